This design comes from an exercise in tuning for small area, a short achievable clock period and few clock cycles per item on the open sky130 flow, not from production work. In this exercise RTL edits were held to simulation tests only and were not proved equivalent to the original. The runs stand in the order in which they began. Some may have run side by side, so a run need not build on the results above it, and the first need not be the original design. Some runs may be left out. An edit can pass the tests and still lose a function that they never use. Power figures rest on the tool's default switching activity, not on a simulated workload.

==> design.v <==
module pow5_pipelined_valid
#(
  parameter DATA_WIDTH = 8
)
(
  input  logic                      clk_i,
  input  logic                      rst_i,
  input  logic [DATA_WIDTH-1:0]     pow_data_i,
  input  logic                      data_valid_i,
  output logic [(5*DATA_WIDTH)-1:0] pow_data_o,
  output logic                      data_valid_o
);
  logic [DATA_WIDTH-1:0] pow_input_ff;
  logic [(2*DATA_WIDTH)-1:0] pow_mul_stage_1;
  logic [(3*DATA_WIDTH)-1:0] pow_mul_stage_2;
  logic [(4*DATA_WIDTH)-1:0] pow_mul_stage_3;
  logic [(5*DATA_WIDTH)-1:0] pow_mul_stage_4;
  logic [(2*DATA_WIDTH)-1:0] pow_data_stage_1_ff;
  logic [(3*DATA_WIDTH)-1:0] pow_data_stage_2_ff;
  logic [(4*DATA_WIDTH)-1:0] pow_data_stage_3_ff;
  logic [DATA_WIDTH-1:0] pow_input_stage_1_ff;
  logic [DATA_WIDTH-1:0] pow_input_stage_2_ff;
  logic [DATA_WIDTH-1:0] pow_input_stage_3_ff;
  logic [(5*DATA_WIDTH)-1:0] pow_output_ff;
  logic input_valid_ff;
  logic data_valid_stage_1_ff;
  logic data_valid_stage_2_ff;
  logic data_valid_stage_3_ff;
  logic output_valid_ff;
  always_ff @ (posedge clk_i or posedge rst_i)
    if (rst_i)
      input_valid_ff <= '0;
    else
      input_valid_ff <= data_valid_i;
  always_ff @ (posedge clk_i or posedge rst_i)
    if (rst_i) begin
      data_valid_stage_1_ff <= '0;
      data_valid_stage_2_ff <= '0;
      data_valid_stage_3_ff <= '0;
    end
    else begin
      data_valid_stage_1_ff <= input_valid_ff;
      data_valid_stage_2_ff <= data_valid_stage_1_ff;
      data_valid_stage_3_ff <= data_valid_stage_2_ff;
    end
  always_ff @ (posedge clk_i or posedge rst_i)
    if (rst_i)
      output_valid_ff <= '0;
    else
      output_valid_ff <= data_valid_stage_3_ff;
  always_ff @ (posedge clk_i or posedge rst_i)
    if (rst_i)
      pow_input_ff <= '0;
    else
      pow_input_ff <= pow_data_i;
  always_ff @ (posedge clk_i or posedge rst_i)
    if (rst_i)
      pow_input_stage_1_ff <= '0;
    else
      pow_input_stage_1_ff <= pow_input_ff;
  always_ff @ (posedge clk_i or posedge rst_i)
    if (rst_i)
      pow_input_stage_2_ff <= '0;
    else
      pow_input_stage_2_ff <= pow_input_stage_1_ff;
  always_ff @ (posedge clk_i or posedge rst_i)
    if (rst_i)
      pow_input_stage_3_ff <= '0;
    else
      pow_input_stage_3_ff <= pow_input_stage_2_ff;
    assign pow_mul_stage_1 = pow_input_ff        * pow_input_ff;
    assign pow_mul_stage_2 = pow_data_stage_1_ff * pow_input_stage_1_ff;
    assign pow_mul_stage_3 = pow_data_stage_2_ff * pow_input_stage_2_ff;
    assign pow_mul_stage_4 = pow_data_stage_3_ff * pow_input_stage_3_ff;
  always_ff @ (posedge clk_i or posedge rst_i)
    if (rst_i)
      pow_data_stage_1_ff <= '0;
    else
      pow_data_stage_1_ff <= pow_mul_stage_1;
  always_ff @ (posedge clk_i or posedge rst_i)
    if (rst_i)
      pow_data_stage_2_ff <= '0;
    else
      pow_data_stage_2_ff <= pow_mul_stage_2;
  always_ff @ (posedge clk_i or posedge rst_i)
    if (rst_i)
      pow_data_stage_3_ff <= '0;
    else
      pow_data_stage_3_ff <= pow_mul_stage_3;
  always_ff @ (posedge clk_i or posedge rst_i)
    if (rst_i)
      pow_output_ff <= '0;
    else
      pow_output_ff <= pow_mul_stage_4;
  assign pow_data_o   = pow_output_ff;
  assign data_valid_o = output_valid_ff;
endmodule
==> run.sh <==
#!/bin/bash
# synth_recipe.tcl (not shown) runs the flow's synth.tcl, then flattens the netlist and writes it again
# the make line also repeats each setting of config.mk as NAME=value (left out here)
make -C /OpenROAD-flow-scripts/flow DESIGN_CONFIG=/design/flow/config.mk WORK_HOME=/design/flow/orfs CLKGATE_MAP_FILE= SYNTH_SCRIPT=/design/flow/synth_recipe.tcl finish
==> config.mk <==
export PLATFORM = sky130hd
export DESIGN_NAME = pow5_pipelined_valid
export DESIGN_NICKNAME = pow5_pipelined_valid
export VERILOG_FILES = /design/flow/design.v
export SDC_FILE = /design/flow/constraint.sdc
export NUM_CORES = 4
export LEC_CHECK = 0
export CAP_MARGIN = 20
export CORE_MARGIN = 2
export CORE_UTILIZATION = 40
export SLEW_MARGIN = 20
==> constraint.sdc <==
create_clock -name core_clock -period 5.5 [get_ports {clk_i}]
set_input_delay 1.1000 -clock core_clock [delete_from_list [all_inputs] [get_ports {clk_i}]]
set_output_delay 1.1000 -clock core_clock [all_outputs]
set_load 0.01 [all_outputs]
==> results of run 1 <==
[Yosys cell counts (2+ instances only)]
| cell type | number |
|---|---|
| a31oi_1 | 9 |
| a311oi_1 | 3 |
| xnor2_1 | 66 |
| fa_1 | 416 |
| a21o_2 | 3 |
| o21a_1 | 13 |
| clkbuf_1 | 60 |
| a41oi_1 | 3 |
| or3_1 | 3 |
| o41ai_1 | 2 |
| a211o_1 | 3 |
| and3_1 | 8 |
| o22ai_1 | 2 |
| and2_1 | 416 |
| conb_1 | 2 |
| a21o_1 | 38 |
| mux2i_1 | 3 |
| a211oi_1 | 6 |
| nand2_1 | 227 |
| o211ai_1 | 8 |
| ha_1 | 186 |
| xor2_1 | 25 |
| o31ai_1 | 9 |
| a2111oi_0 | 2 |
| nand2b_1 | 8 |
| nor2b_1 | 13 |
| o31a_1 | 2 |
| nor3_1 | 15 |
| inv_1 | 383 |
| dfrtp_1 | 145 |
| o21ai_0 | 31 |
| nand4_1 | 12 |
| clkbuf_8 | 2 |
| nor2_1 | 60 |
| nand3_1 | 13 |
| and2_2 | 2 |
| or2_2 | 5 |
| o21bai_1 | 8 |
| a21oi_1 | 75 |
| o221ai_1 | 3 |
[placed cells by master, fill, tap and decap left out, types with 13 or more instances in the layout]
cell	synthesis	routed
clkbuf_16	0	17
nand2_1	227	227
fa_1	416	416
o21ai_0	31	31
nand3_1	13	13
xor2_1	25	25
clkdlybuf4s50_1	0	51
nor2_1	60	60
a21o_1	38	38
inv_1	383	382
ha_1	186	186
o21a_1	13	13
buf_4	1	31
nor2b_1	13	13
dfrtp_1	145	143
and2_1	416	416
a21oi_1	75	75
xnor2_1	66	66
nor3_1	15	15
[final cells by class]
cell class / count / area, um2 / share of cell area
flip-flops and latches: 145 / 3630 / 0.146
clock buffers: 18 / 439 / 0.0177
clock inverters: 14 / 169 / 0.00681
inverters: 383 / 1440 / 0.0582
multi-input cells: 1733 / 17400 / 0.702
repair buffers: 83 / 763 / 0.0308
well taps: 756 / 946 / 0.0381
[worst max-delay path, cell delays in order (launching register included)]
cell	delay [ns]
dfrtp_1	0.57
and2_1	0.26
fa_1	0.53
inv_1	0.06
fa_1	0.53
inv_1	0.05
fa_1	0.49
fa_1	0.41
ha_1	0.33
o21ai_0	0.15
a211oi_1	0.26
o31ai_1	0.15
a21oi_1	0.41
a21oi_1	0.19
a221oi_1	0.34
buf_4	0.18
a311oi_1	0.10
xnor2_1	0.14
[flip-flops by register name (all words and copies together), names as in the netlist]
name	flops
output_valid_ff	1
pow_data_stage_1_ff	14
pow_input_ff	8
pow_data_stage_3_ff	32
data_valid_stage_1_ff	1
data_valid_stage_3_ff	1
pow_input_stage_1_ff	8
data_valid_stage_2_ff	1
input_valid_ff	1
pow_input_stage_3_ff	7
pow_data_stage_2_ff	24
pow_output_ff	40
pow_input_stage_2_ff	7
[layer usage]
metal / track usage / wire length, um / vias up / share of wire
li1: - / - / 7249 / -
met1: 0.230 / 21900 / 7929 / 0.44
met2: 0.310 / 24700 / 248 / 0.50
met3: 0.0256 / 1360 / 77 / 0.028
met4: 0.0652 / 1370 / 0 / 0.028
met5: 0 / 0 / - / 0
[cell families (layout without fill, tap and decap cells)]
group	Yosys count	count (layout)
AND/OR/NAND/NOR	791	791
adder cells (fa/ha/maj)	602	602
buffers and inverters	447	498
AO/OA/AOI/OAI	242	242
flip-flops	145	145
XOR/XNOR	91	91
multiplexers	4	4
other	2	3
[worst paths after layout]
| check | start | endpoint | slack [ns] | depth (start not counted) |
|---|---|---|---|---|
| setup / recovery | pow_input_stage_2_ff[2] | pow_data_stage_3_ff[30] | 0.25 | 17 |
| hold / removal | data_valid_stage_1_ff | data_valid_stage_2_ff | 0.35 | 0 |
| setup reg to reg | pow_input_stage_2_ff[2] | pow_data_stage_3_ff[30] | 0.25 | 17 |
| hold reg to reg | data_valid_stage_1_ff | data_valid_stage_2_ff | 0.35 | 0 |
| max in group asynchronous | rst_i | pow_output_ff[34] | 3.46 | 3 |
| min in group asynchronous | rst_i | pow_output_ff[3] | 1.11 | 2 |
[through the flow]
step | instances | worst slack, ns | cell area (um2) | utilization
final | 3132 | 0.254 | 24800 | 0.441
after detailed placement | 3100 | 0.163 | 24200 | 0.429
after CTS | 3132 | 0.146 | 24800 | 0.440
after floorplan | 2325 | 0.505 | 22700 | -
after global placement | 3100 | 0.255 | 24200 | 0.429
after global routing | 3132 | 0.00853 | 24800 | 0.441
==> flow_summary.json, run 1 <==
{
  "outcome": "no timing/DRC/antenna violations",
  "postSynthCellCount": 2324,
  "startpoint_type": "flip-flop",
  "syn-cell-area_um2": 22700,
  "maxSlewViolCount": 0,
  "seq_area_frac_synth": 0.160,
  "row_count": 87,
  "synth-simple-area-share": 0.186,
  "ant_nets": 0,
  "clockBufferDepth": 2,
  "yosys.area.top_type_share": 0.367,
  "synth-seq-cells": 145,
  "netlist-cell-type-count": 74,
  "fillers": 5329,
  "drtIter0Drc": 606,
  "syn_to_final_growth_pct": 9.17,
  "drv_cap": 0,
  "worstMarginPinSlew_ns": 0.951,
  "wl_per_cell_um": 15.8,
  "first_global_vias": 17106,
  "port_buffers": 51,
  "cts_buffers": 17,
  "track_usage": 0.180,
  "start_util": 0.404,
  "finalSetupViolations": 0,
  "end_kind": "flip-flop",
  "die_w_um": 242,
  "fin_skew_ns": 0.0222,
  "hold_buffers": 0,
  "gp_congestion": 0.828,
  "io_pins": 52,
  "drtPass1Iterations": 5,
  "cp_max_fo": 15,
  "cts_sinks": 145,
  "die-area_um2": 58700,
  "vias": 15503,
  "nNetsFinal": 2976,
  "ys_top_cells_by_area": "fa_1 37%, dfrtp_1 16%, and2_1 11%",
  "crit_type": "flip-flop to flip-flop",
  "relSlewSlack": 0.366,
  "fp.coreArea_um2": 56300,
  "synth_xor_area_frac": 0.0351,
  "synth_compound_area_frac": 0.0731,
  "htreeDepth": 4,
  "fin_crit_ns": 5.25,
  "antenna_found_initial": 0,
  "dp_hpwl_mm": 40.2,
  "grt_pass1_wl_mm": 85.5,
  "clk_pin_slew_worst_paths_ns": 0.07,
  "synth_fa_ha_area_frac": 0.469,
  "synth_edf_count": 0,
  "wl_mm": 49.4,
  "hold_path_class": "flip-flop to flip-flop",
  "antennaDiodeCount": 0,
  "drc": 0,
  "rsz0062_at_grt": "false",
  "ys_dominant_reg_cell": "dfrtp_1",
  "drive_gt1_frac": 0.0391,
  "synth.area.mux_share": 0.00182,
  "ys_warn_count": 1,
  "holdWs_ns": 0.348,
  "routed_via_density": 4.95,
  "postCtsSetupRepairBufs": 0,
  "cts-resized-gates": 0,
  "ctsRootBufferMaster": "clkbuf_16",
  "clock.fmax_mhz": 191,
  "grt_start_max_net_pins": 80,
  "arrival_ns": 5.62,
  "fin_setup_tns_ns": 0,
  "clk_latency_ns": 0.49,
  "hold_viol_final": 0,
  "die_height_um": 242,
  "post-route-period-util": 0.954,
  "postSynthAreaPerCell_um2": 9.77,
  "synth_top_family_by_area": "adder cells",
  "async_reset_ff_frac": 1.00,
  "synth_area_leader_cell": "fa_1",
  "cts_tree": "done",
  "grt-ovfl-total": 0,
  "cp_data_required_time_ns": 5.87
}
Testbench counts, summed over its fixed seeds: cycles 16,032, items 16,000.
Power of run 1 is not shown: default switching activity piles up to over one toggle a cycle in this logic, so the estimate is an artifact.
## Run 2: large edit since run 1, in outline
design.v: 97 -> 2095 lines; modules unchanged: 0
  pow5_pipelined_valid: edited, 97 -> 24 lines
  pow5_logic: new, 2071 lines, shown in part
==> module pow5_pipelined_valid as of run 2 <==
module pow5_pipelined_valid
#(
  parameter DATA_WIDTH = 8
)
(
  input  logic                      clk_i,
  input  logic                      rst_i,
  input  logic [DATA_WIDTH-1:0]     pow_data_i,
  input  logic                      data_valid_i,
  output logic [(5*DATA_WIDTH)-1:0] pow_data_o,
  output logic                      data_valid_o
);
  logic                  valid_ff;
  logic [DATA_WIDTH-1:0] data_ff;
  always_ff @ (posedge clk_i or posedge rst_i)
    if (rst_i)
      valid_ff <= 1'b0;
    else
      valid_ff <= data_valid_i;
  always_ff @ (posedge clk_i)
    data_ff <= pow_data_i;
  pow5_logic u_pow5 (.x(data_ff), .y(pow_data_o));
  assign data_valid_o = valid_ff;
endmodule
==> module pow5_logic as of run 2, first 112 of 2071 lines <==
module pow5_logic (
  input logic [7:0] x,
  output logic [39:0] y
);
  logic _0000_;
  logic _0001_;
  logic _0002_;
  logic _0003_;
  logic _0004_;
  logic _0005_;
  logic _0006_;
  logic _0007_;
  logic _0008_;
  logic _0009_;
  logic _0010_;
  logic _0011_;
  logic _0012_;
  logic _0013_;
  logic _0014_;
  logic _0015_;
  logic _0016_;
  logic _0017_;
  logic _0018_;
  logic _0019_;
  logic _0020_;
  logic _0021_;
  logic _0022_;
  logic _0023_;
  logic _0024_;
  logic _0025_;
  logic _0026_;
  logic _0027_;
  logic _0028_;
  logic _0029_;
  logic _0030_;
  logic _0031_;
  logic _0032_;
  logic _0033_;
  logic _0034_;
  logic _0035_;
  logic _0036_;
  logic _0037_;
  logic _0038_;
  logic _0039_;
  logic _0040_;
  logic _0041_;
  logic _0042_;
  logic _0043_;
  logic _0044_;
  logic _0045_;
  logic _0046_;
  logic _0047_;
  logic _0048_;
  logic _0049_;
  logic _0050_;
  logic _0051_;
  logic _0052_;
  logic _0053_;
  logic _0054_;
  logic _0055_;
  logic _0056_;
  logic _0057_;
  logic _0058_;
  logic _0059_;
  logic _0060_;
  logic _0061_;
  logic _0062_;
  logic _0063_;
  logic _0064_;
  logic _0065_;
  logic _0066_;
  logic _0067_;
  logic _0068_;
  logic _0069_;
  logic _0070_;
  logic _0071_;
  logic _0072_;
  logic _0073_;
  logic _0074_;
  logic _0075_;
  logic _0076_;
  logic _0077_;
  logic _0078_;
  logic _0079_;
  logic _0080_;
  logic _0081_;
  logic _0082_;
  logic _0083_;
  logic _0084_;
  logic _0085_;
  logic _0086_;
  logic _0087_;
  logic _0088_;
  logic _0089_;
  logic _0090_;
  logic _0091_;
  logic _0092_;
  logic _0093_;
  logic _0094_;
  logic _0095_;
  logic _0096_;
  logic _0097_;
  logic _0098_;
  logic _0099_;
  logic _0100_;
  logic _0101_;
  logic _0102_;
  logic _0103_;
  logic _0104_;
  logic _0105_;
  logic _0106_;
  logic _0107_;
--- a/config.mk
+++ b/config.mk
@@ -6,6 +6,7 @@
 export NUM_CORES = 4
 export LEC_CHECK = 0
+export ABC_AREA = 1
 export CAP_MARGIN = 20
 export CORE_MARGIN = 2
-export CORE_UTILIZATION = 40
+export CORE_UTILIZATION = 25
 export SLEW_MARGIN = 20
==> flow_summary.json, run 2 <==
{
  "post_layout_nonfiller_instances": 1813,
  "synth_area_leader_cell": "nand2_1",
  "drive_gt1_frac": 0.0983,
  "grt_start_max_net_pins": 45,
  "cp_data_required_time_ns": 4.40,
  "htreeDepth": 1,
  "wl_mm": 75.1,
  "post-route-period-util": 1.02,
  "postCtsSetupRepairBufs": 0,
  "fin_setup_tns_ns": -0.0838,
  "end_kind": "output port",
  "drv_cap": 0,
  "hold_path_class": "input port to asynchronous set/reset pin",
  "grt_pass1_wl_mm": 100,
  "ctsRootBufferMaster": "clkbuf_16",
  "cts_sinks": 9,
  "syn_to_final_growth_pct": 25.1,
  "rsz0062_at_grt": "false",
  "syn-cell-area_um2": 6400,
  "outcome": "finished with violations",
  "dp_slack_ns": 0.803,
  "postSynthAreaPerCell_um2": 4.67,
  "ys_dominant_reg_cell": "dfxtp_1",
  "yosys.area.top_type_share": 0.286,
  "top_register": "data_ff",
  "clock.fmax_mhz": 179,
  "cts-resized-gates": 0,
  "antenna_found_initial": 9,
  "fp.coreArea_um2": 25200,
  "cp_max_fo": 24,
  "row_count": 58,
  "grt-ovfl-total": 0,
  "drtPass1Iterations": 11,
  "holdWs_ns": 0.981,
  "synth_edf_count": 0,
  "setup_ws_ns": -0.0838,
  "nNetsFinal": 1502,
  "ys_top_cells_by_area": "nand2_1 29%, nand3_1 20%, nor2_1 8.0%",
  "arrival_ns": 4.48,
  "async_reset_ff_frac": 0.111,
  "hold_buffers": 0,
  "postSynthCellCount": 1371,
  "drtIter0Drc": 2925,
  "startpoint_type": "flip-flop",
  "dp_cells": 1801,
  "hold_viol_final": 0,
  "die_height_um": 164,
  "cts_buffers": 3,
  "clk_pin_slew_worst_paths_ns": 0.05,
  "fillers": 3019,
  "ys_warn_count": 1,
  "largest_reg_flops": 8,
  "seq_area_frac_synth": 0.0289,
  "cpPeakStageDelay_ns": 0.88,
  "fin_crit_ns": 5.58,
  "finalSetupViolations": 1,
  "first_global_vias": 11972,
  "routed_via_density": 7.16,
  "track_usage": 0.549,
  "crit_type": "flip-flop to output port",
  "relSlewSlack": 0.224,
  "maxSlewViolCount": 0,
  "cts_tree": "done",
  "vias": 12976,
  "gp_congestion": 1.31,
  "irDropWorstVdd_v": 0.000153,
  "dp_hpwl_mm": 55.6,
  "p_leak_nw": 4.11,
  "layout_common_cells": "488 x nand2_1, 256 x nand3_1, 136 x nor2_1",
  "synth_commonest_cells": "488 x nand2_1, 256 x nand3_1, 137 x nor2_1",
  "p_per_area_nw_per_um2": 171,
  "die-area_um2": 26900,
  "worstMarginPinSlew_ns": 1.16,
  "synth-seq-cells": 9,
  "die_w_um": 164,
  "layout_commonest_cell": "nand2_1",
  "start_util": 0.254,
  "cp_common_cell": "nand2_1",
  "crit_chain": "buf_4 -> nor2_2 -> inv_1 -> nand2_1 -> nand2_1 -> nand2_1 -> nand2_1 -> nand3_1 -> nand3_1 -> nand2_1 -> nand2_1 -> nand2_1 -> clkdlybuf4s50_1",
  "yosysMostFrequentCell": "nand2_1",
  "clockBufferDepth": 2,
  "netlist-cell-type-count": 36,
  "wl_per_cell_um": 41.4,
  "reg_top3": "data_ff: 8 flops, valid_ff: 1 flops",
  "port_buffers": 51,
  "io_pins": 52,
  "so_faults": "negative setup slack",
  "slowest_stage": "dfxtp_2",
  "ant_nets": 0,
  "drc": 0
}
==> run 2: cell count changes after synthesis, sizes merged, moves of 23 or more <==
cell | previous run | this run
a21o | 41 | 0
and2 | 418 | 1
buf | 1 | 43
clkbuf | 63 | 26
dfrtp | 145 | 1
fa | 416 | 0
ha | 186 | 15
inv | 383 | 103
nand2 | 227 | 495
nand3 | 13 | 256
nor2 | 60 | 145
o21ai | 33 | 79
xnor2 | 66 | 0
xor2 | 25 | 2
==> run 2: logic make-up (layout without fill, tap and decap cells) <==
group | count (synthesis) | after routing | synth area share
and+or+nand+nor | 948 | 948 | 0.634
AOI/OAI and AO/OA | 219 | 219 | 0.191
buffers and inverters | 178 | 282 | 0.114
adders and majority gates | 15 | 15 | 0.0293
DFF | 9 | 9 | 0.0289
xor gates and xnor gates | 2 | 2 | 0.00274
other | 0 | 8 | 0
==> run 2: where the power goes <==
part | switching [mW] | internal [mW] | leakage [nW]
registers | 0.0105 | 0.0694 | 0.0792
logic | 0.851 | 0.299 | 3.99
clock network | 0.0422 | 0.0979 | 0.0382
total | 0.904 | 0.467 | 4.11
==> run 2: critical path, delay by kind of cell (launching register included) <==
kind                   cells  cell delay, ns
and+or+nand+nor           10            1.80
buffers and inverters      3            1.52
DFF                        1            0.88
==> run 2: worst paths after layout <==
check,from,end
min in group core_clock,data_valid_i,valid_ff
worst max-delay path,data_ff[3],pow_data_o[29]
max in group asynchronous,rst_i,valid_ff
worst min-delay path,rst_i,valid_ff
==> run 2: cell type report <==
class,instances,area (um2),share of cell area
multi-input combinational,1184,5490,0.686
timing repair buffer,169,1410,0.176
antenna,8,20.0,0.00250
clock buffer,4,78.8,0.00984
sequential,9,189,0.0236
tap,330,413,0.0516
inverter,109,409,0.0511
==> run 2: metal layers <==
| layer | track usage | vias up | wire length (um) | part of all wire |
|---|---|---|---|---|
| met4 | 0.473 | 4 | 9080 | 0.12 |
| met1 | 0.606 | 5844 | 24500 | 0.33 |
| met2 | 0.725 | 1697 | 27200 | 0.36 |
| met5 | 0 | - | 60 | 0.00080 |
| li1 | - | 4824 | - | - |
| met3 | 0.342 | 607 | 14200 | 0.19 |
==> run 2: metrics by stage <==
step	total power, mW	utilization	instance area (um2)
finish	1.37	0.318	8010
global placement	1.14	0.314	7910
CTS	1.24	0.317	7990
global route	1.36	0.317	7990
floorplan	0.560	-	6400
detailed placement	1.10	0.314	7910
Testbench counts for the RTL of run 2, summed over its fixed seeds: cycles 16,000, items 16,000.
--- run 3: outline of the changes from run 2 ---
design.v: 2095 -> 2248 lines; modules unchanged: 0
  pow5_pipelined_valid: edited, 24 -> 31 lines
  pow5_logic: edited, 2071 -> 2217 lines, shown in part
==> module pow5_pipelined_valid as of run 3 <==
module pow5_pipelined_valid
#(
  parameter DATA_WIDTH = 8
)
(
  input  logic                      clk_i,
  input  logic                      rst_i,
  input  logic [DATA_WIDTH-1:0]     pow_data_i,
  input  logic                      data_valid_i,
  output logic [(5*DATA_WIDTH)-1:0] pow_data_o,
  output logic                      data_valid_o
);
  logic                      valid_1_ff;
  logic                      valid_2_ff;
  logic [(5*DATA_WIDTH)-1:0] pow5;
  logic [(5*DATA_WIDTH)-1:0] pow_ff;
  always_ff @ (posedge clk_i or posedge rst_i)
    if (rst_i) begin
      valid_1_ff <= 1'b0;
      valid_2_ff <= 1'b0;
    end
    else begin
      valid_1_ff <= data_valid_i;
      valid_2_ff <= valid_1_ff;
    end
  always_ff @ (posedge clk_i)
    pow_ff <= pow5;
  pow5_logic u_pow5 (.clk(clk_i), .x(pow_data_i), .y(pow5));
  assign pow_data_o   = pow_ff;
  assign data_valid_o = valid_2_ff;
endmodule
==> module pow5_logic, changes in run 3, first 104 of 2931 lines <==
@@ -1,128 +1,71 @@
 module pow5_logic (
-  input logic [7:0] x,
+  input  logic clk,
+  input  logic [7:0] x,
   output logic [39:0] y
 );
+  logic _0478_;
+  logic _0489_;
+  logic _0500_;
+  logic _0511_;
+  logic _0521_;
+  logic _0531_;
+  logic _0541_;
+  logic _0552_;
+  logic _0563_;
+  logic _0574_;
+  logic _0584_;
+  logic _0595_;
+  logic _0606_;
+  logic _0617_;
+  logic _0628_;
+  logic _0638_;
+  logic _0649_;
+  logic _0660_;
+  logic _0670_;
+  logic _0681_;
+  logic _0692_;
+  logic _0703_;
+  logic _0713_;
+  logic _0724_;
+  logic _0735_;
+  logic _0746_;
+  logic _0756_;
+  logic _0767_;
+  logic _0777_;
+  logic _0788_;
+  logic _0799_;
+  logic _0809_;
+  logic _0820_;
+  logic _0831_;
+  logic _0842_;
+  logic _0852_;
+  logic _0863_;
+  logic _0873_;
+  logic _0884_;
+  logic _0894_;
+  logic _0905_;
+  logic _0916_;
+  logic _0926_;
+  logic _0937_;
+  logic _0947_;
+  logic _0958_;
+  logic _0968_;
+  logic _0979_;
+  logic _0989_;
+  logic _1000_;
+  logic _1010_;
+  logic _1021_;
   logic _0000_;
-  logic _0001_;
-  logic _0002_;
-  logic _0003_;
-  logic _0004_;
-  logic _0005_;
-  logic _0006_;
-  logic _0007_;
-  logic _0008_;
-  logic _0009_;
-  logic _0010_;
   logic _0011_;
-  logic _0012_;
-  logic _0013_;
-  logic _0014_;
-  logic _0015_;
-  logic _0016_;
-  logic _0017_;
-  logic _0018_;
-  logic _0019_;
-  logic _0020_;
   logic _0021_;
-  logic _0022_;
-  logic _0023_;
-  logic _0024_;
-  logic _0025_;
-  logic _0026_;
-  logic _0027_;
-  logic _0028_;
-  logic _0029_;
-  logic _0030_;
-  logic _0031_;
   logic _0032_;
-  logic _0033_;
-  logic _0034_;
-  logic _0035_;
-  logic _0036_;
-  logic _0037_;
-  logic _0038_;
-  logic _0039_;
-  logic _0040_;
-  logic _0041_;
   logic _0042_;
-  logic _0043_;
-  logic _0044_;
--- a/config.mk
+++ b/config.mk
@@ -6,7 +6,7 @@
 export NUM_CORES = 4
 export LEC_CHECK = 0
-export ABC_AREA = 1
 export CAP_MARGIN = 20
 export CORE_MARGIN = 2
-export CORE_UTILIZATION = 25
+export CORE_UTILIZATION = 30
+export PLACE_DENSITY = 0.45
 export SLEW_MARGIN = 20
==> flow_summary.json, run 3 <==
{
  "ctsRootBufferMaster": "clkbuf_16",
  "first_global_vias": 11814,
  "fin_setup_tns_ns": 0,
  "vias": 12719,
  "critPathTopFamily": "simple AND/OR/NAND/NOR gates",
  "crit_type": "flip-flop to flip-flop",
  "ant_nets": 0,
  "p_leak_nw": 3.24,
  "largest_reg_flops": 40,
  "postCtsSetupRepairBufs": 0,
  "antenna_found_initial": 10,
  "path_depth": 5,
  "clockBufferDepth": 2,
  "ys_warn_count": 2,
  "setup_ws_ns": 1.68,
  "rsz0062_at_grt": "false",
  "cts_sinks": 70,
  "finalSetupViolations": 0,
  "slowest_stage": "nor2_1",
  "drtPass1Iterations": 22,
  "cp_max_fo": 34,
  "nNetsFinal": 1209,
  "post-route-util": 0.347,
  "startpoint_type": "flip-flop",
  "hold_path_class": "flip-flop to flip-flop",
  "critPathBufInv": 0,
  "drive_gt1_frac": 0.114,
  "clk_pin_slew_worst_paths_ns": 0.08,
  "top_register": "pow_ff",
  "syn-cell-area_um2": 8010,
  "r2r_cells": 5,
  "cp_data_required_time_ns": 5.73,
  "grt_start_max_net_pins": 84,
  "crit_chain": "nand2_1 -> nor2_1 -> o21ai_0 -> a311oi_1 -> o21ai_1",
  "post-route-period-util": 0.695,
  "cts_buffers": 9,
  "die_height_um": 167,
  "syn_to_final_growth_pct": 13.3,
  "htreeDepth": 3,
  "wl_mm": 73.8,
  "seq_area_frac_synth": 0.176,
  "cpPeakStageDelay_ns": 1.07,
  "io_pins": 52,
  "cts_tree": "done",
  "fin_crit_ns": 3.82,
  "postSynthCellCount": 1206,
  "die-area_um2": 28000,
  "yosys.area.top_type_share": 0.170,
  "dp_hpwl_mm": 50.0,
  "p_per_area_nw_per_um2": 259,
  "wl_per_cell_um": 47.9,
  "synth_edf_count": 0,
  "busiest_layer": "met2",
  "ys_dominant_reg_cell": "dfxtp_1",
  "fp.coreArea_um2": 26100,
  "hold_buffers": 0,
  "grtUsageMet3": 0.328,
  "track_usage": 0.510,
  "grt-ovfl-total": 0,
  "cts-resized-gates": 0,
  "multi_input_area_um2": 5840,
  "hold_viol_final": 0,
  "synth-seq-cells": 70,
  "post_layout_nonfiller_instances": 1539,
  "async_reset_ff_frac": 0.0286,
  "yosysMostFrequentCell": "nor2_1",
  "irDropWorstVdd_v": 0.000154,
  "worstMarginPinSlew_ns": 1.29,
  "die_w_um": 167,
  "layout_common_cells": "120 x nor2_1, 120 x nand2_1, 107 x o21ai_0",
  "synth_commonest_cells": "125 x nor2_1, 120 x nand2_1, 108 x o21ai_0",
  "postSynthAreaPerCell_um2": 6.64,
  "ff_latch_area_um2": 1420,
  "dp_slack_ns": 2.26,
  "gp_congestion": 1.19,
  "drv_cap": 0,
  "row_count": 59,
  "use_met1": 0.578,
  "maxSlewViolCount": 0,
  "grt_use_met2": 0.658,
  "reg_top3": "pow_ff: 40 flops, u_pow5.rq: 28 flops",
  "netlist-cell-type-count": 97,
  "start_util": 0.307,
  "routed_via_density": 8.26,
  "drtIter0Drc": 3176,
  "grt_pass1_wl_mm": 99.3,
  "port_buffers": 51,
  "min_path_cells": 0,
  "ys_top_cells_by_area": "dfxtp_1 17%, o21ai_0 6.7%, a21oi_1 6.1%",
  "arrival_ns": 4.05,
  "synth_area_leader_cell": "dfxtp_1",
  "outcome": "no timing/DRC/antenna violations",
  "holdWs_ns": 0.354,
  "fin_skew_ns": 0.0166,
  "dp_cells": 1516,
  "fillers": 2972,
  "end_kind": "flip-flop",
  "clock.fmax_mhz": 262,
  "relSlewSlack": 0.136,
  "drc": 0,
  "clk_latency_ns": 0.38
}
[run 3: power by group]
part	switching (mW)	total (mW)	internal, mW
Sequential	0.0688	0.626	0.557
Clock	0.325	0.685	0.360
Combinational	0.750	1.04	0.291
Total	1.14	2.35	1.21
[run 3: worst paths after layout]
path | startpoint | endpoint | slack [ns]
min | valid_1_ff | valid_2_ff | 0.35
min reg2reg | valid_1_ff | valid_2_ff | 0.35
max reg2reg | u_pow5.rq[19] | pow_ff[32] | 1.68
max | u_pow5.rq[19] | pow_ff[32] | 1.68
min in group asynchronous | rst_i | valid_2_ff | 0.86
max in group asynchronous | rst_i | valid_1_ff | 4.52
[run 3: kinds of logic (layout without fill, tap and decap cells)]
logic type / after synthesis / count (layout) / synth area share
xor+xnor: 3 / 3 / 0.00328
mux: 3 / 3 / 0.00375
other cells: 0 / 6 / 0
simple gates: 461 / 461 / 0.280
flops: 70 / 70 / 0.176
fa+ha+maj: 6 / 6 / 0.00906
buf+inv: 163 / 155 / 0.0973
compound gates: 500 / 500 / 0.430
[run 3: metal layers]
layer,vias to the layer above,share of wire
met5,-,0.00098
met4,8,0.12
met3,617,0.19
met2,1611,0.36
met1,5930,0.34
li1,4553,-
[run 3: layout make-up]
type                            count  share of cell area
Antenna cell                        6             0.00165
Clock buffer                        9              0.0248
Clock inverter                      7             0.00882
Inverter                           29              0.0120
Multi-Input combinational cell    973               0.644
Sequential cell                    70               0.157
Tap cell                          335              0.0462
Timing Repair Buffer              110               0.106
[run 3: worst register-to-register path: cells and delay by family, from the launching register on]
family	cells	cell delay [ns]
AOI/OAI and AO/OA	3	0.96
DFF	1	0.98
and+or+nand+nor	2	1.75
[run 3: stage by stage]
step                      power [mW]  instance area [um2]
after detailed placement        1.55                 8740
after global placement          1.59                 8740
after CTS                       2.23                 9040
after global routing            2.34                 9060
after floorplan                 1.09                 8010
final                           2.35                 9080
Testbench counts for the RTL of run 3, summed over its fixed seeds: cycles 16,008, items 16,000.
==> run 4: changes to the inputs <==
--- a/config.mk
+++ b/config.mk
@@ -8,5 +8,6 @@
 export CAP_MARGIN = 20
 export CORE_MARGIN = 2
-export CORE_UTILIZATION = 30
-export PLACE_DENSITY = 0.45
+export CORE_UTILIZATION = 20
+export PLACE_DENSITY = 0.3
+export SETUP_SLACK_MARGIN = 3.0
 export SLEW_MARGIN = 20
==> flow_summary.json, run 4 <==
{
  "outcome": "no timing/DRC/antenna violations",
  "ff_latch_area_um2": 1450,
  "clock_power_share": 0.268,
  "start_util": 0.202,
  "grt_use_met2": 0.535,
  "cts_sinks": 70,
  "busiest_layer": "met2",
  "reg_top3": "pow_ff: 40 flops, u_pow5.rq: 28 flops",
  "p_leak_nw": 3.64,
  "fin_area_um2": 10400,
  "drtPass1Iterations": 6,
  "postSynthAreaPerCell_um2": 6.64,
  "post-route-period-util": 0.476,
  "ys_dominant_reg_cell": "dfxtp_1",
  "fillers": 4520,
  "cts_tree": "done",
  "grt_pass1_wl_mm": 109,
  "die-area_um2": 41700,
  "drv_cap": 0,
  "grt-ovfl-total": 0,
  "ctsRootBufferMaster": "clkbuf_16",
  "use_met1": 0.470,
  "htreeDepth": 3,
  "rrSetupSlack_ns": 2.88,
  "cellInternalPower_mw": 1.27,
  "row_count": 73,
  "ys_warn_count": 2,
  "p_sw_frac": 0.484,
  "nNetsFinal": 1260,
  "seq_area_frac_synth": 0.176,
  "layout_commonest_cell": "nand2_1",
  "p_comb_frac": 0.488,
  "post_layout_nonfiller_instances": 1778,
  "worstMarginPinSlew_ns": 1.22,
  "postSynthCellCount": 1206,
  "rsz0062_at_grt": "true",
  "grt_start_max_net_pins": 54,
  "arrival_ns": 2.90,
  "gp_congestion": 1.10,
  "r2r_start": "u_pow5.rq[3]",
  "maxSlewViolCount": 0,
  "cts_buffers": 9,
  "track_usage": 0.387,
  "ys_top_cells_by_area": "dfxtp_1 17%, o21ai_0 6.7%, a21oi_1 6.1%",
  "yosys.area.top_type_share": 0.170,
  "dp_cells": 1724,
  "io_pins": 52,
  "syn_to_final_growth_pct": 29.5,
  "relSlewSlack": 0.186,
  "crit_type": "flip-flop to flip-flop",
  "synth_commonest_cells": "125 x nor2_1, 120 x nand2_1, 108 x o21ai_0",
  "multi_input_area_um2": 6320,
  "p_per_area_nw_per_um2": 237,
  "grtUsageMet3": 0.171,
  "yosysMostFrequentCell": "nor2_1",
  "clk_latency_ns": 0.39,
  "hold_viol_final": 0,
  "wl_mm": 82.2,
  "die_height_um": 204,
  "p_switching_mw": 1.19,
  "fp.coreArea_um2": 39600,
  "finalSetupViolations": 0,
  "clockBufferDepth": 2,
  "synth_area_leader_cell": "dfxtp_1",
  "die_w_um": 204,
  "drtIter0Drc": 2322,
  "ant_nets": 0,
  "top_register": "pow_ff",
  "irDropWorstVdd_v": 0.000150,
  "layout_common_cells": "115 x nand2_1, 106 x nor2_1, 97 x o21ai_0",
  "netlist-cell-type-count": 97,
  "placedInstanceArea_um2": 9100,
  "largest_reg_flops": 40,
  "fin_crit_ns": 2.62,
  "min_to": "valid_2_ff",
  "fin_skew_ns": 0.0120,
  "startpoint_type": "flip-flop",
  "drive_gt1_frac": 0.224,
  "cp_data_required_time_ns": 5.78,
  "r2r-end": "pow_ff[22]",
  "async_reset_ff_frac": 0.0286,
  "dp_hpwl_mm": 56.2,
  "end_kind": "flip-flop",
  "clk_pin_slew_worst_paths_ns": 0.08,
  "routed_via_density": 7.19,
  "synth_edf_count": 0,
  "hold_path_class": "flip-flop to flip-flop",
  "cp_max_fo": 30,
  "min_path_cells": 0,
  "syn-cell-area_um2": 8010,
  "r2r_cells": 5,
  "holdWs_ns": 0.352,
  "clock.fmax_mhz": 382,
  "antenna_found_initial": 6,
  "vias": 12775,
  "pwr-share-seq": 0.244,
  "drc": 0,
  "crit_path_start": "u_pow5.rq[3]",
  "port_buffers": 51,
  "synth-seq-cells": 70,
  "first_global_vias": 11878,
  "fin_setup_tns_ns": 0,
  "holdCritStartpoint": "valid_1_ff",
  "wl_per_cell_um": 46.2
}
run 4: cell counts after synthesis:
No cell type changed its count.
run 4: final cells by class:
cell class | count | share of cell area
diodes | 4 | 0.000964
clock buffers | 10 | 0.0221
clock inverters | 6 | 0.00675
inverters | 29 | 0.0117
multi-input cells | 973 | 0.609
flip-flops and latches | 70 | 0.140
well taps | 525 | 0.0633
repair buffers | 161 | 0.147
run 4: how the worst max path moves through the flow:
stage,depth (start not counted),endpoint,slack (ns)
finish,5,pow_ff[22],2.88
global route,13,pow_ff[21],2.91
CTS,8,pow_ff[26],2.95
detailed placement,6,pow_ff[25],1.96
global placement,5,pow_ff[25],1.77
floorplan,11,pow_ff[9],3.11
run 4: kinds of logic (layout without fill, tap and decap cells):
kind of cell | count (synthesis) | in the layout | share of synthesized area
AO/OA/AOI/OAI | 500 | 500 | 0.430
AND/OR/NAND/NOR | 461 | 461 | 0.280
buffers and inverters | 163 | 206 | 0.0973
flip-flops | 70 | 70 | 0.176
adder cells (fa/ha/maj) | 6 | 6 | 0.00906
XOR/XNOR | 3 | 3 | 0.00328
multiplexers | 3 | 3 | 0.00375
other | 0 | 4 | 0
run 4: worst max-delay path: stages (launching register included):
cell and delay (ns):
dfxtp_2 0.34, buf_6 0.37, a2bb2oi_2 0.23, nor4_1 0.70
o221ai_1 0.42, a311oi_2 0.43
run 4: routing by layer:
| layer | wire length, um | share of wire | vias up |
|---|---|---|---|
| met3 | 12200 | 0.15 | 477 |
| li1 | - | - | 4662 |
| met4 | 8370 | 0.10 | 6 |
| met1 | 30200 | 0.37 | 6190 |
| met2 | 31300 | 0.38 | 1440 |
| met5 | 92 | 0.0011 | - |
run 4: stage by stage:
step	util	setup WS (ns)	power [mW]
floorplan	-	3.11	1.09
global placement	0.230	1.77	1.65
detailed placement	0.230	1.96	1.61
CTS	0.253	2.95	2.34
global route	0.262	2.91	2.47
finish	0.262	2.88	2.46
run 4: what timing repair did:
action | 4_1_cts | 5_1_grt
gates cloned | 1 | 0
hold buffers | 0 | 0
endpoints found under the hold margin | 0 | 0
resized for setup | 114 | 63
pin swaps | 6 | 7
setup endpoints to repair | 34 | 28
setup buffers | 26 | 6
run 4: power by group through the flow:
stage	combinational (mW)	clock, mW	sequential (mW)
3_3_place_gp	1.04	0	0.612
2_1_floorplan	0.480	0	0.606
3_5_place_dp	1.00	0	0.612
4_1_cts	1.07	0.675	0.598
5_1_grt	1.18	0.692	0.600
6_report	1.20	0.659	0.599
==> run 5: changes to the inputs <==
--- a/config.mk
+++ b/config.mk
@@ -10,4 +10,4 @@
 export CORE_UTILIZATION = 20
 export PLACE_DENSITY = 0.3
-export SETUP_SLACK_MARGIN = 3.0
+export SETUP_SLACK_MARGIN = 3.4
 export SLEW_MARGIN = 20
==> flow_summary.json, run 5 <==
{
  "outcome": "no timing/DRC/antenna violations",
  "arrival_ns": 2.74,
  "nNetsFinal": 1397,
  "irDropWorstVdd_v": 0.000189,
  "netlist-cell-type-count": 97,
  "postSynthAreaPerCell_um2": 6.64,
  "relSlewSlack": 0.390,
  "p_leak_nw": 4.91,
  "first_global_vias": 12513,
  "cp_data_required_time_ns": 5.79,
  "track_usage": 0.425,
  "start_util": 0.202,
  "hold_buffers": 0,
  "hold_viol_final": 0,
  "postSynthCellCount": 1206,
  "vias": 13535,
  "end_kind": "flip-flop",
  "layout_commonest_cell": "buf_4",
  "ys_dominant_reg_cell": "dfxtp_1",
  "clock.fmax_mhz": 408,
  "ys_top_cells_by_area": "dfxtp_1 17%, o21ai_0 6.7%, a21oi_1 6.1%",
  "cts_tree": "done",
  "rsz0062_at_grt": "true",
  "post-route-util": 0.337,
  "grt-ovfl-total": 0,
  "fillers": 4406,
  "hold_path_class": "flip-flop to flip-flop",
  "drtIter0Drc": 2393,
  "crit_type": "flip-flop to flip-flop",
  "startpoint_type": "flip-flop",
  "setup_ws_ns": 3.05,
  "port_buffers": 51,
  "row_count": 73,
  "cts_sinks": 70,
  "reg_top3": "pow_ff: 40 flops, u_pow5.rq: 28 flops",
  "routed_via_density": 7.08,
  "clk_latency_ns": 0.41,
  "fin_skew_ns": 0.0205,
  "drive_gt1_frac": 0.430,
  "fp.coreArea_um2": 39600,
  "synth_commonest_cells": "125 x nor2_1, 120 x nand2_1, 108 x o21ai_0",
  "cts_buffers": 9,
  "syn_to_final_growth_pct": 66.7,
  "die_w_um": 204,
  "dp_slack_ns": 2.04,
  "die-area_um2": 41700,
  "yosysMostFrequentCell": "nor2_1",
  "synth-seq-cells": 70,
  "gp_congestion": 1.09,
  "die_height_um": 204,
  "dp_hpwl_mm": 60.1,
  "finalSetupViolations": 0,
  "seq_area_frac_synth": 0.176,
  "worstMarginPinSlew_ns": 0.914,
  "clk_pin_slew_worst_paths_ns": 0.07,
  "post-route-period-util": 0.446,
  "clockBufferDepth": 2,
  "synth_area_leader_cell": "dfxtp_1",
  "yosys.area.top_type_share": 0.170,
  "layout_common_cells": "163 x buf_4, 97 x nand2_1, 87 x nor2_1",
  "ctsRootBufferMaster": "clkbuf_16",
  "p_per_area_nw_per_um2": 214,
  "holdWs_ns": 0.351,
  "cp_max_fo": 7,
  "antenna_found_initial": 0,
  "grt_pass1_wl_mm": 118,
  "grt_start_max_net_pins": 51,
  "drc": 0,
  "fin_crit_ns": 2.45,
  "synth_edf_count": 0,
  "async_reset_ff_frac": 0.0286,
  "wl_per_cell_um": 47.1,
  "htreeDepth": 3,
  "ant_nets": 0,
  "largest_reg_flops": 40,
  "maxSlewViolCount": 0,
  "syn-cell-area_um2": 8010,
  "wl_mm": 90.1,
  "io_pins": 52,
  "drv_cap": 0,
  "ys_warn_count": 2,
  "top_register": "pow_ff",
  "drtPass1Iterations": 8,
  "fin_setup_tns_ns": 0
}
-- run 5: cell counts after synthesis --
Identical to the previous run, type by type.
-- run 5: logic make-up after synthesis --
group,count (synthesis),share of synthesized area
flops,70,0.176
fa+ha+maj,6,0.00906
mux,3,0.00375
buf+inv,163,0.0973
simple gates,461,0.280
xor+xnor,3,0.00328
compound gates,500,0.430
-- run 5: worst paths after layout --
path	slack [ns]	start	to	depth (start not counted)
worst max-delay path	3.05	u_pow5.rq[13]	pow_ff[13]	9
worst min-delay path	0.35	valid_1_ff	valid_2_ff	0
worst max register to register	3.05	u_pow5.rq[13]	pow_ff[13]	9
worst min register to register	0.35	valid_1_ff	valid_2_ff	0
max in group asynchronous	4.55	rst_i	valid_1_ff	2
min in group asynchronous	0.84	rst_i	valid_2_ff	2
-- run 5: power by group --
group	internal, mW	total [mW]	switching (mW)
Sequential	0.555	0.597	0.0419
Combinational	0.515	1.50	0.986
Clock	0.454	0.759	0.304
Total	1.52	2.86	1.33
-- run 5: stage by stage --
stage	area, um2	instances	power, mW
after global routing	13400	1910	2.87
final	13400	1911	2.86
after floorplan	8030	1206	1.09
after global placement	9170	1733	1.69
after CTS	11900	1840	2.62
after detailed placement	9170	1733	1.65
-- run 5: repair_timing --
item	4_1_cts	5_1_grt
pin swaps	45	86
endpoints found under the setup margin	77	38
setup buffers	88	67
gates resized for setup	433	191
cloned	4	3
endpoints found under the hold margin	0	0
-- run 5: area by class of cell --
class	count	area (um2)	share of cell area
inverter	29	154	0.0115
antenna	1	2.50	0.000187
clock buffer	10	239	0.0179
timing repair buffer	298	3150	0.236
clock inverter	5	106	0.00796
tap	525	657	0.0492
multi-input combinational	973	7570	0.567
sequential	70	1480	0.110
-- run 5: metal layers --
metal / GRT usage / vias up / part of all wire
met2: 0.596 / 1433 / 0.39
met5: 0.00119 / - / 0
met3: 0.188 / 519 / 0.15
li1: - / 4938 / -
met4: 0.325 / 0 / 0.10
met1: 0.504 / 6645 / 0.36
-- run 5: worst max-delay path, cell delays in order, from the launching register on --
cell and delay (ns):
dfxtp_4 0.37, buf_8 0.15, buf_4 0.18, o22a_4 0.30
nor2_4 0.10, buf_6 0.17, a311oi_1 0.07, a31oi_1 0.42
o211ai_1 0.16, a2111oi_2 0.42
==> run 6: changes to the inputs <==
==> flow/run.sh (new file) <==
#!/bin/bash
# Own flow: the standard synthesis, then the combinational logic re-mapped by abc
# with an area-recovering script (flip-flops untouched), then the standard layout.
set -euo pipefail
R=orfs/results/${FLOW_PLATFORM}/pow5_pipelined_valid/base
bash standard.sh synth > log_synth_standard.log 2>&1
cp $R/1_2_yosys.v standard_1_2_yosys.v
ABC_SCRIPT=$(cat flow/abc_script.txt)
bash flow/remap.sh standard_1_2_yosys.v remapped.v "$ABC_SCRIPT" > log_remap_yosys.log 2>&1
cp remapped.v $R/1_2_yosys.v
rm -f $R/1_synth.odb $R/1_synth.sdc
bash standard.sh > log_layout.log 2>&1
==> flow/abc_script.txt (new file) <==
strash;dch;map -a;mfs2;strash;dch;map -a
==> flow/cellmodels.py (new file) <==
#!/usr/bin/env python3
"""Write Verilog models (one assign per output) of the combinational cells of a Liberty
file. usage: cellmodels.py LIB > models.v"""
import re, sys
txt = open(sys.argv[1]).read()
# split into cells
out = []
for m in re.finditer(r'\n\s*cell\s*\(\s*"?(\w+)"?\s*\)\s*\{', txt):
    name = m.group(1)
    start = m.end(); depth = 1; i = start
    while depth:
        c = txt[i]
        if c == '{': depth += 1
        elif c == '}': depth -= 1
        i += 1
    body = txt[start:i]
    if re.search(r'\b(ff|latch|statetable)\s*\(', body):
        continue
    pins = {}
    for pm in re.finditer(r'\bpin\s*\(\s*"?(\w+)"?\s*\)\s*\{', body):
        s = pm.end(); d = 1; j = s
        while d:
            if body[j] == '{': d += 1
            elif body[j] == '}': d -= 1
            j += 1
        pb = body[s:j]
        dm = re.search(r'direction\s*:\s*"?(\w+)"?', pb)
        fm = re.search(r'\bfunction\s*:\s*"([^"]*)"', pb)
        pins[pm.group(1)] = (dm.group(1) if dm else None, fm.group(1) if fm else None)
    outs = [p for p, (d, f) in pins.items() if d == 'output' and f]
    ins = [p for p, (d, f) in pins.items() if d == 'input']
    if not outs or any(d == 'output' and not f for p, (d, f) in pins.items()):
        continue
    def conv(f):
        f = f.replace('!', '~')
        toks = re.findall(r'\w+|[~&|^()*+]', f)
        r, prev = [], False
        for t in toks:
            if t == '*': t = '&'
            if t == '+': t = '|'
            opn = t in '(~' or re.match(r'\w', t)
            if prev and opn: r.append('&')
            r.append(t)
            prev = bool(re.match(r'\w', t)) or t == ')'
        return ' '.join(r)
    out.append(f"module {name} ({', '.join(ins + outs)});")
    for p in ins: out.append(f"  input {p};")
    for p in outs: out.append(f"  output {p};")
    for p in outs: out.append(f"  assign {p} = {conv(pins[p][1])};")
    out.append("endmodule")
print("\n".join(out))
==> flow/remap.sh (new file) <==
#!/bin/bash
# remap.sh IN.v OUT.v ABC_SCRIPT : re-map the combinational logic of the standard synthesis
# netlist with another abc script; every flip-flop instance (name, cell, connections) is kept.
set -euo pipefail
IN=$1; OUT=$2; SCR=$3
D=$(cd "$(dirname "$0")" && pwd)
YOSYS=$(command -v yosys || echo /OpenROAD-flow-scripts/tools/install/yosys/bin/yosys)
PLAT=${FLOW_HOME:-/OpenROAD-flow-scripts/flow}/platforms/sky130hd
LIB=$PLAT/lib/sky130_fd_sc_hd__tt_025C_1v80.lib
echo "$SCR" | tr ';' '\n' > remap_abc.script
DU=""
for c in $(grep -o "sky130_fd_sc_hd__lpflow\w*\|sky130_fd_sc_hd__probe\w*" $PLAT/config.mk | sort -u); do DU="$DU -dont_use $c"; done
python3 $D/cellmodels.py $LIB > remap_models.v
$YOSYS -p "read_verilog remap_models.v; read_liberty -lib -ignore_redef $LIB; read_verilog $IN; hierarchy -top $FLOW_TOP; flatten; techmap; opt -fast; opt_clean -purge; stat; abc -script remap_abc.script -liberty $LIB $DU; opt_clean -purge; splitnets; opt_clean -purge; hilomap -singleton -hicell sky130_fd_sc_hd__conb_1 HI -locell sky130_fd_sc_hd__conb_1 LO; insbuf -buf sky130_fd_sc_hd__buf_4 A X; stat -liberty $LIB; write_verilog -noattr -nohex -nodec $OUT"
==> standard.sh (new file) <==
#!/bin/bash
# synth_recipe.tcl (not shown) runs the flow's synth.tcl, then flattens the netlist and writes it again
# the make line also repeats each setting of config.mk as NAME=value (left out here)
make -C /OpenROAD-flow-scripts/flow DESIGN_CONFIG=/design/flow/config.mk WORK_HOME=/design/flow/orfs CLKGATE_MAP_FILE= SYNTH_SCRIPT=/design/flow/synth_recipe.tcl "${@:-finish}"
--- a/config.mk
+++ b/config.mk
@@ -10,4 +10,4 @@
 export CORE_UTILIZATION = 20
 export PLACE_DENSITY = 0.3
-export SETUP_SLACK_MARGIN = 3.4
+export SETUP_SLACK_MARGIN = 3.0
 export SLEW_MARGIN = 20
removed: run.sh
==> flow_summary.json, run 6 <==
{
  "track_usage": 0.490,
  "p_switching_mw": 1.25,
  "pwr-share-seq": 0.234,
  "crit_chain": "nor2_2 -> clkinv_1 -> buf_4 -> nor2_2 -> nor2_1 -> a22oi_1 -> nor2_1 -> nor3_1 -> o221a_2",
  "postSynthCellCount": 1158,
  "htreeDepth": 3,
  "cts_sinks": 70,
  "gp_congestion": 1.18,
  "layout_common_cells": "166 x nor2_1, 136 x buf_4, 120 x clkinv_1",
  "top_register": "pow_ff",
  "outcome": "no timing/DRC/antenna violations",
  "fin_skew_ns": 0.0165,
  "fin_crit_ns": 2.59,
  "row_count": 67,
  "cpPeakStageDelay_ns": 0.41,
  "cp_max_fo": 6,
  "drc": 0,
  "fp.coreArea_um2": 33400,
  "wl_per_cell_um": 47.5,
  "drtIter0Drc": 2264,
  "post-route-period-util": 0.472,
  "first_global_vias": 11956,
  "die_height_um": 188,
  "grt_pass1_wl_mm": 114,
  "startpoint_type": "flip-flop",
  "p_sw_frac": 0.495,
  "cts_buffers": 9,
  "drv_cap": 0,
  "dp_hpwl_mm": 64.8,
  "holdWs_ns": 0.374,
  "p_per_area_nw_per_um2": 241,
  "p_comb_frac": 0.500,
  "clock_power_share": 0.266,
  "worstMarginPinSlew_ns": 1.01,
  "clock.fmax_mhz": 385,
  "hold_viol_final": 0,
  "maxSlewViolCount": 0,
  "clockBufferDepth": 2,
  "ant_nets": 0,
  "largest_reg_flops": 40,
  "finalSetupViolations": 0,
  "critPathTopFamily": "simple AND/OR/NAND/NOR gates",
  "reg_top3": "pow_ff: 40 flops, u_pow5.rq: 28 flops",
  "start_util": 0.202,
  "antenna_found_initial": 8,
  "postSynthAreaPerCell_um2": 5.83,
  "hold_path_class": "flip-flop to flip-flop",
  "wl_mm": 87.3,
  "die-area_um2": 35200,
  "grt-ovfl-total": 0,
  "relSlewSlack": 0.328,
  "end_kind": "flip-flop",
  "syn-cell-area_um2": 6750,
  "arrival_ns": 2.93,
  "die_w_um": 188,
  "io_pins": 52,
  "port_buffers": 51,
  "fillers": 3881,
  "clk_latency_ns": 0.39,
  "critPathBufInv": 2,
  "cp_data_required_time_ns": 5.83,
  "dp_slack_ns": 1.34,
  "hold_buffers": 0,
  "grt_start_max_net_pins": 36,
  "fin_setup_tns_ns": 0,
  "clk_pin_slew_worst_paths_ns": 0.08,
  "slowest_stage": "dfxtp_4",
  "layout_commonest_cell": "nor2_1",
  "rsz0062_at_grt": "true",
  "irDropWorstVdd_v": 0.000174,
  "cts_tree": "done",
  "nNetsFinal": 1389,
  "crit_type": "flip-flop to flip-flop",
  "syn_to_final_growth_pct": 55.9,
  "path_depth": 9,
  "p_leak_nw": 3.72,
  "r2r_cells": 9,
  "setup_ws_ns": 2.91,
  "ys_warn_count": 2,
  "drtPass1Iterations": 8,
  "cellInternalPower_mw": 1.28,
  "min_path_cells": 0,
  "drive_gt1_frac": 0.278,
  "routed_via_density": 6.91,
  "ctsRootBufferMaster": "clkbuf_16",
  "vias": 12709
}
run 6: cell type report:
| cell class | instances | area, um2 | area share |
|---|---|---|---|
| sequential | 70 | 1450 | 0.138 |
| antenna | 7 | 17.5 | 0.00167 |
| inverter | 164 | 744 | 0.0708 |
| clock inverter | 6 | 70.1 | 0.00666 |
| multi-input combinational | 925 | 5610 | 0.533 |
| clock buffer | 10 | 239 | 0.0227 |
| tap | 448 | 561 | 0.0533 |
| timing repair buffer | 208 | 1830 | 0.174 |
run 6: metal layers:
| metal | GRT usage | vias to the layer above | wire (um) |
|---|---|---|---|
| met1 | 0.565 | 6060 | 31100 |
| met4 | 0.383 | 6 | 9600 |
| li1 | - | 4675 | - |
| met2 | 0.670 | 1452 | 32700 |
| met3 | 0.257 | 516 | 13800 |
| met5 | 0.0234 | - | 149 |
run 6: repair_timing:
item | in CTS | in global routing
pin swaps | 18 | 24
endpoints found under the setup margin | 33 | 30
setup buffers | 25 | 23
endpoints found under the hold margin | 0 | 0
cloned | 1 | 0
resized for setup | 215 | 110
run 6: per-stage QoR:
stage | util | instances | total power, mW | area, um2
2_1_floorplan | - | 1158 | 0.995 | 6760
3_3_place_gp | 0.260 | 1766 | 1.66 | 8670
3_5_place_dp | 0.260 | 1766 | 1.61 | 8670
4_1_cts | 0.296 | 1808 | 2.37 | 9890
5_1_grt | 0.315 | 1831 | 2.54 | 10500
6_report | 0.315 | 1838 | 2.53 | 10500
run 6: worst paths after layout:
check,from,slack [ns],endpoint
min in group asynchronous,rst_i,0.86,valid_1_ff
hold / removal,valid_1_ff,0.37,valid_2_ff
setup / recovery,u_pow5.rq[12],2.91,pow_ff[14]
setup reg to reg,u_pow5.rq[12],2.91,pow_ff[14]
max in group asynchronous,rst_i,4.55,valid_2_ff
hold reg to reg,valid_1_ff,0.37,valid_2_ff
run 6: power by group through the flow:
stage          Sequential, mW  Combinational (mW)  Clock (mW)
3_3_place_gp            0.604                1.05           0
3_5_place_dp            0.603                1.01           0
6_report                0.593                1.27       0.672
5_1_grt                 0.595                1.24       0.701
4_1_cts                 0.593                1.10       0.680
2_1_floorplan           0.629               0.366           0
==> run 7: changes to the inputs <==
--- a/flow/run.sh
+++ b/flow/run.sh
@@ -1,5 +1,6 @@
 #!/bin/bash
 # Own flow: the standard synthesis, then the combinational logic re-mapped by abc
-# with an area-recovering script (flip-flops untouched), then the standard layout.
+# with an area-recovering script (flip-flops untouched), then the standard layout
+# with plain buf_1 cells as the port buffers.
 set -euo pipefail
 R=orfs/results/${FLOW_PLATFORM}/pow5_pipelined_valid/base
@@ -10,3 +11,3 @@
 cp remapped.v $R/1_2_yosys.v
 rm -f $R/1_synth.odb $R/1_synth.sdc
-bash standard.sh > log_layout.log 2>&1
+bash standard.sh "BUFFER_PORTS_ARGS=-buffer_cell sky130_fd_sc_hd__buf_1" finish > log_layout.log 2>&1
==> flow/abc_script.txt (replaced) <==
strash;dch;map -a;mfs2;strash;dch;map -a;topo;buffer -c;upsize -D 1500;dnsize -D 1500
==> flow_summary.json, run 7 <==
{
  "crit_path_start": "u_pow5.rq[14]",
  "finalSetupViolations": 0,
  "gp_congestion": 1.18,
  "drc": 0,
  "r2r_start": "u_pow5.rq[14]",
  "nNetsFinal": 1417,
  "outcome": "no timing/DRC/antenna violations",
  "maxSlewViolCount": 0,
  "postSynthAreaPerCell_um2": 5.79,
  "worstMarginPinSlew_ns": 0.957,
  "first_global_vias": 12055,
  "io_pins": 52,
  "port_buffers": 51,
  "grt_pass1_wl_mm": 112,
  "cts_tree": "done",
  "layout_common_cells": "163 x nor2_1, 157 x buf_4, 114 x inv_1",
  "post-route-util": 0.312,
  "clk_latency_ns": 0.40,
  "wl_mm": 86.9,
  "post-route-period-util": 0.487,
  "irDropWorstVdd_v": 0.000180,
  "rsz0062_at_grt": "true",
  "hold_path_class": "flip-flop to flip-flop",
  "relSlewSlack": 0.359,
  "drive_gt1_frac": 0.305,
  "htreeDepth": 3,
  "r2r_cells": 8,
  "p_leak_nw": 3.97,
  "row_count": 67,
  "dp_slack_ns": 0.900,
  "fp.coreArea_um2": 33700,
  "fin_crit_ns": 2.68,
  "totalPowerFinal_mw": 2.50,
  "cts_buffers": 9,
  "reg_top3": "pow_ff: 40 flops, u_pow5.rq: 28 flops",
  "routed_via_density": 6.96,
  "vias": 12971,
  "grt-ovfl-total": 0,
  "p_per_area_nw_per_um2": 238,
  "crit_type": "flip-flop to flip-flop",
  "ys_warn_count": 2,
  "antenna_found_initial": 10,
  "r2r-end": "pow_ff[26]",
  "cp_max_fo": 12,
  "fin_skew_ns": 0.0190,
  "end_kind": "flip-flop",
  "hold_viol_final": 0,
  "start_util": 0.204,
  "holdWs_ns": 0.352,
  "cp-endpoint": "pow_ff[26]",
  "ant_nets": 0,
  "fillers": 3953,
  "drtPass1Iterations": 8,
  "cp_data_required_time_ns": 5.76,
  "clk_pin_slew_worst_paths_ns": 0.08,
  "clockBufferDepth": 2,
  "syn-cell-area_um2": 6860,
  "die_w_um": 189,
  "grt_start_max_net_pins": 46,
  "wl_per_cell_um": 46.6,
  "clock.fmax_mhz": 373,
  "layout_commonest_cell": "nor2_1",
  "startpoint_type": "flip-flop",
  "arrival_ns": 2.94,
  "ctsRootBufferMaster": "clkbuf_16",
  "syn_to_final_growth_pct": 53.3,
  "fin_setup_tns_ns": 0,
  "largest_reg_flops": 40,
  "die-area_um2": 35800,
  "postSynthCellCount": 1185,
  "drv_cap": 0,
  "die_height_um": 189,
  "rrSetupSlack_ns": 2.82,
  "setup_ws_ns": 2.82,
  "track_usage": 0.475,
  "drtIter0Drc": 2420,
  "top_register": "pow_ff",
  "hold_buffers": 0,
  "dp_hpwl_mm": 62.1,
  "cts_sinks": 70
}
==> run 7: layout make-up <==
type                    count  area, um2  area share
multi-input cells         924       5640       0.537
repair buffers            237       1840       0.175
flip-flops and latches     70       1450       0.138
inverters                 164        717      0.0682
well taps                 448        561      0.0533
clock buffers               9        225      0.0214
clock inverters             7       70.1     0.00666
diodes                      5       12.5     0.00119
==> run 7: critical path, cell delays in order, from the launching register on <==
cell and delay (ns):
dfxtp_1 0.47, buf_4 0.41, clkinvlp_4 0.34, nand2_2 0.28
nand2_1 0.16, o21ai_0 0.27, a31oi_1 0.11, nor3_2 0.38
o22ai_1 0.13
==> run 7: per-layer routing <==
layer	GRT usage	routed length [um]	vias up	share of wire
met5	0.0179	231	-	0.0027
met1	0.532	30100	6152	0.35
met3	0.272	14300	589	0.16
met4	0.400	9730	18	0.11
li1	-	-	4721	-
met2	0.642	32600	1491	0.37
==> run 7: how the worst min path moves through the flow <==
stage / start / end / cells past startpoint / slack, ns
after detailed placement: valid_1_ff / valid_2_ff / 0 / 0.34
after floorplan: valid_1_ff / valid_2_ff / 0 / 0.33
after global routing: valid_1_ff / valid_2_ff / 0 / 0.37
after CTS: valid_1_ff / valid_2_ff / 0 / 0.36
after global placement: valid_1_ff / valid_2_ff / 0 / 0.34
final: valid_1_ff / valid_2_ff / 0 / 0.35
==> run 7: per-stage QoR <==
| stage | cell area [um2] | instances |
|---|---|---|
| floorplan | 6860 | 1185 |
| global placement | 8180 | 1743 |
| detailed placement | 8180 | 1743 |
| CTS | 9610 | 1814 |
| global route | 10500 | 1859 |
| finish | 10500 | 1864 |
==> run 7: power breakdown <==
| part | total (mW) | internal [mW] | switching (mW) |
|---|---|---|---|
| sequential | 0.593 | 0.555 | 0.0378 |
| clock | 0.664 | 0.323 | 0.342 |
| combinational | 1.24 | 0.327 | 0.916 |
| total | 2.50 | 1.21 | 1.30 |
==> run 7: timing repair <==
item | 4_1_cts | 5_1_grt
cloned | 1 | 1
endpoints found under the setup margin | 33 | 30
gates resized for setup | 204 | 139
pin swaps | 24 | 33
buffers inserted | 54 | 44
==> run 8: changes to the inputs <==
--- a/config.mk
+++ b/config.mk
@@ -10,4 +10,4 @@
 export CORE_UTILIZATION = 20
 export PLACE_DENSITY = 0.3
-export SETUP_SLACK_MARGIN = 3.0
+export SETUP_SLACK_MARGIN = 2.8
 export SLEW_MARGIN = 20
==> flow_summary.json, run 8 <==
{
  "hold_buffers": 0,
  "drc": 0,
  "row_count": 67,
  "clockBufferDepth": 2,
  "cts_tree": "done",
  "port_buffers": 51,
  "dp_hpwl_mm": 62.1,
  "wl_per_cell_um": 46.8,
  "drv_cap": 0,
  "drtPass1Iterations": 14,
  "grt_start_max_net_pins": 46,
  "finalSetupViolations": 0,
  "antenna_found_initial": 10,
  "end_kind": "flip-flop",
  "fp.coreArea_um2": 33700,
  "reg_top3": "pow_ff: 40 flops, u_pow5.rq: 28 flops",
  "clock_power_share": 0.276,
  "layout_common_cells": "176 x nor2_1, 129 x inv_1, 127 x buf_4",
  "irDropWorstVdd_v": 0.000174,
  "critPathTopFamily": "buffers and inverters",
  "outcome": "no timing/DRC/antenna violations",
  "grt-ovfl-total": 0,
  "syn_to_final_growth_pct": 41.5,
  "busiest_layer": "met2",
  "die_height_um": 189,
  "layout_commonest_cell": "nor2_1",
  "wl_mm": 85.4,
  "largest_reg_flops": 40,
  "holdWs_ns": 0.355,
  "clock.fmax_mhz": 350,
  "postSynthAreaPerCell_um2": 5.79,
  "cellInternalPower_mw": 1.16,
  "drive_gt1_frac": 0.235,
  "top_register": "pow_ff",
  "relSlewSlack": 0.224,
  "p_switching_mw": 1.25,
  "p_leak_nw": 3.69,
  "fin_setup_tns_ns": 0,
  "maxSlewViolCount": 0,
  "multi_input_area_um2": 5310,
  "ff_latch_area_um2": 1430,
  "p_per_area_nw_per_um2": 249,
  "ant_nets": 0,
  "cpPeakStageDelay_ns": 0.39,
  "nNetsFinal": 1375,
  "die_w_um": 189,
  "grtUsageMet3": 0.256,
  "postSynthCellCount": 1185,
  "startpoint_type": "flip-flop",
  "grt_use_met2": 0.648,
  "cp_data_required_time_ns": 5.78,
  "pwr-share-seq": 0.248,
  "gp_congestion": 1.18,
  "setup_ws_ns": 2.64,
  "arrival_ns": 3.14,
  "dp_slack_ns": 0.900,
  "ctsRootBufferMaster": "clkbuf_16",
  "die-area_um2": 35800,
  "first_global_vias": 11827,
  "use_met1": 0.529,
  "slowest_stage": "dfxtp_4",
  "drtIter0Drc": 2452,
  "p_comb_frac": 0.476,
  "hold_viol_final": 0,
  "placedInstanceArea_um2": 8180,
  "start_util": 0.204,
  "post-route-period-util": 0.519,
  "grt_pass1_wl_mm": 111,
  "cts_sinks": 70,
  "clk_pin_slew_worst_paths_ns": 0.09,
  "crit_chain": "buf_12 -> nor2_2 -> buf_4 -> nor2_1 -> inv_2 -> nor2_4 -> nand2_1 -> buf_4 -> o311ai_0 -> o2111ai_1 -> nand2_1 -> a31oi_1",
  "p_sw_frac": 0.519,
  "hold_path_class": "flip-flop to flip-flop",
  "critPathBufInv": 4,
  "rrSetupSlack_ns": 2.64,
  "ys_warn_count": 2,
  "syn-cell-area_um2": 6860,
  "htreeDepth": 3,
  "vias": 12664,
  "fin_skew_ns": 0.0159,
  "cp_max_fo": 10,
  "routed_via_density": 6.94,
  "fillers": 4018,
  "worstMarginPinSlew_ns": 1.16,
  "io_pins": 52,
  "track_usage": 0.469,
  "cts_buffers": 9,
  "fin_crit_ns": 2.86,
  "fin_area_um2": 9710,
  "clk_latency_ns": 0.40,
  "crit_type": "flip-flop to flip-flop",
  "rsz0062_at_grt": "true"
}
run 8: path summary, 6_finish.rpt:
path / start / to / depth (start not counted)
min reg2reg: valid_1_ff / valid_2_ff / 0
max reg2reg: u_pow5.rq[19] / pow_ff[25] / 12
min in group asynchronous: rst_i / valid_2_ff / 2
max in group asynchronous: rst_i / valid_1_ff / 2
max: u_pow5.rq[19] / pow_ff[25] / 12
min: valid_1_ff / valid_2_ff / 0
run 8: repair_timing:
item                       4_1_cts  5_1_grt
setup endpoints to repair       33       27
setup buffers                   22       34
pin swaps                       10       22
resized for setup              112      110
cloned                           0        2
run 8: worst register-to-register path, stage by stage (launching register included):
cell and delay [ns]:
dfxtp_4 0.39, buf_12 0.18, nor2_2 0.27, buf_4 0.30
nor2_1 0.10, inv_2 0.24, nor2_4 0.15, nand2_1 0.09
buf_4 0.10, o311ai_0 0.27, o2111ai_1 0.22, nand2_1 0.12
a31oi_1 0.31
run 8: cell type report:
class / count / area share
tap: 448 / 0.0577
inverter: 164 / 0.0701
timing repair buffer: 194 / 0.145
antenna: 8 / 0.00206
clock inverter: 7 / 0.00721
timing repair inverter: 1 / 0.000515
clock buffer: 9 / 0.0232
sequential: 70 / 0.148
multi-input combinational: 924 / 0.547
run 8: through the flow:
stage | utilization | total power, mW | std cells
detailed placement | 0.243 | 1.52 | 1743
finish | 0.288 | 2.41 | 1825
global route | 0.288 | 2.41 | 1817
global placement | 0.243 | 1.56 | 1743
CTS | 0.268 | 2.24 | 1781
floorplan | - | 0.996 | 1185
run 8: power by group through the flow:
stage | clock (mW) | combinational, mW | sequential [mW]
after floorplan | 0 | 0.368 | 0.628
after global placement | 0 | 0.959 | 0.605
after detailed placement | 0 | 0.914 | 0.605
after CTS | 0.677 | 0.971 | 0.595
after global routing | 0.691 | 1.12 | 0.602
final | 0.665 | 1.15 | 0.599
run 8: per-layer routing:
layer	vias to the layer above	routed length [um]
met2	1469	32000
met1	5959	29700
met3	594	14000
met4	4	9630
met5	-	56
li1	4638	-
==> run 9: changes to the inputs <==
--- a/config.mk
+++ b/config.mk
@@ -10,4 +10,4 @@
 export CORE_UTILIZATION = 20
 export PLACE_DENSITY = 0.3
-export SETUP_SLACK_MARGIN = 2.8
+export SETUP_SLACK_MARGIN = 2.5
 export SLEW_MARGIN = 20
==> flow_summary.json, run 9 <==
{
  "outcome": "no timing/DRC/antenna violations",
  "wl_mm": 83.8,
  "cp_max_fo": 10,
  "fin_skew_ns": 0.0178,
  "wl_per_cell_um": 46.8,
  "die_w_um": 189,
  "syn_to_final_growth_pct": 30.8,
  "antenna_found_initial": 6,
  "port_buffers": 51,
  "first_global_vias": 11723,
  "end_kind": "flip-flop",
  "row_count": 67,
  "clockBufferDepth": 2,
  "cp_data_required_time_ns": 5.83,
  "grt_start_max_net_pins": 46,
  "routed_via_density": 6.86,
  "critPathBufInv": 1,
  "critPathTopFamily": "simple AND/OR/NAND/NOR gates",
  "clk_pin_slew_worst_paths_ns": 0.07,
  "finalSetupViolations": 0,
  "hold_path_class": "flip-flop to flip-flop",
  "cts_tree": "done",
  "gp_congestion": 1.18,
  "irDropWorstVdd_v": 0.000179,
  "drtPass1Iterations": 10,
  "p_leak_nw": 3.48,
  "vias": 12278,
  "min_path_cells": 0,
  "cpPeakStageDelay_ns": 0.76,
  "fp.coreArea_um2": 33700,
  "clock_power_share": 0.285,
  "drive_gt1_frac": 0.153,
  "cts_buffers": 9,
  "clock.fmax_mhz": 308,
  "hold_viol_final": 0,
  "dp_hpwl_mm": 62.1,
  "worstMarginPinSlew_ns": 1.11,
  "crit_type": "flip-flop to flip-flop",
  "ctsRootBufferMaster": "clkbuf_16",
  "r2r_start": "u_pow5.rq[11]",
  "grt-ovfl-total": 0,
  "p_sw_frac": 0.520,
  "postSynthCellCount": 1185,
  "r2r-end": "pow_ff[28]",
  "placedInstanceArea_um2": 8180,
  "fillers": 4068,
  "nNetsFinal": 1341,
  "startpoint_type": "flip-flop",
  "ys_warn_count": 2,
  "drtIter0Drc": 2252,
  "relSlewSlack": 0.257,
  "reg_top3": "pow_ff: 40 flops, u_pow5.rq: 28 flops",
  "drc": 0,
  "holdCritStartpoint": "valid_1_ff",
  "r2r_cells": 9,
  "cts_sinks": 70,
  "post_layout_nonfiller_instances": 1790,
  "postSynthAreaPerCell_um2": 5.79,
  "min_to": "valid_2_ff",
  "ant_nets": 0,
  "cellInternalPower_mw": 1.12,
  "die-area_um2": 35800,
  "slowest_stage": "o21ai_0",
  "top_register": "pow_ff",
  "p_switching_mw": 1.21,
  "die_height_um": 189,
  "crit_chain": "nor2_2 -> nor2_1 -> inv_1 -> nor2_2 -> o21ai_0 -> nand3_1 -> nand3_1 -> o21ai_0 -> a21oi_1",
  "layout_commonest_cell": "nor2_1",
  "rsz0062_at_grt": "true",
  "htreeDepth": 3,
  "track_usage": 0.463,
  "start_util": 0.204,
  "p_comb_frac": 0.459,
  "maxSlewViolCount": 0,
  "drv_cap": 0,
  "fin_area_um2": 8970,
  "fin_crit_ns": 3.25,
  "hold_buffers": 0,
  "largest_reg_flops": 40,
  "rrSetupSlack_ns": 2.25,
  "io_pins": 52,
  "layout_common_cells": "218 x nor2_1, 148 x inv_1, 109 x nand2_1",
  "post-route-period-util": 0.591,
  "fin_setup_tns_ns": 0,
  "arrival_ns": 3.58,
  "syn-cell-area_um2": 6860,
  "grt_pass1_wl_mm": 110,
  "pwr-share-seq": 0.256,
  "dp_cells": 1743,
  "p_per_area_nw_per_um2": 259,
  "holdWs_ns": 0.353,
  "clk_latency_ns": 0.41
}
-- run 9: worst max path at each step --
stage | from | end | cells after the start
after floorplan | u_pow5.rq[4] | pow_ff[31] | 6
after global placement | u_pow5.rq[3] | pow_ff[14] | 8
after detailed placement | u_pow5.rq[3] | pow_ff[14] | 8
after CTS | u_pow5.rq[13] | pow_ff[21] | 13
after global routing | u_pow5.rq[11] | pow_ff[28] | 9
final | u_pow5.rq[11] | pow_ff[28] | 9
-- run 9: layout make-up --
class / instances / area (um2) / area share
Tap cell: 448 / 561 / 0.0625
Antenna cell: 7 / 17.5 / 0.00195
Multi-Input combinational cell: 924 / 4990 / 0.556
Sequential cell: 70 / 1420 / 0.158
Inverter: 164 / 648 / 0.0722
Clock buffer: 9 / 225 / 0.0251
Clock inverter: 7 / 70.1 / 0.00781
Timing Repair Buffer: 161 / 1040 / 0.116
-- run 9: power groups by stage --
stage,registers (mW),clock network [mW],logic (mW)
floorplan,0.628,0,0.368
detailed placement,0.605,0,0.914
global route,0.599,0.695,1.04
finish,0.596,0.664,1.07
global placement,0.605,0,0.959
CTS,0.595,0.677,0.940
-- run 9: repair_timing --
action | in CTS | in global routing
buffers inserted | 12 | 11
setup endpoints to repair | 28 | 26
resized for setup | 48 | 43
endpoints found under the hold margin | 0 | 0
pin swaps | 4 | 6
-- run 9: through the flow --
stage          power (mW)  setup WS [ns]  utilization
2_1_floorplan       0.996           3.08            -
3_3_place_gp         1.56          0.561        0.243
3_5_place_dp         1.52          0.900        0.243
4_1_cts              2.21           2.51        0.259
5_1_grt              2.34           2.32        0.266
6_report             2.33           2.25        0.266
-- run 9: layer usage --
metal | global-route usage | vias up | share of wire
li1 | - | 4566 | -
met1 | 0.531 | 5901 | 0.36
met2 | 0.643 | 1299 | 0.38
met5 | 0.00687 | - | 0.00069
met3 | 0.239 | 506 | 0.15
met4 | 0.361 | 6 | 0.11
## Run 10: large edit since run 9, in outline
design.v: 2248 -> 2263 lines; modules unchanged: 1
  pow5_logic: edited, 2217 -> 2232 lines, shown in part
==> module pow5_logic, changes in run 10, first 72 of 1385 lines <==
@@ -1074,224 +1074,212 @@
   logic _0121_;
   logic o_y_7;
-  logic [27:0] rq;
-  assign _0478_ = ( ~ x[5] & ~ x[4] );
-  assign _0511_ = ( ~ x[3] & ~ x[1] );
+  logic p0;
+  logic p1;
+  logic p2;
+  logic p3;
+  logic p4;
+  logic p5;
+  logic p6;
+  logic p7;
+  logic p8;
+  logic p9;
+  logic p10;
+  logic p11;
+  logic p12;
+  logic p13;
+  logic p14;
+  logic p15;
+  logic p16;
+  logic p17;
+  logic p18;
+  logic p19;
+  logic p20;
+  logic p21;
   assign _0521_ = ( ~ x[2] );
   assign _0531_ = ( ~ x[1] );
   assign _0552_ = ( ~ x[2] & ~ x[1] );
   assign _0595_ = ( ~ x[0] );
+  assign _0681_ = ( _0531_ );
   assign _0777_ = ( ~ x[1] & ~ x[0] );
+  assign _0788_ = ( ~ _0777_ );
   assign _0799_ = ( ~ x[1] ) | ( ~ x[0] );
-  assign _0842_ = ( ~ x[4] );
-  assign _0937_ = ( ~ x[3] ) | ( ~ x[1] );
-  assign _0968_ = ( ~ x[5] );
+  assign _0809_ = ( ~ _0788_ ) | ( ~ _0799_ );
   assign _1010_ = ( ~ x[3] );
-  assign _0128_ = ( ~ x[2] & ~ x[0] );
+  assign _0011_ = ( ~ x[2] & ~ _0595_ );
+  assign _0021_ = ( _0011_ );
   assign _0133_ = ( ~ x[2] ) | ( ~ x[0] );
-  assign _0163_ = ( ~ x[3] & ~ x[2] );
-  assign _0202_ = ( ~ x[6] );
-  assign _0206_ = ( ~ x[3] ) | ( ~ x[2] );
-  assign _0246_ = ( ~ x[4] & ~ x[3] );
-  assign _0316_ = ( ~ x[5] & ~ x[6] );
-  assign _0445_ = ( ~ x[4] & ~ _0511_ );
-  always_ff @ (posedge clk) begin
-    rq[0] <= x[0];
-    rq[1] <= x[1];
-    rq[2] <= x[2];
-    rq[3] <= x[3];
-    rq[4] <= x[4];
-    rq[5] <= x[5];
-    rq[6] <= x[6];
-    rq[7] <= x[7];
-    rq[8] <= _0478_;
-    rq[9] <= _0511_;
-    rq[10] <= _0521_;
-    rq[11] <= _0531_;
-    rq[12] <= _0552_;
-    rq[13] <= _0595_;
-    rq[14] <= _0777_;
-    rq[15] <= _0799_;
-    rq[16] <= _0842_;
-    rq[17] <= _0937_;
-    rq[18] <= _0968_;
-    rq[19] <= _1010_;
removed: flow/run.sh
removed: flow/abc_script.txt
removed: flow/cellmodels.py
removed: flow/remap.sh
removed: standard.sh
==> run.sh (new file) <==
#!/bin/bash
# synth_recipe.tcl (not shown) runs the flow's synth.tcl, then flattens the netlist and writes it again
# the make line also repeats each setting of config.mk as NAME=value (left out here)
make -C /OpenROAD-flow-scripts/flow DESIGN_CONFIG=/design/flow/config.mk WORK_HOME=/design/flow/orfs CLKGATE_MAP_FILE= SYNTH_SCRIPT=/design/flow/synth_recipe.tcl finish
--- a/config.mk
+++ b/config.mk
@@ -10,4 +10,4 @@
 export CORE_UTILIZATION = 20
 export PLACE_DENSITY = 0.3
-export SETUP_SLACK_MARGIN = 2.5
+export SETUP_SLACK_MARGIN = 3.2
 export SLEW_MARGIN = 20
==> flow_summary.json, run 10 <==
{
  "finalSetupViolations": 0,
  "fin_crit_ns": 2.45,
  "die_height_um": 205,
  "maxSlewViolCount": 0,
  "p_leak_nw": 3.79,
  "fin_skew_ns": 0.0135,
  "post-route-util": 0.272,
  "fin_area_um2": 10800,
  "wl_per_cell_um": 46.0,
  "netlist-cell-type-count": 90,
  "min_to": "valid_2_ff",
  "relSlewSlack": 0.453,
  "drtPass1Iterations": 9,
  "die_w_um": 205,
  "ys_warn_count": 2,
  "startpoint_type": "flip-flop",
  "cp_data_required_time_ns": 5.75,
  "fp.coreArea_um2": 39800,
  "drc": 0,
  "track_usage": 0.386,
  "ant_nets": 0,
  "post_layout_nonfiller_instances": 1817,
  "ctsRootBufferMaster": "clkbuf_16",
  "ys_dominant_reg_cell": "dfxtp_1",
  "crit_path_start": "u_pow5.p9",
  "grt_pass1_wl_mm": 110,
  "port_buffers": 51,
  "start_util": 0.203,
  "hold_path_class": "flip-flop to flip-flop",
  "worstMarginPinSlew_ns": 0.815,
  "yosysMostFrequentCell": "nand2_1",
  "clk_latency_ns": 0.39,
  "syn_to_final_growth_pct": 33.7,
  "clk_pin_slew_worst_paths_ns": 0.06,
  "cp_max_fo": 13,
  "fin_setup_tns_ns": 0,
  "yosys.area.top_type_share": 0.148,
  "first_global_vias": 12048,
  "async_reset_ff_frac": 0.0323,
  "rsz0062_at_grt": "true",
  "outcome": "no timing/DRC/antenna violations",
  "holdCritStartpoint": "valid_1_ff",
  "r2r_start": "u_pow5.p9",
  "ys_top_cells_by_area": "dfxtp_1 15%, a21oi_1 6.9%, o21ai_0 6.6%",
  "irDropWorstVdd_v": 0.000130,
  "crit_type": "flip-flop to flip-flop",
  "antenna_found_initial": 5,
  "post-route-period-util": 0.446,
  "synth_edf_count": 0,
  "row_count": 73,
  "htreeDepth": 3,
  "postSynthAreaPerCell_um2": 6.51,
  "grt_start_max_net_pins": 73,
  "placedInstanceArea_um2": 9160,
  "syn-cell-area_um2": 8100,
  "layout_common_cells": "108 x nand2_1, 103 x a21oi_1, 94 x o21ai_0",
  "arrival_ns": 2.71,
  "cts_sinks": 62,
  "min_path_cells": 0,
  "drtIter0Drc": 2842,
  "top_register": "pow_ff",
  "clock.fmax_mhz": 407,
  "seq_area_frac_synth": 0.155,
  "routed_via_density": 7.34,
  "postSynthCellCount": 1244,
  "synth-seq-cells": 62,
  "vias": 13342,
  "synth_area_leader_cell": "dfxtp_1",
  "layout_commonest_cell": "nand2_1",
  "cts_buffers": 9,
  "dp_cells": 1745,
  "nNetsFinal": 1296,
  "clockBufferDepth": 2,
  "hold_buffers": 0,
  "rrSetupSlack_ns": 3.05,
  "p_per_area_nw_per_um2": 218,
  "gp_congestion": 1.14,
  "end_kind": "flip-flop",
  "largest_reg_flops": 40,
  "drv_cap": 0,
  "r2r-end": "pow_ff[28]",
  "r2r_cells": 7,
  "dp_hpwl_mm": 55.4,
  "cts_tree": "done",
  "synth_commonest_cells": "116 x nand2_1, 115 x nor2_1, 111 x a21oi_1",
  "io_pins": 52,
  "drive_gt1_frac": 0.241,
  "wl_mm": 83.6,
  "die-area_um2": 42100,
  "hold_viol_final": 0,
  "grt-ovfl-total": 0
}
[run 10: metrics by stage]
stage | worst slack, ns | power, mW | hold WS, ns
final | 3.05 | 2.35 | 0.355
after global routing | 2.97 | 2.37 | 0.367
after CTS | 3.08 | 2.21 | 0.363
after detailed placement | 2.04 | 1.56 | 0.339
after global placement | 2.02 | 1.59 | 0.334
after floorplan | 3.72 | 1.04 | 0.331
[run 10: what timing repair did]
item	CTS	global route
pin swaps	5	8
gates cloned	2	4
resized for setup	194	75
setup endpoints to repair	75	31
setup buffers	26	20
hold endpoints to repair	0	0
[run 10: worst max-delay path by stage]
| stage | to | slack [ns] | cells past startpoint |
|---|---|---|---|
| after CTS | pow_ff[16] | 3.08 | 6 |
| after floorplan | pow_ff[16] | 3.72 | 6 |
| after detailed placement | pow_ff[22] | 2.04 | 7 |
| after global placement | pow_ff[22] | 2.02 | 7 |
| after global routing | pow_ff[28] | 2.97 | 7 |
| final | pow_ff[28] | 3.05 | 7 |
[run 10: critical path, cell delays in order (launching register included)]
cell and delay [ns]:
dfxtp_4 0.42, or2_1 0.24, buf_4 0.24, a21oi_1 0.25, a2bb2oi_1 0.65, o31ai_1 0.27
o32ai_1 0.17, a21oi_1 0.06
[run 10: cell type report]
class                           instances  area [um2]
Clock buffer                            9         225
Fill cell                            4549       29000
Multi-Input combinational cell       1012        6710
Antenna cell                            4        10.0
Sequential cell                        62        1300
Inverter                               23         104
Timing Repair Buffer                  175        1760
Tap cell                              525         657
Clock inverter                          7        57.6
[run 10: report_power, final]
part,switching (mW),total (mW),internal (mW)
combinational,0.870,1.22,0.353
sequential,0.0457,0.540,0.495
clock,0.282,0.591,0.309
total,1.20,2.35,1.16
[run 10: logic make-up (layout without fill, tap and decap cells)]
family                     count (synthesis)  count (layout)  share of synthesized area
AOI/OAI and AO/OA                        526             526                      0.443
adders and majority gates                  3               3                    0.00433
DFF                                       62              62                      0.155
other                                      0               4                          0
muxes                                      3               3                    0.00402
and+or+nand+nor                          475             475                      0.291
buffers and inverters                    170             214                     0.0972
xor gates and xnor gates                   5               5                    0.00634
[run 10: routing by layer]
metal	wire, um	share of wire	vias up	track usage
met2	31400	0.38	1582	0.537
met5	11	0.00013	-	0
met4	8280	0.099	2	0.259
li1	-	-	4866	-
met1	30200	0.36	6361	0.465
met3	13600	0.16	531	0.188
Testbench counts for the RTL of run 10, summed over its fixed seeds: cycles 16,008, items 16,000.
==> run 11: changes to the inputs <==
==> flow/run.sh (new file) <==
#!/bin/bash
# Own flow: the standard flow (standard synthesis and layout) with one change:
# the port buffers are plain sky130_fd_sc_hd__buf_1 cells.
set -euo pipefail
bash standard.sh "BUFFER_PORTS_ARGS=-buffer_cell sky130_fd_sc_hd__buf_1" finish > log_standard_flow.log 2>&1
==> standard.sh (new file) <==
#!/bin/bash
# synth_recipe.tcl (not shown) runs the flow's synth.tcl, then flattens the netlist and writes it again
# the make line also repeats each setting of config.mk as NAME=value (left out here)
make -C /OpenROAD-flow-scripts/flow DESIGN_CONFIG=/design/flow/config.mk WORK_HOME=/design/flow/orfs CLKGATE_MAP_FILE= SYNTH_SCRIPT=/design/flow/synth_recipe.tcl "${@:-finish}"
--- a/config.mk
+++ b/config.mk
@@ -9,4 +9,5 @@
 export CORE_MARGIN = 2
 export CORE_UTILIZATION = 20
+export CTS_BUF_LIST = sky130_fd_sc_hd__clkbuf_8
 export PLACE_DENSITY = 0.3
 export SETUP_SLACK_MARGIN = 3.2
removed: run.sh
==> flow_summary.json, run 11 <==
{
  "worstMarginPinSlew_ns": 0.896,
  "p_per_area_nw_per_um2": 210,
  "ys_dominant_reg_cell": "dfxtp_1",
  "fin_crit_ns": 2.45,
  "ctsRootBufferMaster": "clkbuf_8",
  "die_w_um": 205,
  "synth-simple-area-share": 0.291,
  "postSynthCellCount": 1244,
  "port_buffers": 51,
  "startpoint_type": "flip-flop",
  "clk_latency_ns": 0.48,
  "syn_to_final_growth_pct": 32.7,
  "cp_common_cell": "nand3_1",
  "synth-seq-cells": 62,
  "seq_area_frac_synth": 0.155,
  "drtPass1Iterations": 6,
  "relSlewSlack": 0.396,
  "cts_tree": "done",
  "clockBufferDepth": 2,
  "post-route-util": 0.270,
  "netlist-cell-type-count": 90,
  "maxSlewViolCount": 0,
  "clock.fmax_mhz": 409,
  "cp_max_fo": 10,
  "vias": 13265,
  "drive_gt1_frac": 0.263,
  "outcome": "no timing/DRC/antenna violations",
  "yosysMostFrequentCell": "nand2_1",
  "ant_nets": 0,
  "postSynthAreaPerCell_um2": 6.51,
  "nNetsFinal": 1318,
  "first_global_vias": 12189,
  "yosys.area.top_type_share": 0.148,
  "rsz0062_at_grt": "true",
  "wl_per_cell_um": 46.3,
  "critPathBufInv": 1,
  "htreeDepth": 3,
  "cpPeakStageDelay_ns": 0.73,
  "post-route-period-util": 0.445,
  "finalSetupViolations": 0,
  "layout_common_cells": "105 x nand2_1, 103 x buf_4, 102 x a21oi_1",
  "track_usage": 0.398,
  "fp.coreArea_um2": 39800,
  "ys_top_cells_by_area": "dfxtp_1 15%, a21oi_1 6.9%, o21ai_0 6.6%",
  "die-area_um2": 42100,
  "ff_latch_area_um2": 1290,
  "crit_chain": "buf_4 -> o21ai_0 -> nand3_1 -> nand3_1 -> a21oi_1 -> o311a_1",
  "grt_pass1_wl_mm": 112,
  "grt-ovfl-total": 0,
  "multi_input_area_um2": 6770,
  "fillers": 4575,
  "synth_commonest_cells": "116 x nand2_1, 115 x nor2_1, 111 x a21oi_1",
  "hold_path_class": "flip-flop to flip-flop",
  "hold_viol_final": 0,
  "critPathTopFamily": "compound AO/OA/AOI/OAI gates",
  "slowest_stage": "o21ai_0",
  "wl_mm": 85.2,
  "arrival_ns": 2.81,
  "syn-cell-area_um2": 8100,
  "cp_data_required_time_ns": 5.86,
  "die_height_um": 205,
  "layout_commonest_cell": "nand2_1",
  "crit_type": "flip-flop to flip-flop",
  "async_reset_ff_frac": 0.0323,
  "gp_congestion": 1.11,
  "end_kind": "flip-flop",
  "p_leak_nw": 3.70,
  "synth_area_leader_cell": "dfxtp_1",
  "dp_hpwl_mm": 55.6,
  "routed_via_density": 7.21,
  "io_pins": 52,
  "cts_buffers": 9,
  "synth_xor_area_frac": 0.00634,
  "cts_sinks": 62,
  "ys_warn_count": 2,
  "synth.area.mux_share": 0.00402,
  "drtIter0Drc": 2363,
  "antenna_found_initial": 8,
  "start_util": 0.203,
  "drc": 0,
  "synth_fa_ha_area_frac": 0.00433,
  "fin_setup_tns_ns": 0,
  "synth_compound_area_frac": 0.443,
  "synth_edf_count": 0,
  "fin_skew_ns": 0.0212,
  "grt_start_max_net_pins": 55,
  "largest_reg_flops": 40,
  "irDropWorstVdd_v": 0.000130,
  "row_count": 73,
  "top_register": "pow_ff",
  "clk_pin_slew_worst_paths_ns": 0.08,
  "drv_cap": 0,
  "synth_top_family_by_area": "compound AO/OA/AOI/OAI gates"
}
-- run 11: kinds of logic (layout without fill, tap and decap cells) --
| group | Yosys count | after routing |
|---|---|---|
| AOI/OAI and AO/OA | 526 | 526 |
| and+or+nand+nor | 475 | 475 |
| buffers and inverters | 170 | 236 |
| DFF | 62 | 62 |
| xor gates and xnor gates | 5 | 5 |
| adders and majority gates | 3 | 3 |
| muxes | 3 | 3 |
| other | 0 | 4 |
-- run 11: cell type report --
cell class,count,area share
Antenna cell,4,0.000931
Clock buffer,9,0.0115
Inverter,23,0.00955
Multi-Input combinational cell,1012,0.630
Timing Repair Buffer,197,0.160
Sequential cell,62,0.120
Clock inverter,7,0.00745
Tap cell,525,0.0611
-- run 11: worst paths after layout --
path                            start          to  slack [ns]  cells past startpoint
hold / removal             valid_1_ff  valid_2_ff        0.36                      0
setup / recovery            u_pow5.p1  pow_ff[17]        3.05                      6
setup reg to reg            u_pow5.p1  pow_ff[17]        3.05                      6
min in group asynchronous       rst_i  valid_1_ff        0.44                      2
hold reg to reg            valid_1_ff  valid_2_ff        0.36                      0
max in group asynchronous       rst_i  valid_2_ff        4.96                      2
-- run 11: metrics by stage --
stage	area, um2	hold WS (ns)	instances	worst slack (ns)	total power [mW]
CTS	10100	0.367	1807	3.11	2.11
global placement	8860	0.339	1746	2.15	1.55
global route	10700	0.385	1835	3.10	2.27
floorplan	8100	0.331	1244	3.72	1.04
finish	10700	0.363	1839	3.05	2.25
detailed placement	8860	0.337	1746	2.24	1.52
-- run 11: report_power, final --
part	switching, mW	internal, mW	leakage, nW
registers	0.0466	0.495	0.531
logic	0.882	0.351	3.08
clock network	0.265	0.213	0.0969
total	1.19	1.06	3.70
-- run 11: per-layer routing --
| layer | track usage | wire length, um | vias to the layer above |
|---|---|---|---|
| met5 | 0.00833 | 50 | - |
| met1 | 0.484 | 31600 | 6402 |
| met2 | 0.552 | 32600 | 1470 |
| li1 | - | - | 4912 |
| met4 | 0.266 | 7850 | 8 |
| met3 | 0.189 | 13100 | 473 |
-- run 11: repair_timing --
item                                   4_1_cts  5_1_grt
endpoints found under the hold margin        0        0
hold buffers                                 0        0
pin swaps                                   10       11
setup endpoints to repair                   33       28
setup buffers                               42       26
cloned                                       3        2
resized for setup                          156       83
==> run 12: changes to the inputs <==
==> run.sh (new file) <==
#!/bin/bash
# synth_recipe.tcl (not shown) runs the flow's synth.tcl, then flattens the netlist and writes it again
# the make line also repeats each setting of config.mk as NAME=value (left out here)
make -C /OpenROAD-flow-scripts/flow DESIGN_CONFIG=/design/flow/config.mk WORK_HOME=/design/flow/orfs CLKGATE_MAP_FILE= SYNTH_SCRIPT=/design/flow/synth_recipe.tcl finish
--- a/config.mk
+++ b/config.mk
@@ -6,8 +6,8 @@
 export NUM_CORES = 4
 export LEC_CHECK = 0
+export ABC_AREA = 1
 export CAP_MARGIN = 20
 export CORE_MARGIN = 2
 export CORE_UTILIZATION = 20
-export CTS_BUF_LIST = sky130_fd_sc_hd__clkbuf_8
 export PLACE_DENSITY = 0.3
 export SETUP_SLACK_MARGIN = 3.2
removed: flow/run.sh
removed: standard.sh
==> flow_summary.json, run 12 <==
{
  "yosysMostFrequentCell": "nand2_1",
  "syn_to_final_growth_pct": 32.7,
  "cts_buffers": 9,
  "seq_area_frac_synth": 0.168,
  "irDropWorstVdd_v": 0.000171,
  "start_util": 0.203,
  "r2r_start": "u_pow5.p5",
  "die_w_um": 197,
  "track_usage": 0.439,
  "synth_area_leader_cell": "nand2_1",
  "fp.coreArea_um2": 36600,
  "wl_mm": 85.6,
  "row_count": 70,
  "synth-seq-cells": 62,
  "outcome": "no timing/DRC/antenna violations",
  "synth_top_family_by_area": "simple AND/OR/NAND/NOR gates",
  "drtIter0Drc": 2257,
  "die-area_um2": 38700,
  "layout_commonest_cell": "nand2_1",
  "grt_start_max_net_pins": 57,
  "fin_setup_tns_ns": 0,
  "holdWs_ns": 0.358,
  "port_buffers": 51,
  "cp_data_required_time_ns": 5.77,
  "maxSlewViolCount": 0,
  "nNetsFinal": 1506,
  "drtPass1Iterations": 6,
  "postSynthAreaPerCell_um2": 5.21,
  "startpoint_type": "flip-flop",
  "rsz0062_at_grt": "true",
  "grt-ovfl-total": 0,
  "ys_warn_count": 2,
  "grt_pass1_wl_mm": 113,
  "synth_fa_ha_area_frac": 0.00337,
  "relSlewSlack": 0.325,
  "htreeDepth": 3,
  "first_global_vias": 12126,
  "ant_nets": 0,
  "yosys.area.top_type_share": 0.223,
  "vias": 12905,
  "p_per_area_nw_per_um2": 238,
  "synth_edf_count": 0,
  "async_reset_ff_frac": 0.0323,
  "synth-simple-area-share": 0.551,
  "finalSetupViolations": 0,
  "p_leak_nw": 4.53,
  "synth_xor_area_frac": 0.00353,
  "hold_path_class": "flip-flop to flip-flop",
  "cts_tree": "done",
  "fin_skew_ns": 0.0120,
  "holdCritStartpoint": "valid_1_ff",
  "gp_congestion": 1.18,
  "wl_per_cell_um": 43.5,
  "end_kind": "flip-flop",
  "postSynthCellCount": 1427,
  "post-route-period-util": 0.441,
  "io_pins": 52,
  "worstMarginPinSlew_ns": 1.01,
  "routed_via_density": 6.56,
  "crit_type": "flip-flop to flip-flop",
  "hold_buffers": 0,
  "setup_ws_ns": 3.07,
  "cp_max_fo": 19,
  "clk_latency_ns": 0.39,
  "dp_slack_ns": 1.92,
  "antenna_found_initial": 3,
  "drive_gt1_frac": 0.179,
  "clock.fmax_mhz": 412,
  "die_height_um": 197,
  "hold_viol_final": 0,
  "clockBufferDepth": 2,
  "syn-cell-area_um2": 7440,
  "layout_common_cells": "399 x nand2_1, 263 x nand3_1, 130 x nor2_1",
  "ctsRootBufferMaster": "clkbuf_16",
  "top_register": "pow_ff",
  "drv_cap": 0,
  "synth_commonest_cells": "441 x nand2_1, 272 x nand3_1, 165 x nor2_1",
  "crit_path_start": "u_pow5.p5",
  "fin_crit_ns": 2.43,
  "drc": 0,
  "netlist-cell-type-count": 39,
  "largest_reg_flops": 40,
  "dp_hpwl_mm": 62.2,
  "ys_top_cells_by_area": "nand2_1 22%, nand3_1 18%, dfxtp_1 16%",
  "synth_compound_area_frac": 0.165,
  "cts_sinks": 62,
  "ys_dominant_reg_cell": "dfxtp_1",
  "synth.area.mux_share": 0,
  "clk_pin_slew_worst_paths_ns": 0.07,
  "arrival_ns": 2.70
}
run 12: changes by cell type after synthesis, moves of 32 or more:
cell      delta
buf_2       -32
nand3_1    +224
inv_1       +85
nor3_1      -44
clkbuf_1    -41
nand2_1    +325
nor2_1      +50
run 12: cell families after synthesis:
kind of cell,count (synthesis)
AOI/OAI and AO/OA,224
DFF,62
and+or+nand+nor,947
adders and majority gates,2
xor gates and xnor gates,3
buffers and inverters,189
run 12: metal layers:
| layer | global-route usage | vias up | share of wire |
|---|---|---|---|
| li1 | - | 4901 | - |
| met1 | 0.519 | 6165 | 0.37 |
| met2 | 0.599 | 1371 | 0.38 |
| met3 | 0.208 | 466 | 0.15 |
| met4 | 0.356 | 2 | 0.11 |
| met5 | 0 | - | 0.00015 |
run 12: timing repair:
action,in CTS,in global routing
gates resized for setup,199,79
setup buffers,25,11
pin swaps,4,7
setup endpoints to repair,77,31
cloned,1,0
run 12: worst max-delay path, cell delays in order (launching register included):
cell and delay (ns):
dfxtp_2 0.34, buf_12 0.19, inv_8 0.12, nand2_2 0.37
clkinvlp_4 0.23, buf_4 0.24, o211ai_1 0.23, nand4_1 0.31
nand2_1 0.18, nand2_1 0.07
run 12: cell type report:
cell class | count | area [um2]
antenna | 1 | 2.50
clock buffer | 9 | 225
clock inverter | 7 | 61.3
fill | 4308 | 26700
inverter | 116 | 533
multi-input combinational | 1176 | 5940
sequential | 62 | 1280
tap | 468 | 586
timing repair buffer | 128 | 1240
run 12: path summary, 6_finish.rpt:
check | depth (start not counted) | end | slack, ns
worst min-delay path | 0 | valid_2_ff | 0.36
worst min register to register | 0 | valid_2_ff | 0.36
max in group asynchronous | 2 | valid_1_ff | 4.53
worst max register to register | 9 | pow_ff[20] | 3.07
worst max-delay path | 9 | pow_ff[20] | 3.07
min in group asynchronous | 2 | valid_2_ff | 0.87
run 12: metrics by stage:
step	cells	area, um2	utilization	power [mW]
3_5_place_dp	1913	8470	0.231	1.55
2_1_floorplan	1427	7440	-	0.999
5_1_grt	1966	9870	0.269	2.37
6_report	1967	9870	0.270	2.35
4_1_cts	1955	9490	0.259	2.23
3_3_place_gp	1911	8450	0.231	1.59
run 12: where the power goes:
part | switching, mW | internal (mW)
combinational | 0.898 | 0.282
clock | 0.310 | 0.316
sequential | 0.0441 | 0.496
total | 1.25 | 1.09
==> run 13: changes to the inputs <==
--- a/config.mk
+++ b/config.mk
@@ -11,4 +11,4 @@
 export CORE_UTILIZATION = 20
 export PLACE_DENSITY = 0.3
-export SETUP_SLACK_MARGIN = 3.2
+export SETUP_SLACK_MARGIN = 3.4
 export SLEW_MARGIN = 20
==> flow_summary.json, run 13 <==
{
  "drtIter0Drc": 2543,
  "cts_sinks": 62,
  "die_height_um": 197,
  "gp_congestion": 1.18,
  "nNetsFinal": 1588,
  "synth_xor_area_frac": 0.00353,
  "clock.fmax_mhz": 441,
  "cp_max_fo": 7,
  "arrival_ns": 2.55,
  "yosysMostFrequentCell": "nand2_1",
  "netlist-cell-type-count": 39,
  "rsz0062_at_grt": "true",
  "syn_to_final_growth_pct": 52.2,
  "grt_start_max_net_pins": 57,
  "holdCritStartpoint": "valid_1_ff",
  "finalSetupViolations": 0,
  "crit_chain": "clkbuf_16 -> nand2_8 -> nor2_1 -> nor3_2 -> buf_2 -> nand3b_1 -> nand4_1 -> nand2_1 -> nand2_1",
  "fin_skew_ns": 0.0132,
  "ys_top_cells_by_area": "nand2_1 22%, nand3_1 18%, dfxtp_1 16%",
  "clk_latency_ns": 0.39,
  "vias": 13423,
  "synth_edf_count": 0,
  "postSynthAreaPerCell_um2": 5.21,
  "die-area_um2": 38700,
  "clockBufferDepth": 2,
  "async_reset_ff_frac": 0.0323,
  "synth_compound_area_frac": 0.165,
  "p_leak_nw": 5.13,
  "first_global_vias": 12393,
  "wl_mm": 89.0,
  "dp_slack_ns": 1.92,
  "relSlewSlack": 0.428,
  "drv_cap": 0,
  "cts_tree": "done",
  "setup_ws_ns": 3.23,
  "maxSlewViolCount": 0,
  "yosys.area.top_type_share": 0.223,
  "crit_path_start": "u_pow5.p3",
  "r2r_start": "u_pow5.p3",
  "drtPass1Iterations": 12,
  "fp.coreArea_um2": 36600,
  "start_util": 0.203,
  "track_usage": 0.441,
  "dp_hpwl_mm": 62.2,
  "cp_common_cell": "nand2_1",
  "seq_area_frac_synth": 0.168,
  "synth_top_family_by_area": "simple AND/OR/NAND/NOR gates",
  "p_per_area_nw_per_um2": 221,
  "synth_area_leader_cell": "nand2_1",
  "top_register": "pow_ff",
  "clk_pin_slew_worst_paths_ns": 0.08,
  "end_kind": "flip-flop",
  "ys_warn_count": 2,
  "postSynthCellCount": 1427,
  "synth_commonest_cells": "441 x nand2_1, 272 x nand3_1, 165 x nor2_1",
  "cpPeakStageDelay_ns": 0.64,
  "routed_via_density": 6.55,
  "startpoint_type": "flip-flop",
  "ant_nets": 0,
  "die_w_um": 197,
  "htreeDepth": 3,
  "hold_viol_final": 0,
  "grt-ovfl-total": 0,
  "syn-cell-area_um2": 7440,
  "hold_path_class": "flip-flop to flip-flop",
  "cp_data_required_time_ns": 5.79,
  "grt_pass1_wl_mm": 113,
  "drive_gt1_frac": 0.266,
  "post-route-period-util": 0.412,
  "cts_buffers": 9,
  "synth-seq-cells": 62,
  "largest_reg_flops": 40,
  "layout_common_cells": "373 x nand2_1, 260 x nand3_1, 112 x nor2_1, 112 x buf_4, 79 x a21oi_1",
  "io_pins": 52,
  "fin_crit_ns": 2.27,
  "ctsRootBufferMaster": "clkbuf_16",
  "crit_type": "flip-flop to flip-flop",
  "slowest_stage": "nor3_2",
  "ys_dominant_reg_cell": "dfxtp_1",
  "synth_fa_ha_area_frac": 0.00337,
  "worstMarginPinSlew_ns": 0.857,
  "irDropWorstVdd_v": 0.000175,
  "antenna_found_initial": 7,
  "synth-simple-area-share": 0.551,
  "fin_setup_tns_ns": 0,
  "outcome": "no timing/DRC/antenna violations",
  "row_count": 70,
  "layout_commonest_cell": "nand2_1",
  "drc": 0,
  "wl_per_cell_um": 43.4,
  "port_buffers": 51,
  "synth.area.mux_share": 0
}
## run 13: cells by family after synthesis
kind of cell | count (synthesis)
compound gates | 224
xor+xnor | 3
fa+ha+maj | 2
buf+inv | 189
flops | 62
simple gates | 947
## run 13: area by class of cell
class | count | area [um2]
Sequential cell | 62 | 1300
Inverter | 116 | 588
Antenna cell | 1 | 2.50
Tap cell | 468 | 586
Timing Repair Buffer | 209 | 2200
Clock inverter | 7 | 61.3
Fill cell | 4246 | 25300
Clock buffer | 9 | 225
Timing Repair inverter | 1 | 8.76
Multi-Input combinational cell | 1176 | 6340
## run 13: critical path, delay by kind of cell (launching register included)
family	cells	cell delay (ns)
DFF	1	0.40
buffers and inverters	2	0.50
and+or+nand+nor	7	1.26
## run 13: routing by layer
layer | global-route usage | vias to the layer above | share of wire
met5 | 0.00894 | - | 0.0023
met2 | 0.599 | 1470 | 0.37
met3 | 0.208 | 574 | 0.15
li1 | - | 5090 | -
met1 | 0.519 | 6277 | 0.36
met4 | 0.374 | 12 | 0.11
## run 13: worst paths after layout
check / end / slack (ns) / cells after the start
max in group asynchronous: valid_2_ff / 4.53 / 2
min in group asynchronous: valid_1_ff / 0.86 / 2
setup / recovery: pow_ff[12] / 3.23 / 9
hold reg to reg: valid_2_ff / 0.36 / 0
setup reg to reg: pow_ff[12] / 3.23 / 9
hold / removal: valid_2_ff / 0.36 / 0
## run 13: stage by stage
stage                     utilization  hold slack, ns  std cells  area, um2  power [mW]
after floorplan                     -           0.331       1427       7440       0.999
after global placement          0.231           0.342       1911       8450        1.59
after detailed placement        0.231           0.346       1913       8470        1.55
after CTS                       0.276           0.361       1985      10100        2.28
after global routing            0.309           0.367       2048      11300        2.51
final                           0.309           0.358       2049      11300        2.50
## run 13: what timing repair did
item                                    CTS  global route
setup buffers                            55            56
hold buffers                              0             0
pin swaps                                 9            30
hold endpoints to repair                  0             0
endpoints found under the setup margin   77            42
gates resized for setup                 306           160
gates cloned                              1             7
## run 13: power breakdown
part / internal (mW) / switching (mW) / leakage (nW)
clock: 0.316 / 0.313 / 0.143
combinational: 0.367 / 0.963 / 4.45
sequential: 0.494 / 0.0449 / 0.532
total: 1.18 / 1.32 / 5.13
==> run 14: changes to the inputs <==
--- a/config.mk
+++ b/config.mk
@@ -9,6 +9,6 @@
 export CAP_MARGIN = 20
 export CORE_MARGIN = 2
-export CORE_UTILIZATION = 20
-export PLACE_DENSITY = 0.3
-export SETUP_SLACK_MARGIN = 3.4
+export CORE_UTILIZATION = 25
+export PLACE_DENSITY = 0.4
+export SETUP_SLACK_MARGIN = 3.2
 export SLEW_MARGIN = 20
==> flow_summary.json, run 14 <==
{
  "outcome": "no timing/DRC/antenna violations",
  "row_count": 63,
  "drv_cap": 0,
  "ys_top_cells_by_area": "nand2_1 22%, nand3_1 18%, dfxtp_1 16%",
  "antenna_found_initial": 6,
  "async_reset_ff_frac": 0.0323,
  "crit_chain": "inv_1 -> nand2_1 -> nand2_2 -> o211ai_1 -> nand4_1 -> nand2_1 -> nand2_1",
  "cpPeakStageDelay_ns": 1.01,
  "clk_pin_slew_worst_paths_ns": 0.06,
  "layout_common_cells": "409 x nand2_1, 268 x nand3_1, 137 x nor2_1",
  "setup_ws_ns": 2.86,
  "largest_reg_flops": 40,
  "cts_sinks": 62,
  "ys_warn_count": 2,
  "drc": 0,
  "synth_edf_count": 0,
  "r2r_cells": 7,
  "grt_start_max_net_pins": 43,
  "netlist-cell-type-count": 39,
  "htreeDepth": 3,
  "top_register": "pow_ff",
  "drtPass1Iterations": 14,
  "syn_to_final_growth_pct": 26.6,
  "die_height_um": 176,
  "finalSetupViolations": 0,
  "clk_latency_ns": 0.40,
  "path_depth": 7,
  "rsz0062_at_grt": "true",
  "yosysMostFrequentCell": "nand2_1",
  "track_usage": 0.500,
  "post-route-period-util": 0.480,
  "p_per_area_nw_per_um2": 246,
  "nNetsFinal": 1502,
  "seq_area_frac_synth": 0.168,
  "yosys.area.top_type_share": 0.223,
  "wl_mm": 79.3,
  "synth-seq-cells": 62,
  "fin_crit_ns": 2.64,
  "dp_slack_ns": 2.23,
  "layout_commonest_cell": "nand2_1",
  "postSynthAreaPerCell_um2": 5.21,
  "drtIter0Drc": 3133,
  "drive_gt1_frac": 0.157,
  "slowest_stage": "o211ai_1",
  "crit_path_start": "u_pow5.p11",
  "ant_nets": 0,
  "cp-endpoint": "pow_ff[20]",
  "cp_data_required_time_ns": 5.77,
  "startpoint_type": "flip-flop",
  "port_buffers": 51,
  "io_pins": 52,
  "clock.fmax_mhz": 379,
  "gp_congestion": 1.21,
  "synth_commonest_cells": "441 x nand2_1, 272 x nand3_1, 165 x nor2_1",
  "maxSlewViolCount": 0,
  "vias": 13354,
  "synth_area_leader_cell": "nand2_1",
  "rrSetupSlack_ns": 2.86,
  "r2r-end": "pow_ff[20]",
  "die_w_um": 176,
  "critPathTopFamily": "compound AO/OA/AOI/OAI gates",
  "ctsRootBufferMaster": "clkbuf_16",
  "critPathBufInv": 1,
  "die-area_um2": 31100,
  "holdWs_ns": 0.354,
  "hold_buffers": 0,
  "postSynthCellCount": 1427,
  "routed_via_density": 7.07,
  "crit_type": "flip-flop to flip-flop",
  "clockBufferDepth": 2,
  "end_kind": "flip-flop",
  "cp_common_cell": "nand2_1",
  "wl_per_cell_um": 42.0,
  "grt-ovfl-total": 0,
  "dp_hpwl_mm": 54.9,
  "fp.coreArea_um2": 29500,
  "syn-cell-area_um2": 7440,
  "hold_path_class": "flip-flop to flip-flop",
  "cts_tree": "done",
  "start_util": 0.252,
  "grt_pass1_wl_mm": 104,
  "relSlewSlack": 0.204,
  "cts_buffers": 9,
  "r2r_start": "u_pow5.p11",
  "fin_skew_ns": 0.0177,
  "cp_max_fo": 8,
  "ys_dominant_reg_cell": "dfxtp_1",
  "hold_viol_final": 0,
  "totalPowerFinal_mw": 2.32,
  "irDropWorstVdd_v": 0.000159,
  "arrival_ns": 2.91,
  "worstMarginPinSlew_ns": 1.19,
  "fin_setup_tns_ns": 0,
  "p_leak_nw": 4.46,
  "first_global_vias": 12130
}
[run 14: cell count changes in the layout (fill, tap and decap cells not counted), sizes merged, moves of 4 or more]
cell | previous run | this run
clkdlybuf4s15 | 12 | 0
clkinv | 5 | 1
diode | 1 | 5
inv | 99 | 111
buf | 151 | 71
dlygate4sd2 | 27 | 41
clkinvlp | 20 | 10
clkbuf | 17 | 11
[run 14: area by class of cell]
class,count,area [um2]
fillers,3516,20100
well taps,390,488
diodes,5,12.5
inverters,116,487
clock buffers,9,225
flip-flops and latches,62,1290
multi-input cells,1176,5700
repair buffers,124,1130
clock inverters,7,77.6
[run 14: worst reg2reg max path, stage by stage, from the launching register on]
cell	delay, ns
dfxtp_2	0.57
inv_1	0.17
nand2_1	0.13
nand2_2	0.22
o211ai_1	1.02
nand4_1	0.22
nand2_1	0.13
nand2_1	0.07
[run 14: what timing repair did]
| action | in CTS | in global routing |
|---|---|---|
| gates resized for setup | 132 | 71 |
| endpoints found under the setup margin | 76 | 30 |
| setup buffers | 16 | 23 |
| pin swaps | 1 | 5 |
| gates cloned | 0 | 1 |
[run 14: worst min path at each step]
stage / from / end / slack [ns] / depth (start not counted)
3_5_place_dp: valid_1_ff / valid_2_ff / 0.34 / 0
4_1_cts: valid_1_ff / valid_2_ff / 0.36 / 0
6_report: valid_1_ff / valid_2_ff / 0.35 / 0
2_1_floorplan: valid_1_ff / valid_2_ff / 0.33 / 0
5_1_grt: valid_1_ff / valid_2_ff / 0.36 / 0
3_3_place_gp: valid_1_ff / valid_2_ff / 0.34 / 0
[run 14: kinds of logic (layout without fill, tap and decap cells)]
logic type / count (synthesis) / in the layout / synth area share
adder cells (fa/ha/maj): 2 / 2 / 0.00336
AO/OA/AOI/OAI: 224 / 224 / 0.165
XOR/XNOR: 3 / 3 / 0.00353
flip-flops: 62 / 62 / 0.168
buffers and inverters: 189 / 256 / 0.109
other: 0 / 5 / 0
AND/OR/NAND/NOR: 947 / 947 / 0.551
[run 14: layer usage]
metal | track usage | up-vias | wire (um)
met4 | 0.405 | 6 | 8960
met1 | 0.560 | 6201 | 27000
met2 | 0.652 | 1657 | 28800
li1 | - | 4887 | -
met3 | 0.327 | 603 | 14400
met5 | 0.0128 | - | 85
[run 14: stage by stage]
stage                     instances  utilization  instance area (um2)
after floorplan                1427            -                 7440
after global placement         1828        0.282                 8320
after detailed placement       1828        0.282                 8320
after CTS                      1860        0.304                 8970
after global routing           1884        0.319                 9400
final                          1889        0.319                 9410
[run 14: report_power, final]
| part | switching, mW | leakage, nW | internal, mW |
|---|---|---|---|
| Combinational | 0.852 | 3.78 | 0.265 |
| Clock | 0.302 | 0.147 | 0.356 |
| Sequential | 0.0477 | 0.531 | 0.496 |
| Total | 1.20 | 4.46 | 1.12 |
==> run 15: changes to the inputs <==
--- a/config.mk
+++ b/config.mk
@@ -9,6 +9,7 @@
 export CAP_MARGIN = 20
 export CORE_MARGIN = 2
-export CORE_UTILIZATION = 25
-export PLACE_DENSITY = 0.4
+export CORE_UTILIZATION = 20
+export PLACE_DENSITY = 0.3
 export SETUP_SLACK_MARGIN = 3.2
 export SLEW_MARGIN = 20
+export TNS_END_PERCENT = 5
==> flow_summary.json, run 15 <==
{
  "outcome": "no timing/DRC/antenna violations",
  "synth.area.mux_share": 0,
  "end_kind": "flip-flop",
  "cts_tree": "done",
  "rrSetupSlack_ns": 2.99,
  "async_reset_ff_frac": 0.0323,
  "fin_setup_tns_ns": 0,
  "routed_via_density": 6.55,
  "p_comb_frac": 0.506,
  "crit_chain": "buf_4 -> clkinvlp_4 -> buf_4 -> nand2_1 -> nand2_1 -> inv_1 -> o21ai_0 -> nand3_1 -> nand4_1 -> nand3_1 -> nand2_1",
  "synth_fa_ha_area_frac": 0.00337,
  "drv_cap": 0,
  "cpPeakStageDelay_ns": 0.31,
  "hold_viol_final": 0,
  "ys_warn_count": 2,
  "netlist-cell-type-count": 39,
  "synth-seq-cells": 62,
  "die_height_um": 197,
  "synth_commonest_cells": "441 x nand2_1, 272 x nand3_1, 165 x nor2_1",
  "cp_common_cell": "nand2_1",
  "slowest_stage": "dfxtp_1",
  "cp_data_required_time_ns": 5.76,
  "hold_path_class": "flip-flop to flip-flop",
  "top_register": "pow_ff",
  "p_sw_frac": 0.529,
  "cp_max_fo": 13,
  "clock.fmax_mhz": 398,
  "row_count": 70,
  "nNetsFinal": 1507,
  "synth_xor_area_frac": 0.00353,
  "ff_latch_area_um2": 1280,
  "synth_compound_area_frac": 0.165,
  "ys_dominant_reg_cell": "dfxtp_1",
  "drtPass1Iterations": 11,
  "gp_congestion": 1.18,
  "drive_gt1_frac": 0.167,
  "setup_ws_ns": 2.99,
  "synth-simple-area-share": 0.551,
  "p_switching_mw": 1.26,
  "cts_sinks": 62,
  "relSlewSlack": 0.342,
  "postSynthCellCount": 1427,
  "dp_slack_ns": 1.92,
  "grt_pass1_wl_mm": 112,
  "yosysMostFrequentCell": "nand2_1",
  "cts_buffers": 9,
  "dp_cells": 1913,
  "layout_commonest_cell": "nand2_1",
  "irDropWorstVdd_v": 0.000177,
  "p_per_area_nw_per_um2": 241,
  "p_leak_nw": 4.46,
  "largest_reg_flops": 40,
  "maxSlewViolCount": 0,
  "first_global_vias": 12033,
  "start_util": 0.203,
  "clockBufferDepth": 2,
  "synth_area_leader_cell": "nand2_1",
  "fin_crit_ns": 2.51,
  "ctsRootBufferMaster": "clkbuf_16",
  "vias": 12888,
  "startpoint_type": "flip-flop",
  "wl_mm": 86.5,
  "rsz0062_at_grt": "true",
  "finalSetupViolations": 0,
  "io_pins": 52,
  "multi_input_area_um2": 5830,
  "syn_to_final_growth_pct": 32.2,
  "ant_nets": 0,
  "pwr-share-seq": 0.228,
  "postSynthAreaPerCell_um2": 5.21,
  "grt_start_max_net_pins": 57,
  "dp_hpwl_mm": 62.2,
  "drc": 0,
  "track_usage": 0.438,
  "synth_edf_count": 0,
  "critPathTopFamily": "buffers and inverters",
  "grt-ovfl-total": 0,
  "seq_area_frac_synth": 0.168,
  "crit_type": "flip-flop to flip-flop",
  "port_buffers": 51,
  "post_layout_nonfiller_instances": 1969,
  "fillers": 4285,
  "synth_top_family_by_area": "simple AND/OR/NAND/NOR gates",
  "cellInternalPower_mw": 1.12,
  "totalPowerFinal_mw": 2.37,
  "yosys.area.top_type_share": 0.223,
  "syn-cell-area_um2": 7440,
  "clock_power_share": 0.265,
  "layout_common_cells": "405 x nand2_1, 266 x nand3_1, 132 x nor2_1",
  "htreeDepth": 3,
  "fp.coreArea_um2": 36600,
  "antenna_found_initial": 3,
  "critPathBufInv": 4,
  "fin_skew_ns": 0.0110,
  "wl_per_cell_um": 43.9,
  "post-route-util": 0.269,
  "arrival_ns": 2.77,
  "clk_pin_slew_worst_paths_ns": 0.08,
  "die-area_um2": 38700,
  "clk_latency_ns": 0.40,
  "post-route-period-util": 0.457,
  "worstMarginPinSlew_ns": 0.981,
  "drtIter0Drc": 2312,
  "ys_top_cells_by_area": "nand2_1 22%, nand3_1 18%, dfxtp_1 16%",
  "die_w_um": 197
}
[run 15: changes by cell type in the layout (fill, tap and decap cells not counted), sizes merged]
cell           delta
dlygate4sd2      -40
clkdlybuf4s50    +39
inv               -5
clkinvlp          +4
buf               +3
diode             -3
clkbuf            +2
clkinv            +2
bufinv            -1
dlymetal6s2s      +1
[run 15: layer usage]
metal	up-vias	wire length (um)	global-route usage
met1	6087	31800	0.519
met3	490	12600	0.205
met4	2	9140	0.350
met5	-	9	0
li1	4916	-	-
met2	1393	32900	0.599
[run 15: logic make-up after synthesis]
kind of cell,after synthesis
and+or+nand+nor,947
AOI/OAI and AO/OA,224
buffers and inverters,189
DFF,62
xor gates and xnor gates,3
adders and majority gates,2
[run 15: metrics by stage]
step / hold slack [ns] / cell area (um2)
floorplan: 0.331 / 7440
global placement: 0.342 / 8450
detailed placement: 0.346 / 8470
CTS: 0.361 / 9390
global route: 0.367 / 9830
finish: 0.359 / 9830
[run 15: timing repair]
item	CTS	global route
hold buffers	0	0
setup buffers	25	11
setup endpoints to repair	77	73
cloned	0	2
gates resized for setup	127	87
pin swaps	3	8
[run 15: worst reg2reg max path: stages (launching register included)]
cell and delay [ns]:
dfxtp_1 0.31, buf_4 0.31, clkinvlp_4 0.19, buf_4 0.20, nand2_1 0.24, nand2_1 0.19
inv_1 0.29, o21ai_0 0.25, nand3_1 0.15, nand4_1 0.08, nand3_1 0.09, nand2_1 0.09
[run 15: power groups by stage]
stage,combinational [mW],clock [mW],sequential [mW]
detailed placement,0.998,0,0.550
global route,1.19,0.656,0.544
global placement,1.04,0,0.551
finish,1.20,0.630,0.542
floorplan,0.458,0,0.542
CTS,1.06,0.640,0.540
[run 15: final timing paths]
kind / depth (start not counted) / start / endpoint
min in group asynchronous: 2 / rst_i / valid_1_ff
max in group asynchronous: 2 / rst_i / valid_2_ff
hold / removal: 0 / valid_1_ff / valid_2_ff
setup / recovery: 11 / u_pow5.p8 / pow_ff[32]
hold reg to reg: 0 / valid_1_ff / valid_2_ff
setup reg to reg: 11 / u_pow5.p8 / pow_ff[32]
[run 15: area by class of cell]
cell class / instances / area share
clock inverter: 7 / 0.00624
timing repair buffer: 129 / 0.133
tap: 468 / 0.0596
multi-input combinational: 1176 / 0.593
inverter: 116 / 0.0538
sequential: 62 / 0.131
antenna: 2 / 0.000509
clock buffer: 9 / 0.0229
==> run 16: changes to the inputs <==
--- a/config.mk
+++ b/config.mk
@@ -10,6 +10,6 @@
 export CORE_MARGIN = 2
 export CORE_UTILIZATION = 20
+export GPL_TIMING_DRIVEN = 0
 export PLACE_DENSITY = 0.3
 export SETUP_SLACK_MARGIN = 3.2
 export SLEW_MARGIN = 20
-export TNS_END_PERCENT = 5
==> flow_summary.json, run 16 <==
{
  "worstMarginPinSlew_ns": 1.20,
  "drive_gt1_frac": 0.189,
  "track_usage": 0.487,
  "async_reset_ff_frac": 0.0323,
  "drc": 0,
  "startpoint_type": "flip-flop",
  "fin_setup_tns_ns": 0,
  "routed_via_density": 6.68,
  "dp_cells": 1949,
  "finalSetupViolations": 0,
  "antenna_found_initial": 12,
  "p_comb_frac": 0.519,
  "seq_area_frac_synth": 0.168,
  "fp.coreArea_um2": 36600,
  "end_kind": "flip-flop",
  "drtIter0Drc": 2863,
  "port_buffers": 51,
  "totalPowerFinal_mw": 2.47,
  "postSynthCellCount": 1427,
  "first_global_vias": 12365,
  "layout_common_cells": "385 x nand2_1, 266 x nand3_1, 128 x nor2_1",
  "outcome": "no timing/DRC/antenna violations",
  "gp_congestion": 1.15,
  "htreeDepth": 3,
  "yosys.area.top_type_share": 0.223,
  "synth_compound_area_frac": 0.165,
  "clock.fmax_mhz": 405,
  "die-area_um2": 38700,
  "synth_xor_area_frac": 0.00353,
  "fin_area_um2": 10100,
  "cts_sinks": 62,
  "syn-cell-area_um2": 7440,
  "maxSlewViolCount": 0,
  "grt-ovfl-total": 0,
  "irDropWorstVdd_v": 0.000182,
  "wl_mm": 95.1,
  "ys_warn_count": 2,
  "slowest_stage": "inv_1",
  "ant_nets": 0,
  "synth_edf_count": 0,
  "syn_to_final_growth_pct": 35.2,
  "post-route-util": 0.275,
  "crit_chain": "clkbuf_4 -> inv_1 -> nand2_2 -> a21oi_1 -> nand2_1 -> nand4_1 -> nand2_1 -> nand2_1 -> nor2_1",
  "p_sw_frac": 0.533,
  "cpPeakStageDelay_ns": 0.43,
  "clk_pin_slew_worst_paths_ns": 0.07,
  "layout_commonest_cell": "nand2_1",
  "synth_fa_ha_area_frac": 0.00337,
  "clockBufferDepth": 2,
  "crit_type": "flip-flop to flip-flop",
  "netlist-cell-type-count": 39,
  "synth_area_leader_cell": "nand2_1",
  "io_pins": 52,
  "drv_cap": 0,
  "relSlewSlack": 0.203,
  "postSynthAreaPerCell_um2": 5.21,
  "cts_tree": "done",
  "cp_common_cell": "nand2_1",
  "drtPass1Iterations": 8,
  "dp_hpwl_mm": 70.3,
  "p_leak_nw": 4.66,
  "grt_start_max_net_pins": 13,
  "hold_buffers": 0,
  "vias": 13407,
  "top_register": "pow_ff",
  "post_layout_nonfiller_instances": 2006,
  "start_util": 0.203,
  "die_height_um": 197,
  "row_count": 70,
  "synth-simple-area-share": 0.551,
  "wl_per_cell_um": 47.4,
  "rrSetupSlack_ns": 3.03,
  "post-route-period-util": 0.449,
  "yosysMostFrequentCell": "nand2_1",
  "holdWs_ns": 0.363,
  "grt_pass1_wl_mm": 122,
  "synth-seq-cells": 62,
  "cellInternalPower_mw": 1.15,
  "cp_data_required_time_ns": 5.81,
  "hold_path_class": "flip-flop to flip-flop",
  "hold_viol_final": 0,
  "largest_reg_flops": 40,
  "arrival_ns": 2.78,
  "cp_max_fo": 7,
  "synth_commonest_cells": "441 x nand2_1, 272 x nand3_1, 165 x nor2_1",
  "p_per_area_nw_per_um2": 245,
  "setup_ws_ns": 3.03,
  "p_switching_mw": 1.31,
  "pwr-share-seq": 0.211,
  "rsz0062_at_grt": "true",
  "nNetsFinal": 1541,
  "fin_crit_ns": 2.47,
  "synth.area.mux_share": 0,
  "ys_dominant_reg_cell": "dfxtp_1",
  "critPathBufInv": 2,
  "clock_power_share": 0.269,
  "dp_slack_ns": 2.04,
  "placedInstanceArea_um2": 8580,
  "synth_top_family_by_area": "simple AND/OR/NAND/NOR gates",
  "clk_latency_ns": 0.42,
  "fillers": 4386,
  "ys_top_cells_by_area": "nand2_1 22%, nand3_1 18%, dfxtp_1 16%",
  "cts_buffers": 9,
  "critPathTopFamily": "simple AND/OR/NAND/NOR gates",
  "fin_skew_ns": 0.0231,
  "ctsRootBufferMaster": "clkbuf_16",
  "die_w_um": 197
}
-- run 16: kinds of logic (layout without fill, tap and decap cells) --
logic type | Yosys count | in the layout
XOR/XNOR | 3 | 3
flip-flops | 62 | 62
adder cells (fa/ha/maj) | 2 | 2
AND/OR/NAND/NOR | 947 | 947
buffers and inverters | 189 | 295
other | 0 | 5
AO/OA/AOI/OAI | 224 | 224
-- run 16: cell type report --
| class | count | area (um2) | area share |
|---|---|---|---|
| multi-input cells | 1176 | 6010 | 0.598 |
| diodes | 5 | 12.5 | 0.00124 |
| flip-flops and latches | 62 | 1260 | 0.125 |
| plain buffers | 73 | 543 | 0.0540 |
| clock buffers | 10 | 239 | 0.0238 |
| inverters | 116 | 509 | 0.0506 |
| repair buffers | 90 | 826 | 0.0821 |
| clock inverters | 6 | 70.1 | 0.00697 |
| well taps | 468 | 586 | 0.0582 |
-- run 16: worst paths after layout --
check                      depth (start not counted)          to  startpoint
setup / recovery                                   9  pow_ff[18]  u_pow5.p10
hold / removal                                     0  valid_2_ff  valid_1_ff
setup reg to reg                                   9  pow_ff[18]  u_pow5.p10
hold reg to reg                                    0  valid_2_ff  valid_1_ff
max in group asynchronous                          2  valid_1_ff       rst_i
min in group asynchronous                          2  valid_2_ff       rst_i
-- run 16: power by group through the flow --
stage	clock network, mW	logic [mW]	registers, mW
floorplan	0	0.458	0.542
global placement	0	1.11	0.525
detailed placement	0	1.07	0.527
CTS	0.672	1.12	0.518
global route	0.686	1.25	0.526
finish	0.664	1.28	0.521
-- run 16: timing repair --
action	4_1_cts	5_1_grt
gates resized for setup	209	119
buffers inserted	24	12
pin swaps	6	7
setup endpoints to repair	75	28
-- run 16: per-layer routing --
layer | track usage | vias to the layer above | wire, um | part of all wire
li1 | - | 4989 | - | -
met1 | 0.551 | 6361 | 33700 | 0.35
met2 | 0.653 | 1519 | 35200 | 0.37
met3 | 0.272 | 532 | 15400 | 0.16
met4 | 0.416 | 6 | 10700 | 0.11
met5 | 0.0153 | - | 37 | 0.00039
--- run 17: outline of the changes from run 16 ---
design.v: 2263 -> 2301 lines; modules unchanged: 1
  pow5_logic: edited, 2232 -> 2270 lines, shown in part
==> module pow5_logic, changes in run 17, first 106 of 3178 lines <==
@@ -4,98 +4,71 @@
   output logic [39:0] y
 );
-  logic _0478_;
-  logic _0489_;
-  logic _0500_;
-  logic _0511_;
-  logic _0521_;
-  logic _0531_;
-  logic _0541_;
-  logic _0552_;
-  logic _0563_;
-  logic _0574_;
-  logic _0584_;
-  logic _0595_;
-  logic _0606_;
-  logic _0617_;
-  logic _0628_;
-  logic _0638_;
-  logic _0649_;
-  logic _0660_;
-  logic _0670_;
-  logic _0681_;
-  logic _0692_;
-  logic _0703_;
-  logic _0713_;
-  logic _0724_;
-  logic _0735_;
-  logic _0746_;
-  logic _0756_;
-  logic _0767_;
-  logic _0777_;
-  logic _0788_;
-  logic _0799_;
-  logic _0809_;
-  logic _0820_;
-  logic _0831_;
-  logic _0842_;
-  logic _0852_;
-  logic _0863_;
-  logic _0873_;
-  logic _0884_;
-  logic _0894_;
-  logic _0905_;
-  logic _0916_;
-  logic _0926_;
-  logic _0937_;
-  logic _0947_;
-  logic _0958_;
-  logic _0968_;
-  logic _0979_;
-  logic _0989_;
-  logic _1000_;
-  logic _1010_;
-  logic _1021_;
+  logic _0507_;
+  logic _0516_;
+  logic _0527_;
+  logic _0538_;
+  logic _0549_;
+  logic _0560_;
+  logic _0570_;
+  logic _0580_;
+  logic _0591_;
+  logic _0601_;
+  logic _0612_;
+  logic _0623_;
+  logic _0634_;
+  logic _0644_;
+  logic _0655_;
+  logic _0666_;
+  logic _0677_;
+  logic _0687_;
+  logic _0698_;
+  logic _0709_;
+  logic _0720_;
+  logic _0730_;
+  logic _0741_;
+  logic _0752_;
+  logic _0763_;
+  logic _0773_;
+  logic _0784_;
+  logic _0795_;
+  logic _0806_;
+  logic _0816_;
+  logic _0827_;
+  logic _0838_;
+  logic _0848_;
+  logic _0859_;
+  logic _0870_;
+  logic _0880_;
+  logic _0891_;
+  logic _0902_;
+  logic _0912_;
+  logic _0923_;
+  logic _0933_;
+  logic _0944_;
+  logic _0954_;
+  logic _0965_;
+  logic _0976_;
+  logic _0986_;
+  logic _0997_;
+  logic _1007_;
+  logic _1018_;
+  logic _1028_;
+  logic _1039_;
--- a/config.mk
+++ b/config.mk
@@ -10,5 +10,4 @@
 export CORE_MARGIN = 2
 export CORE_UTILIZATION = 20
-export GPL_TIMING_DRIVEN = 0
 export PLACE_DENSITY = 0.3
 export SETUP_SLACK_MARGIN = 3.2
==> flow_summary.json, run 17 <==
{
  "yosys.area.top_type_share": 0.259,
  "worstMarginPinSlew_ns": 0.786,
  "syn_to_final_growth_pct": 35.4,
  "relSlewSlack": 0.474,
  "finalSetupViolations": 0,
  "drv_cap": 0,
  "p_comb_frac": 0.586,
  "fin_crit_ns": 2.44,
  "ctsRootBufferMaster": "clkbuf_16",
  "maxSlewViolCount": 0,
  "top_register": "pow_ff",
  "ff_latch_area_um2": 1110,
  "row_count": 69,
  "multi_input_area_um2": 6200,
  "synth-seq-cells": 54,
  "seq_area_frac_synth": 0.150,
  "layout_common_cells": "433 x nand2_1, 268 x nand3_1, 109 x nor2_1",
  "crit_type": "flip-flop to flip-flop",
  "synth_xor_area_frac": 0.00360,
  "ant_nets": 0,
  "cellInternalPower_mw": 0.929,
  "cts_tree": "done",
  "synth_area_leader_cell": "nand2_1",
  "p_switching_mw": 1.14,
  "fillers": 4289,
  "r2r_start": "u_pow5.p1",
  "grt_pass1_wl_mm": 110,
  "end_kind": "flip-flop",
  "postSynthAreaPerCell_um2": 5.06,
  "clockBufferDepth": 2,
  "min_to": "valid_2_ff",
  "drc": 0,
  "fin_area_um2": 9870,
  "hold_buffers": 0,
  "holdCritStartpoint": "valid_1_ff",
  "async_reset_ff_frac": 0.0370,
  "cts_sinks": 54,
  "clock_power_share": 0.193,
  "cp_max_fo": 15,
  "totalPowerFinal_mw": 2.07,
  "hold_viol_final": 0,
  "fp.coreArea_um2": 35700,
  "r2r_cells": 10,
  "drtPass1Iterations": 10,
  "io_pins": 52,
  "htreeDepth": 2,
  "start_util": 0.204,
  "post_layout_nonfiller_instances": 1979,
  "vias": 12963,
  "clk_pin_slew_worst_paths_ns": 0.09,
  "ys_warn_count": 2,
  "synth_edf_count": 0,
  "ys_dominant_reg_cell": "dfxtp_1",
  "synth.area.mux_share": 0,
  "fin_skew_ns": 0.0142,
  "port_buffers": 51,
  "routed_via_density": 6.55,
  "synth_compound_area_frac": 0.178,
  "synth_commonest_cells": "503 x nand2_1, 275 x nand3_1, 146 x nor2_1",
  "grt_start_max_net_pins": 84,
  "pwr-share-seq": 0.220,
  "p_sw_frac": 0.551,
  "yosysMostFrequentCell": "nand2_1",
  "min_path_cells": 0,
  "drtIter0Drc": 2454,
  "wl_per_cell_um": 42.7,
  "synth_top_family_by_area": "simple AND/OR/NAND/NOR gates",
  "rrSetupSlack_ns": 3.06,
  "track_usage": 0.430,
  "die_w_um": 195,
  "startpoint_type": "flip-flop",
  "ys_top_cells_by_area": "nand2_1 26%, nand3_1 19%, dfxtp_1 14%",
  "post-route-util": 0.276,
  "nNetsFinal": 1522,
  "outcome": "no timing/DRC/antenna violations",
  "clk_latency_ns": 0.36,
  "p_leak_nw": 4.62,
  "antenna_found_initial": 8,
  "arrival_ns": 2.70,
  "cts_buffers": 5,
  "crit_path_start": "u_pow5.p1",
  "layout_commonest_cell": "nand2_1",
  "grt-ovfl-total": 0,
  "largest_reg_flops": 40,
  "cp_data_required_time_ns": 5.76,
  "first_global_vias": 11973,
  "postSynthCellCount": 1442,
  "irDropWorstVdd_v": 0.000143,
  "rsz0062_at_grt": "true",
  "die_height_um": 195,
  "clock.fmax_mhz": 410,
  "synth_fa_ha_area_frac": 0,
  "placedInstanceArea_um2": 8350,
  "wl_mm": 84.4,
  "syn-cell-area_um2": 7290,
  "post-route-period-util": 0.444,
  "fin_setup_tns_ns": 0,
  "p_per_area_nw_per_um2": 210,
  "hold_path_class": "flip-flop to flip-flop",
  "drive_gt1_frac": 0.183,
  "synth-simple-area-share": 0.572,
  "r2r-end": "pow_ff[10]",
  "die-area_um2": 38000,
  "dp_hpwl_mm": 61.1,
  "gp_congestion": 1.12,
  "dp_cells": 1918,
  "netlist-cell-type-count": 36
}
-- run 17: cell count changes in the layout (fill, tap and decap cells not counted), sizes merged, moves of 8 or more --
| cell | before | now |
|---|---|---|
| a21oi | 91 | 103 |
| clkbuf | 37 | 9 |
| dfxtp | 60 | 52 |
| inv | 107 | 81 |
| nand2 | 450 | 510 |
| nand4 | 31 | 22 |
| nor2 | 181 | 162 |
-- run 17: metal layers --
metal	wire length (um)	GRT usage
met2	32200	0.603
met3	12500	0.177
met4	8630	0.323
met1	30900	0.519
met5	151	0.00383
-- run 17: worst max path at each step --
stage	endpoint	slack, ns
final	pow_ff[10]	3.06
after global routing	pow_ff[16]	3.12
after CTS	pow_ff[12]	3.04
after detailed placement	pow_ff[10]	2.34
after global placement	pow_ff[28]	2.15
after floorplan	pow_ff[18]	3.93
-- run 17: cells by family after synthesis --
logic type | after synthesis
buffers and inverters | 169
XOR/XNOR | 3
flip-flops | 54
AND/OR/NAND/NOR | 976
AO/OA/AOI/OAI | 240
-- run 17: power by group through the flow --
stage	sequential (mW)	combinational [mW]	clock, mW
2_1_floorplan	0.476	0.461	0
3_3_place_gp	0.468	1.06	0
3_5_place_dp	0.468	1.01	0
4_1_cts	0.457	1.06	0.424
5_1_grt	0.461	1.20	0.424
6_report	0.456	1.21	0.401
-- run 17: timing repair --
item / in CTS / in global routing
resized for setup: 195 / 104
gates cloned: 1 / 2
buffers inserted: 25 / 19
setup endpoints to repair: 70 / 35
pin swaps: 7 / 10
-- run 17: critical path, stage by stage (launching register included) --
cell and delay, ns:
dfxtp_4 0.42, buf_12 0.23, nand2_1 0.22, nand2_8 0.25
nand2_2 0.27, a21oi_2 0.42, nor2_1 0.08, o21ai_0 0.13
nand3_1 0.18, nand2_1 0.10, nor2_1 0.05
-- run 17: through the flow --
stage / setup slack, ns / hold slack, ns
after floorplan: 3.93 / 0.331
after global placement: 2.15 / 0.340
after detailed placement: 2.34 / 0.348
after CTS: 3.04 / 0.366
after global routing: 3.12 / 0.375
final: 3.06 / 0.360
-- run 17: final cells by class --
| cell class | count | share of cell area |
|---|---|---|
| multi-input combinational | 1219 | 0.628 |
| timing repair buffer | 139 | 0.143 |
| sequential | 54 | 0.112 |
| tap | 461 | 0.0584 |
| inverter | 92 | 0.0408 |
| clock buffer | 7 | 0.0155 |
| antenna | 6 | 0.00152 |
| clock inverter | 1 | 0.000887 |
Testbench counts for the RTL of run 17, summed over its fixed seeds: cycles 16,008, items 16,000.
==> run 18: changes to the inputs <==
==> design.v: back to that of run 10 <==
--- a/config.mk
+++ b/config.mk
@@ -11,4 +11,4 @@
 export CORE_UTILIZATION = 20
 export PLACE_DENSITY = 0.3
-export SETUP_SLACK_MARGIN = 3.2
+export SETUP_SLACK_MARGIN = 3.0
 export SLEW_MARGIN = 20
==> flow_summary.json, run 18 <==
{
  "outcome": "no timing/DRC/antenna violations",
  "synth_edf_count": 0,
  "path_depth": 12,
  "io_pins": 52,
  "synth_area_leader_cell": "nand2_1",
  "grt_pass1_wl_mm": 111,
  "fin_skew_ns": 0.0137,
  "p_sw_frac": 0.528,
  "drc": 0,
  "routed_via_density": 6.51,
  "r2r_start": "u_pow5.p8",
  "arrival_ns": 3.02,
  "p_per_area_nw_per_um2": 247,
  "synth_commonest_cells": "441 x nand2_1, 272 x nand3_1, 165 x nor2_1",
  "start_util": 0.203,
  "wl_mm": 85.2,
  "rsz0062_at_grt": "true",
  "post-route-util": 0.258,
  "layout_common_cells": "413 x nand2_1, 270 x nand3_1, 139 x nor2_1",
  "track_usage": 0.434,
  "drtPass1Iterations": 7,
  "ctsRootBufferMaster": "clkbuf_16",
  "clk_latency_ns": 0.39,
  "cp_data_required_time_ns": 5.81,
  "crit_path_start": "u_pow5.p8",
  "syn-cell-area_um2": 7440,
  "clock.fmax_mhz": 368,
  "postSynthCellCount": 1427,
  "drtIter0Drc": 2286,
  "cts_buffers": 9,
  "min_path_cells": 0,
  "cp_max_fo": 13,
  "fin_area_um2": 9430,
  "drive_gt1_frac": 0.142,
  "grt-ovfl-total": 0,
  "fp.coreArea_um2": 36600,
  "r2r_cells": 12,
  "die_height_um": 197,
  "cts_sinks": 62,
  "ant_nets": 0,
  "ys_warn_count": 2,
  "row_count": 70,
  "holdCritStartpoint": "valid_1_ff",
  "critPathTopFamily": "simple AND/OR/NAND/NOR gates",
  "p_leak_nw": 4.34,
  "htreeDepth": 3,
  "wl_per_cell_um": 43.5,
  "gp_congestion": 1.18,
  "layout_commonest_cell": "nand2_1",
  "drv_cap": 0,
  "die_w_um": 197,
  "slowest_stage": "nor2_1",
  "p_switching_mw": 1.23,
  "largest_reg_flops": 40,
  "top_register": "pow_ff",
  "netlist-cell-type-count": 39,
  "placedInstanceArea_um2": 8470,
  "syn_to_final_growth_pct": 26.9,
  "cellInternalPower_mw": 1.10,
  "end_kind": "flip-flop",
  "irDropWorstVdd_v": 0.000171,
  "clockBufferDepth": 2,
  "maxSlewViolCount": 0,
  "port_buffers": 51,
  "fillers": 4313,
  "cpPeakStageDelay_ns": 0.84,
  "crit_chain": "buf_4 -> nor2_1 -> nor2_1 -> inv_1 -> nand2_1 -> nand3_1 -> nand2_1 -> inv_1 -> nand2_1 -> nand2_1 -> nand2_1 -> nor2_1",
  "cts_tree": "done",
  "post-route-period-util": 0.494,
  "hold_viol_final": 0,
  "vias": 12738,
  "critPathBufInv": 3,
  "antenna_found_initial": 2,
  "dp_hpwl_mm": 62.2,
  "async_reset_ff_frac": 0.0323,
  "grt_start_max_net_pins": 57,
  "crit_type": "flip-flop to flip-flop",
  "nNetsFinal": 1496,
  "clk_pin_slew_worst_paths_ns": 0.07,
  "relSlewSlack": 0.290,
  "yosys.area.top_type_share": 0.223,
  "finalSetupViolations": 0,
  "startpoint_type": "flip-flop",
  "seq_area_frac_synth": 0.168,
  "pwr-share-seq": 0.233,
  "yosysMostFrequentCell": "nand2_1",
  "clock_power_share": 0.269,
  "hold_buffers": 0,
  "synth-seq-cells": 62,
  "worstMarginPinSlew_ns": 1.06,
  "postSynthAreaPerCell_um2": 5.21,
  "p_comb_frac": 0.498,
  "fin_setup_tns_ns": 0,
  "ys_dominant_reg_cell": "dfxtp_1",
  "cp_common_cell": "nand2_1",
  "first_global_vias": 11967,
  "die-area_um2": 38700,
  "ys_top_cells_by_area": "nand2_1 22%, nand3_1 18%, dfxtp_1 16%",
  "hold_path_class": "flip-flop to flip-flop",
  "fin_crit_ns": 2.71
}
-- run 18: cell type report --
cell class              count  area [um2]  share of cell area
multi-input cells        1176        5640               0.598
flip-flops and latches     62        1270               0.135
repair buffers            118        1150               0.122
well taps                 468         586              0.0621
inverters                 116         494              0.0524
clock buffers               9         225              0.0239
clock inverters             7        61.3             0.00650
diodes                      2        5.00            0.000531
-- run 18: per-layer routing --
metal | global-route usage | vias to the layer above | wire length (um)
met4 | 0.329 | 4 | 8420
met5 | 0 | - | 20
li1 | - | 4878 | -
met2 | 0.603 | 1357 | 32900
met1 | 0.519 | 6046 | 31400
met3 | 0.195 | 453 | 12400
-- run 18: final timing paths --
path	to	slack, ns
min in group asynchronous	valid_2_ff	0.86
max in group asynchronous	valid_1_ff	4.53
min	valid_2_ff	0.36
min reg2reg	valid_2_ff	0.36
max reg2reg	pow_ff[18]	2.79
max	pow_ff[18]	2.79
-- run 18: through the flow --
stage	worst slack, ns	hold slack, ns	std cells	total power [mW]
after floorplan	3.96	0.331	1427	0.999
after global placement	1.84	0.342	1911	1.59
after detailed placement	1.92	0.346	1913	1.55
after CTS	2.95	0.361	1948	2.22
after global routing	2.91	0.367	1956	2.35
final	2.79	0.359	1958	2.33
-- run 18: logic make-up (layout without fill, tap and decap cells) --
logic type               count (synthesis)  count (layout)  share of synthesized area
AND/OR/NAND/NOR                        947             947                      0.551
adder cells (fa/ha/maj)                  2               2                    0.00336
buffers and inverters                  189             250                      0.109
AO/OA/AOI/OAI                          224             224                      0.165
other                                    0               2                          0
XOR/XNOR                                 3               3                    0.00353
flip-flops                              62              62                      0.168
-- run 18: what timing repair did --
action | in CTS | in global routing
hold endpoints to repair | 0 | 0
pin swaps | 2 | 4
gates resized for setup | 87 | 43
buffers inserted | 19 | 8
endpoints found under the setup margin | 36 | 29
gates cloned | 0 | 0
-- run 18: power by group through the flow --
stage               Combinational (mW)  Clock [mW]  Sequential [mW]
floorplan                        0.458           0            0.542
global placement                  1.04           0            0.551
detailed placement               0.998           0            0.550
CTS                               1.04       0.640            0.541
global route                      1.15       0.655            0.545
finish                            1.16       0.626            0.543
Testbench counts for the RTL of run 18, summed over its fixed seeds: cycles 16,008, items 16,000.
==> run 19: changes to the inputs <==
--- a/config.mk
+++ b/config.mk
@@ -7,8 +7,8 @@
 export LEC_CHECK = 0
 export ABC_AREA = 1
-export CAP_MARGIN = 20
+export CAP_MARGIN = 0
 export CORE_MARGIN = 2
 export CORE_UTILIZATION = 20
 export PLACE_DENSITY = 0.3
-export SETUP_SLACK_MARGIN = 3.0
-export SLEW_MARGIN = 20
+export SETUP_SLACK_MARGIN = 3.2
+export SLEW_MARGIN = 0
==> flow_summary.json, run 19 <==
{
  "yosysMostFrequentCell": "nand2_1",
  "synth_area_leader_cell": "nand2_1",
  "p_sw_frac": 0.521,
  "top_register": "pow_ff",
  "grt_pass1_wl_mm": 113,
  "postSynthCellCount": 1427,
  "r2r_start": "u_pow5.p5",
  "synth_edf_count": 0,
  "die_height_um": 197,
  "end_kind": "flip-flop",
  "gp_congestion": 1.18,
  "yosys.area.top_type_share": 0.223,
  "fin_skew_ns": 0.0278,
  "p_leak_nw": 4.68,
  "hold_viol_final": 0,
  "clk_pin_slew_worst_paths_ns": 0.07,
  "pwr-share-seq": 0.222,
  "setup_ws_ns": 3.02,
  "totalPowerFinal_mw": 2.40,
  "die_w_um": 197,
  "post-route-util": 0.276,
  "largest_reg_flops": 40,
  "postSynthAreaPerCell_um2": 5.21,
  "relSlewSlack": 0.339,
  "drtPass1Iterations": 7,
  "ys_top_cells_by_area": "nand2_1 22%, nand3_1 18%, dfxtp_1 16%",
  "synth-seq-cells": 62,
  "dp_slack_ns": 1.94,
  "p_switching_mw": 1.25,
  "cellInternalPower_mw": 1.15,
  "holdCritStartpoint": "valid_1_ff",
  "fin_area_um2": 10100,
  "ant_nets": 0,
  "cp_max_fo": 17,
  "dp_cells": 1911,
  "hold_path_class": "flip-flop to flip-flop",
  "track_usage": 0.441,
  "outcome": "no timing/DRC/antenna violations",
  "row_count": 70,
  "antenna_found_initial": 8,
  "htreeDepth": 3,
  "irDropWorstVdd_v": 0.000162,
  "syn_to_final_growth_pct": 35.9,
  "holdWs_ns": 0.360,
  "wl_mm": 86.8,
  "async_reset_ff_frac": 0.0323,
  "nNetsFinal": 1530,
  "crit_type": "flip-flop to flip-flop",
  "placedInstanceArea_um2": 8450,
  "fp.coreArea_um2": 36600,
  "cts_tree": "done",
  "cts_buffers": 9,
  "drtIter0Drc": 2584,
  "layout_common_cells": "403 x nand2_1, 265 x nand3_1, 131 x nor2_1",
  "drc": 0,
  "drv_cap": 0,
  "io_pins": 52,
  "wl_per_cell_um": 43.6,
  "fin_setup_tns_ns": 0,
  "post-route-period-util": 0.451,
  "cts_sinks": 62,
  "p_per_area_nw_per_um2": 237,
  "start_util": 0.203,
  "seq_area_frac_synth": 0.168,
  "ys_dominant_reg_cell": "dfxtp_1",
  "clockBufferDepth": 2,
  "port_buffers": 51,
  "clk_latency_ns": 0.40,
  "routed_via_density": 6.54,
  "ctsRootBufferMaster": "clkbuf_16",
  "grt-ovfl-total": 0,
  "p_comb_frac": 0.505,
  "dp_hpwl_mm": 62.2,
  "rsz0062_at_grt": "true",
  "fin_crit_ns": 2.48,
  "finalSetupViolations": 0,
  "hold_buffers": 0,
  "clock_power_share": 0.273,
  "vias": 13033,
  "clock.fmax_mhz": 403,
  "netlist-cell-type-count": 39,
  "maxSlewViolCount": 0,
  "drive_gt1_frac": 0.183,
  "cp_data_required_time_ns": 5.77,
  "post_layout_nonfiller_instances": 1993,
  "syn-cell-area_um2": 7440,
  "crit_path_start": "u_pow5.p5",
  "first_global_vias": 12119,
  "ys_warn_count": 2,
  "arrival_ns": 2.75,
  "layout_commonest_cell": "nand2_1",
  "startpoint_type": "flip-flop",
  "grt_start_max_net_pins": 57,
  "die-area_um2": 38700,
  "synth_commonest_cells": "441 x nand2_1, 272 x nand3_1, 165 x nor2_1",
  "worstMarginPinSlew_ns": 0.984
}
[run 19: layout make-up]
class | count | area (um2)
antenna | 3 | 7.51
inverter | 116 | 533
sequential | 62 | 1290
fill | 4374 | 26500
timing repair buffer | 152 | 1480
clock buffer | 9 | 225
multi-input combinational | 1176 | 5900
tap | 468 | 586
clock inverter | 7 | 80.1
[run 19: cell families after synthesis]
family,synth area share
and+or+nand+nor,0.551
xor gates and xnor gates,0.00353
buffers and inverters,0.109
DFF,0.168
adders and majority gates,0.00336
AOI/OAI and AO/OA,0.165
[run 19: what timing repair did]
action,in CTS,in global routing
setup endpoints to repair,77,30
buffers inserted,28,33
cloned,1,1
pin swaps,5,9
gates resized for setup,206,66
[run 19: critical path, stage by stage, from the launching register on]
cell	delay, ns
dfxtp_2	0.34
buf_12	0.16
clkinv_8	0.17
nand2_8	0.19
clkinvlp_4	0.14
buf_4	0.22
o211ai_1	0.44
nand4_1	0.40
nand2_1	0.18
nand2_1	0.07
[run 19: worst paths after layout]
path / slack, ns / to / depth (start not counted)
hold reg to reg: 0.36 / valid_2_ff / 0
min in group asynchronous: 0.87 / valid_1_ff / 2
max in group asynchronous: 4.52 / valid_2_ff / 2
setup reg to reg: 3.02 / pow_ff[20] / 9
hold / removal: 0.36 / valid_2_ff / 0
setup / recovery: 3.02 / pow_ff[20] / 9
[run 19: power groups by stage]
stage | registers, mW | logic, mW | clock network (mW)
3_3_place_gp | 0.551 | 1.04 | 0
4_1_cts | 0.540 | 1.05 | 0.668
6_report | 0.533 | 1.21 | 0.654
3_5_place_dp | 0.550 | 0.996 | 0
5_1_grt | 0.537 | 1.19 | 0.678
2_1_floorplan | 0.542 | 0.458 | 0
[run 19: layer usage]
layer  up-vias  wire, um  global-route usage
li1       4966         -                   -
met5         -       175              0.0204
met4        12      9120               0.332
met2      1450     32700               0.608
met1      6107     31700               0.530
met3       498     13100               0.200
==> run 20: changes to the inputs <==
--- a/config.mk
+++ b/config.mk
@@ -7,8 +7,8 @@
 export LEC_CHECK = 0
 export ABC_AREA = 1
-export CAP_MARGIN = 0
+export CAP_MARGIN = 20
 export CORE_MARGIN = 2
 export CORE_UTILIZATION = 20
 export PLACE_DENSITY = 0.3
-export SETUP_SLACK_MARGIN = 3.2
-export SLEW_MARGIN = 0
+export SETUP_SLACK_MARGIN = 3.3
+export SLEW_MARGIN = 20
==> flow_summary.json, run 20 <==
{
  "outcome": "no timing/DRC/antenna violations",
  "relSlewSlack": 0.277,
  "die_height_um": 197,
  "arrival_ns": 2.62,
  "fin_setup_tns_ns": 0,
  "drive_gt1_frac": 0.214,
  "p_per_area_nw_per_um2": 229,
  "hold_buffers": 0,
  "rsz0062_at_grt": "true",
  "worstMarginPinSlew_ns": 1.08,
  "clk_latency_ns": 0.39,
  "startpoint_type": "flip-flop",
  "io_pins": 52,
  "finalSetupViolations": 0,
  "clockBufferDepth": 2,
  "dp_slack_ns": 1.92,
  "routed_via_density": 6.65,
  "grtUsageMet3": 0.208,
  "hold_path_class": "flip-flop to flip-flop",
  "top_register": "pow_ff",
  "synth_area_leader_cell": "nand2_1",
  "wl_mm": 87.0,
  "htreeDepth": 3,
  "layout_commonest_cell": "nand2_1",
  "fin_skew_ns": 0.0126,
  "cts_sinks": 62,
  "row_count": 70,
  "r2r_start": "u_pow5.p15",
  "nNetsFinal": 1547,
  "dp_hpwl_mm": 62.2,
  "busiest_layer": "met2",
  "postSynthAreaPerCell_um2": 5.21,
  "wl_per_cell_um": 43.3,
  "cp_common_cell": "nand3_1",
  "ys_top_cells_by_area": "nand2_1 22%, nand3_1 18%, dfxtp_1 16%",
  "synth_commonest_cells": "441 x nand2_1, 272 x nand3_1, 165 x nor2_1",
  "holdCritStartpoint": "valid_1_ff",
  "synth-seq-cells": 62,
  "grt_start_max_net_pins": 57,
  "totalPowerFinal_mw": 2.41,
  "track_usage": 0.446,
  "drtIter0Drc": 2490,
  "netlist-cell-type-count": 39,
  "p_leak_nw": 4.83,
  "seq_area_frac_synth": 0.168,
  "post-route-period-util": 0.432,
  "clk_pin_slew_worst_paths_ns": 0.07,
  "setup_ws_ns": 3.12,
  "ff_latch_area_um2": 1290,
  "start_util": 0.203,
  "post_layout_nonfiller_instances": 2011,
  "ctsRootBufferMaster": "clkbuf_16",
  "drtPass1Iterations": 7,
  "syn-cell-area_um2": 7440,
  "die-area_um2": 38700,
  "cpPeakStageDelay_ns": 0.46,
  "grt_use_met2": 0.600,
  "grt_pass1_wl_mm": 114,
  "yosys.area.top_type_share": 0.223,
  "cts_tree": "done",
  "crit_type": "flip-flop to flip-flop",
  "postSynthCellCount": 1427,
  "dp_cells": 1913,
  "layout_common_cells": "391 x nand2_1, 263 x nand3_1, 123 x nor2_1",
  "clock.fmax_mhz": 421,
  "crit_chain": "nand2_2 -> clkinv_2 -> nand2_2 -> nand3_1 -> nand3_1 -> nand3_1 -> nor2_1 -> a21oi_1",
  "antenna_found_initial": 3,
  "cp_data_required_time_ns": 5.74,
  "cp_max_fo": 9,
  "largest_reg_flops": 40,
  "irDropWorstVdd_v": 0.000176,
  "cts_buffers": 9,
  "fillers": 4278,
  "vias": 13364,
  "ant_nets": 0,
  "post-route-util": 0.288,
  "maxSlewViolCount": 0,
  "drc": 0,
  "grt-ovfl-total": 0,
  "first_global_vias": 12233,
  "multi_input_area_um2": 6080,
  "hold_viol_final": 0,
  "crit_path_start": "u_pow5.p15",
  "gp_congestion": 1.18,
  "drv_cap": 0,
  "slowest_stage": "dfxtp_2",
  "async_reset_ff_frac": 0.0323,
  "fp.coreArea_um2": 36600,
  "yosysMostFrequentCell": "nand2_1",
  "end_kind": "flip-flop",
  "ys_warn_count": 2,
  "synth_edf_count": 0,
  "syn_to_final_growth_pct": 41.6,
  "die_w_um": 197,
  "use_met1": 0.530,
  "fin_crit_ns": 2.38,
  "ys_dominant_reg_cell": "dfxtp_1",
  "port_buffers": 51
}
[run 20: cell counts after synthesis]
No cell type changed its count.
[run 20: layer usage]
| metal | share of wire | up-vias |
|---|---|---|
| met5 | 0.00046 | - |
| met4 | 0.11 | 6 |
| met3 | 0.15 | 470 |
| met2 | 0.38 | 1463 |
| met1 | 0.37 | 6428 |
| li1 | - | 4997 |
[run 20: repair_timing]
item	4_1_cts	5_1_grt
pin swaps	7	11
gates resized for setup	251	92
hold endpoints to repair	0	0
endpoints found under the setup margin	77	29
cloned	2	0
buffers inserted	40	36
[run 20: final timing paths]
path | endpoint | slack (ns) | cells past startpoint
worst max-delay path | pow_ff[9] | 3.12 | 8
worst min-delay path | valid_2_ff | 0.36 | 0
worst max register to register | pow_ff[9] | 3.12 | 8
worst min register to register | valid_2_ff | 0.36 | 0
max in group asynchronous | valid_2_ff | 4.54 | 2
min in group asynchronous | valid_1_ff | 0.86 | 2
[run 20: kinds of logic (layout without fill, tap and decap cells)]
logic type,count (synthesis),in the layout,synth area share
and+or+nand+nor,947,947,0.551
AOI/OAI and AO/OA,224,224,0.165
buffers and inverters,189,301,0.109
DFF,62,62,0.168
xor gates and xnor gates,3,3,0.00353
adders and majority gates,2,2,0.00336
other,0,4,0
[run 20: layout make-up]
type | count | share of cell area
Inverter | 116 | 0.0520
Clock buffer | 9 | 0.0214
Multi-Input combinational cell | 1176 | 0.578
Clock inverter | 7 | 0.00582
Antenna cell | 4 | 0.000950
Sequential cell | 62 | 0.123
Tap cell | 468 | 0.0556
Timing Repair Buffer | 169 | 0.164
[run 20: per-stage QoR]
stage / area, um2 / hold slack, ns
finish: 10500 / 0.359
global route: 10500 / 0.367
CTS: 9850 / 0.361
detailed placement: 8470 / 0.346
global placement: 8450 / 0.342
floorplan: 7440 / 0.331
[run 20: report_power, final]
part | internal, mW | switching, mW
combinational | 0.324 | 0.924
clock | 0.315 | 0.306
sequential | 0.495 | 0.0452
total | 1.13 | 1.28
[run 20: critical path, delay by kind of cell, from the launching register on]
family          cells  cell delay [ns]
compound gates      1             0.05
buf+inv             1             0.34
flops               1             0.46
simple gates        6             1.36
==> run 21: changes to the inputs <==
==> design.v: back to that of run 17 <==
--- a/config.mk
+++ b/config.mk
@@ -9,6 +9,6 @@
 export CAP_MARGIN = 20
 export CORE_MARGIN = 2
-export CORE_UTILIZATION = 20
-export PLACE_DENSITY = 0.3
-export SETUP_SLACK_MARGIN = 3.3
+export CORE_UTILIZATION = 25
+export PLACE_DENSITY = 0.4
+export SETUP_SLACK_MARGIN = 3.2
 export SLEW_MARGIN = 20
==> flow_summary.json, run 21 <==
{
  "drtPass1Iterations": 9,
  "htreeDepth": 2,
  "io_pins": 52,
  "fin_crit_ns": 2.45,
  "synth_edf_count": 0,
  "end_kind": "flip-flop",
  "outcome": "no timing/DRC/antenna violations",
  "pwr-share-seq": 0.228,
  "irDropWorstVdd_v": 0.000115,
  "postSynthAreaPerCell_um2": 5.06,
  "die_w_um": 175,
  "cellInternalPower_mw": 0.921,
  "critPathBufInv": 1,
  "fin_setup_tns_ns": 0,
  "fp.coreArea_um2": 28700,
  "gp_congestion": 1.21,
  "vias": 12996,
  "cts_sinks": 54,
  "port_buffers": 51,
  "track_usage": 0.485,
  "finalSetupViolations": 0,
  "yosys.area.top_type_share": 0.259,
  "synth-seq-cells": 54,
  "p_leak_nw": 4.67,
  "fin_skew_ns": 0.00958,
  "syn_to_final_growth_pct": 32.0,
  "drive_gt1_frac": 0.169,
  "antenna_found_initial": 6,
  "yosysMostFrequentCell": "nand2_1",
  "clockBufferDepth": 2,
  "start_util": 0.254,
  "ys_warn_count": 2,
  "setup_ws_ns": 3.05,
  "p_switching_mw": 1.08,
  "syn-cell-area_um2": 7290,
  "grt_start_max_net_pins": 43,
  "netlist-cell-type-count": 36,
  "crit_type": "flip-flop to flip-flop",
  "die-area_um2": 30500,
  "wl_mm": 76.1,
  "ys_dominant_reg_cell": "dfxtp_1",
  "nNetsFinal": 1517,
  "arrival_ns": 2.67,
  "die_height_um": 175,
  "async_reset_ff_frac": 0.0370,
  "relSlewSlack": 0.461,
  "dp_cells": 1846,
  "hold_buffers": 0,
  "cts_tree": "done",
  "hold_path_class": "flip-flop to flip-flop",
  "cpPeakStageDelay_ns": 0.41,
  "maxSlewViolCount": 0,
  "critPathTopFamily": "simple AND/OR/NAND/NOR gates",
  "largest_reg_flops": 40,
  "p_comb_frac": 0.584,
  "cts_buffers": 5,
  "ant_nets": 0,
  "synth_commonest_cells": "503 x nand2_1, 275 x nand3_1, 146 x nor2_1",
  "r2r_cells": 12,
  "grt-ovfl-total": 0,
  "p_per_area_nw_per_um2": 208,
  "layout_commonest_cell": "nand2_1",
  "wl_per_cell_um": 40.1,
  "synth_area_leader_cell": "nand2_1",
  "startpoint_type": "flip-flop",
  "hold_viol_final": 0,
  "clock_power_share": 0.188,
  "ctsRootBufferMaster": "clkbuf_16",
  "crit_chain": "buf_8 -> nor2_4 -> nand2_4 -> nand3_1 -> nand2_4 -> nand2_1 -> nand2_1 -> nand2_1 -> nand3_1 -> nand2_1 -> nand2_1 -> nand2_1",
  "ys_top_cells_by_area": "nand2_1 26%, nand3_1 19%, dfxtp_1 14%",
  "cp_max_fo": 17,
  "rrSetupSlack_ns": 3.05,
  "worstMarginPinSlew_ns": 0.805,
  "slowest_stage": "dfxtp_1",
  "first_global_vias": 11825,
  "cp_common_cell": "nand2_1",
  "seq_area_frac_synth": 0.150,
  "clock.fmax_mhz": 409,
  "clk_latency_ns": 0.34,
  "min_path_cells": 0,
  "post-route-period-util": 0.445,
  "drtIter0Drc": 2701,
  "clk_pin_slew_worst_paths_ns": 0.08,
  "postSynthCellCount": 1442,
  "post_layout_nonfiller_instances": 1896,
  "layout_common_cells": "436 x nand2_1, 269 x nand3_1, 116 x nor2_1",
  "p_sw_frac": 0.539,
  "cp_data_required_time_ns": 5.73,
  "grt_pass1_wl_mm": 101,
  "drc": 0,
  "holdWs_ns": 0.364,
  "top_register": "pow_ff",
  "totalPowerFinal_mw": 2.00,
  "row_count": 62,
  "dp_hpwl_mm": 54.3,
  "rsz0062_at_grt": "true",
  "dp_slack_ns": 2.01,
  "drv_cap": 0,
  "path_depth": 12,
  "routed_via_density": 6.85
}
## run 21: cell count changes after synthesis, sizes merged, moves of 8 or more
| cell | previous run | this run |
|---|---|---|
| inv | 116 | 90 |
| dfxtp | 60 | 52 |
| a21oi | 91 | 103 |
| nor2 | 181 | 162 |
| nand2 | 450 | 510 |
| nand4 | 31 | 22 |
## run 21: routing by layer
metal	share of wire	global-route usage	wire length, um	up-vias
li1	-	-	-	4962
met1	0.34	0.565	26200	5936
met2	0.37	0.651	28000	1553
met3	0.17	0.258	13000	539
met4	0.12	0.396	8800	6
met5	0.0012	0.00641	89	-
## run 21: power by group through the flow
| stage | clock, mW | combinational, mW | sequential, mW |
|---|---|---|---|
| after floorplan | 0 | 0.461 | 0.476 |
| after global placement | 0 | 0.998 | 0.464 |
| after detailed placement | 0 | 0.961 | 0.464 |
| after CTS | 0.391 | 1.01 | 0.455 |
| after global routing | 0.400 | 1.16 | 0.459 |
| final | 0.375 | 1.17 | 0.456 |
## run 21: metrics by stage
stage	cell area, um2	util
after floorplan	7290	-
final	9620	0.335
after CTS	8950	0.312
after detailed placement	8280	0.288
after global placement	8280	0.288
after global routing	9610	0.335
## run 21: final cells by class
cell class / instances / area, um2
clock inverters: 2 / 16.3
clock buffers: 6 / 139
diodes: 5 / 12.5
inverters: 92 / 395
multi-input cells: 1219 / 6070
flip-flops and latches: 54 / 1110
fillers: 3376 / 19100
repair buffers: 134 / 1400
well taps: 384 / 480
## run 21: kinds of logic (layout without fill, tap and decap cells)
family                 count (synthesis)  in the layout  share of synthesized area
buffers and inverters                169            234                     0.0970
AO/OA/AOI/OAI                        240            240                      0.178
flip-flops                            54             54                      0.150
AND/OR/NAND/NOR                      976            976                      0.572
other                                  0              5                          0
XOR/XNOR                               3              3                    0.00360
## run 21: worst paths after layout
| check | startpoint | end |
|---|---|---|
| max reg2reg | u_pow5.p3 | pow_ff[27] |
| min in group asynchronous | rst_i | valid_1_ff |
| min | valid_1_ff | valid_2_ff |
| max in group asynchronous | rst_i | valid_2_ff |
| max | u_pow5.p3 | pow_ff[27] |
| min reg2reg | valid_1_ff | valid_2_ff |
## run 21: worst reg2reg max path: cells and delay by family (launching register included)
family / cells / cell delay [ns]
flops: 1 / 0.41
simple gates: 11 / 1.66
buf+inv: 1 / 0.26
## run 21: repair_timing
action / in CTS / in global routing
setup buffers: 12 / 23
setup endpoints to repair: 44 / 49
pin swaps: 3 / 9
resized for setup: 134 / 122
gates cloned: 1 / 1
Testbench counts for the RTL of run 21, summed over its fixed seeds: cycles 16,008, items 16,000.

-- port drivers added, routing unchanged --
How much do the figures lean on ideal ports? The routed layouts below were timed once more, with nothing changed but the port constraints.
Step 1, drivers: a clkbuf_16 drives clk_i and a buf_2 each remaining input, both assumed.
Step 2 moves the port delays by t, midway between the first and last clock arrival at a register: inputs arrive t later, outputs are due t later. That takes back most of the time a late clock gives input paths.
Three values: ideal, step 1, step 2; two values: the first two.
| run | shift t [ns] | setup WS [ns] | worst setup path at the end | slew at the worst register clock pin (ns) |
|---|---|---|---|---|
| run 1 | 0.531 | 0.254 / 0.254 / 0.254 | register to register | 0.07 / 0.07 |
| run 2 | 0.277 | -0.084 / -0.113 / 0.164 | register to output | 0.05 / 0.05 |
| run 3 | 0.421 | 1.678 / 1.678 / 1.678 | register to register | 0.09 / 0.09 |
| run 4 | 0.442 | 2.880 / 2.880 / 2.880 | register to register | 0.08 / 0.08 |
| run 5 | 0.462 | 3.046 / 3.046 / 3.046 | register to register | 0.08 / 0.08 |
| run 6 | 0.442 | 2.906 / 2.906 / 2.906 | register to register | 0.08 / 0.08 |
| run 7 | 0.447 | 2.819 / 2.819 / 2.819 | register to register | 0.09 / 0.09 |
| run 8 | 0.448 | 2.643 / 2.643 / 2.643 | register to register | 0.09 / 0.09 |
| run 9 | 0.459 | 2.250 / 2.250 / 2.250 | register to register | 0.09 / 0.09 |
| run 10 | 0.435 | 3.046 / 3.046 / 3.046 | register to register | 0.07 / 0.07 |
| run 11 | 0.526 | 3.054 / 3.054 / 3.054 | register to register | 0.10 / 0.10 |
| run 12 | 0.444 | 3.073 / 3.073 / 3.073 | register to register | 0.08 / 0.08 |
| run 13 | 0.443 | 3.234 / 3.234 / 3.234 | register to register | 0.08 / 0.08 |
| run 14 | 0.448 | 2.861 / 2.861 / 2.861 | register to register | 0.08 / 0.08 |
| run 15 | 0.451 | 2.987 / 2.987 / 2.987 | register to register | 0.08 / 0.08 |
| run 16 | 0.459 | 3.031 / 3.031 / 3.031 | register to register | 0.08 / 0.08 |
| run 17 | 0.409 | 3.059 / 3.059 / 3.059 | register to register | 0.09 / 0.09 |
| run 18 | 0.447 | 2.785 / 2.785 / 2.785 | register to register | 0.08 / 0.08 |
| run 19 | 0.445 | 3.020 / 3.020 / 3.020 | register to register | 0.09 / 0.09 |
| run 20 | 0.440 | 3.123 / 3.123 / 3.123 | register to register | 0.08 / 0.08 |
| run 21 | 0.381 | 3.054 / 3.054 / 3.054 | register to register | 0.09 / 0.09 |
